This design comes from an exercise in tuning for small area and a short achievable clock period on the open sky130 flow, not from production work. At most, simulation tests tie the RTL to the original design; equivalence was not proved. Order is by start time. A run may have started before the one above it ended, and the first run may already hold edits. Some runs may be left out. An edit can pass the tests and still lose a function that they never use. For runs 2 to 7 and 23, only the layout was checked, not whether the RTL still works.

`flow/design.v`:
```
module fp_multi
#(parameter number_length = 27,
				exponent_length = 8,
				fraction_length = 18)
(
	input [number_length-1:0] in_A,
	input [number_length-1:0] in_B,
	output [number_length-1:0] out_Prod
);
	wire								A_s;
	wire [exponent_length-1:0]	A_e;
	wire [fraction_length-1:0]	A_f;
	wire								B_s;
	wire [exponent_length-1:0]	B_e;
	wire [fraction_length-1:0]	B_f;
	assign A_s = in_A[number_length-1];
	assign A_e = in_A[number_length-2:fraction_length];
	assign A_f = {1'b1, in_A[fraction_length-1:1]};			 
	assign B_s = in_B[number_length-1];
	assign B_e = in_B[number_length-2:fraction_length];
	assign B_f = {1'b1, in_B[fraction_length-1:1]};
	wire        out_Prod_s;
	assign out_Prod_s = A_s ^ B_s;
	wire [fraction_length+fraction_length-1:0] pre_prod_frac;
	assign pre_prod_frac = A_f * B_f;
	wire [exponent_length:0]  pre_prod_exp;		 
	assign pre_prod_exp = A_e + B_e;
	wire [exponent_length-1:0] out_Prod_e;
	wire [fraction_length-1:0] out_Prod_f;
	assign out_Prod_e = pre_prod_frac[fraction_length+fraction_length-1] ? (pre_prod_exp-9'd126) : (pre_prod_exp - 9'd127);  
	assign out_Prod_f = pre_prod_frac[fraction_length+fraction_length-1] ? pre_prod_frac[fraction_length+fraction_length-2:fraction_length-1] : 
																							  pre_prod_frac[fraction_length+fraction_length-3:fraction_length-2];
	wire        underflow;
	assign underflow = pre_prod_exp < 9'h80;
	assign out_Prod = underflow     	  ? 27'b0 :
							(B_e == 8'd0)    ? 27'b0 :
							(A_e == 8'd0)    ? 27'b0 :
							{out_Prod_s, out_Prod_e, out_Prod_f};
endmodule
module fp_adder 
#(parameter number_length = 27,
				exponent_length = 8,
				fraction_length = 18)
(
	input clock,
	input [number_length-1:0] in_A,
	input [number_length-1:0] in_B,
	output [number_length-1:0] out_Sum
);
	wire								A_s;
	wire [exponent_length-1:0]	A_e;
	wire [fraction_length-1:0]	A_f;
	wire								B_s;
	wire [exponent_length-1:0]	B_e;
	wire [fraction_length-1:0]	B_f;
	assign A_s = in_A[number_length-1];
	assign A_e = in_A[number_length-2:fraction_length];
	assign A_f = {1'b1, in_A[fraction_length-1:1]};			 
	assign B_s = in_B[number_length-1];
	assign B_e = in_B[number_length-2:fraction_length];
	assign B_f = {1'b1, in_B[fraction_length-1:1]};
	wire [exponent_length-1:0] exp_diff_A;
	wire [exponent_length-1:0] exp_diff_B;
	wire [exponent_length-1:0] exp_larger;
	wire [fraction_length+fraction_length:0] A_f_shifted;
	wire [fraction_length+fraction_length:0] B_f_shifted;
	wire	A_larger;
	assign A_larger = (A_e > B_e) ? 1'b1:							 
							((A_e == B_e) && (A_f > B_f)) ? 1'b1 : 1'b0;
	assign exp_diff_A = B_e - A_e;  
	assign exp_diff_B = A_e - B_e;  
	assign exp_larger = (B_e > A_e) ? B_e : A_e;
	assign A_f_shifted = A_larger ? {1'b0, A_f, {fraction_length{1'b0}}} : 		 
								(exp_diff_A > 8'd21) ? 37'b0 :
								({1'b0, A_f, {fraction_length{1'b0}}} >> exp_diff_A);	
	assign B_f_shifted = ~A_larger ? {1'b0, B_f, {fraction_length{1'b0}}} : 
								(exp_diff_B > 8'd21) ? 37'b0 :
								({1'b0, B_f, {fraction_length{1'b0}}} >> exp_diff_B);
	wire [fraction_length+fraction_length:0] pre_sum;
	assign pre_sum = ((A_s^B_s) &  A_larger) ? A_f_shifted - B_f_shifted :
                    ((A_s^B_s) & ~A_larger) ? B_f_shifted - A_f_shifted :
                    A_f_shifted + B_f_shifted;
	reg  [fraction_length+fraction_length:0] 		buf_pre_sum;
	reg  [exponent_length-1:0]  						buf_larger_exp;
	reg         											buf_A_e_zero;
	reg         											buf_B_e_zero;
	reg  [number_length-1:0] 							buf_A;
	reg  [number_length-1:0] 							buf_B;
	reg         											buf_out_Sum_s;
	always @(posedge clock) begin
        buf_pre_sum    <= pre_sum;
        buf_larger_exp <= exp_larger;
        buf_A_e_zero   <= (A_e == 8'b0);
        buf_B_e_zero   <= (B_e == 8'b0);
        buf_A          <= in_A;
        buf_B          <= in_B;
        buf_out_Sum_s  <= A_larger ? A_s : B_s;
    end
	wire [fraction_length+fraction_length:0] pre_frac;
	assign pre_frac = buf_pre_sum;
	wire [fraction_length-1:0] out_Sum_f;
	wire [7:0]  shft_amount;
	assign shft_amount =  pre_frac[36] ? 8'd0  : pre_frac[35] ? 8'd1  :
								 pre_frac[34] ? 8'd2  : pre_frac[33] ? 8'd3  :
								 pre_frac[32] ? 8'd4  : pre_frac[31] ? 8'd5  :
								 pre_frac[30] ? 8'd6  : pre_frac[29] ? 8'd7  :
								 pre_frac[28] ? 8'd8  : pre_frac[27] ? 8'd9  :
								 pre_frac[26] ? 8'd10 : pre_frac[25] ? 8'd11 :
								 pre_frac[24] ? 8'd12 : pre_frac[23] ? 8'd13 :
								 pre_frac[22] ? 8'd14 : pre_frac[21] ? 8'd15 :
								 pre_frac[20] ? 8'd16 : pre_frac[19] ? 8'd17 :
								 pre_frac[18] ? 8'd18 : pre_frac[17] ? 8'd19 :
								 pre_frac[16] ? 8'd20 : pre_frac[15] ? 8'd21 :
								 pre_frac[14] ? 8'd22 : pre_frac[13] ? 8'd23 :
								 pre_frac[12] ? 8'd24 : pre_frac[11] ? 8'd25 :
								 pre_frac[10] ? 8'd26 : pre_frac[9]  ? 8'd27 :
								 pre_frac[8]  ? 8'd28 : pre_frac[7]  ? 8'd29 :
								 pre_frac[6]  ? 8'd30 : pre_frac[5]  ? 8'd31 :
								 pre_frac[4]  ? 8'd32 : pre_frac[3]  ? 8'd33 :
								 pre_frac[2]  ? 8'd34 : pre_frac[1]  ? 8'd35 :
								 pre_frac[0]  ? 8'd36 : 8'd37;
	wire [53:0] pre_frac_shft, uflow_shft;
	assign pre_frac_shft = {pre_frac, 17'b0} << (shft_amount+1);
	assign uflow_shft = {pre_frac, 17'b0} << (shft_amount);
	assign out_Sum_f = pre_frac_shft[53:36];
	wire [7:0] out_Sum_e;
	assign out_Sum_e = buf_larger_exp - shft_amount + 8'b1;
	wire underflow;
	assign underflow = ~uflow_shft[53];	 
	assign out_Sum = (buf_A_e_zero && buf_B_e_zero)   ? 27'b0 :		 
							buf_A_e_zero                     ? buf_B :
							buf_B_e_zero                     ? buf_A :
							underflow                        ? 27'b0 :
							(pre_frac == 0)                  ? 27'b0 :
							{buf_out_Sum_s, out_Sum_e, out_Sum_f};
endmodule 
module jh_efield(
	input rst,
	input clock,
	input [26:0] r,				 
	input [26:0] V_right,				 
	input [26:0] V_left,					 
	input [26:0] V_top,		 
	input [26:0] V_bottom,	 
	output [26:0] fdtd_result
);
	wire [26:0] const1, const2, const3, const1xr;
	assign const1 = 27'b001110101110011010101100000;		 
	assign const2 = 27'b001111001010110100000001000;		 
	assign const3 = 27'b001111101111010100101111111;		 
	wire [26:0] out1, out2, out3, out4, out5;
	wire [26:0] out6, out7, out8;
	reg [26:0] dalayed_out4;
	reg [26:0] dalayed_out5;
	reg [26:0] dalayed_out6, dalayed_out6_2, dalayed_out6_3;
	reg [26:0] dalayed_out7;
	always @(posedge clock) begin
		dalayed_out4 <= out4;
		dalayed_out5 <= out5;
		dalayed_out6 <= out6;
		dalayed_out7 <= out7;
		dalayed_out6_2 <= dalayed_out6;
		dalayed_out6_3 <= dalayed_out6_2;
	end
	fp_multi mul0(const1, r, const1xr);
	fp_adder add1(clock, V_top, {~V_bottom[26], V_bottom[25:0]}, out1);	
	fp_adder add2(clock, V_top, V_bottom, out2);
	fp_adder add3(clock, V_right, V_left, out3);
	fp_multi mul1(out1, const1xr, out4);	
	fp_multi mul2(out2, const2, out5);
	fp_multi mul3(out3, const3, out6);
	fp_adder add5(clock, dalayed_out5, dalayed_out4, out7);
	fp_adder add6(clock, dalayed_out6_3, dalayed_out7, out8); 
	assign fdtd_result = out8; 
endmodule 
```
`flow/run.sh`:
```
#!/bin/bash
# synth_recipe.tcl (not shown) runs the flow's synth.tcl, then flattens the netlist and writes it again
# the make line also repeats each setting of config.mk as NAME=value (left out here)
make -C /OpenROAD-flow-scripts/flow DESIGN_CONFIG=/design/flow/config.mk WORK_HOME=/design/flow/orfs CLKGATE_MAP_FILE= SYNTH_SCRIPT=/design/flow/synth_recipe.tcl finish
```
`flow/config.mk`:
```
export PLATFORM = sky130hd
export DESIGN_NAME = jh_efield
export DESIGN_NICKNAME = jh_efield
export VERILOG_FILES = /design/flow/design.v
export SDC_FILE = /design/flow/constraint.sdc
export NUM_CORES = 4
export LEC_CHECK = 0
export CAP_MARGIN = 20
export CORE_MARGIN = 2
export CORE_UTILIZATION = 40
export SLEW_MARGIN = 20
```
`flow/constraint.sdc`:
```
create_clock -name core_clock -period 17.0 [get_ports {clock}]
set_input_delay 3.4000 -clock core_clock [delete_from_list [all_inputs] [get_ports {clock}]]
set_output_delay 3.4000 -clock core_clock [all_outputs]
set_load 0.01 [all_outputs]
```
==> results.yml, run 1 <==
synth:
  synth_area_sq_um: 90200
  synth_fp_nets: 13300
  syn_inst: 11600
  synth-async-reset-ratio: 0
  synth_edf_count: 0
  yosysSeqAreaShare: 0.134
  ys_types: 104
  syn_avg_cell_area_sq_um: 7.79
  yosys_warnings: 2
  yosys_register_bits: 604
  synth_flop_cell: "dfxtp_1"
cts:
  cts_buffers: 69
  tritoncts: "done"
  clock_sinks: 604
  hold_buffers: 0
  path_clk_slew_ns: 0.06
  insertion_delay_ns: 0.73
  clock_path_buffers: 3
  cts-root-buf: "clkbuf_16"
  h-tree-depth: 3
routing:
  vias: 85800
  postRouteAntennaNets: 0
  drt_iter0_markers: 7926
  drt-wirelength-per-cell_um: 22.0
  vias_per_cell: 5.83
  dr.pass1.iters: 8
  drc: 0
  routed_wirelength_mm: 323
critical_path:
  cp_max_fo: 11
  slowest_delay_ns: 0.58
  worstSetupPathType: "in -> reg"
  r2r-start: "add3.buf_pre_sum[2]"
  ff2ff_setup_slack_ns: 4.00
  cp-end-kind: "flip-flop"
  cpMostUsedCell: "fa_1"
  path_buf_inv: 14
  worst_setup_path_start_kind: "input pin"
  worstRegToRegCells: 39
  critical_path_arrival_ns: 16.97
  cp_slowest_cell: "fa_1"
  critPathTopFamily: "adder cells"
  regToRegEndpoint: "dalayed_out6[5]"
  worstPathRequired_ns: 17.56
worst_hold_path:
  whs_path_depth: 0
  holdPathEnd: "dalayed_out6_2[15]"
  hp-start: "dalayed_out6[15]"
  hp-class: "reg -> reg"
final_layout:
  final_cell_mix: "inv_1, nand2_1, nor2_1"
  seqCellArea_sq_um: 12100
  final_util: 0.441
  drive_gt1_frac: 0.0709
  syn_to_final_growth_pct: 9.71
  fin_nets: 13300
  multiInputGateArea_sq_um: 71600
  layout_commonest_cell: "inv_1"
  fill_cells: 22600
sta:
  worstMarginPinSlew_ns: 1.27
  finalSetupViolations: 0
  finClkSkew_ns: 0.0398
  slew_viol_final: 0
  hold_violations: 0
  fmax_mhz: 60.9
  min_period_ns: 16.41
  relSlewSlack: 0.151
  finalCritPeriodShare: 0.965
global_routing:
  grt-ovfl-total: 0
  grt_pass1_vias: 83500
  antenna_found_initial: 31
  grt_usage: 0.273
  grt_max_degree: 71
  grt_pass1_wl_mm: 495
place:
  place_congestion: 1.01
  hpwlAfterDp_mm: 267
  portBuffers: 157
die:
  die_width_um: 479
  start_util: 0.402
  io_pins: 164
  die_area_sq_um: 229000
  core-area_sq_um: 224000
  num_rows: 174
  fp.dieH_um: 479
job:
  drv_cap: 0
outcome:
  status: "timing/DRC/antenna clean"
sequential cells by signal, summed over array words and instances, names as in the netlist, 27 cells and up:
signal            cells
add2.buf_pre_sum     37
add5.buf_A           27
add3.buf_pre_sum     37
add6.buf_pre_sum     37
add6.buf_A           27
dalayed_out6_3       27
dalayed_out5         27
add6.buf_B           27
dalayed_out6_2       27
dalayed_out6         27
add5.buf_B           27
dalayed_out4         27
add1.buf_pre_sum     36
dalayed_out7         27
add5.buf_pre_sum     37
worst register-to-register path: cells and delay by family, from the launching register on:
| kind | cells | cell delay, ns |
|---|---|---|
| AOI/OAI and AO/OA | 18 | 4.89 |
| DFF | 1 | 0.46 |
| muxes | 3 | 0.79 |
| and+or+nand+nor | 4 | 1.29 |
| adders and majority gates | 8 | 3.81 |
| buffers and inverters | 6 | 1.63 |
routing by layer:
metal / vias up / wire length, um / track usage
met3: 567 / 23000 / 0.0380
li1: 40500 / - / -
met1: 41400 / 141000 / 0.368
met4: 12 / 12100 / 0.0955
met2: 3268 / 147000 / 0.447
met5: - / 87 / 0
what timing repair did:
| action | 4_1_cts | 5_1_grt |
|---|---|---|
| endpoints found under the hold margin | 0 | 0 |
| buffers inserted | 1 | 2 |
| pin swaps | 1 | 6 |
| gates resized for setup | 1 | 16 |
| cloned | 0 | 0 |
| endpoints found under the setup margin | 11 | 26 |
worst max path at each step:
| stage | startpoint | end | slack, ns | cells past startpoint |
|---|---|---|---|---|
| finish | r[2] | dalayed_out4[22] | 0.59 | 58 |
| global route | r[2] | dalayed_out4[12] | -0.05 | 57 |
| CTS | r[4] | dalayed_out4[22] | 0.05 | 58 |
| detailed placement | r[4] | dalayed_out4[22] | -0.79 | 57 |
| global placement | r[4] | dalayed_out4[7] | -0.70 | 59 |
| floorplan | r[4] | dalayed_out4[19] | 0.31 | 50 |
synth_stat cells, types with 185 or more instances:
library cell  count  share of area
a21o_1          198          0.016
a21oi_1         819          0.045
clkbuf_1        394          0.016
dfxtp_1         604           0.13
fa_1            545           0.12
ha_1            997           0.14
inv_1          1323          0.055
mux2i_1         454          0.050
nand2_1        1126          0.047
nand3_1         201          0.011
nor2_1         1030          0.043
nor3_1          278          0.015
o21ai_0         745          0.041
xnor2_1         344          0.033
xor2_1          185          0.018
cell families (layout without fill, tap and decap cells):
logic type               count (synthesis)  after routing  synth area share
other                                    0              3                 0
buffers and inverters                 1824           1956            0.0767
flip-flops                             604            604             0.134
XOR/XNOR                               532            532            0.0519
AO/OA/AOI/OAI                         2952           2952             0.208
multiplexers                           688            688            0.0967
adder cells (fa/ha/maj)               1542           1542             0.259
AND/OR/NAND/NOR                       3439           3439             0.174
area by class of cell:
| class | instances | share of cell area |
|---|---|---|
| diodes | 3 | 0.0000758 |
| flip-flops and latches | 604 | 0.122 |
| well taps | 2992 | 0.0378 |
| clock buffers | 91 | 0.0193 |
| clock inverters | 34 | 0.00458 |
| repair buffers | 492 | 0.0420 |
| inverters | 1339 | 0.0508 |
| multi-input cells | 9153 | 0.723 |
stage by stage:
stage / worst slack [ns] / cells / setup TNS, ns / hold slack [ns] / area, sq um
6_report: 0.592 / 14700 / 0 / 0.316 / 99000
5_1_grt: -0.0467 / 14700 / -0.207 / 0.330 / 99000
4_1_cts: 0.0514 / 14700 / 0 / 0.320 / 98900
3_5_place_dp: -0.794 / 14600 / -16.65 / 0.312 / 96500
3_3_place_gp: -0.696 / 14600 / -13.98 / 0.310 / 96500
2_1_floorplan: 0.312 / 11600 / 0 / 0.310 / 90200
Power of run 1 is left out: the tool's default activity adds up to more than one toggle a clock period on the data nets, which glitch-free logic cannot reach.
==> run 2: changes to the inputs <==
==> flow/design.v (replaced) <==
module fpa_prep (
	input  [26:0] in_A,
	input  [26:0] in_B,
	output        a_gt,
	output [26:0] L,
	output        S_s,
	output [16:0] S_f,
	output [4:0]  d5,
	output        S_z
);
	assign a_gt = in_A[25:1] > in_B[25:1];
	assign L   = a_gt ? in_A : in_B;
	wire [26:0] S = a_gt ? in_B : in_A;
	wire [7:0] d = a_gt ? (in_A[25:18] - in_B[25:18]) : (in_B[25:18] - in_A[25:18]);
	assign S_s = S[26];
	assign S_f = S[17:1];
	assign d5  = (d > 8'd21) ? 5'd31 : d[4:0];
	assign S_z = (S[25:18] == 8'd0);
endmodule
module fpa_align (
	input  [26:0] L,
	input  [16:0] S_f,
	input  [4:0]  d5,
	input         S_z,
	output [20:0] Lt,
	output [19:0] Xw,
	output        st
);
	wire L_z = (L[25:18] == 8'd0);
	wire [17:0] Sf = {1'b1, S_f};
	wire big = (d5 > 5'd21) | S_z;
	assign Lt = L_z ? 21'd0 : {2'b01, L[17:1], L[0] & S_z, 1'b0};
	assign Xw = big ? 20'd0 : ({Sf, 2'b00} >> d5);
	reg s;
	integer i;
	always @* begin
		s = 1'b0;
		for (i = 0; i < 18; i = i + 1)
			if ((i + 18 >= d5) && (i + 3 <= d5)) s = s | Sf[i];
	end
	assign st = s & ~big;
endmodule
module fpa_norm (
	input         sgn,
	input  [7:0]  Le,
	input  [20:0] F,
	output [26:0] out_Sum
);
	reg [4:0] lz;
	integer i;
	always @* begin
		lz = 5'd0;
		for (i = 0; i < 21; i = i + 1) if (F[i]) lz = 5'd20 - i;
	end
	wire [20:0] Fn = F << lz;
	wire [7:0] e = Le + 8'd1 - {3'b0, lz};
	assign out_Sum = (F == 21'd0) ? 27'd0 : {sgn, e, Fn[19:2]};
endmodule
module fpa_norm_add (
	input         sgn,
	input  [7:0]  Le,
	input  [20:0] F,
	output [26:0] out_Sum
);
	assign out_Sum = F[20] ? {sgn, Le + 8'd1, F[19:2]} :
	                 F[19] ? {sgn, Le, F[18:1]} : 27'd0;
endmodule
module fpa_front (
	input  [26:0] in_A,
	input  [26:0] in_B,
	output [29:0] pre
);
	wire a_gt, S_s, S_z;
	wire [26:0] L;
	wire [16:0] S_f;
	wire [4:0] d5;
	fpa_prep p (.in_A(in_A), .in_B(in_B), .a_gt(a_gt), .L(L), .S_s(S_s), .S_f(S_f), .d5(d5), .S_z(S_z));
	wire [20:0] Lt;
	wire [19:0] Xw;
	wire st;
	fpa_align a (.L(L), .S_f(S_f), .d5(d5), .S_z(S_z), .Lt(Lt), .Xw(Xw), .st(st));
	wire sub = L[26] ^ S_s;
	wire [20:0] F = sub ? (Lt - {1'b0, Xw} - {20'd0, st}) : (Lt + {1'b0, Xw});
	assign pre = {L[26], L[25:18], F};
endmodule
module fp_multi (
	input  [26:0] in_A,
	input  [26:0] in_B,
	output [26:0] out_Prod
);
	wire [35:0] p = {1'b1, in_A[17:1]} * {1'b1, in_B[17:1]};
	wire [8:0] es = in_A[25:18] + in_B[25:18];
	wire [7:0] e = es[7:0] + (p[35] ? 8'd130 : 8'd129);
	wire z = (es < 9'h80) | (in_A[25:18] == 8'd0) | (in_B[25:18] == 8'd0);
	assign out_Prod = z ? 27'd0 : {in_A[26] ^ in_B[26], e, p[35] ? p[34:17] : p[33:16]};
endmodule
module fpm_out #(parameter [7:0] ce = 8'd0) (
	input  [26:0] in_A,
	input  [35:0] p,
	output [26:0] out_Prod
);
	wire [8:0] es = in_A[25:18] + ce;
	wire [7:0] e = es[7:0] + (p[35] ? 8'd130 : 8'd129);
	wire z = (es < 9'h80) | (in_A[25:18] == 8'd0);
	assign out_Prod = z ? 27'd0 : {in_A[26], e, p[35] ? p[34:17] : p[33:16]};
endmodule
module fp_mul_c1 (input [26:0] in_A, output [26:0] out_Prod);
	wire [17:0] x = {1'b1, in_A[17:1]};
	wire [35:0] p = {x, 18'd0} - {x, 15'd0} + {x, 13'd0} - {x, 10'd0} - {x, 8'd0} - {x, 6'd0} - {x, 4'd0};
	fpm_out #(8'd117) o (.in_A(in_A), .p(p), .out_Prod(out_Prod));
endmodule
module fp_mul_c2 (input [26:0] in_A, output [26:0] out_Prod);
	wire [17:0] x = {1'b1, in_A[17:1]};
	wire [35:0] p = {x, 18'd0} - {x, 16'd0} - {x, 14'd0} - {x, 12'd0} + {x, 10'd0} + {x, 2'd0};
	fpm_out #(8'd121) o (.in_A(in_A), .p(p), .out_Prod(out_Prod));
endmodule
module fp_mul_c3 (input [26:0] in_A, output [26:0] out_Prod);
	wire [17:0] x = {1'b1, in_A[17:1]};
	wire [35:0] p = {x, 18'd0} - {x, 14'd0} + {x, 12'd0} + {x, 10'd0} + {x, 8'd0} - {x, 6'd0} - {18'd0, x};
	fpm_out #(8'd125) o (.in_A(in_A), .p(p), .out_Prod(out_Prod));
endmodule
module jh_efield(
	input rst,
	input clock,
	input [26:0] r,				 
	input [26:0] V_right,				 
	input [26:0] V_left,					 
	input [26:0] V_top,		 
	input [26:0] V_bottom,	 
	output [26:0] fdtd_result
);
	wire        tb_gt, tb_Ss, tb_Sz;
	wire [26:0] tb_L;
	wire [16:0] tb_Sf;
	wire [4:0]  tb_d5;
	fpa_prep prep12 (.in_A(V_top), .in_B(V_bottom), .a_gt(tb_gt), .L(tb_L), .S_s(tb_Ss),
	                 .S_f(tb_Sf), .d5(tb_d5), .S_z(tb_Sz));
	wire        rl_gt, rl_Ss, rl_Sz;
	wire [26:0] rl_L;
	wire [16:0] rl_Sf;
	wire [4:0]  rl_d5;
	fpa_prep prep3 (.in_A(V_right), .in_B(V_left), .a_gt(rl_gt), .L(rl_L), .S_s(rl_Ss),
	                .S_f(rl_Sf), .d5(rl_d5), .S_z(rl_Sz));
	reg        s0_tb_gt, s0_tb_Ss, s0_tb_Sz, s0_rl_Ss, s0_rl_Sz;
	reg [26:0] s0_tb_L, s0_rl_L, s0_r;
	reg [16:0] s0_tb_Sf, s0_rl_Sf;
	reg [4:0]  s0_tb_d5, s0_rl_d5;
	always @(posedge clock) begin
		s0_tb_gt <= tb_gt; s0_tb_L <= tb_L; s0_tb_Ss <= tb_Ss; s0_tb_Sf <= tb_Sf;
		s0_tb_d5 <= tb_d5; s0_tb_Sz <= tb_Sz;
		s0_rl_L <= rl_L; s0_rl_Ss <= rl_Ss; s0_rl_Sf <= rl_Sf;
		s0_rl_d5 <= rl_d5; s0_rl_Sz <= rl_Sz;
		s0_r <= r;
	end
	wire [20:0] tb_Lt;
	wire [19:0] tb_Xw;
	wire        tb_st;
	fpa_align al12 (.L(s0_tb_L), .S_f(s0_tb_Sf), .d5(s0_tb_d5), .S_z(s0_tb_Sz),
	                .Lt(tb_Lt), .Xw(tb_Xw), .st(tb_st));
	wire [20:0] tb_Fa = tb_Lt + {1'b0, tb_Xw};
	wire [20:0] tb_Fs = tb_Lt - {1'b0, tb_Xw} - {20'd0, tb_st};
	wire sg2 = s0_tb_L[26];
	wire sg1 = s0_tb_L[26] ^ ~s0_tb_gt;
	wire [26:0] tb_sum, tb_dif;
	fpa_norm_add n_a (.sgn(1'b0), .Le(s0_tb_L[25:18]), .F(tb_Fa), .out_Sum(tb_sum));
	fpa_norm     n_s (.sgn(1'b0), .Le(s0_tb_L[25:18]), .F(tb_Fs), .out_Sum(tb_dif));
	wire sub2 = s0_tb_L[26] ^ s0_tb_Ss;
	wire [26:0] out1 = {sg1, sub2 ? tb_sum[25:0] : tb_dif[25:0]};
	wire [26:0] out2 = {sg2, sub2 ? tb_dif[25:0] : tb_sum[25:0]};
	wire [20:0] rl_Lt;
	wire [19:0] rl_Xw;
	wire        rl_st;
	fpa_align al3 (.L(s0_rl_L), .S_f(s0_rl_Sf), .d5(s0_rl_d5), .S_z(s0_rl_Sz),
	               .Lt(rl_Lt), .Xw(rl_Xw), .st(rl_st));
	wire sub3 = s0_rl_L[26] ^ s0_rl_Ss;
	wire [20:0] rl_F = sub3 ? (rl_Lt - {1'b0, rl_Xw} - {20'd0, rl_st}) : (rl_Lt + {1'b0, rl_Xw});
	wire [26:0] out3;
	fpa_norm n3 (.sgn(s0_rl_L[26]), .Le(s0_rl_L[25:18]), .F(rl_F), .out_Sum(out3));
	wire [26:0] c1r;
	fp_mul_c1 mul0 (.in_A(s0_r), .out_Prod(c1r));
	reg [26:1] s1_t1, s1_t2, s1_t3, s1_c1r;
	always @(posedge clock) begin
		s1_t1 <= out1[26:1];
		s1_t2 <= out2[26:1];
		s1_t3 <= out3[26:1];
		s1_c1r <= c1r[26:1];
	end
	wire [26:0] out4, out5, out6;
	fp_multi  mul1 (.in_A({s1_t1, 1'b0}), .in_B({s1_c1r, 1'b0}), .out_Prod(out4));
	fp_mul_c2 mul2 (.in_A({s1_t2, 1'b0}), .out_Prod(out5));
	fp_mul_c3 mul3 (.in_A({s1_t3, 1'b0}), .out_Prod(out6));
	reg [26:0] s2_p4, s2_p5, s2_p6;
	always @(posedge clock) begin
		s2_p4 <= out4;
		s2_p5 <= out5;
		s2_p6 <= out6;
	end
	wire [29:0] pre5;
	fpa_front add5 (.in_A(s2_p5), .in_B(s2_p4), .pre(pre5));
	reg [29:0] s3_pre5;
	reg [26:0] s3_p6;
	always @(posedge clock) begin
		s3_pre5 <= pre5;
		s3_p6 <= s2_p6;
	end
	wire [26:0] out7;
	fpa_norm n5 (.sgn(s3_pre5[29]), .Le(s3_pre5[28:21]), .F(s3_pre5[20:0]), .out_Sum(out7));
	wire [29:0] pre6;
	fpa_front add6 (.in_A(s3_p6), .in_B(out7), .pre(pre6));
	reg [29:0] s4_pre6;
	always @(posedge clock) s4_pre6 <= pre6;
	fpa_norm n6 (.sgn(s4_pre6[29]), .Le(s4_pre6[28:21]), .F(s4_pre6[20:0]), .out_Sum(fdtd_result));
endmodule
--- a/flow/config.mk
+++ b/flow/config.mk
@@ -5,6 +5,7 @@
 export SDC_FILE = /design/flow/constraint.sdc
 export NUM_CORES = 4
 export LEC_CHECK = 0
+export ABC_AREA = 1
 export CAP_MARGIN = 20
 export CORE_MARGIN = 2
 export CORE_UTILIZATION = 40
==> run 2 against run 1 <==
Compared with the run above: register-to-register slack improved by 0.65 ns; worst setup slack gained 4.1 ns; first-iteration DRC count is 54% lower; non-clock buffer count is 283 lower; hold slack about the same; global-route usage shrank 5.3 points; sequential cell count is 203 lower; die area shrank 36%; largest cell class unchanged.
==> results.yml, run 2 <==
global_routing:
  grt_pass1_vias: 51400
  antenna_found_initial: 2
  grt-ovfl-total: 0
  grt_usage: 0.221
  grt_max_degree: 92
  grt_pass1_wl_mm: 267
final_layout:
  fin_cells: 10300
  reg_top3: "s3_pre5: 30 flops, s4_pre6: 30 flops"
  fill_cells: 14700
  layout_commonest_cell: "nand2_1"
  syn_to_final_growth_pct: 8.72
  num_antenna_cells: 0
  postLayoutCellArea_sq_um: 62100
  drive_gt1_frac: 0.0266
  final_cell_mix: "nand2_1, inv_1, ha_1"
  fin_nets: 9734
place:
  dpl-instance-area_sq_um: 60500
  portBuffers: 161
  place_congestion: 0.943
  hpwlAfterDp_mm: 134
  place_inst: 10200
  place_ws_ns: 4.91
sta:
  slew_viol_final: 0
  relSlewSlack: 0.298
  worstMarginPinSlew_ns: 1.05
  hold_violations: 0
  rsz0062_at_grt: "no"
  fin_ws_ns: 4.65
  min_period_ns: 12.35
  finClkSkew_ns: 0.0358
  fmax_mhz: 81.0
  setup_tns_ns: 0
  finalSetupViolations: 0
  finalCritPeriodShare: 0.727
routing:
  drc: 0
  drt-wirelength-per-cell_um: 15.7
  drt_iter0_markers: 3611
  routed_wirelength_mm: 162
  vias: 52800
  dr.pass1.iters: 6
  vias_per_cell: 5.12
  postRouteAntennaNets: 0
critical_path:
  cp_max_fo: 35
  worst_setup_path_start_kind: "flip-flop"
  worstPathRequired_ns: 17.57
  critical_path_arrival_ns: 12.92
  r2r-start: "s3_pre5[2]"
  regToRegEndpoint: "s4_pre6[20]"
  cp_slowest_cell: "inv_1"
  worstSetupPathType: "reg -> reg"
  cp-end-kind: "flip-flop"
  ff2ff_setup_slack_ns: 4.65
  critPathLaunch: "s3_pre5[2]"
  slowest_delay_ns: 0.78
  cpMostUsedCell: "nand2_1"
  worstRegToRegCells: 68
worst_hold_path:
  hp-class: "reg -> reg"
  hp-start: "s2_p6[24]"
  holdPathEnd: "s3_p6[24]"
  whs_path_depth: 0
synth:
  ys_top_cells_by_count: "nand2_1, inv_1, ha_1, o21ai_0, nand3_1"
  yosysTopAreaCell: "ha_1"
  yosys_warnings: 3
  ys_types: 72
  synth_area_sq_um: 57100
  yosysSeqAreaShare: 0.140
  synth-async-reset-ratio: 0
  synth_flop_cell: "dfxtp_1"
  yosys-top-cells-area: "ha_1, fa_1, dfxtp_1"
  yosys_register_bits: 401
  yosysMostFrequentCell: "nand2_1"
  yosysTopAreaCellShare: 0.166
  synth_fp_nets: 9731
  syn_avg_cell_area_sq_um: 6.82
  synth_edf_count: 0
  syn_inst: 8381
cts:
  tritoncts: "done"
  h-tree-depth: 2
  insertion_delay_ns: 0.64
  cts-root-buf: "clkbuf_16"
  clock_path_buffers: 3
  cts_resized: 0
  clock_sinks: 401
  postCtsSetupRepairBufs: 0
  path_clk_slew_ns: 0.06
  hold_buffers: 0
  cts_buffers: 48
die:
  die_area_sq_um: 146000
  num_rows: 138
  io_pins: 164
  core-area_sq_um: 142000
  die_width_um: 382
  fp.dieH_um: 382
  start_util: 0.403
job:
  drv_cap: 0
outcome:
  status: "timing/DRC/antenna clean"
## run 2: cell types whose count changed in the layout (fill, tap and decap cells not counted), moves of 266 or more
cell / delta
a21oi_1: -334
buf_4: -283
mux2i_1: -441
nand2_1: +846
nand3_1: +383
nor2_1: -478
xnor2_1: -266
## run 2: how the worst max path moves through the flow
stage	end	slack, ns	cells after the start
after global routing	s4_pre6[20]	3.22	68
after CTS	s4_pre6[20]	4.84	68
after detailed placement	s4_pre6[20]	4.91	68
after global placement	s4_pre6[20]	5.03	67
after floorplan	s4_pre6[19]	8.20	77
final	s4_pre6[20]	4.65	68
## run 2: final cells by class
| class | count | area, sq um | share of cell area |
|---|---|---|---|
| Timing Repair Buffer | 209 | 1970 | 0.0317 |
| Multi-Input combinational cell | 6230 | 42500 | 0.684 |
| Tap cell | 1890 | 2360 | 0.0381 |
| Clock buffer | 57 | 1310 | 0.0210 |
| Inverter | 1494 | 5610 | 0.0903 |
| Sequential cell | 401 | 8030 | 0.129 |
| Clock inverter | 30 | 365 | 0.00588 |
## run 2: per-stage QoR
stage	util	hold WS (ns)
after floorplan	-	0.310
after global placement	0.426	0.312
after detailed placement	0.426	0.312
after CTS	0.438	0.304
after global routing	0.438	0.308
final	0.438	0.315
## run 2: logic make-up (layout without fill, tap and decap cells)
kind of cell | count (synthesis) | in the layout | share of synthesized area
and+or+nand+nor | 3350 | 3350 | 0.243
AOI/OAI and AO/OA | 1445 | 1445 | 0.141
DFF | 401 | 401 | 0.140
muxes | 14 | 14 | 0.00247
other | 1 | 1 | 0.0000656
adders and majority gates | 1213 | 1213 | 0.325
buffers and inverters | 1750 | 1790 | 0.116
xor gates and xnor gates | 207 | 207 | 0.0319
## run 2: routing by layer
| metal | routed length (um) | vias to the layer above | GRT usage |
|---|---|---|---|
| met2 | 72700 | 1341 | 0.364 |
| met5 | 0 | - | 0 |
| met1 | 77300 | 24400 | 0.310 |
| met3 | 7700 | 211 | 0.0216 |
| met4 | 3880 | 0 | 0.0527 |
| li1 | - | 26800 | - |
## run 2: critical path: cells and delay by family, from the launching register on
family                     cells  cell delay, ns
AOI/OAI and AO/OA             14            2.32
adders and majority gates      5            1.54
buffers and inverters         10            2.45
DFF                            1            0.38
and+or+nand+nor               39            5.56
Power of run 2 is left out for the same reason.
==> run 3: changes to the inputs <==
--- a/flow/config.mk
+++ b/flow/config.mk
@@ -5,7 +5,7 @@
 export SDC_FILE = /design/flow/constraint.sdc
 export NUM_CORES = 4
 export LEC_CHECK = 0
-export ABC_AREA = 1
+export ABC_AREA = 0
 export CAP_MARGIN = 20
 export CORE_MARGIN = 2
 export CORE_UTILIZATION = 40
==> run 3 against run 2 <==
Compared with the run above: still clean on timing, DRC and antenna; critical path depth shrank 23; utilization grew 0.17 points; sequential share of layout area shrank 0.40 points; die area grew 2.8%; synthesized cell count shrank 13%; routed wire length grew 2.5%; non-clock buffer count grew 21; synthesized area grew 2.8%; final cell count shrank 10%.
==> results.yml, run 3 <==
global_routing:
  grt_usage: 0.217
  grt_pass1_wl_mm: 270
  grt_max_degree: 71
  grt-ovfl-total: 0
  antenna_found_initial: 1
  grt_pass1_vias: 50500
die:
  core-area_sq_um: 146000
  die_area_sq_um: 150000
  num_rows: 140
  fp.dieH_um: 387
  die_width_um: 387
  io_pins: 164
  start_util: 0.403
outcome:
  status: "timing/DRC/antenna clean"
cts:
  path_clk_slew_ns: 0.06
  clock_sinks: 401
  cts-root-buf: "clkbuf_16"
  h-tree-depth: 2
  insertion_delay_ns: 0.64
  postCtsSetupRepairBufs: 0
  hold_buffers: 0
  cts_resized: 0
  clock_path_buffers: 3
  cts_buffers: 50
  tritoncts: "done"
final_layout:
  layout_commonest_cell: "inv_1"
  reg_top3: "s3_pre5: 30 flops, s4_pre6: 30 flops"
  drive_gt1_frac: 0.0542
  final_cell_mix: "inv_1, ha_1, nand2_1"
  num_antenna_cells: 0
  postLayoutCellArea_sq_um: 64100
  fin_nets: 8674
  syn_to_final_growth_pct: 9.14
synth:
  yosysMostFrequentCell: "inv_1"
  synth_edf_count: 0
  ys_top_cells_by_count: "inv_1, ha_1, nand2_1, nor2_1, a21oi_1"
  ys_types: 110
  yosysSeqAreaShare: 0.137
  synth_fp_nets: 8668
  syn_inst: 7318
  yosys_warnings: 3
  synth-async-reset-ratio: 0
  yosys_register_bits: 401
  synth_area_sq_um: 58800
  synth_flop_cell: "dfxtp_1"
  syn_avg_cell_area_sq_um: 8.03
  yosys-top-cells-area: "ha_1, fa_1, dfxtp_1"
  yosysTopAreaCell: "ha_1"
  yosysTopAreaCellShare: 0.162
place:
  portBuffers: 161
  hpwlAfterDp_mm: 135
  dpl-instance-area_sq_um: 62300
  place_congestion: 0.930
worst_hold_path:
  hp-class: "reg -> reg"
  hp-start: "s2_p6[11]"
  holdPathEnd: "s3_p6[11]"
  whs_path_depth: 0
critical_path:
  cp_slowest_cell: "or4_1"
  cp-end-kind: "flip-flop"
  critical_path_arrival_ns: 12.43
  worstPathRequired_ns: 17.51
  cp_max_fo: 50
  cpMostUsedCell: "a21oi_1"
  worstRegToRegCells: 45
  r2r-start: "s3_pre5[1]"
  regToRegEndpoint: "s4_pre6[19]"
  ff2ff_setup_slack_ns: 5.09
  critPathTopFamily: "compound AO/OA/AOI/OAI gates"
  worst_setup_path_start_kind: "flip-flop"
  worstSetupPathType: "reg -> reg"
  path_buf_inv: 4
  cp_num_cells: 45
  slowest_delay_ns: 0.56
sta:
  rsz0062_at_grt: "no"
  finClkSkew_ns: 0.0289
  fmax_mhz: 83.9
  worstMarginPinSlew_ns: 1.05
  finalSetupViolations: 0
  hold_violations: 0
  setup_tns_ns: 0
  finalCritPeriodShare: 0.701
  min_period_ns: 11.91
  slew_viol_final: 0
  relSlewSlack: 0.299
job:
  drv_cap: 0
routing:
  drt-wirelength-per-cell_um: 17.8
  drt_iter0_markers: 3531
  vias_per_cell: 5.50
  dr.pass1.iters: 7
  drc: 0
  vias: 51000
  postRouteAntennaNets: 0
  routed_wirelength_mm: 166
## run 3: cell type report
cell class / instances / area [sq um]
well taps: 1917 / 2400
repair buffers: 230 / 2140
inverters: 922 / 3460
flip-flops and latches: 401 / 8030
fillers: 14600 / 81600
clock buffers: 57 / 1350
clock inverters: 33 / 419
multi-input cells: 5719 / 46300
## run 3: worst max-delay path by stage
| stage | from | endpoint | slack (ns) |
|---|---|---|---|
| 2_1_floorplan | s3_pre5[12] | s4_pre6[19] | 7.19 |
| 3_3_place_gp | s3_pre5[1] | s4_pre6[19] | 5.18 |
| 3_5_place_dp | s3_pre5[1] | s4_pre6[19] | 5.26 |
| 4_1_cts | s3_pre5[1] | s4_pre6[19] | 5.18 |
| 5_1_grt | s3_pre5[1] | s4_pre6[19] | 4.13 |
| 6_report | s3_pre5[1] | s4_pre6[19] | 5.09 |
## run 3: logic make-up after synthesis
kind of cell | Yosys count | share of synthesized area
flops | 401 | 0.137
mux | 333 | 0.0625
compound gates | 1695 | 0.189
other cells | 1 | 0.0000638
xor+xnor | 271 | 0.0410
buf+inv | 1198 | 0.0774
fa+ha+maj | 1213 | 0.316
simple gates | 2206 | 0.177
## run 3: per-stage QoR
step	std cells	util	setup WS, ns	hold slack, ns
floorplan	7318	-	7.19	0.310
global placement	9187	0.428	5.18	0.312
detailed placement	9187	0.428	5.26	0.312
CTS	9277	0.440	5.18	0.326
global route	9279	0.440	4.13	0.338
finish	9279	0.440	5.09	0.327
## run 3: metal layers
layer | GRT usage | part of all wire | vias up | wire length, um
met1 | 0.294 | 0.47 | 24300 | 77200
met2 | 0.371 | 0.47 | 1228 | 77600
met4 | 0.0559 | 0.025 | 0 | 4220
met5 | 0 | 0 | - | 0
met3 | 0.0188 | 0.040 | 227 | 6600
li1 | - | - | 25200 | -
Power of run 3 is left out for the same reason.
==> run 4: changes to the inputs <==
--- a/flow/config.mk
+++ b/flow/config.mk
@@ -5,8 +5,9 @@
 export SDC_FILE = /design/flow/constraint.sdc
 export NUM_CORES = 4
 export LEC_CHECK = 0
-export ABC_AREA = 0
+export ABC_AREA = 1
 export CAP_MARGIN = 20
 export CORE_MARGIN = 2
-export CORE_UTILIZATION = 40
+export CORE_UTILIZATION = 65
+export SETUP_SLACK_MARGIN = 5
 export SLEW_MARGIN = 20
==> run 4 against run 3 <==
Compared with the run above: routed wire length is 7.9% lower; critical path type unchanged; critical path depth rose by 13; global-route usage up 12 points; sequential share of layout area up 0.60 points; sequential cell count unchanged; fmax rose by 9.7%; utilization up 26 points.
==> results.yml, run 4 <==
outcome:
  status: "timing/DRC/antenna clean"
final_layout:
  num_antenna_cells: 0
  fin_nets: 9731
  reg_top3: "s3_pre5: 30 flops, s4_pre6: 30 flops"
  seqCellArea_sq_um: 8030
  layout_commonest_cell: "nand2_1"
  drive_gt1_frac: 0.0271
  postLayoutCellArea_sq_um: 61200
  syn_to_final_growth_pct: 7.07
  fill_cells: 7527
  fin_cells: 9572
  multiInputGateArea_sq_um: 42500
  final_cell_mix: "nand2_1, inv_1, ha_1"
sta:
  fmax_mhz: 92.1
  finalCritPeriodShare: 0.639
  worstMarginPinSlew_ns: 1.09
  slew_viol_final: 0
  hold_violations: 0
  finalSetupViolations: 0
  setup_tns_ns: 0
  finClkSkew_ns: 0.0350
  rsz0062_at_grt: "no"
  min_period_ns: 10.86
  relSlewSlack: 0.274
worst_hold_path:
  hp-start: "s2_p6[24]"
  holdPathEnd: "s3_p6[24]"
  whs_path_depth: 0
  hp-class: "reg -> reg"
global_routing:
  grt_pass1_vias: 52300
  antenna_found_initial: 0
  grt_usage: 0.337
  grt-ovfl-total: 0
  grt_max_degree: 92
  grt_pass1_wl_mm: 253
critical_path:
  cp_slowest_cell: "buf_4"
  critical_path_arrival_ns: 11.34
  worst_setup_path_start_kind: "flip-flop"
  worstSetupPathType: "reg -> reg"
  ff2ff_setup_slack_ns: 6.14
  worstRegToRegCells: 58
  cp-end-kind: "flip-flop"
  worstPathRequired_ns: 17.49
  slowest_delay_ns: 0.53
  regToRegEndpoint: "s4_pre6[20]"
  r2r-start: "s3_pre5[17]"
  cpMostUsedCell: "nor2_1"
  cp_max_fo: 68
synth:
  synth-async-reset-ratio: 0
  yosysSeqAreaShare: 0.140
  ys_top_cells_by_count: "nand2_1, inv_1, ha_1, o21ai_0, nand3_1"
  ys_types: 72
  yosysTopAreaCell: "ha_1"
  yosys-top-cells-area: "ha_1, fa_1, dfxtp_1"
  yosysMostFrequentCell: "nand2_1"
  syn_inst: 8381
  synth_area_sq_um: 57100
  syn_avg_cell_area_sq_um: 6.82
  synth_fp_nets: 9731
  yosysTopAreaCellShare: 0.166
  yosys_register_bits: 401
  yosys_warnings: 3
  synth_edf_count: 0
  synth_flop_cell: "dfxtp_1"
cts:
  hold_buffers: 0
  path_clk_slew_ns: 0.06
  h-tree-depth: 2
  cts-root-buf: "clkbuf_16"
  clock_sinks: 401
  insertion_delay_ns: 0.60
  cts_buffers: 45
  tritoncts: "done"
  clock_path_buffers: 3
die:
  die_width_um: 301
  start_util: 0.658
  fp.dieH_um: 301
  io_pins: 164
  core-area_sq_um: 86900
  num_rows: 108
  die_area_sq_um: 90300
place:
  place_inst: 9475
  dpl-instance-area_sq_um: 59400
  portBuffers: 161
  place_congestion: 1.01
  hpwlAfterDp_mm: 126
routing:
  drc: 0
  drt_iter0_markers: 4237
  drt-wirelength-per-cell_um: 15.9
  routed_wirelength_mm: 153
  vias_per_cell: 5.65
  dr.pass1.iters: 9
  vias: 54100
  postRouteAntennaNets: 0
job:
  drv_cap: 0
run 4: cell types whose count changed after synthesis, moves of 164 or more:
cell     delta
nand2_1  +1272
inv_1     +547
and2_1    -164
o21ai_0   +276
mux2i_1   -204
nand3_1   +410
run 4: area by class of cell:
class	count	share of cell area
Sequential cell	401	0.131
Tap cell	1155	0.0236
Clock buffer	55	0.0203
Multi-Input combinational cell	6231	0.695
Inverter	1494	0.0918
Clock inverter	28	0.00558
Timing Repair Buffer	207	0.0322
Timing Repair inverter	1	0.0000818
run 4: cells by family (layout without fill, tap and decap cells):
logic type,Yosys count,in the layout,share of synthesized area
xor gates and xnor gates,207,207,0.0319
adders and majority gates,1213,1213,0.325
AOI/OAI and AO/OA,1445,1445,0.141
DFF,401,401,0.140
muxes,14,14,0.00247
buffers and inverters,1750,1785,0.116
other,1,1,0.0000656
and+or+nand+nor,3350,3351,0.243
run 4: worst max path at each step:
stage | cells past startpoint | slack [ns] | endpoint | from
2_1_floorplan | 77 | 8.20 | s4_pre6[19] | s3_pre5[1]
3_3_place_gp | 66 | 5.33 | s4_pre6[20] | s3_pre5[1]
3_5_place_dp | 58 | 5.27 | s4_pre6[20] | s3_pre5[17]
4_1_cts | 74 | 5.19 | s4_pre6[20] | s3_pre5[3]
5_1_grt | 87 | 4.97 | s4_pre6[19] | s3_pre5[3]
6_report | 58 | 6.14 | s4_pre6[20] | s3_pre5[17]
run 4: worst max-delay path: cells and delay by family, from the launching register on:
family | cells | cell delay [ns]
AND/OR/NAND/NOR | 32 | 4.49
XOR/XNOR | 2 | 0.28
AO/OA/AOI/OAI | 12 | 2.41
flip-flops | 1 | 0.33
adder cells (fa/ha/maj) | 5 | 1.75
buffers and inverters | 7 | 1.47
run 4: through the flow:
stage	hold WS [ns]	setup WS [ns]	utilization
2_1_floorplan	0.310	8.20	-
3_3_place_gp	0.310	5.33	0.684
3_5_place_dp	0.312	5.27	0.684
4_1_cts	0.284	5.19	0.702
5_1_grt	0.290	4.97	0.704
6_report	0.292	6.14	0.704
run 4: per-layer routing:
metal,global-route usage,vias to the layer above,share of wire
li1,-,26800,-
met1,0.440,25000,0.43
met5,0,-,0
met4,0.117,0,0.037
met2,0.576,1830,0.47
met3,0.0397,382,0.067
run 4: repair_timing:
| action | CTS | global route |
|---|---|---|
| gates resized for setup | 0 | 13 |
| buffers inserted | 0 | 11 |
| endpoints found under the setup margin | 0 | 12 |
Power of run 4 is left out for the same reason.
==> run 5: changes to the inputs <==
==> flow/design.v (replaced) <==
module fpa_prep (
	input  [26:0] in_A,
	input  [26:0] in_B,
	output [26:0] L,
	output        S_s,
	output [16:0] S_f,
	output [4:0]  d5,
	output        S_z,
	output        a_gt
);
	wire [8:0] dAB = {1'b0, in_A[25:18]} - {1'b0, in_B[25:18]};
	wire [8:0] dBA = {1'b0, in_B[25:18]} - {1'b0, in_A[25:18]};
	assign a_gt = dBA[8];
	assign L = a_gt ? in_A : in_B;
	wire [26:0] S = a_gt ? in_B : in_A;
	wire [7:0] d = a_gt ? dAB[7:0] : dBA[7:0];
	assign S_s = S[26];
	assign S_f = S[17:1];
	assign d5  = (d > 8'd21) ? 5'd31 : d[4:0];
	assign S_z = (S[25:18] == 8'd0);
endmodule
module fpa_core (
	input  [26:0] L,
	input         L_s,
	input         S_s,
	input         sub,
	input  [16:0] S_f,
	input  [4:0]  d5,
	input         S_z,
	output        sgn,
	output [20:0] F,
	output [4:0]  lz,
	output        z
);
	wire [17:0] Lf = {1'b1, L[17:1]};
	wire [17:0] Sf = {1'b1, S_f};
	wire L_z = (L[25:18] == 8'd0);
	wire big = (d5 > 5'd21) | S_z;
	wire [20:0] Lt = L_z ? 21'd0 : {2'b01, L[17:1], L[0] & S_z, 1'b0};
	wire [19:0] Xw = big ? 20'd0 : ({Sf, 2'b00} >> d5);
	reg s;
	integer i;
	always @* begin
		s = 1'b0;
		for (i = 0; i < 18; i = i + 1)
			if ((i + 18 >= d5) && (i + 3 <= d5)) s = s | Sf[i];
	end
	wire st = s & ~big;
	wire [20:0] Ff = sub ? (Lt - {1'b0, Xw} - {20'd0, st}) : (Lt + {1'b0, Xw});
	wire [4:0] lzf = Ff[20] ? 5'd0 : Ff[19] ? 5'd1 : 5'd2;
	wire close = sub & ~S_z & (d5[4:1] == 4'd0);
	wire [19:0] X1 = {1'b0, Lf, 1'b0} - (d5[0] ? {2'b0, Sf} : {1'b0, Sf, 1'b0});
	wire [18:0] X2 = {Sf, 1'b0} - {Lf, 1'b0};
	wire use1 = d5[0] | ~X1[19];
	wire [18:0] R = use1 ? X1[18:0] : X2;
	reg [4:0] lzc;
	always @* begin
		lzc = 5'd19;
		for (i = 0; i < 19; i = i + 1) if (R[i]) lzc = 5'd18 - i;
	end
	assign sgn = (close & ~use1) ? S_s : L_s;
	assign F  = close ? {1'b0, R, 1'b0} : Ff;
	assign lz = close ? lzc + 5'd1 : lzf;
	assign z  = close ? (R == 19'd0) : L_z;
endmodule
module fpa_back (
	input         sgn,
	input  [7:0]  Le,
	input  [20:0] F,
	input  [4:0]  lz,
	input         z,
	output [26:0] out_Sum
);
	wire [20:0] Fn = F << lz;
	wire [7:0] e = Le + 8'd1 - {3'b0, lz};
	assign out_Sum = z ? 27'd0 : {sgn, e, Fn[19:2]};
endmodule
module fpa_front (
	input  [26:0] in_A,
	input  [26:0] in_B,
	output [35:0] pre
);
	wire [26:0] L;
	wire S_s, S_z;
	wire [16:0] S_f;
	wire [4:0] d5;
	fpa_prep p (.in_A(in_A), .in_B(in_B), .L(L), .S_s(S_s), .S_f(S_f), .d5(d5), .S_z(S_z), .a_gt());
	wire sgn, z;
	wire [20:0] F;
	wire [4:0] lz;
	fpa_core c (.L(L), .L_s(L[26]), .S_s(S_s), .sub(L[26] ^ S_s), .S_f(S_f), .d5(d5), .S_z(S_z), .sgn(sgn), .F(F), .lz(lz), .z(z));
	assign pre = {sgn, L[25:18], F, lz, z};
endmodule
module fpa_norm (
	input  [35:0] pre,
	output [26:0] out_Sum
);
	fpa_back b (.sgn(pre[35]), .Le(pre[34:27]), .F(pre[26:6]), .lz(pre[5:1]), .z(pre[0]), .out_Sum(out_Sum));
endmodule
module fp_multi (
	input  [26:0] in_A,
	input  [26:0] in_B,
	output [26:0] out_Prod
);
	wire [35:0] p = {1'b1, in_A[17:1]} * {1'b1, in_B[17:1]};
	wire [8:0] es = in_A[25:18] + in_B[25:18];
	wire [7:0] e = es[7:0] + (p[35] ? 8'd130 : 8'd129);
	wire z = (es < 9'h80) | (in_A[25:18] == 8'd0) | (in_B[25:18] == 8'd0);
	assign out_Prod = z ? 27'd0 : {in_A[26] ^ in_B[26], e, p[35] ? p[34:17] : p[33:16]};
endmodule
module fpm_out #(parameter [7:0] ce = 8'd0) (
	input  [26:0] in_A,
	input  [35:0] p,
	output [26:0] out_Prod
);
	wire [8:0] es = in_A[25:18] + ce;
	wire [7:0] e = es[7:0] + (p[35] ? 8'd130 : 8'd129);
	wire z = (es < 9'h80) | (in_A[25:18] == 8'd0);
	assign out_Prod = z ? 27'd0 : {in_A[26], e, p[35] ? p[34:17] : p[33:16]};
endmodule
module fp_mul_c1 (input [26:0] in_A, output [26:0] out_Prod);
	wire [17:0] x = {1'b1, in_A[17:1]};
	wire [35:0] p = {x, 18'd0} - {x, 15'd0} + {x, 13'd0} - {x, 10'd0} - {x, 8'd0} - {x, 6'd0} - {x, 4'd0};
	fpm_out #(8'd117) o (.in_A(in_A), .p(p), .out_Prod(out_Prod));
endmodule
module fp_mul_c2 (input [26:0] in_A, output [26:0] out_Prod);
	wire [17:0] x = {1'b1, in_A[17:1]};
	wire [35:0] p = {x, 18'd0} - {x, 16'd0} - {x, 14'd0} - {x, 12'd0} + {x, 10'd0} + {x, 2'd0};
	fpm_out #(8'd121) o (.in_A(in_A), .p(p), .out_Prod(out_Prod));
endmodule
module fp_mul_c3 (input [26:0] in_A, output [26:0] out_Prod);
	wire [17:0] x = {1'b1, in_A[17:1]};
	wire [35:0] p = {x, 18'd0} - {x, 14'd0} + {x, 12'd0} + {x, 10'd0} + {x, 8'd0} - {x, 6'd0} - {18'd0, x};
	fpm_out #(8'd125) o (.in_A(in_A), .p(p), .out_Prod(out_Prod));
endmodule
module jh_efield(
	input rst,
	input clock,
	input [26:0] r,				 
	input [26:0] V_right,				 
	input [26:0] V_left,					 
	input [26:0] V_top,		 
	input [26:0] V_bottom,	 
	output [26:0] fdtd_result
);
	wire        tb_gt, tb_Ss, tb_Sz;
	wire [26:0] tb_L;
	wire [16:0] tb_Sf;
	wire [4:0]  tb_d5;
	fpa_prep prep12 (.in_A(V_top), .in_B(V_bottom), .L(tb_L), .S_s(tb_Ss),
	                 .S_f(tb_Sf), .d5(tb_d5), .S_z(tb_Sz), .a_gt(tb_gt));
	wire        rl_Ss, rl_Sz;
	wire [26:0] rl_L;
	wire [16:0] rl_Sf;
	wire [4:0]  rl_d5;
	fpa_prep prep3 (.in_A(V_right), .in_B(V_left), .L(rl_L), .S_s(rl_Ss),
	                .S_f(rl_Sf), .d5(rl_d5), .S_z(rl_Sz), .a_gt());
	reg        s0_tb_gt, s0_tb_Ss, s0_tb_Sz, s0_rl_Ss, s0_rl_Sz;
	reg [26:0] s0_tb_L, s0_rl_L, s0_r;
	reg [16:0] s0_tb_Sf, s0_rl_Sf;
	reg [4:0]  s0_tb_d5, s0_rl_d5;
	always @(posedge clock) begin
		s0_tb_gt <= tb_gt; s0_tb_L <= tb_L; s0_tb_Ss <= tb_Ss; s0_tb_Sf <= tb_Sf;
		s0_tb_d5 <= tb_d5; s0_tb_Sz <= tb_Sz;
		s0_rl_L <= rl_L; s0_rl_Ss <= rl_Ss; s0_rl_Sf <= rl_Sf;
		s0_rl_d5 <= rl_d5; s0_rl_Sz <= rl_Sz;
		s0_r <= r;
	end
	wire sub2 = s0_tb_L[26] ^ s0_tb_Ss;
	wire dL_s = s0_tb_L[26] ^ ~(sub2 | s0_tb_gt);
	wire dS_s = s0_tb_Ss ^ ~(sub2 | ~s0_tb_gt);
	wire top_s = s0_tb_gt ? s0_tb_L[26] : s0_tb_Ss;
	wire        a_sgn, a_z, d_sgn, d_z;
	wire [20:0] a_F, d_F;
	wire [4:0]  a_lz, d_lz;
	fpa_core c_add (.L(s0_tb_L), .L_s(top_s), .S_s(s0_tb_Ss), .sub(1'b0), .S_f(s0_tb_Sf),
	                .d5(s0_tb_d5), .S_z(s0_tb_Sz), .sgn(a_sgn), .F(a_F), .lz(a_lz), .z(a_z));
	fpa_core c_dif (.L(s0_tb_L), .L_s(sub2 ? s0_tb_L[26] : dL_s), .S_s(sub2 ? s0_tb_Ss : dS_s),
	                .sub(1'b1), .S_f(s0_tb_Sf),
	                .d5(s0_tb_d5), .S_z(s0_tb_Sz), .sgn(d_sgn), .F(d_F), .lz(d_lz), .z(d_z));
	wire [26:0] tb_sum = a_z ? 27'd0 : a_F[20] ? {a_sgn, s0_tb_L[25:18] + 8'd1, a_F[19:2]}
	                                           : {a_sgn, s0_tb_L[25:18], a_F[18:1]};
	wire [26:0] tb_dif;
	fpa_back b_dif (.sgn(d_sgn), .Le(s0_tb_L[25:18]), .F(d_F), .lz(d_lz), .z(d_z), .out_Sum(tb_dif));
	wire [26:0] out1 = sub2 ? tb_sum : tb_dif;
	wire [26:0] out2 = sub2 ? tb_dif : tb_sum;
	wire        rl_sgn, rl_z;
	wire [20:0] rl_F;
	wire [4:0]  rl_lz;
	fpa_core c3 (.L(s0_rl_L), .L_s(s0_rl_L[26]), .S_s(s0_rl_Ss), .sub(s0_rl_L[26] ^ s0_rl_Ss),
	             .S_f(s0_rl_Sf), .d5(s0_rl_d5), .S_z(s0_rl_Sz),
	             .sgn(rl_sgn), .F(rl_F), .lz(rl_lz), .z(rl_z));
	wire [26:0] out3;
	fpa_back b3 (.sgn(rl_sgn), .Le(s0_rl_L[25:18]), .F(rl_F), .lz(rl_lz), .z(rl_z), .out_Sum(out3));
	wire [26:0] c1r;
	fp_mul_c1 mul0 (.in_A(s0_r), .out_Prod(c1r));
	reg [26:1] s1_t1, s1_t2, s1_t3, s1_c1r;
	always @(posedge clock) begin
		s1_t1 <= out1[26:1];
		s1_t2 <= out2[26:1];
		s1_t3 <= out3[26:1];
		s1_c1r <= c1r[26:1];
	end
	wire [26:0] out4, out5, out6;
	fp_multi  mul1 (.in_A({s1_t1, 1'b0}), .in_B({s1_c1r, 1'b0}), .out_Prod(out4));
	fp_mul_c2 mul2 (.in_A({s1_t2, 1'b0}), .out_Prod(out5));
	fp_mul_c3 mul3 (.in_A({s1_t3, 1'b0}), .out_Prod(out6));
	reg [26:0] s2_p4, s2_p5, s2_p6;
	always @(posedge clock) begin
		s2_p4 <= out4;
		s2_p5 <= out5;
		s2_p6 <= out6;
	end
	wire [35:0] pre5;
	fpa_front add5 (.in_A(s2_p5), .in_B(s2_p4), .pre(pre5));
	reg [35:0] s3_pre5;
	reg [26:0] s3_p6;
	always @(posedge clock) begin
		s3_pre5 <= pre5;
		s3_p6 <= s2_p6;
	end
	wire [26:0] out7;
	fpa_norm n5 (.pre(s3_pre5), .out_Sum(out7));
	wire [35:0] pre6;
	fpa_front add6 (.in_A(s3_p6), .in_B(out7), .pre(pre6));
	reg [35:0] s4_pre6;
	always @(posedge clock) s4_pre6 <= pre6;
	fpa_norm n6 (.pre(s4_pre6), .out_Sum(fdtd_result));
endmodule
--- a/flow/config.mk
+++ b/flow/config.mk
@@ -8,6 +8,5 @@
 export ABC_AREA = 1
 export CAP_MARGIN = 20
 export CORE_MARGIN = 2
-export CORE_UTILIZATION = 65
-export SETUP_SLACK_MARGIN = 5
+export CORE_UTILIZATION = 40
 export SLEW_MARGIN = 20
==> run 5 against run 4 <==
Compared with the run above: register-to-register slack lost 0.35 ns; global-route usage is 10 points lower; non-clock buffer count up 14; final cell count up 21%; hold slack better by 0.025 ns; routed wire length rose by 25%; critical path depth shrank 2; cell area is 13% higher; die area increased by 80%; fmax down 3.1%.
==> results.yml, run 5 <==
sta:
  fmax_mhz: 89.3
  rsz0062_at_grt: "no"
  min_period_ns: 11.20
  relSlewSlack: 0.320
  finClkSkew_ns: 0.0377
  hold_violations: 0
  worstMarginPinSlew_ns: 1.02
  slew_viol_final: 0
  setup_tns_ns: 0
  finalCritPeriodShare: 0.659
  finalSetupViolations: 0
synth:
  yosysMostFrequentCell: "nand2_1"
  synth-async-reset-ratio: 0
  yosys_warnings: 2
  synth_fp_nets: 10900
  ys_top_cells_by_count: "nand2_1, inv_1, ha_1, o21ai_0, nor2_1"
  syn_avg_cell_area_sq_um: 6.72
  yosysTopAreaCellShare: 0.159
  synth_edf_count: 0
  yosys_register_bits: 411
  yosysTopAreaCell: "ha_1"
  yosys-top-cells-area: "ha_1, fa_1, dfxtp_1"
  ys_types: 87
  yosysSeqAreaShare: 0.129
  synth_flop_cell: "dfxtp_1"
  synth_area_sq_um: 63700
  syn_inst: 9477
cts:
  path_clk_slew_ns: 0.07
  insertion_delay_ns: 0.66
  postCtsSetupRepairBufs: 0
  h-tree-depth: 2
  hold_buffers: 0
  cts_resized: 0
  clock_sinks: 411
  clock_path_buffers: 3
  tritoncts: "done"
  cts-root-buf: "clkbuf_16"
  cts_buffers: 49
critical_path:
  critical_path_arrival_ns: 11.76
  slowest_delay_ns: 0.59
  cpMostUsedCell: "nand2_1"
  critPathLaunch: "s3_pre5[3]"
  cp_max_fo: 34
  r2r-start: "s3_pre5[3]"
  cp-end-kind: "flip-flop"
  cp_slowest_cell: "clkinv_1"
  worstRegToRegCells: 56
  worstSetupPathType: "reg -> reg"
  worstPathRequired_ns: 17.55
  worst_setup_path_start_kind: "flip-flop"
global_routing:
  grt_max_degree: 81
  grt-ovfl-total: 0
  grt_pass1_wl_mm: 306
  antenna_found_initial: 1
  grt_pass1_vias: 57600
  grt_usage: 0.232
worst_hold_path:
  hp-start: "s2_p6[5]"
  whs_path_depth: 0
  hp-class: "reg -> reg"
place:
  place_congestion: 0.953
  hpwlAfterDp_mm: 159
  portBuffers: 161
die:
  num_rows: 146
  die_area_sq_um: 162000
  fp.dieH_um: 403
  die_width_um: 403
  io_pins: 164
  start_util: 0.402
  core-area_sq_um: 158000
routing:
  drc: 0
  drt-wirelength-per-cell_um: 16.5
  postRouteAntennaNets: 0
  dr.pass1.iters: 8
  vias_per_cell: 5.16
  drt_iter0_markers: 4183
  vias: 59700
  routed_wirelength_mm: 191
final_layout:
  syn_to_final_growth_pct: 8.15
  fin_nets: 10900
  multiInputGateArea_sq_um: 47800
  layout_commonest_cell: "nand2_1"
  fill_cells: 16600
  seqCellArea_sq_um: 8230
  final_cell_mix: "nand2_1, inv_1, ha_1"
  reg_top3: "s3_pre5: 35 flops, s4_pre6: 35 flops"
  drive_gt1_frac: 0.0345
outcome:
  status: "timing/DRC/antenna clean"
job:
  drv_cap: 0
==> run 5: path summary, 6_finish.rpt <==
kind                                    to  slack (ns)
worst max-delay path            s4_pre6[2]        5.80
worst min register to register    s3_p6[5]        0.32
worst min-delay path              s3_p6[5]        0.32
worst max register to register  s4_pre6[2]        5.80
==> run 5: kinds of logic (layout without fill, tap and decap cells) <==
| group | Yosys count | count (layout) | synth area share |
|---|---|---|---|
| simple gates | 3598 | 3598 | 0.234 |
| buf+inv | 1976 | 2010 | 0.120 |
| compound gates | 1879 | 1879 | 0.166 |
| fa+ha+maj | 1269 | 1269 | 0.304 |
| flops | 411 | 411 | 0.129 |
| xor+xnor | 312 | 312 | 0.0429 |
| mux | 31 | 31 | 0.00487 |
| other cells | 1 | 2 | 0.0000589 |
==> run 5: routing by layer <==
metal | global-route usage | routed length (um) | vias up
li1 | - | - | 30400
met1 | 0.318 | 90200 | 27600
met2 | 0.385 | 85900 | 1505
met3 | 0.0203 | 9030 | 278
met4 | 0.0730 | 6300 | 0
met5 | 0 | 0 | -
==> run 5: through the flow <==
| step | hold slack [ns] | std cells | area [sq um] | utilization | worst slack [ns] |
|---|---|---|---|---|---|
| 6_report | 0.317 | 11600 | 68800 | 0.435 | 5.80 |
| 5_1_grt | 0.330 | 11600 | 68800 | 0.435 | 4.65 |
| 4_1_cts | 0.323 | 11600 | 68800 | 0.435 | 5.95 |
| 3_5_place_dp | 0.312 | 11500 | 67100 | 0.424 | 5.98 |
| 3_3_place_gp | 0.310 | 11500 | 67100 | 0.424 | 5.86 |
| 2_1_floorplan | 0.310 | 9477 | 63700 | - | 8.64 |
==> run 5: worst max-delay path, delay by kind of cell, from the launching register on <==
family,cells,cell delay (ns)
flip-flops,1,0.50
AO/OA/AOI/OAI,12,2.39
XOR/XNOR,1,0.13
AND/OR/NAND/NOR,28,3.92
adder cells (fa/ha/maj),5,1.99
buffers and inverters,10,2.18
==> run 5: area by class of cell <==
cell class              instances  area share
clock inverters                29     0.00620
inverters                    1697      0.0925
multi-input cells            7090       0.694
well taps                    2072      0.0377
repair buffers                221      0.0299
flip-flops and latches        411       0.120
diodes                          1   0.0000363
clock buffers                  63      0.0197
Power of run 5 is left out for the same reason.
==> run 6: changes to the inputs <==
--- a/flow/design.v
+++ b/flow/design.v
@@ -28,10 +28,12 @@
 	input  [4:0]  d5,
 	input         S_z,
 	output        sgn,
+	output [7:0]  e,
 	output [20:0] F,
 	output [4:0]  lz,
 	output        z
 );
+	wire [7:0] Le = L[25:18];
 	wire [17:0] Lf = {1'b1, L[17:1]};
 	wire [17:0] Sf = {1'b1, S_f};
 	wire L_z = (L[25:18] == 8'd0);
@@ -62,17 +64,18 @@
 	assign F  = close ? {1'b0, R, 1'b0} : Ff;
 	assign lz = close ? lzc + 5'd1 : lzf;
 	assign z  = close ? (R == 19'd0) : L_z;
+	wire [7:0] ef = Ff[20] ? Le + 8'd1 : Ff[19] ? Le : Le - 8'd1;
+	assign e  = close ? Le - {3'b0, lzc} : ef;
 endmodule
 module fpa_back (
 	input         sgn,
-	input  [7:0]  Le,
+	input  [7:0]  e,
 	input  [20:0] F,
 	input  [4:0]  lz,
 	input         z,
 	output [26:0] out_Sum
 );
 	wire [20:0] Fn = F << lz;
-	wire [7:0] e = Le + 8'd1 - {3'b0, lz};
 	assign out_Sum = z ? 27'd0 : {sgn, e, Fn[19:2]};
 endmodule
 module fpa_front (
@@ -86,16 +89,18 @@
 	wire [4:0] d5;
 	fpa_prep p (.in_A(in_A), .in_B(in_B), .L(L), .S_s(S_s), .S_f(S_f), .d5(d5), .S_z(S_z), .a_gt());
 	wire sgn, z;
+	wire [7:0] e;
 	wire [20:0] F;
 	wire [4:0] lz;
-	fpa_core c (.L(L), .L_s(L[26]), .S_s(S_s), .sub(L[26] ^ S_s), .S_f(S_f), .d5(d5), .S_z(S_z), .sgn(sgn), .F(F), .lz(lz), .z(z));
-	assign pre = {sgn, L[25:18], F, lz, z};
+	fpa_core c (.L(L), .L_s(L[26]), .S_s(S_s), .sub(L[26] ^ S_s), .S_f(S_f), .d5(d5), .S_z(S_z),
+	            .sgn(sgn), .e(e), .F(F), .lz(lz), .z(z));
+	assign pre = {sgn, e, F, lz, z};
 endmodule
 module fpa_norm (
 	input  [35:0] pre,
 	output [26:0] out_Sum
 );
-	fpa_back b (.sgn(pre[35]), .Le(pre[34:27]), .F(pre[26:6]), .lz(pre[5:1]), .z(pre[0]), .out_Sum(out_Sum));
+	fpa_back b (.sgn(pre[35]), .e(pre[34:27]), .F(pre[26:6]), .lz(pre[5:1]), .z(pre[0]), .out_Sum(out_Sum));
 endmodule
 module fp_multi (
 	input  [26:0] in_A,
@@ -103,6 +108,42 @@
 	output [26:0] out_Prod
 );
 	wire [35:0] p = {1'b1, in_A[17:1]} * {1'b1, in_B[17:1]};
+	wire [8:0] es = in_A[25:18] + in_B[25:18];
+	wire [7:0] e = es[7:0] + (p[35] ? 8'd130 : 8'd129);
+	wire z = (es < 9'h80) | (in_A[25:18] == 8'd0) | (in_B[25:18] == 8'd0);
+	assign out_Prod = z ? 27'd0 : {in_A[26] ^ in_B[26], e, p[35] ? p[34:17] : p[33:16]};
+endmodule
+module fp_mul_b8 (
+	input  [26:0] in_A,
+	input  [26:0] in_B,
+	input  [19:0] c3,
+	output [26:0] out_Prod
+);
+	wire [17:0] y  = {1'b1, in_A[17:1]};
+	wire [17:0] cf = {1'b1, in_B[17:1]};
+	wire [18:0] yx = {y, 1'b0};
+	reg  [35:0] row [0:5];
+	reg  [5:0]  s;
+	reg  [19:0] m;
+	reg  [3:0]  g;
+	integer i;
+	always @* begin
+		for (i = 0; i < 6; i = i + 1) begin
+			g = yx[3*i +: 4];
+			s[i] = g[3];
+			case (g)
+				4'b0001, 4'b0010, 4'b1101, 4'b1110: m = {2'b00, cf};
+				4'b0011, 4'b0100, 4'b1011, 4'b1100: m = {1'b0, cf, 1'b0};
+				4'b0101, 4'b0110, 4'b1001, 4'b1010: m = c3;
+				4'b0111, 4'b1000:                   m = {cf, 2'b00};
+				default:                            m = 20'd0;
+			endcase
+			row[i] = {15'd0, ~s[i], m ^ {20{s[i]}}} << (3 * i);
+		end
+	end
+	wire [35:0] negs = {15'd0, s[5], 2'b00, s[4], 2'b00, s[3], 2'b00, s[2], 2'b00, s[1], 2'b00, s[0]};
+	localparam [35:0] K = 36'h0 - 36'h924900000;    
+	wire [35:0] p = row[0] + row[1] + row[2] + row[3] + row[4] + row[5] + {cf, 18'd0} + negs + K;
 	wire [8:0] es = in_A[25:18] + in_B[25:18];
 	wire [7:0] e = es[7:0] + (p[35] ? 8'd130 : 8'd129);
 	wire z = (es < 9'h80) | (in_A[25:18] == 8'd0) | (in_B[25:18] == 8'd0);
@@ -156,7 +197,7 @@
 	fpa_prep prep3 (.in_A(V_right), .in_B(V_left), .L(rl_L), .S_s(rl_Ss),
 	                .S_f(rl_Sf), .d5(rl_d5), .S_z(rl_Sz), .a_gt());
 	reg        s0_tb_gt, s0_tb_Ss, s0_tb_Sz, s0_rl_Ss, s0_rl_Sz;
-	reg [26:0] s0_tb_L, s0_rl_L, s0_r;
+	reg [26:0] s0_tb_L, s0_rl_L;
 	reg [16:0] s0_tb_Sf, s0_rl_Sf;
 	reg [4:0]  s0_tb_d5, s0_rl_d5;
 	always @(posedge clock) begin
@@ -164,45 +205,52 @@
 		s0_tb_d5 <= tb_d5; s0_tb_Sz <= tb_Sz;
 		s0_rl_L <= rl_L; s0_rl_Ss <= rl_Ss; s0_rl_Sf <= rl_Sf;
 		s0_rl_d5 <= rl_d5; s0_rl_Sz <= rl_Sz;
-		s0_r <= r;
+	end
+	reg  [26:1] r_q1, c1r_q2;
+	reg  [19:0] c3_q3;
+	wire [26:0] c1r;
+	fp_mul_c1 mul0 (.in_A({r_q1, 1'b0}), .out_Prod(c1r));
+	wire [17:0] c1f = {1'b1, c1r_q2[17:1]};
+	always @(posedge clock) begin
+		r_q1 <= r[26:1];
+		c1r_q2 <= c1r[26:1];
+		c3_q3 <= {2'b00, c1f} + {1'b0, c1f, 1'b0};
 	end
 	wire sub2 = s0_tb_L[26] ^ s0_tb_Ss;
 	wire dL_s = s0_tb_L[26] ^ ~(sub2 | s0_tb_gt);
 	wire dS_s = s0_tb_Ss ^ ~(sub2 | ~s0_tb_gt);
 	wire top_s = s0_tb_gt ? s0_tb_L[26] : s0_tb_Ss;
 	wire        a_sgn, a_z, d_sgn, d_z;
+	wire [7:0]  a_e, d_e;
 	wire [20:0] a_F, d_F;
 	wire [4:0]  a_lz, d_lz;
 	fpa_core c_add (.L(s0_tb_L), .L_s(top_s), .S_s(s0_tb_Ss), .sub(1'b0), .S_f(s0_tb_Sf),
-	                .d5(s0_tb_d5), .S_z(s0_tb_Sz), .sgn(a_sgn), .F(a_F), .lz(a_lz), .z(a_z));
+	                .d5(s0_tb_d5), .S_z(s0_tb_Sz), .sgn(a_sgn), .e(a_e), .F(a_F), .lz(a_lz), .z(a_z));
 	fpa_core c_dif (.L(s0_tb_L), .L_s(sub2 ? s0_tb_L[26] : dL_s), .S_s(sub2 ? s0_tb_Ss : dS_s),
 	                .sub(1'b1), .S_f(s0_tb_Sf),
-	                .d5(s0_tb_d5), .S_z(s0_tb_Sz), .sgn(d_sgn), .F(d_F), .lz(d_lz), .z(d_z));
-	wire [26:0] tb_sum = a_z ? 27'd0 : a_F[20] ? {a_sgn, s0_tb_L[25:18] + 8'd1, a_F[19:2]}
-	                                           : {a_sgn, s0_tb_L[25:18], a_F[18:1]};
+	                .d5(s0_tb_d5), .S_z(s0_tb_Sz), .sgn(d_sgn), .e(d_e), .F(d_F), .lz(d_lz), .z(d_z));
+	wire [26:0] tb_sum = a_z ? 27'd0 : {a_sgn, a_e, a_F[20] ? a_F[19:2] : a_F[18:1]};
 	wire [26:0] tb_dif;
-	fpa_back b_dif (.sgn(d_sgn), .Le(s0_tb_L[25:18]), .F(d_F), .lz(d_lz), .z(d_z), .out_Sum(tb_dif));
+	fpa_back b_dif (.sgn(d_sgn), .e(d_e), .F(d_F), .lz(d_lz), .z(d_z), .out_Sum(tb_dif));
 	wire [26:0] out1 = sub2 ? tb_sum : tb_dif;
 	wire [26:0] out2 = sub2 ? tb_dif : tb_sum;
 	wire        rl_sgn, rl_z;
+	wire [7:0]  rl_e;
 	wire [20:0] rl_F;
 	wire [4:0]  rl_lz;
 	fpa_core c3 (.L(s0_rl_L), .L_s(s0_rl_L[26]), .S_s(s0_rl_Ss), .sub(s0_rl_L[26] ^ s0_rl_Ss),
 	             .S_f(s0_rl_Sf), .d5(s0_rl_d5), .S_z(s0_rl_Sz),
-	             .sgn(rl_sgn), .F(rl_F), .lz(rl_lz), .z(rl_z));
+	             .sgn(rl_sgn), .e(rl_e), .F(rl_F), .lz(rl_lz), .z(rl_z));
 	wire [26:0] out3;
-	fpa_back b3 (.sgn(rl_sgn), .Le(s0_rl_L[25:18]), .F(rl_F), .lz(rl_lz), .z(rl_z), .out_Sum(out3));
-	wire [26:0] c1r;
-	fp_mul_c1 mul0 (.in_A(s0_r), .out_Prod(c1r));
-	reg [26:1] s1_t1, s1_t2, s1_t3, s1_c1r;
+	fpa_back b3 (.sgn(rl_sgn), .e(rl_e), .F(rl_F), .lz(rl_lz), .z(rl_z), .out_Sum(out3));
+	reg [26:1] s1_t1, s1_t2, s1_t3;
 	always @(posedge clock) begin
 		s1_t1 <= out1[26:1];
 		s1_t2 <= out2[26:1];
 		s1_t3 <= out3[26:1];
-		s1_c1r <= c1r[26:1];
 	end
 	wire [26:0] out4, out5, out6;
-	fp_multi  mul1 (.in_A({s1_t1, 1'b0}), .in_B({s1_c1r, 1'b0}), .out_Prod(out4));
+	fp_mul_b8 mul1 (.in_A({s1_t1, 1'b0}), .in_B({c1r_q2, 1'b0}), .c3(c3_q3), .out_Prod(out4));
 	fp_mul_c2 mul2 (.in_A({s1_t2, 1'b0}), .out_Prod(out5));
 	fp_mul_c3 mul3 (.in_A({s1_t3, 1'b0}), .out_Prod(out6));
 	reg [26:0] s2_p4, s2_p5, s2_p6;
==> flow/flow/run.sh (new file) <==
#!/bin/bash
# Layout flow: the standard flow (standard.sh), with one change to synthesis:
# Yosys does not map adders onto the library's full/half-adder cells
# (ADDER_MAP_FILE left empty), so ABC maps that logic together with the rest
# and can time it. Everything else is the standard flow and settings.
set -euo pipefail
cd "$(dirname "$0")/.."
export ADDER_MAP_FILE=
bash standard.sh > standard.log 2>&1
==> flow/standard.sh (new file) <==
#!/bin/bash
# synth_recipe.tcl (not shown) runs the flow's synth.tcl, then flattens the netlist and writes it again
# the make line also repeats each setting of config.mk as NAME=value (left out here)
make -C /OpenROAD-flow-scripts/flow DESIGN_CONFIG=/design/flow/config.mk WORK_HOME=/design/flow/orfs CLKGATE_MAP_FILE= SYNTH_SCRIPT=/design/flow/synth_recipe.tcl "${@:-finish}"
--- a/flow/config.mk
+++ b/flow/config.mk
@@ -8,5 +8,6 @@
 export ABC_AREA = 1
 export CAP_MARGIN = 20
 export CORE_MARGIN = 2
-export CORE_UTILIZATION = 40
+export CORE_UTILIZATION = 65
+export SETUP_SLACK_MARGIN = 5
 export SLEW_MARGIN = 20
removed: flow/run.sh
==> run 6 against run 5 <==
Compared with the run above: synthesized area up 1.9%; clock skew fell by 0.0059 ns; worst setup slack better by 2.8 ns; die area is 37% lower; sequential share of layout area up 0.63 points; hold slack got worse by 0.0047 ns; register-to-register slack better by 2.8 ns; highest routed layer is now met5.
==> results.yml, run 6 <==
cts:
  clock_path_buffers: 3
  h-tree-depth: 2
  tritoncts: "done"
  hold_buffers: 0
  cts_buffers: 51
  postCtsSetupRepairBufs: 0
  cts_resized: 0
  path_clk_slew_ns: 0.06
  cts-root-buf: "clkbuf_16"
  clock_sinks: 431
  insertion_delay_ns: 0.69
place:
  portBuffers: 161
  dpl-instance-area_sq_um: 66700
  hpwlAfterDp_mm: 180
  place_inst: 13600
  place_congestion: 1.06
  place_ws_ns: 9.17
synth:
  synth_edf_count: 0
  yosysSeqAreaShare: 0.133
  synthAdderAreaFrac: 0.00280
  synth_compound_area_frac: 0.193
  synth_top_family_by_area: "simple AND/OR/NAND/NOR gates"
  yosysMostFrequentCell: "nand2_1"
  ys_types: 80
  syn_avg_cell_area_sq_um: 5.21
  yosysTopAreaCellShare: 0.231
  syn_inst: 12400
  synth_fp_nets: 12600
  synth_xor_area_frac: 0.0841
  yosys-top-cells-area: "nand2_1, dfxtp_1, inv_1"
  synth_area_sq_um: 64900
  synth_flop_cell: "dfxtp_1"
  yosysTopAreaCell: "nand2_1"
  synthMuxAreaShare: 0.00343
  ys_top_cells_by_count: "nand2_1, inv_1, nor2_1, nand3_1, o21ai_0"
  yosys_warnings: 4
  synth-async-reset-ratio: 0
  yosys.area_share.simple: 0.455
  yosys_register_bits: 431
critical_path:
  cp-end-kind: "flip-flop"
  worstSetupPathType: "reg -> reg"
  cp_slowest_cell: "nand3_2"
  path_buf_inv: 5
  worstPathRequired_ns: 17.57
  ff2ff_setup_slack_ns: 8.63
  cpMostUsedCell: "nand2_1"
  worstRegToRegCells: 40
  regToRegEndpoint: "s3_pre5[34]"
  slowest_delay_ns: 0.65
  critical_path_arrival_ns: 8.94
  worst_setup_path_start_kind: "flip-flop"
  critPathTopFamily: "simple AND/OR/NAND/NOR gates"
  cp_max_fo: 87
  r2r-start: "s2_p4[21]"
routing:
  drc: 0
  drt-wirelength-per-cell_um: 16.5
  postRouteAntennaNets: 0
  drt_iter0_markers: 10100
  vias: 81000
  vias_per_cell: 5.92
  dr.pass1.iters: 13
  routed_wirelength_mm: 226
global_routing:
  grt_pass1_vias: 72300
  antenna_found_initial: 2
  grt_max_degree: 88
  grt-ovfl-total: 0
  grt_usage: 0.420
  grt_pass1_wl_mm: 357
die:
  die_area_sq_um: 102000
  num_rows: 115
  die_width_um: 320
  fp.dieH_um: 320
  core-area_sq_um: 98700
  io_pins: 164
  start_util: 0.657
sta:
  rsz0062_at_grt: "no"
  finalCritPeriodShare: 0.492
  finClkSkew_ns: 0.0317
  fmax_mhz: 119
  worstMarginPinSlew_ns: 1.19
  slew_viol_final: 0
  setup_tns_ns: 0
  relSlewSlack: 0.198
  fin_ws_ns: 8.63
  hold_violations: 0
  finalSetupViolations: 0
  min_period_ns: 8.37
final_layout:
  fin_nets: 12500
  syn_to_final_growth_pct: 5.70
  drive_gt1_frac: 0.0481
  num_antenna_cells: 0
  final_cell_mix: "nand2_1, inv_1, nor2_1"
  reg_top3: "s3_pre5: 35 flops, s4_pre6: 35 flops"
  fin_cells: 13700
  layout_commonest_cell: "nand2_1"
  postLayoutCellArea_sq_um: 68600
worst_hold_path:
  holdPathEnd: "s3_p6[6]"
  hp-class: "reg -> reg"
  whs_path_depth: 0
  hp-start: "s2_p6[6]"
job:
  drv_cap: 0
outcome:
  status: "timing/DRC/antenna clean"
[run 6: cell types whose count changed in the layout (fill, tap and decap cells not counted), moves of 54 or more]
| cell | change |
|---|---|
| a221oi_1 | +54 |
| or2_2 | +78 |
| nand3_1 | +473 |
| nand2_2 | +65 |
| a21oi_1 | -98 |
| o21ai_1 | +105 |
| nand2_1 | +1799 |
| xor2_1 | +262 |
| fa_1 | -460 |
| ha_1 | -809 |
| nand4_1 | +71 |
| o22ai_1 | +80 |
| nor2_1 | +810 |
| o21ai_0 | +82 |
[run 6: layout make-up]
cell class	count	area (sq um)
Clock inverter	27	405
Sequential cell	431	8630
Multi-Input combinational cell	9891	47900
Clock buffer	64	1400
Tap cell	1287	1610
Fill cell	9179	30200
Timing Repair Buffer	201	1930
Inverter	1785	6710
[run 6: how the worst max path moves through the flow]
stage / startpoint / endpoint / slack (ns) / cells after the start
after floorplan: V_left[20] / s0_rl_d5[0] / 11.42 / 16
after global placement: s2_p4[21] / s3_pre5[34] / 9.44 / 40
after detailed placement: s2_p4[21] / s3_pre5[34] / 9.17 / 40
after CTS: s2_p4[21] / s3_pre5[34] / 9.04 / 40
after global routing: s2_p4[21] / s3_pre5[34] / 8.12 / 40
final: s2_p4[21] / s3_pre5[34] / 8.63 / 40
[run 6: per-layer routing]
layer | routed length [um] | part of all wire | global-route usage
met5 | 9 | 0.000040 | 0.00142
met4 | 11200 | 0.050 | 0.192
met3 | 26600 | 0.12 | 0.0906
met2 | 97300 | 0.43 | 0.674
met1 | 91100 | 0.40 | 0.537
[run 6: cell families after synthesis]
| kind of cell | Yosys count |
|---|---|
| flops | 431 |
| fa+ha+maj | 18 |
| compound gates | 2177 |
| simple gates | 7056 |
| mux | 22 |
| buf+inv | 2126 |
| xor+xnor | 618 |
[run 6: stage by stage]
step,utilization,hold WS (ns)
finish,0.695,0.312
global route,0.695,0.326
CTS,0.694,0.309
detailed placement,0.676,0.312
global placement,0.676,0.312
floorplan,-,0.310
Power of run 6 is left out for the same reason.
==> run 7: changes to the inputs <==
--- a/flow/design.v
+++ b/flow/design.v
@@ -8,15 +8,34 @@
 	output        S_z,
 	output        a_gt
 );
+	fpa_diff  df (.in_A(in_A), .in_B(in_B), .a_gt(a_gt), .d5(d5));
+	fpa_swap  sw (.in_A(in_A), .in_B(in_B), .a_gt(a_gt), .L(L), .S_s(S_s), .S_f(S_f), .S_z(S_z));
+endmodule
+module fpa_diff (
+	input  [26:0] in_A,
+	input  [26:0] in_B,
+	output        a_gt,
+	output [4:0]  d5
+);
 	wire [8:0] dAB = {1'b0, in_A[25:18]} - {1'b0, in_B[25:18]};
 	wire [8:0] dBA = {1'b0, in_B[25:18]} - {1'b0, in_A[25:18]};
 	assign a_gt = dBA[8];
+	wire [7:0] d = a_gt ? dAB[7:0] : dBA[7:0];
+	assign d5  = (d > 8'd21) ? 5'd31 : d[4:0];
+endmodule
+module fpa_swap (
+	input  [26:0] in_A,
+	input  [26:0] in_B,
+	input         a_gt,
+	output [26:0] L,
+	output        S_s,
+	output [16:0] S_f,
+	output        S_z
+);
 	assign L = a_gt ? in_A : in_B;
 	wire [26:0] S = a_gt ? in_B : in_A;
-	wire [7:0] d = a_gt ? dAB[7:0] : dBA[7:0];
 	assign S_s = S[26];
 	assign S_f = S[17:1];
-	assign d5  = (d > 8'd21) ? 5'd31 : d[4:0];
 	assign S_z = (S[25:18] == 8'd0);
 endmodule
 module fpa_core (
@@ -184,28 +203,22 @@
 	input [26:0] V_bottom,	 
 	output [26:0] fdtd_result
 );
-	wire        tb_gt, tb_Ss, tb_Sz;
-	wire [26:0] tb_L;
-	wire [16:0] tb_Sf;
-	wire [4:0]  tb_d5;
-	fpa_prep prep12 (.in_A(V_top), .in_B(V_bottom), .L(tb_L), .S_s(tb_Ss),
-	                 .S_f(tb_Sf), .d5(tb_d5), .S_z(tb_Sz), .a_gt(tb_gt));
-	wire        rl_Ss, rl_Sz;
-	wire [26:0] rl_L;
-	wire [16:0] rl_Sf;
-	wire [4:0]  rl_d5;
-	fpa_prep prep3 (.in_A(V_right), .in_B(V_left), .L(rl_L), .S_s(rl_Ss),
-	                .S_f(rl_Sf), .d5(rl_d5), .S_z(rl_Sz), .a_gt());
-	reg        s0_tb_gt, s0_tb_Ss, s0_tb_Sz, s0_rl_Ss, s0_rl_Sz;
-	reg [26:0] s0_tb_L, s0_rl_L;
-	reg [16:0] s0_tb_Sf, s0_rl_Sf;
-	reg [4:0]  s0_tb_d5, s0_rl_d5;
-	always @(posedge clock) begin
-		s0_tb_gt <= tb_gt; s0_tb_L <= tb_L; s0_tb_Ss <= tb_Ss; s0_tb_Sf <= tb_Sf;
-		s0_tb_d5 <= tb_d5; s0_tb_Sz <= tb_Sz;
-		s0_rl_L <= rl_L; s0_rl_Ss <= rl_Ss; s0_rl_Sf <= rl_Sf;
-		s0_rl_d5 <= rl_d5; s0_rl_Sz <= rl_Sz;
-	end
+	reg [26:0] s0_top, s0_bot, s0_rgt, s0_lft;
+	always @(posedge clock) begin
+		s0_top <= V_top; s0_bot <= V_bottom;
+		s0_rgt <= V_right; s0_lft <= V_left;
+	end
+	wire       s0_tb_gt, s0_rl_gt;
+	wire [4:0] s0_tb_d5, s0_rl_d5;
+	fpa_diff diff12 (.in_A(s0_top), .in_B(s0_bot), .a_gt(s0_tb_gt), .d5(s0_tb_d5));
+	fpa_diff diff3 (.in_A(s0_rgt), .in_B(s0_lft), .a_gt(s0_rl_gt), .d5(s0_rl_d5));
+	wire        s0_tb_Ss, s0_tb_Sz, s0_rl_Ss, s0_rl_Sz;
+	wire [26:0] s0_tb_L, s0_rl_L;
+	wire [16:0] s0_tb_Sf, s0_rl_Sf;
+	fpa_swap swap12 (.in_A(s0_top), .in_B(s0_bot), .a_gt(s0_tb_gt), .L(s0_tb_L), .S_s(s0_tb_Ss),
+	                 .S_f(s0_tb_Sf), .S_z(s0_tb_Sz));
+	fpa_swap swap3 (.in_A(s0_rgt), .in_B(s0_lft), .a_gt(s0_rl_gt), .L(s0_rl_L), .S_s(s0_rl_Ss),
+	                .S_f(s0_rl_Sf), .S_z(s0_rl_Sz));
 	reg  [26:1] r_q1, c1r_q2;
 	reg  [19:0] c3_q3;
 	wire [26:0] c1r;
--- a/flow/config.mk
+++ b/flow/config.mk
@@ -8,6 +8,6 @@
 export ABC_AREA = 1
 export CAP_MARGIN = 20
 export CORE_MARGIN = 2
-export CORE_UTILIZATION = 65
+export CORE_UTILIZATION = 55
 export SETUP_SLACK_MARGIN = 5
 export SLEW_MARGIN = 20
==> run 7 against run 6 <==
Compared with the run above: global-route usage shrank 5.4 points; synthesized cell count grew 4.6%; non-clock buffer count shrank 6; first-iteration DRC count shrank 8.7%; die area grew 23%; fmax grew 1.5%; synthesized area grew 4.4%; routed wire length grew 7.0%; critical endpoint is now s1_t3[12]; highest routed layer unchanged.
==> results.yml, run 7 <==
outcome:
  status: "timing/DRC/antenna clean"
global_routing:
  grt_max_degree: 89
  grt-ovfl-total: 0
  grt_pass1_vias: 74300
  busiest_layer: "met2"
  grt_pass1_wl_mm: 381
  use_met2: 0.570
  use_met1: 0.496
  grt_usage: 0.366
  antenna_found_initial: 6
  use_met3: 0.0741
place:
  place_congestion: 1.09
  portBuffers: 161
  hpwlAfterDp_mm: 199
synth:
  yosysTopAreaCell: "nand2_1"
  ys_top_cells_by_count: "nand2_1, inv_1, nor2_1, nand3_1, o21ai_0"
  yosys_register_bits: 436
  ys_types: 96
  yosysSeqAreaShare: 0.129
  synth_edf_count: 0
  syn_avg_cell_area_sq_um: 5.20
  yosys-top-cells-area: "nand2_1, dfxtp_1, inv_1"
  synth_area_sq_um: 67700
  yosysTopAreaCellShare: 0.241
  yosysMostFrequentCell: "nand2_1"
  synth-async-reset-ratio: 0
  yosys_warnings: 4
  synth_flop_cell: "dfxtp_1"
  syn_inst: 13000
  synth_fp_nets: 13200
routing:
  routed_wirelength_mm: 242
  postRouteAntennaNets: 0
  drt_iter0_markers: 9262
  dr.pass1.iters: 10
  drt-wirelength-per-cell_um: 16.6
  drc: 0
  vias: 83500
  vias_per_cell: 5.72
critical_path:
  critPathLaunch: "s0_rgt[22]"
  worstPathRequired_ns: 17.52
  cp_max_fo: 81
  cp-end-kind: "flip-flop"
  worstRegToRegCells: 41
  critical_path_arrival_ns: 8.77
  slowest_delay_ns: 0.88
  worst_setup_path_start_kind: "flip-flop"
  cp_slowest_cell: "o21ai_0"
  worstSetupPathType: "reg -> reg"
  r2r-start: "s0_rgt[22]"
  cpMostUsedCell: "nand2_1"
final_layout:
  reg_top3: "s3_pre5: 35 flops, s4_pre6: 35 flops"
  layout_commonest_cell: "nand2_1"
  multiInputGateArea_sq_um: 50300
  fin_nets: 13100
  final_cell_mix: "nand2_1, inv_1, nor2_1"
  drive_gt1_frac: 0.0480
  seqCellArea_sq_um: 8730
  fill_cells: 12700
  syn_to_final_growth_pct: 5.87
worst_hold_path:
  whs_path_depth: 0
  hp-class: "reg -> reg"
  hp-start: "s2_p6[2]"
die:
  die_area_sq_um: 126000
  fp.dieH_um: 355
  die_width_um: 355
  start_util: 0.555
  core-area_sq_um: 122000
  io_pins: 164
  num_rows: 128
cts:
  postCtsSetupRepairBufs: 0
  hold_buffers: 0
  clock_path_buffers: 3
  cts_resized: 0
  cts-root-buf: "clkbuf_16"
  cts_buffers: 49
  h-tree-depth: 2
  path_clk_slew_ns: 0.06
  tritoncts: "done"
  insertion_delay_ns: 0.66
  clock_sinks: 436
sta:
  rsz0062_at_grt: "no"
  fmax_mhz: 121
  worstMarginPinSlew_ns: 1.20
  finalSetupViolations: 0
  min_period_ns: 8.25
  finalCritPeriodShare: 0.485
  setup_tns_ns: 0
  hold_violations: 0
  finClkSkew_ns: 0.0360
  slew_viol_final: 0
  relSlewSlack: 0.199
job:
  drv_cap: 0
[run 7: metrics by stage]
step	cell area, sq um	cells	worst slack (ns)	hold slack, ns	utilization
finish	71700	14600	8.75	0.325	0.588
global route	71700	14600	7.88	0.331	0.588
CTS	71700	14600	8.99	0.325	0.588
detailed placement	69900	14500	9.04	0.312	0.573
global placement	69900	14500	9.12	0.311	0.573
floorplan	67700	13000	11.87	0.310	-
[run 7: worst paths after layout]
path                            slack [ns]        end
worst max-delay path                  8.75  s1_t3[12]
worst min-delay path                  0.33   s3_p6[2]
worst max register to register        8.75  s1_t3[12]
worst min register to register        0.33   s3_p6[2]
[run 7: critical path, delay by kind of cell, from the launching register on]
family | cells | cell delay, ns
and+or+nand+nor | 34 | 5.62
AOI/OAI and AO/OA | 1 | 0.88
buffers and inverters | 6 | 1.25
DFF | 1 | 0.34
[run 7: routing by layer]
layer	up-vias	routed length [um]
li1	41700	-
met1	37200	105000
met2	4049	101000
met3	648	26000
met4	8	10000
met5	-	69
[run 7: cells by family (layout without fill, tap and decap cells)]
family	after synthesis	in the layout	synth area share
mux	15	15	0.00224
xor+xnor	616	616	0.0801
buf+inv	2197	2156	0.129
simple gates	7610	7610	0.475
compound gates	2130	2130	0.182
flops	436	436	0.129
fa+ha+maj	15	15	0.00222
other cells	0	1	0
[run 7: layout make-up]
cell class	count	area share
repair buffers	195	0.0260
multi-input cells	10400	0.701
clock inverters	32	0.00579
flip-flops and latches	436	0.122
diodes	1	0.0000349
well taps	1625	0.0284
inverters	1869	0.0981
clock buffers	60	0.0188
Power of run 7 is left out for the same reason.
==> run 8: changes to the inputs <==
--- a/flow/design.v
+++ b/flow/design.v
@@ -67,7 +67,7 @@
 			if ((i + 18 >= d5) && (i + 3 <= d5)) s = s | Sf[i];
 	end
 	wire st = s & ~big;
-	wire [20:0] Ff = sub ? (Lt - {1'b0, Xw} - {20'd0, st}) : (Lt + {1'b0, Xw});
+	wire [20:0] Ff = Lt + {sub, Xw ^ {20{sub}}} + {20'd0, sub & ~st};
 	wire [4:0] lzf = Ff[20] ? 5'd0 : Ff[19] ? 5'd1 : 5'd2;
 	wire close = sub & ~S_z & (d5[4:1] == 4'd0);
 	wire [19:0] X1 = {1'b0, Lf, 1'b0} - (d5[0] ? {2'b0, Sf} : {1'b0, Sf, 1'b0});
@@ -273,18 +273,19 @@
 		s2_p6 <= out6;
 	end
 	wire [35:0] pre5;
+	wire [26:0] out7;
 	fpa_front add5 (.in_A(s2_p5), .in_B(s2_p4), .pre(pre5));
-	reg [35:0] s3_pre5;
-	reg [26:0] s3_p6;
-	always @(posedge clock) begin
-		s3_pre5 <= pre5;
+	fpa_norm n5 (.pre(pre5), .out_Sum(out7));
+	reg [26:0] s3_p7, s3_p6;
+	always @(posedge clock) begin
+		s3_p7 <= out7;
 		s3_p6 <= s2_p6;
 	end
-	wire [26:0] out7;
-	fpa_norm n5 (.pre(s3_pre5), .out_Sum(out7));
 	wire [35:0] pre6;
-	fpa_front add6 (.in_A(s3_p6), .in_B(out7), .pre(pre6));
-	reg [35:0] s4_pre6;
-	always @(posedge clock) s4_pre6 <= pre6;
-	fpa_norm n6 (.pre(s4_pre6), .out_Sum(fdtd_result));
-endmodule
+	wire [26:0] out8;
+	fpa_front add6 (.in_A(s3_p6), .in_B(s3_p7), .pre(pre6));
+	fpa_norm n6 (.pre(pre6), .out_Sum(out8));
+	reg [26:0] s4_out;
+	always @(posedge clock) s4_out <= out8;
+	assign fdtd_result = s4_out;
+endmodule
==> flow/flow/run.sh (replaced) <==
#!/bin/bash
# Layout flow: the standard flow (standard.sh) with two changes:
# - synthesis does not map adders onto the library's full/half-adder cells
#   (ADDER_MAP_FILE left empty), so ABC maps and times that logic with the rest;
# - timing repair (floorplan, CTS and global-route steps) aims for 10 ns of
#   setup slack instead of 0 (SETUP_SLACK_MARGIN), so that it works on the
#   paths that set the period the design achieves. The clock period and the
#   constraints are the design's, unchanged.
set -euo pipefail
cd "$(dirname "$0")/.."
export ADDER_MAP_FILE=
export SETUP_SLACK_MARGIN=10
bash standard.sh > standard.log 2>&1
--- a/flow/config.mk
+++ b/flow/config.mk
@@ -8,6 +8,5 @@
 export ABC_AREA = 1
 export CAP_MARGIN = 20
 export CORE_MARGIN = 2
-export CORE_UTILIZATION = 55
-export SETUP_SLACK_MARGIN = 5
+export CORE_UTILIZATION = 50
 export SLEW_MARGIN = 20
==> run 8 against run 7 <==
Compared with the run above: sequential cell count fell by 16; die area rose by 2.4%; critical path depth rose by 5; largest cell class unchanged; hold slack got worse by 0.0015 ns; first-iteration DRC count fell by 13%; utilization fell by 3.3 points; highest routed layer unchanged; still clean; synthesized area fell by 6.9%; non-clock buffer count rose by 132.
==> results.yml, run 8 <==
global_routing:
  grt-ovfl-total: 0
  grt_pass1_wl_mm: 363
  grt_usage: 0.341
  grt_pass1_vias: 68500
  grt_max_degree: 76
  antenna_found_initial: 2
synth:
  syn_inst: 11900
  synth_edf_count: 0
  synth_flop_cell: "dfxtp_1"
  yosysTopAreaCellShare: 0.235
  synth-async-reset-ratio: 0
  synth_compound_area_frac: 0.177
  synthAdderAreaFrac: 0.00304
  ys_top_cells_by_count: "nand2_1, inv_1, nor2_1, nand3_1, o21ai_0"
  yosysSeqAreaShare: 0.133
  syn_avg_cell_area_sq_um: 5.30
  synth_fp_nets: 12000
  yosys_register_bits: 420
  yosys_warnings: 4
  yosysMostFrequentCell: "nand2_1"
  yosys.area_share.simple: 0.460
  synthMuxAreaShare: 0.00111
  yosys-top-cells-area: "nand2_1, dfxtp_1, inv_1"
  synth_top_family_by_area: "simple AND/OR/NAND/NOR gates"
  synth_area_sq_um: 63100
  synth_xor_area_frac: 0.102
  ys_types: 94
  yosysTopAreaCell: "nand2_1"
critical_path:
  slowest_delay_ns: 0.50
  critical_path_arrival_ns: 7.18
  ff2ff_setup_slack_ns: 10.36
  worst_setup_path_start_kind: "flip-flop"
  path_buf_inv: 9
  cp_max_fo: 18
  cpMostUsedCell: "nand2_1"
  cp-end-kind: "flip-flop"
  worstSetupPathType: "reg -> reg"
  critPathTopFamily: "simple AND/OR/NAND/NOR gates"
  worstPathRequired_ns: 17.54
  cp_slowest_cell: "dfxtp_2"
place:
  hpwlAfterDp_mm: 186
  place_congestion: 1.01
  place_ws_ns: 8.62
  portBuffers: 161
final_layout:
  drive_gt1_frac: 0.0675
  final_util: 0.554
  syn_to_final_growth_pct: 10.2
  layout_commonest_cell: "nand2_1"
  fill_cells: 13300
  num_antenna_cells: 0
  final_cell_mix: "nand2_1, inv_1, nor2_1"
  multiInputGateArea_sq_um: 48100
  seqCellArea_sq_um: 8420
  fin_nets: 12100
sta:
  min_period_ns: 6.64
  finClkSkew_ns: 0.0558
  relSlewSlack: 0.122
  hold_violations: 0
  fin_ws_ns: 10.36
  slew_viol_final: 0
  setup_tns_ns: 0
  rsz0062_at_grt: "yes"
  finalSetupViolations: 0
  fmax_mhz: 151
  worstMarginPinSlew_ns: 1.31
  finalCritPeriodShare: 0.390
die:
  num_rows: 130
  start_util: 0.503
  fp.dieH_um: 359
  core-area_sq_um: 125000
  io_pins: 164
  die_area_sq_um: 129000
  die_width_um: 359
cts:
  cts-root-buf: "clkbuf_16"
  h-tree-depth: 2
  insertion_delay_ns: 0.67
  clock_sinks: 420
  tritoncts: "done"
  clock_path_buffers: 3
  cts_buffers: 48
  hold_buffers: 0
  path_clk_slew_ns: 0.07
routing:
  wl_met3_mm: 19.2
  postRouteAntennaNets: 0
  drc: 0
  top_layer: "met5"
  drt_iter0_markers: 8098
  routed_wirelength_mm: 235
  met1_length_mm: 102
  vias_per_cell: 5.64
  dr.pass1.iters: 8
  vias: 77100
  drt-wirelength-per-cell_um: 17.2
  dr_wl_met2_mm: 103
worst_hold_path:
  hp-class: "reg -> reg"
outcome:
  status: "timing/DRC/antenna clean"
job:
  drv_cap: 0
==> run 8: cell families (layout without fill, tap and decap cells) <==
| family | after synthesis | count (layout) |
|---|---|---|
| compound gates | 1937 | 1937 |
| xor+xnor | 734 | 734 |
| fa+ha+maj | 19 | 19 |
| buf+inv | 1940 | 2044 |
| flops | 420 | 420 |
| mux | 7 | 7 |
| simple gates | 6841 | 6871 |
==> run 8: routing by layer <==
metal / track usage / vias to the layer above
li1: - / 38500
met1: 0.456 / 34700
met2: 0.558 / 3266
met3: 0.0421 / 553
met4: 0.130 / 2
met5: 0 / -
==> run 8: stage by stage <==
step / hold slack, ns / instances / cell area (sq um)
after CTS: 0.325 / 13600 / 67600
final: 0.324 / 13700 / 69500
after global placement: 0.311 / 13400 / 65400
after detailed placement: 0.312 / 13400 / 65400
after floorplan: 0.310 / 11900 / 63100
after global routing: 0.333 / 13700 / 69500
==> run 8: worst paths after layout <==
check / to / start / cells after the start
setup reg to reg: s3_p7[13] / s2_p5[25] / 46
hold reg to reg: s3_p6[5] / s2_p6[5] / 0
hold / removal: s3_p6[5] / s2_p6[5] / 0
setup / recovery: s3_p7[13] / s2_p5[25] / 46
==> run 8: layout make-up <==
class	count	area share
clock buffer	62	0.0190
tap	1650	0.0297
timing repair buffer	327	0.0453
inverter	1630	0.0897
sequential	420	0.121
clock inverter	23	0.00346
timing repair inverter	2	0.000180
multi-input combinational	9568	0.691
==> run 8: timing repair <==
item,4_1_cts,5_1_grt
resized for setup,57,198
setup buffers,22,102
pin swaps,17,38
cloned,13,22
setup endpoints to repair,156,155
Power of run 8 is left out for the same reason.
==> run 9: changes to the inputs <==
==> flow/flow/run.sh (replaced) <==
#!/bin/bash
# Layout flow: the standard flow (standard.sh) with two changes:
# - synthesis does not map adders onto the library's full/half-adder cells
#   (ADDER_MAP_FILE left empty), so ABC maps and times that logic with the rest;
# - timing repair (floorplan, CTS and global-route steps) aims for 11.5 ns of
#   setup slack instead of 0 (SETUP_SLACK_MARGIN), so that it works on the
#   paths that set the period the design achieves. The clock period and the
#   constraints are the design's, unchanged.
set -euo pipefail
cd "$(dirname "$0")/.."
export ADDER_MAP_FILE=
export SETUP_SLACK_MARGIN=11.5
bash standard.sh > standard.log 2>&1
==> run 9 against run 8 <==
Compared with the run above: synthesized area unchanged; global-route usage increased by 2.7 points; sequential cell count unchanged; fmax increased by 12%; critical endpoint is now s1_t2[16]; highest routed layer unchanged.
==> results.yml, run 9 <==
final_layout:
  num_antenna_cells: 0
  drive_gt1_frac: 0.321
  seqCellArea_sq_um: 8620
  multiInputGateArea_sq_um: 60900
  fin_nets: 13000
  layout_commonest_cell: "nand2_1"
  postLayoutCellArea_sq_um: 90500
  fill_cells: 10300
  final_cell_mix: "nand2_1, inv_1, nor2_1"
  syn_to_final_growth_pct: 43.5
  final_util: 0.722
global_routing:
  grt_usage: 0.368
  grt_max_degree: 53
  grt-ovfl-total: 0
  grt_pass1_vias: 74100
  antenna_found_initial: 1
  grt_pass1_wl_mm: 391
synth:
  syn_inst: 11900
  synth_area_sq_um: 63100
  yosysTopAreaCell: "nand2_1"
  syn_avg_cell_area_sq_um: 5.30
  synth_edf_count: 0
  yosysMostFrequentCell: "nand2_1"
  synth_flop_cell: "dfxtp_1"
  yosysSeqAreaShare: 0.133
  synth-async-reset-ratio: 0
  yosys-top-cells-area: "nand2_1, dfxtp_1, inv_1"
  yosysTopAreaCellShare: 0.235
  synth_fp_nets: 12000
  yosys_register_bits: 420
  ys_top_cells_by_count: "nand2_1, inv_1, nor2_1, nand3_1, o21ai_0"
  ys_types: 94
  yosys_warnings: 4
cts:
  path_clk_slew_ns: 0.06
  cts_buffers: 48
  clock_sinks: 420
  h-tree-depth: 2
  insertion_delay_ns: 0.68
  clock_path_buffers: 3
  hold_buffers: 0
  tritoncts: "done"
  cts-root-buf: "clkbuf_16"
routing:
  vias_per_cell: 5.93
  routed_wirelength_mm: 279
  postRouteAntennaNets: 0
  dr.pass1.iters: 10
  drt-wirelength-per-cell_um: 19.2
  drt_iter0_markers: 10400
  vias: 86300
  drc: 0
job:
  drv_cap: 0
critical_path:
  slowest_delay_ns: 0.37
  critical_path_arrival_ns: 6.57
  worst_setup_path_start_kind: "flip-flop"
  cp_max_fo: 7
  critPathTopFamily: "simple AND/OR/NAND/NOR gates"
  worstPathRequired_ns: 17.62
  cp-end-kind: "flip-flop"
  cpMostUsedCell: "nand2_1"
  cp_slowest_cell: "dfxtp_4"
  worstSetupPathType: "reg -> reg"
  path_buf_inv: 8
sta:
  min_period_ns: 5.95
  fmax_mhz: 168
  whs_ns: 0.318
  worstMarginPinSlew_ns: 1.09
  setup_tns_ns: 0
  hold_violations: 0
  finalSetupViolations: 0
  relSlewSlack: 0.268
  rsz0062_at_grt: "yes"
  slew_viol_final: 0
  finalCritPeriodShare: 0.350
  finClkSkew_ns: 0.0541
die:
  fp.dieH_um: 359
  core-area_sq_um: 125000
  start_util: 0.503
  num_rows: 130
  die_width_um: 359
  io_pins: 164
  die_area_sq_um: 129000
place:
  portBuffers: 161
  hpwlAfterDp_mm: 186
  dpl-instance-area_sq_um: 65400
  place_congestion: 1.01
worst_hold_path:
  hp-class: "reg -> reg"
outcome:
  status: "timing/DRC/antenna clean"
==> run 9: cell count changes in the layout (fill, tap and decap cells not counted), moves of 267 or more <==
cell / change
nand3_1: -373
nand2_2: +687
nand2_1: -1041
nand2_4: +335
buf_4: +641
o21ai_0: -267
nor2_1: -271
nand3_2: +281
==> run 9: stage by stage <==
step	setup slack (ns)	std cells
detailed placement	8.62	13400
global placement	8.63	13400
finish	11.05	14600
global route	10.84	14600
CTS	11.48	14000
floorplan	12.24	11900
==> run 9: layout make-up <==
class	count	share of cell area
clock buffers	62	0.0146
clock inverters	23	0.00265
inverters	1630	0.0728
multi-input cells	9602	0.673
flip-flops and latches	420	0.0952
well taps	1650	0.0228
repair buffers	1150	0.118
repair inverters	15	0.00148
==> run 9: path summary, 6_finish.rpt <==
path | depth (start not counted) | to | slack (ns) | start
max | 49 | s1_t2[16] | 11.05 | s0_bot[24]
min | 0 | s3_p6[15] | 0.32 | s2_p6[15]
max reg2reg | 49 | s1_t2[16] | 11.05 | s0_bot[24]
min reg2reg | 0 | s3_p6[15] | 0.32 | s2_p6[15]
==> run 9: worst reg2reg max path, delay by kind of cell, from the launching register on <==
| family | cells | cell delay (ns) |
|---|---|---|
| DFF | 1 | 0.37 |
| xor gates and xnor gates | 1 | 0.20 |
| buffers and inverters | 8 | 1.01 |
| AOI/OAI and AO/OA | 2 | 0.47 |
| and+or+nand+nor | 38 | 3.87 |
==> run 9: cells by family after synthesis <==
| kind of cell | synth area share |
|---|---|
| AND/OR/NAND/NOR | 0.460 |
| buffers and inverters | 0.123 |
| AO/OA/AOI/OAI | 0.177 |
| XOR/XNOR | 0.102 |
| flip-flops | 0.133 |
| adder cells (fa/ha/maj) | 0.00304 |
| multiplexers | 0.00111 |
==> run 9: timing repair <==
item	in CTS	in global routing
buffers inserted	421	510
endpoints found under the hold margin	0	0
endpoints found under the setup margin	189	205
gates resized for setup	1424	2691
pin swaps	351	978
gates cloned	73	25
==> run 9: layer usage <==
layer	share of wire	global-route usage	wire length, um
met3	0.099	0.0544	27500
met2	0.44	0.603	124000
met5	0.000072	0	20
met4	0.070	0.182	19400
met1	0.39	0.471	108000
Power of run 9 is left out for the same reason.
==> run 10: changes to the inputs <==
--- a/flow/design.v
+++ b/flow/design.v
@@ -17,10 +17,28 @@
 	output        a_gt,
 	output [4:0]  d5
 );
-	wire [8:0] dAB = {1'b0, in_A[25:18]} - {1'b0, in_B[25:18]};
-	wire [8:0] dBA = {1'b0, in_B[25:18]} - {1'b0, in_A[25:18]};
+	wire [7:0] dAB;
+	wire [8:0] dBA;
+	fpa_esub es (.eA(in_A[25:18]), .eB(in_B[25:18]), .dAB(dAB), .dBA(dBA));
+	fpa_dsel ds (.dAB(dAB), .dBA(dBA), .a_gt(a_gt), .d5(d5));
+endmodule
+module fpa_esub (
+	input  [7:0] eA,
+	input  [7:0] eB,
+	output [7:0] dAB,
+	output [8:0] dBA
+);
+	assign dAB = eA - eB;
+	assign dBA = {1'b0, eB} - {1'b0, eA};
+endmodule
+module fpa_dsel (
+	input  [7:0] dAB,
+	input  [8:0] dBA,
+	output       a_gt,
+	output [4:0] d5
+);
 	assign a_gt = dBA[8];
-	wire [7:0] d = a_gt ? dAB[7:0] : dBA[7:0];
+	wire [7:0] d = a_gt ? dAB : dBA[7:0];
 	assign d5  = (d > 8'd21) ? 5'd31 : d[4:0];
 endmodule
 module fpa_swap (
@@ -203,15 +221,23 @@
 	input [26:0] V_bottom,	 
 	output [26:0] fdtd_result
 );
+	wire [7:0] tb_dAB, rl_dAB;
+	wire [8:0] tb_dBA, rl_dBA;
+	fpa_esub es12 (.eA(V_top[25:18]), .eB(V_bottom[25:18]), .dAB(tb_dAB), .dBA(tb_dBA));
+	fpa_esub es3 (.eA(V_right[25:18]), .eB(V_left[25:18]), .dAB(rl_dAB), .dBA(rl_dBA));
 	reg [26:0] s0_top, s0_bot, s0_rgt, s0_lft;
+	reg [7:0]  s0_tb_dAB, s0_rl_dAB;
+	reg [8:0]  s0_tb_dBA, s0_rl_dBA;
 	always @(posedge clock) begin
 		s0_top <= V_top; s0_bot <= V_bottom;
 		s0_rgt <= V_right; s0_lft <= V_left;
+		s0_tb_dAB <= tb_dAB; s0_tb_dBA <= tb_dBA;
+		s0_rl_dAB <= rl_dAB; s0_rl_dBA <= rl_dBA;
 	end
 	wire       s0_tb_gt, s0_rl_gt;
 	wire [4:0] s0_tb_d5, s0_rl_d5;
-	fpa_diff diff12 (.in_A(s0_top), .in_B(s0_bot), .a_gt(s0_tb_gt), .d5(s0_tb_d5));
-	fpa_diff diff3 (.in_A(s0_rgt), .in_B(s0_lft), .a_gt(s0_rl_gt), .d5(s0_rl_d5));
+	fpa_dsel ds12 (.dAB(s0_tb_dAB), .dBA(s0_tb_dBA), .a_gt(s0_tb_gt), .d5(s0_tb_d5));
+	fpa_dsel ds3 (.dAB(s0_rl_dAB), .dBA(s0_rl_dBA), .a_gt(s0_rl_gt), .d5(s0_rl_d5));
 	wire        s0_tb_Ss, s0_tb_Sz, s0_rl_Ss, s0_rl_Sz;
 	wire [26:0] s0_tb_L, s0_rl_L;
 	wire [16:0] s0_tb_Sf, s0_rl_Sf;
@@ -273,19 +299,34 @@
 		s2_p6 <= out6;
 	end
 	wire [35:0] pre5;
-	wire [26:0] out7;
 	fpa_front add5 (.in_A(s2_p5), .in_B(s2_p4), .pre(pre5));
-	fpa_norm n5 (.pre(pre5), .out_Sum(out7));
-	reg [26:0] s3_p7, s3_p6;
+	reg [35:0] s3_pre5;
+	reg [26:0] s3_p6;
 	always @(posedge clock) begin
-		s3_p7 <= out7;
+		s3_pre5 <= pre5;
 		s3_p6 <= s2_p6;
 	end
-	wire [35:0] pre6;
-	wire [26:0] out8;
-	fpa_front add6 (.in_A(s3_p6), .in_B(s3_p7), .pre(pre6));
-	fpa_norm n6 (.pre(pre6), .out_Sum(out8));
-	reg [26:0] s4_out;
-	always @(posedge clock) s4_out <= out8;
-	assign fdtd_result = s4_out;
+	wire [26:0] out7;
+	fpa_norm n5 (.pre(s3_pre5), .out_Sum(out7));
+	wire [7:0] e7 = s3_pre5[0] ? 8'd0 : s3_pre5[34:27];
+	wire [7:0] a6_dAB;
+	wire [8:0] a6_dBA;
+	fpa_esub es6 (.eA(s3_p6[25:18]), .eB(e7), .dAB(a6_dAB), .dBA(a6_dBA));
+	wire       a6_gt;
+	wire [4:0] a6_d5;
+	fpa_dsel ds6 (.dAB(a6_dAB), .dBA(a6_dBA), .a_gt(a6_gt), .d5(a6_d5));
+	wire        a6_Ss, a6_Sz;
+	wire [26:0] a6_L;
+	wire [16:0] a6_Sf;
+	fpa_swap swap6 (.in_A(s3_p6), .in_B(out7), .a_gt(a6_gt), .L(a6_L), .S_s(a6_Ss),
+	                .S_f(a6_Sf), .S_z(a6_Sz));
+	wire        a6_sgn, a6_z;
+	wire [7:0]  a6_e;
+	wire [20:0] a6_F;
+	wire [4:0]  a6_lz;
+	fpa_core c6 (.L(a6_L), .L_s(a6_L[26]), .S_s(a6_Ss), .sub(a6_L[26] ^ a6_Ss), .S_f(a6_Sf),
+	             .d5(a6_d5), .S_z(a6_Sz), .sgn(a6_sgn), .e(a6_e), .F(a6_F), .lz(a6_lz), .z(a6_z));
+	reg [35:0] s4_pre6;
+	always @(posedge clock) s4_pre6 <= {a6_sgn, a6_e, a6_F, a6_lz, a6_z};
+	fpa_norm n6 (.pre(s4_pre6), .out_Sum(fdtd_result));
 endmodule
==> flow/flow/run.sh (replaced) <==
#!/bin/bash
# Layout flow: the standard flow (standard.sh) with two changes:
# - synthesis does not map adders onto the library's full/half-adder cells
#   (ADDER_MAP_FILE left empty), so ABC maps and times that logic with the rest;
# - timing repair (floorplan, CTS and global-route steps) aims for 10.5 ns of
#   setup slack instead of 0 (SETUP_SLACK_MARGIN), so that it works on the
#   paths that set the period the design achieves. The clock period and the
#   constraints are the design's, unchanged.
set -euo pipefail
cd "$(dirname "$0")/.."
export ADDER_MAP_FILE=
export SETUP_SLACK_MARGIN=10.5
bash standard.sh > standard.log 2>&1
==> run 10 against run 9 <==
Compared with the run above: die area grew 3.9%; fmax decreased by 4.3%; critical path depth decreased by 38; synthesized area grew 3.9%; cell area down 21%; clock skew rose by 0.023 ns; utilization shrank 17 points; largest cell class unchanged.
==> results.yml, run 10 <==
synth:
  synth-async-reset-ratio: 0
  synthAdderAreaFrac: 0.00275
  yosysSeqAreaShare: 0.143
  yosys_register_bits: 468
  yosysMostFrequentCell: "nand2_1"
  synth_compound_area_frac: 0.180
  syn_avg_cell_area_sq_um: 5.41
  yosys_warnings: 4
  synth_edf_count: 0
  ys_types: 98
  yosysTopAreaCell: "nand2_1"
  yosys-top-cells-area: "nand2_1, dfxtp_1, inv_1"
  yosysTopAreaCellShare: 0.219
  synth_top_family_by_area: "simple AND/OR/NAND/NOR gates"
  synth_area_sq_um: 65600
  ys_top_cells_by_count: "nand2_1, inv_1, nor2_1, nand3_1, o21ai_0"
  synth_xor_area_frac: 0.0920
  synth_fp_nets: 12300
  synth_flop_cell: "dfxtp_1"
  synthMuxAreaShare: 0.00155
  yosys.area_share.simple: 0.451
  syn_inst: 12100
sta:
  setup_tns_ns: 0
  fmax_mhz: 161
  finalSetupViolations: 0
  finClkSkew_ns: 0.0776
  relSlewSlack: 0.208
  rsz0062_at_grt: "no"
  worstMarginPinSlew_ns: 1.18
  finalCritPeriodShare: 0.366
  min_period_ns: 6.22
  hold_violations: 0
  slew_viol_final: 0
critical_path:
  cp_max_fo: 20
  cp-end-kind: "primary output"
  worstPathRequired_ns: 13.60
  regToRegEndpoint: "s3_pre5[28]"
  critical_path_arrival_ns: 2.82
  worstRegToRegCells: 37
  r2r-start: "s2_p5[24]"
  ff2ff_setup_slack_ns: 10.84
  worst_setup_path_start_kind: "flip-flop"
  worstSetupPathType: "reg -> out"
global_routing:
  grt-ovfl-total: 0
  antenna_found_initial: 5
  grt_pass1_wl_mm: 362
  grt_usage: 0.326
  grt_max_degree: 92
  grt_pass1_vias: 68700
worst_hold_path:
  holdPathEnd: "s3_p6[0]"
  hp-class: "reg -> reg"
  hp-start: "s2_p6[0]"
  whs_path_depth: 0
cts:
  cts-root-buf: "clkbuf_16"
  insertion_delay_ns: 0.70
  hold_buffers: 0
  clock_sinks: 468
  clock_path_buffers: 3
  h-tree-depth: 2
  cts_buffers: 56
  tritoncts: "done"
  path_clk_slew_ns: 0.06
die:
  fp.dieH_um: 366
  io_pins: 164
  die_width_um: 366
  start_util: 0.505
  num_rows: 132
  core-area_sq_um: 130000
  die_area_sq_um: 134000
final_layout:
  syn_to_final_growth_pct: 9.36
  layout_commonest_cell: "nand2_1"
  num_antenna_cells: 0
  fin_nets: 12300
  final_cell_mix: "nand2_1, inv_1, nor2_1"
  drive_gt1_frac: 0.0863
  reg_top3: "s3_pre5: 35 flops, s4_pre6: 35 flops"
  fill_cells: 13900
routing:
  dr.pass1.iters: 9
  routed_wirelength_mm: 234
  vias: 77500
  vias_per_cell: 5.56
  postRouteAntennaNets: 0
  drc: 0
  drt-wirelength-per-cell_um: 16.8
  drt_iter0_markers: 7856
place:
  place_congestion: 1.01
  portBuffers: 161
  hpwlAfterDp_mm: 185
outcome:
  status: "timing/DRC/antenna clean"
job:
  drv_cap: 0
==> run 10: logic make-up (layout without fill, tap and decap cells) <==
| kind of cell | Yosys count | count (layout) |
|---|---|---|
| XOR/XNOR | 679 | 679 |
| multiplexers | 10 | 10 |
| AO/OA/AOI/OAI | 2017 | 2018 |
| buffers and inverters | 2047 | 2106 |
| AND/OR/NAND/NOR | 6884 | 6911 |
| adder cells (fa/ha/maj) | 18 | 18 |
| flip-flops | 468 | 468 |
==> run 10: per-stage QoR <==
step | util | hold slack [ns] | instances | instance area (sq um) | setup slack (ns)
3_5_place_dp | 0.521 | 0.312 | 13700 | 67600 | 8.95
6_report | 0.552 | 0.324 | 14000 | 71700 | 10.78
2_1_floorplan | - | 0.310 | 12100 | 65600 | 11.90
5_1_grt | 0.552 | 0.333 | 14000 | 71700 | 10.47
3_3_place_gp | 0.521 | 0.310 | 13700 | 67600 | 9.01
4_1_cts | 0.540 | 0.326 | 13900 | 70100 | 10.49
==> run 10: metal layers <==
metal	wire length, um	share of wire	track usage
met1	106000	0.45	0.458
met2	99500	0.43	0.514
met3	21200	0.091	0.0448
met4	7290	0.031	0.0991
met5	26	0.00011	0
==> run 10: worst max path at each step <==
stage / from / end / slack, ns / cells past startpoint
6_report: s4_pre6[1] / fdtd_result[15] / 10.78 / 11
5_1_grt: s0_rl_dBA[8] / s1_t3[9] / 10.47 / 46
4_1_cts: s2_p5[25] / s3_pre5[28] / 10.49 / 32
3_5_place_dp: s0_tb_dBA[8] / s1_t2[4] / 8.95 / 42
3_3_place_gp: s0_tb_dBA[8] / s1_t2[4] / 9.01 / 42
2_1_floorplan: s4_pre6[1] / fdtd_result[17] / 11.90 / 10
==> run 10: cell type report <==
cell class              instances  area (sq um)  area share
inverters                    1711          6560      0.0915
flip-flops and latches        468          9390       0.131
clock buffers                  64          1480      0.0207
clock inverters                42           616     0.00859
repair inverters                3          16.3    0.000227
multi-input cells            9636         48700       0.679
well taps                    1742          2180      0.0304
repair buffers                286          2780      0.0387
==> run 10: worst max-delay path: stages, from the launching register on <==
cell             delay, ns
dfxtp_1               0.30
buf_4                 0.24
inv_4                 0.13
nand2_1               0.08
nand2_1               0.06
o21ai_0               0.24
nor2_1                0.08
a31oi_1               0.28
nand2_1               0.10
nand3_1               0.08
a21oi_1               0.06
clkdlybuf4s50_1       0.49
==> run 10: repair_timing <==
action | in CTS | in global routing
hold endpoints to repair | 0 | 0
setup buffers | 10 | 82
pin swaps | 14 | 32
setup endpoints to repair | 171 | 157
resized for setup | 54 | 191
cloned | 17 | 18
Power of run 10 is left out for the same reason.
==> run 11: changes to the inputs <==
==> flow/flow/run.sh (replaced) <==
#!/bin/bash
# Layout flow: the standard flow (standard.sh) with two changes:
# - synthesis does not map adders onto the library's full/half-adder cells
#   (ADDER_MAP_FILE left empty), so ABC maps and times that logic with the rest;
# - timing repair (floorplan, CTS and global-route steps) aims for 11 ns of
#   setup slack instead of 0 (SETUP_SLACK_MARGIN), so that it works on the
#   paths that set the period the design achieves. The clock period and the
#   constraints are the design's, unchanged.
set -euo pipefail
cd "$(dirname "$0")/.."
export ADDER_MAP_FILE=
export SETUP_SLACK_MARGIN=11
bash standard.sh > standard.log 2>&1
--- a/flow/config.mk
+++ b/flow/config.mk
@@ -9,4 +9,5 @@
 export CAP_MARGIN = 20
 export CORE_MARGIN = 2
 export CORE_UTILIZATION = 50
+export PLACE_DENSITY = 0.75
 export SLEW_MARGIN = 20
==> run 11 against run 10 <==
Compared with the run above: first-iteration DRC count rose by 12%; fmax rose by 6.2%; sequential cell count unchanged; register-to-register slack gained 0.32 ns; synthesized area unchanged; largest cell class unchanged.
==> results.yml, run 11 <==
outcome:
  status: "timing/DRC/antenna clean"
sta:
  hold_violations: 0
  min_period_ns: 5.86
  slew_viol_final: 0
  finClkSkew_ns: 0.0750
  fin_ws_ns: 11.14
  setup_tns_ns: 0
  rsz0062_at_grt: "yes"
  worstMarginPinSlew_ns: 0.983
  fmax_mhz: 171
  finalCritPeriodShare: 0.345
  finalSetupViolations: 0
  relSlewSlack: 0.338
die:
  num_rows: 132
  start_util: 0.505
  fp.dieH_um: 366
  core-area_sq_um: 130000
  die_width_um: 366
  die_area_sq_um: 134000
  io_pins: 164
synth:
  yosys_warnings: 4
  yosys_register_bits: 468
  synth-async-reset-ratio: 0
  synthAdderAreaFrac: 0.00275
  yosysSeqAreaShare: 0.143
  synth_xor_area_frac: 0.0920
  yosys.area_share.simple: 0.451
  ys_top_cells_by_count: "nand2_1, inv_1, nor2_1, nand3_1, o21ai_0"
  synth_compound_area_frac: 0.180
  yosysTopAreaCell: "nand2_1"
  synth_top_family_by_area: "simple AND/OR/NAND/NOR gates"
  ys_types: 98
  yosysTopAreaCellShare: 0.219
  yosys-top-cells-area: "nand2_1, dfxtp_1, inv_1"
  synth_area_sq_um: 65600
  syn_inst: 12100
  synth_fp_nets: 12300
  yosysMostFrequentCell: "nand2_1"
  synthMuxAreaShare: 0.00155
  synth_flop_cell: "dfxtp_1"
  syn_avg_cell_area_sq_um: 5.41
  synth_edf_count: 0
cts:
  cts_buffers: 54
  clock_path_buffers: 3
  cts-root-buf: "clkbuf_16"
  path_clk_slew_ns: 0.06
  tritoncts: "done"
  insertion_delay_ns: 0.68
  hold_buffers: 0
  clock_sinks: 468
  h-tree-depth: 2
final_layout:
  seqCellArea_sq_um: 9420
  final_cell_mix: "nand2_1, inv_1, nor2_1"
  syn_to_final_growth_pct: 13.3
  fill_cells: 13300
  fin_nets: 12400
  postLayoutCellArea_sq_um: 74300
  drive_gt1_frac: 0.117
  fin_cells: 14100
  layout_commonest_cell: "nand2_1"
  multiInputGateArea_sq_um: 50400
  reg_top3: "s3_pre5: 35 flops, s4_pre6: 35 flops"
routing:
  routed_wirelength_mm: 236
  vias_per_cell: 5.62
  vias: 79000
  drt-wirelength-per-cell_um: 16.8
  postRouteAntennaNets: 0
  drt_iter0_markers: 8761
  dr.pass1.iters: 9
  drc: 0
critical_path:
  critical_path_arrival_ns: 2.46
  cp-end-kind: "primary output"
  critPathTopFamily: "buffers and inverters"
  cp_slowest_cell: "clkdlybuf4s50_1"
  worstSetupPathType: "reg -> out"
  slowest_delay_ns: 0.56
  cpMostUsedCell: "nand2_1"
  path_buf_inv: 3
  worstPathRequired_ns: 13.60
  cp_max_fo: 10
  cp_cell_sequence: "buf_6, nand2_1, nand3_1, nand2_1, nor2_1, inv_1, o22ai_1, clkdlybuf4s50_1"
  worst_setup_path_start_kind: "flip-flop"
global_routing:
  grt_pass1_vias: 68800
  grt_usage: 0.324
  antenna_found_initial: 1
  grt-ovfl-total: 0
  grt_max_degree: 86
  grt_pass1_wl_mm: 361
job:
  drv_cap: 0
place:
  place_congestion: 1.03
  place_inst: 13700
  dpl-instance-area_sq_um: 67600
  hpwlAfterDp_mm: 181
  place_ws_ns: 8.91
  portBuffers: 161
worst_hold_path:
  hp-class: "reg -> reg"
run 11: cell counts after synthesis:
Identical to the previous run, type by type.
run 11: logic make-up (layout without fill, tap and decap cells):
kind of cell	after synthesis	after routing
compound gates	2017	2018
xor+xnor	679	679
fa+ha+maj	18	18
buf+inv	2047	2199
flops	468	468
mux	10	10
other cells	0	1
simple gates	6884	6921
run 11: worst reg2reg max path: cells and delay by family, from the launching register on:
kind / cells / cell delay, ns
AND/OR/NAND/NOR: 26 / 3.18
buffers and inverters: 6 / 0.89
AO/OA/AOI/OAI: 5 / 1.12
flip-flops: 1 / 0.37
XOR/XNOR: 1 / 0.17
run 11: what timing repair did:
action                                  CTS  global route
endpoints found under the setup margin  185           177
resized for setup                       150           576
buffers inserted                         43           139
cloned                                   23            32
pin swaps                                20           101
run 11: layer usage:
metal / share of wire / vias up / global-route usage / wire length (um)
li1: - / 39400 / - / -
met2: 0.42 / 3477 / 0.508 / 100000
met3: 0.090 / 650 / 0.0449 / 21300
met4: 0.041 / 2 / 0.109 / 9640
met5: 0.000030 / - / 0 / 7
met1: 0.44 / 35600 / 0.452 / 105000
run 11: area by class of cell:
| cell class | count | area share |
|---|---|---|
| diodes | 1 | 0.0000337 |
| clock buffers | 67 | 0.0198 |
| clock inverters | 32 | 0.00596 |
| inverters | 1711 | 0.0893 |
| multi-input cells | 9646 | 0.678 |
| flip-flops and latches | 468 | 0.127 |
| well taps | 1742 | 0.0293 |
| repair buffers | 380 | 0.0499 |
| repair inverters | 9 | 0.000892 |
run 11: per-stage QoR:
stage | util | hold WS (ns)
3_5_place_dp | 0.521 | 0.313
2_1_floorplan | - | 0.310
6_report | 0.572 | 0.322
5_1_grt | 0.572 | 0.325
4_1_cts | 0.544 | 0.326
3_3_place_gp | 0.521 | 0.311
run 11: path summary, 6_finish.rpt:
check / from / endpoint / cells past startpoint / slack (ns)
setup reg to reg: s3_pre5[0] / s4_pre6[29] / 38 / 11.16
setup / recovery: s4_pre6[1] / fdtd_result[8] / 8 / 11.14
hold / removal: s2_p6[22] / s3_p6[22] / 0 / 0.32
hold reg to reg: s2_p6[22] / s3_p6[22] / 0 / 0.32
Power of run 11 is left out for the same reason.
==> run 12: changes to the inputs <==
--- a/flow/config.mk
+++ b/flow/config.mk
@@ -9,5 +9,4 @@
 export CAP_MARGIN = 20
 export CORE_MARGIN = 2
 export CORE_UTILIZATION = 50
-export PLACE_DENSITY = 0.75
 export SLEW_MARGIN = 20
==> run 12 against run 11 <==
Compared with the run above: routed wire length rose by 2.3%; sequential share of layout area down 0.14 points; utilization grew 0.62 points; count of clock-buffer cells in the layout down 3; die area unchanged; fmax down 0.88%; highest routed layer unchanged.
==> results.yml, run 12 <==
outcome:
  status: "timing/DRC/antenna clean"
synth:
  yosys_warnings: 4
  ys_types: 98
  synth_edf_count: 0
  syn_avg_cell_area_sq_um: 5.41
  synth-async-reset-ratio: 0
  yosysMostFrequentCell: "nand2_1"
  synth_fp_nets: 12300
  yosys_register_bits: 468
  synth_flop_cell: "dfxtp_1"
  ys_top_cells_by_count: "nand2_1, inv_1, nor2_1, nand3_1, o21ai_0"
  yosysTopAreaCellShare: 0.219
  yosysSeqAreaShare: 0.143
  synth_area_sq_um: 65600
  yosys-top-cells-area: "nand2_1, dfxtp_1, inv_1"
  syn_inst: 12100
  yosysTopAreaCell: "nand2_1"
sta:
  rsz0062_at_grt: "yes"
  slew_viol_final: 0
  worstMarginPinSlew_ns: 1.12
  finalSetupViolations: 0
  relSlewSlack: 0.245
  min_period_ns: 5.91
  hold_violations: 0
  finClkSkew_ns: 0.0744
  finalCritPeriodShare: 0.348
  fmax_mhz: 169
  setup_tns_ns: 0
critical_path:
  cp_slowest_cell: "clkdlybuf4s50_1"
  worstSetupPathType: "reg -> out"
  critical_path_arrival_ns: 2.51
  worst_setup_path_start_kind: "flip-flop"
  cpMostUsedCell: "nand2_1"
  worstPathRequired_ns: 13.60
  slowest_delay_ns: 0.49
  cp_cell_sequence: "buf_12, inv_8, nand2_1, nand2_1, o21ai_1, nor2_1, a31oi_1, o22ai_1, clkdlybuf4s50_1"
  ff2ff_setup_slack_ns: 11.13
  cp-end-kind: "primary output"
  critPathTopFamily: "buffers and inverters"
  cp_max_fo: 20
  path_buf_inv: 3
final_layout:
  seqCellArea_sq_um: 9420
  layout_commonest_cell: "nand2_1"
  reg_top3: "s3_pre5: 35 flops, s4_pre6: 35 flops"
  syn_to_final_growth_pct: 14.6
  fin_nets: 12400
  multiInputGateArea_sq_um: 50800
  fill_cells: 13600
  num_antenna_cells: 0
  drive_gt1_frac: 0.125
  final_cell_mix: "nand2_1, inv_1, nor2_1"
cts:
  tritoncts: "done"
  cts-root-buf: "clkbuf_16"
  h-tree-depth: 2
  insertion_delay_ns: 0.70
  hold_buffers: 0
  path_clk_slew_ns: 0.06
  clock_sinks: 468
  cts_buffers: 56
  clock_path_buffers: 3
routing:
  vias_per_cell: 5.61
  routed_wirelength_mm: 242
  drc: 0
  dr.pass1.iters: 8
  drt_iter0_markers: 8078
  postRouteAntennaNets: 0
  drt-wirelength-per-cell_um: 17.2
  vias: 78900
place:
  hpwlAfterDp_mm: 185
  place_congestion: 1.01
  portBuffers: 161
die:
  core-area_sq_um: 130000
  die_width_um: 366
  start_util: 0.505
  num_rows: 132
  die_area_sq_um: 134000
  io_pins: 164
  fp.dieH_um: 366
global_routing:
  grt_usage: 0.330
  grt_pass1_vias: 69400
  grt_pass1_wl_mm: 366
  antenna_found_initial: 5
  grt-ovfl-total: 0
  grt_max_degree: 53
worst_hold_path:
  hp-class: "reg -> reg"
job:
  drv_cap: 0
## run 12: layout make-up
type / instances / share of cell area
sequential: 468 / 0.125
clock buffer: 64 / 0.0197
inverter: 1711 / 0.0890
clock inverter: 42 / 0.00820
timing repair buffer: 394 / 0.0520
timing repair inverter: 8 / 0.000800
tap: 1742 / 0.0290
multi-input combinational: 9648 / 0.676
## run 12: worst register-to-register path, delay by kind of cell, from the launching register on
kind | cells | cell delay (ns)
compound gates | 3 | 1.03
xor+xnor | 1 | 0.23
buf+inv | 6 | 0.83
flops | 1 | 0.38
simple gates | 23 | 3.24
## run 12: logic make-up (layout without fill, tap and decap cells)
kind of cell / after synthesis / in the layout / share of synthesized area
AOI/OAI and AO/OA: 2017 / 2018 / 0.180
xor gates and xnor gates: 679 / 679 / 0.0920
adders and majority gates: 18 / 18 / 0.00275
buffers and inverters: 2047 / 2219 / 0.129
DFF: 468 / 468 / 0.143
muxes: 10 / 10 / 0.00155
and+or+nand+nor: 6884 / 6923 / 0.451
## run 12: timing repair
action	4_1_cts	5_1_grt
gates resized for setup	178	664
setup endpoints to repair	190	173
pin swaps	25	133
gates cloned	28	30
buffers inserted	41	153
## run 12: worst paths after layout
path	startpoint	endpoint	cells past startpoint
worst max-delay path	s4_pre6[1]	fdtd_result[13]	9
worst min-delay path	s2_p6[0]	s3_p6[0]	0
worst max register to register	s3_pre5[0]	s4_pre6[28]	33
worst min register to register	s2_p6[0]	s3_p6[0]	0
## run 12: routing by layer
layer | wire, um | track usage | vias up
li1 | - | - | 39400
met1 | 108000 | 0.461 | 35600
met2 | 104000 | 0.521 | 3296
met3 | 21600 | 0.0476 | 575
met4 | 8660 | 0.104 | 4
met5 | 47 | 0 | -
## run 12: stage by stage
stage	instance area [sq um]	cells	setup WS [ns]	hold slack, ns	utilization
floorplan	65600	12100	11.90	0.310	-
global placement	67600	13700	9.01	0.310	0.521
detailed placement	67600	13700	8.95	0.312	0.521
CTS	71000	13900	11.00	0.326	0.547
global route	75100	14100	10.80	0.332	0.579
finish	75100	14100	11.09	0.324	0.579
Power of run 12 is left out for the same reason.
==> run 13: changes to the inputs <==
--- a/flow/design.v
+++ b/flow/design.v
@@ -246,14 +246,14 @@
 	fpa_swap swap3 (.in_A(s0_rgt), .in_B(s0_lft), .a_gt(s0_rl_gt), .L(s0_rl_L), .S_s(s0_rl_Ss),
 	                .S_f(s0_rl_Sf), .S_z(s0_rl_Sz));
 	reg  [26:1] r_q1, c1r_q2;
-	reg  [19:0] c3_q3;
+	reg  [19:0] c3_q2;
 	wire [26:0] c1r;
 	fp_mul_c1 mul0 (.in_A({r_q1, 1'b0}), .out_Prod(c1r));
-	wire [17:0] c1f = {1'b1, c1r_q2[17:1]};
+	wire [17:0] c1f = {1'b1, c1r[17:1]};
 	always @(posedge clock) begin
 		r_q1 <= r[26:1];
 		c1r_q2 <= c1r[26:1];
-		c3_q3 <= {2'b00, c1f} + {1'b0, c1f, 1'b0};
+		c3_q2 <= {2'b00, c1f} + {1'b0, c1f, 1'b0};
 	end
 	wire sub2 = s0_tb_L[26] ^ s0_tb_Ss;
 	wire dL_s = s0_tb_L[26] ^ ~(sub2 | s0_tb_gt);
@@ -289,7 +289,7 @@
 		s1_t3 <= out3[26:1];
 	end
 	wire [26:0] out4, out5, out6;
-	fp_mul_b8 mul1 (.in_A({s1_t1, 1'b0}), .in_B({c1r_q2, 1'b0}), .c3(c3_q3), .out_Prod(out4));
+	fp_mul_b8 mul1 (.in_A({s1_t1, 1'b0}), .in_B({c1r_q2, 1'b0}), .c3(c3_q2), .out_Prod(out4));
 	fp_mul_c2 mul2 (.in_A({s1_t2, 1'b0}), .out_Prod(out5));
 	fp_mul_c3 mul3 (.in_A({s1_t3, 1'b0}), .out_Prod(out6));
 	reg [26:0] s2_p4, s2_p5, s2_p6;
--- a/flow/config.mk
+++ b/flow/config.mk
@@ -9,4 +9,5 @@
 export CAP_MARGIN = 20
 export CORE_MARGIN = 2
 export CORE_UTILIZATION = 50
+export PLACE_DENSITY = 0.75
 export SLEW_MARGIN = 20
==> run 13 against run 12 <==
Compared with the run above: first-iteration DRC count up 7.5%; largest cell class unchanged; non-clock buffer count up 28; sequential share of layout area about the same; register-to-register slack better by 0.03 ns; still clean; critical endpoint unchanged; die area down 0.42%; via count up 1.0%; synthesized cell count up 1.1%; cell area up 0.52%; sequential cell count down 1; global-route usage up 0.79 points.
==> results.yml, run 13 <==
sta:
  worstMarginPinSlew_ns: 1.20
  relSlewSlack: 0.190
  slew_viol_final: 0
  whs_ns: 0.321
  rsz0062_at_grt: "yes"
  finalCritPeriodShare: 0.349
  finalSetupViolations: 0
  hold_violations: 0
  fmax_mhz: 169
  finClkSkew_ns: 0.0608
  setup_tns_ns: 0
  min_period_ns: 5.93
final_layout:
  final_cell_mix: "nand2_1, inv_1, nor2_1"
  syn_to_final_growth_pct: 15.7
  layout_commonest_cell: "nand2_1"
  fill_cells: 13400
  num_antenna_cells: 0
  reg_top3: "s3_pre5: 35 flops, s4_pre6: 35 flops"
  drive_gt1_frac: 0.124
  fin_nets: 12600
die:
  start_util: 0.504
  die_width_um: 365
  num_rows: 132
  io_pins: 164
  fp.dieH_um: 365
  core-area_sq_um: 129000
  die_area_sq_um: 133000
global_routing:
  antenna_found_initial: 3
  grt_usage: 0.338
  grt_pass1_wl_mm: 368
  grt_pass1_vias: 70200
  grt-ovfl-total: 0
  grt_max_degree: 53
synth:
  synthAdderAreaFrac: 0.00245
  yosysTopAreaCell: "nand2_1"
  syn_avg_cell_area_sq_um: 5.32
  yosysSeqAreaShare: 0.143
  syn_inst: 12300
  ys_types: 91
  yosys_register_bits: 467
  synth_xor_area_frac: 0.0923
  yosysTopAreaCellShare: 0.235
  yosys_warnings: 4
  yosys.area_share.simple: 0.456
  ys_top_cells_by_count: "nand2_1, inv_1, nor2_1, nand3_1, o21ai_0"
  synth-async-reset-ratio: 0
  synth_edf_count: 0
  yosysMostFrequentCell: "nand2_1"
  synthMuxAreaShare: 0.00172
  synth_top_family_by_area: "simple AND/OR/NAND/NOR gates"
  synth_area_sq_um: 65300
  synth_compound_area_frac: 0.176
  yosys-top-cells-area: "nand2_1, dfxtp_1, inv_1"
  synth_flop_cell: "dfxtp_1"
  synth_fp_nets: 12400
outcome:
  status: "timing/DRC/antenna clean"
routing:
  dr.pass1.iters: 9
  vias: 79700
  routed_wirelength_mm: 242
  drc: 0
  drt-wirelength-per-cell_um: 17.0
  postRouteAntennaNets: 0
  drt_iter0_markers: 8680
  vias_per_cell: 5.59
worst_hold_path:
  hp-class: "reg -> reg"
  whs_path_depth: 0
cts:
  clock_path_buffers: 3
  path_clk_slew_ns: 0.07
  cts_buffers: 54
  insertion_delay_ns: 0.69
  tritoncts: "done"
  h-tree-depth: 2
  cts-root-buf: "clkbuf_16"
  hold_buffers: 0
  clock_sinks: 467
critical_path:
  worst_setup_path_start_kind: "flip-flop"
  worstRegToRegCells: 36
  critical_path_arrival_ns: 2.53
  worstPathRequired_ns: 13.60
  cp-end-kind: "primary output"
  cp_max_fo: 10
  worstSetupPathType: "reg -> out"
place:
  place_congestion: 1.01
  hpwlAfterDp_mm: 187
  portBuffers: 161
job:
  drv_cap: 0
[run 13: changes by cell type after synthesis, sizes merged, moves of 30 or more]
cell / delta
nand4: -35
nor2: +42
buf: -36
nand2: +205
a21oi: +30
inv: +40
nand3: -43
[run 13: what timing repair did]
item	CTS	global route
endpoints found under the setup margin	206	205
gates resized for setup	251	811
setup buffers	65	147
pin swaps	32	138
cloned	26	27
[run 13: area by class of cell]
| cell class | count | area (sq um) | share of cell area |
|---|---|---|---|
| multi-input cells | 9780 | 50900 | 0.675 |
| flip-flops and latches | 467 | 9470 | 0.125 |
| inverters | 1745 | 6820 | 0.0903 |
| repair buffers | 422 | 4070 | 0.0540 |
| well taps | 1742 | 2180 | 0.0289 |
| clock buffers | 61 | 1430 | 0.0189 |
| clock inverters | 38 | 529 | 0.00701 |
| repair inverters | 7 | 61.3 | 0.000812 |
[run 13: stage by stage]
step	setup WS (ns)	std cells	area, sq um	util
6_report	11.07	14300	75500	0.583
5_1_grt	10.75	14300	75500	0.583
4_1_cts	11.00	14100	71300	0.550
3_5_place_dp	8.86	13900	67600	0.522
3_3_place_gp	8.96	13900	67600	0.522
2_1_floorplan	11.91	12300	65300	-
[run 13: worst max-delay path: stages, from the launching register on]
cell and delay, ns:
dfxtp_4 0.39, buf_4 0.18, nand2_1 0.06, nand2_1 0.16, o21ai_0 0.15, nand2_1 0.09
nand2_1 0.08, o21ai_0 0.17, clkdlybuf4s50_1 0.56
[run 13: metal layers]
metal  up-vias  wire length (um)  GRT usage
li1      39700                 -          -
met1     35800            106000      0.464
met2      3536            106000      0.546
met3       648             21100     0.0449
met4         6              9420      0.107
met5         -                46          0
[run 13: path summary, 6_finish.rpt]
path                            slack [ns]        from               to
worst max-delay path                 11.07  s4_pre6[1]  fdtd_result[13]
worst min-delay path                  0.32    s2_p6[4]         s3_p6[4]
worst max register to register       11.16    s1_t1[6]         s2_p4[6]
worst min register to register        0.32    s2_p6[4]         s3_p6[4]
[run 13: kinds of logic after synthesis]
family | after synthesis
AND/OR/NAND/NOR | 7039
buffers and inverters | 2050
AO/OA/AOI/OAI | 1999
XOR/XNOR | 679
flip-flops | 467
adder cells (fa/ha/maj) | 16
multiplexers | 11
Power of run 13 is left out for the same reason.
==> run 14: changes to the inputs <==
--- a/flow/config.mk
+++ b/flow/config.mk
@@ -9,5 +9,5 @@
 export CAP_MARGIN = 20
 export CORE_MARGIN = 2
 export CORE_UTILIZATION = 50
-export PLACE_DENSITY = 0.75
+export PLACE_DENSITY = 0.85
 export SLEW_MARGIN = 20
==> run 14 against run 13 <==
Compared with the run above: fmax down 0.99%; synthesized area unchanged; count of clock-buffer cells in the layout unchanged; synthesized cell count did not move; register-to-register slack is essentially flat.
==> results.yml, run 14 <==
outcome:
  status: "timing/DRC/antenna clean"
cts:
  cts-root-buf: "clkbuf_16"
  tritoncts: "done"
  clock_sinks: 467
  path_clk_slew_ns: 0.06
  h-tree-depth: 2
  cts_buffers: 52
  insertion_delay_ns: 0.68
  hold_buffers: 0
  clock_path_buffers: 3
sta:
  finClkSkew_ns: 0.0332
  slew_viol_final: 0
  relSlewSlack: 0.228
  hold_violations: 0
  fmax_mhz: 167
  finalCritPeriodShare: 0.352
  rsz0062_at_grt: "yes"
  finalSetupViolations: 0
  setup_tns_ns: 0
  whs_ns: 0.319
  min_period_ns: 5.99
  worstMarginPinSlew_ns: 1.15
critical_path:
  worstPathRequired_ns: 13.60
  cp_cell_sequence: "clkbuf_4, nand2_1, nand3_1, o21ai_0, o21ai_1, o211ai_1, a21oi_1, clkdlybuf4s50_1"
  critical_path_arrival_ns: 2.59
  worstSetupPathType: "reg -> out"
  worst_setup_path_start_kind: "flip-flop"
  cp-end-kind: "primary output"
  path_buf_inv: 2
  cp_slowest_cell: "clkdlybuf4s50_1"
  worstRegToRegCells: 43
  cp_max_fo: 6
  critPathTopFamily: "buffers and inverters"
  ff2ff_setup_slack_ns: 11.15
  slowest_delay_ns: 0.55
  r2r-start: "s3_pre5[0]"
  regToRegEndpoint: "s4_pre6[34]"
place:
  place_inst: 13900
  portBuffers: 161
  hpwlAfterDp_mm: 166
  place_congestion: 1.04
  dpl-instance-area_sq_um: 67600
die:
  die_area_sq_um: 133000
  start_util: 0.504
  io_pins: 164
  fp.dieH_um: 365
  num_rows: 132
  core-area_sq_um: 129000
  die_width_um: 365
routing:
  vias_per_cell: 5.56
  drt_iter0_markers: 10500
  routed_wirelength_mm: 218
  drt-wirelength-per-cell_um: 15.3
  postRouteAntennaNets: 0
  vias: 78900
  dr.pass1.iters: 9
  drc: 0
final_layout:
  final_cell_mix: "nand2_1, inv_1, nor2_1"
  layout_commonest_cell: "nand2_1"
  fin_cells: 14200
  postLayoutCellArea_sq_um: 73500
  fin_nets: 12500
  drive_gt1_frac: 0.103
  syn_to_final_growth_pct: 12.7
  reg_top3: "s3_pre5: 35 flops, s4_pre6: 35 flops"
global_routing:
  grt_pass1_wl_mm: 336
  use_met2: 0.471
  antenna_found_initial: 0
  use_met3: 0.0464
  grt_max_degree: 87
  busiest_layer: "met2"
  use_met1: 0.415
  grt-ovfl-total: 0
  grt_pass1_vias: 67000
  grt_usage: 0.302
worst_hold_path:
  holdPathEnd: "s3_p6[21]"
  whs_path_depth: 0
  hp-start: "s2_p6[21]"
  hp-class: "reg -> reg"
synth:
  yosysTopAreaCellShare: 0.235
  yosysTopAreaCell: "nand2_1"
  yosys_warnings: 4
  ys_types: 91
  syn_avg_cell_area_sq_um: 5.32
  synth-async-reset-ratio: 0
  yosysSeqAreaShare: 0.143
  syn_inst: 12300
  synth_flop_cell: "dfxtp_1"
  synth_fp_nets: 12400
  synth_area_sq_um: 65300
  yosys_register_bits: 467
  yosys-top-cells-area: "nand2_1, dfxtp_1, inv_1"
  yosysMostFrequentCell: "nand2_1"
  ys_top_cells_by_count: "nand2_1, inv_1, nor2_1, nand3_1, o21ai_0"
  synth_edf_count: 0
job:
  drv_cap: 0
[run 14: cell count changes in the layout (fill, tap and decap cells not counted), sizes merged, moves of 2 or more]
cell | previous run | this run
inv | 1712 | 1717
bufbuf | 4 | 1
nand2 | 4216 | 4207
clkbuf | 68 | 71
clkinv | 44 | 36
buf | 250 | 190
nand3 | 907 | 909
[run 14: layout make-up]
class / instances / area [sq um]
Inverter: 1745 / 6780
Timing Repair inverter: 8 / 55.1
Multi-Input combinational cell: 9774 / 49800
Clock inverter: 32 / 405
Antenna cell: 1 / 2.50
Fill cell: 12900 / 55900
Tap cell: 1742 / 2180
Clock buffer: 61 / 1410
Timing Repair Buffer: 362 / 3460
Sequential cell: 467 / 9450
[run 14: worst max path at each step]
stage                 startpoint         endpoint  slack (ns)  cells after the start
global placement    s0_tb_dBA[8]         s1_t2[4]        9.25                     39
CTS                 s0_rl_dBA[8]        s1_t3[17]       10.95                     37
floorplan             s4_pre6[1]  fdtd_result[14]       11.91                     10
finish                s4_pre6[1]  fdtd_result[17]       11.01                      8
detailed placement  s0_tb_dBA[8]         s1_t2[4]        9.24                     39
global route          s3_pre5[0]      s4_pre6[32]       10.84                     44
[run 14: per-stage QoR]
step / utilization / setup WS [ns]
after floorplan: - / 11.91
after global placement: 0.522 / 9.25
after detailed placement: 0.522 / 9.24
after CTS: 0.542 / 10.95
after global routing: 0.568 / 10.84
final: 0.568 / 11.01
[run 14: what timing repair did]
item	4_1_cts	5_1_grt
pin swaps	19	75
setup endpoints to repair	175	209
resized for setup	127	594
gates cloned	16	30
buffers inserted	32	126
[run 14: cell families (layout without fill, tap and decap cells)]
| logic type | after synthesis | count (layout) | synth area share |
|---|---|---|---|
| XOR/XNOR | 679 | 679 | 0.0923 |
| flip-flops | 467 | 467 | 0.143 |
| buffers and inverters | 2050 | 2208 | 0.128 |
| other | 0 | 1 | 0 |
| multiplexers | 11 | 11 | 0.00172 |
| AO/OA/AOI/OAI | 1999 | 2000 | 0.176 |
| AND/OR/NAND/NOR | 7039 | 7068 | 0.456 |
| adder cells (fa/ha/maj) | 16 | 16 | 0.00245 |
[run 14: layer usage]
layer  up-vias  part of all wire
li1      39500                 -
met1     34300              0.42
met2      4311              0.42
met3       770              0.11
met4         0             0.047
met5         -                 0
Power of run 14 is left out for the same reason.
==> run 15: changes to the inputs <==
--- a/flow/config.mk
+++ b/flow/config.mk
@@ -9,5 +9,6 @@
 export CAP_MARGIN = 20
 export CORE_MARGIN = 2
 export CORE_UTILIZATION = 50
-export PLACE_DENSITY = 0.85
+export CTS_BUF_LIST = sky130_fd_sc_hd__clkbuf_8
+export PLACE_DENSITY = 0.75
 export SLEW_MARGIN = 20
==> run 15 against run 14 <==
Compared with the run above: synthesized cell count unchanged; sequential share of layout area is 0.26 points lower; final cell count grew 0.81%; via count is 1.2% higher.
==> results.yml, run 15 <==
final_layout:
  final_cell_mix: "nand2_1, inv_1, nor2_1"
  seqCellArea_sq_um: 9470
  drive_gt1_frac: 0.124
  reg_top3: "s3_pre5: 35 flops, s4_pre6: 35 flops"
  fill_cells: 13400
  syn_to_final_growth_pct: 15.2
  fin_nets: 12600
  final_util: 0.581
  multiInputGateArea_sq_um: 50800
  layout_commonest_cell: "nand2_1"
synth:
  yosysSeqAreaShare: 0.143
  synth_fp_nets: 12400
  synth_area_sq_um: 65300
  yosys-top-cells-area: "nand2_1, dfxtp_1, inv_1"
  yosysTopAreaCell: "nand2_1"
  yosysMostFrequentCell: "nand2_1"
  synth_edf_count: 0
  ys_types: 91
  yosys_register_bits: 467
  yosys_warnings: 4
  syn_inst: 12300
  syn_avg_cell_area_sq_um: 5.32
  yosysTopAreaCellShare: 0.235
  synth_flop_cell: "dfxtp_1"
  synth-async-reset-ratio: 0
  ys_top_cells_by_count: "nand2_1, inv_1, nor2_1, nand3_1, o21ai_0"
worst_hold_path:
  hp-start: "s2_p6[15]"
  hp-class: "reg -> reg"
  holdPathEnd: "s3_p6[15]"
  whs_path_depth: 0
critical_path:
  cp-end-kind: "primary output"
  cp_max_fo: 6
  worstPathRequired_ns: 13.60
  path_buf_inv: 3
  cpMostUsedCell: "nand2_1"
  worstSetupPathType: "reg -> out"
  worst_setup_path_start_kind: "flip-flop"
  regToRegEndpoint: "s1_t1[17]"
  slowest_delay_ns: 0.38
  critPathTopFamily: "buffers and inverters"
  cp_cell_sequence: "buf_4, buf_12, nand2_1, nand2_1, o21ai_1, nor2_1, o311ai_2, a21oi_1, dlygate4sd2_1"
  ff2ff_setup_slack_ns: 11.16
  worstRegToRegCells: 36
  r2r-start: "s0_tb_dBA[8]"
  critical_path_arrival_ns: 2.49
  cp_slowest_cell: "dfxtp_4"
die:
  die_width_um: 365
  core-area_sq_um: 129000
  fp.dieH_um: 365
  start_util: 0.504
  io_pins: 164
  num_rows: 132
  die_area_sq_um: 133000
sta:
  setup_tns_ns: 0
  finalSetupViolations: 0
  relSlewSlack: 0.140
  finClkSkew_ns: 0.0411
  fmax_mhz: 170
  whs_ns: 0.320
  hold_violations: 0
  fin_ws_ns: 11.11
  rsz0062_at_grt: "yes"
  finalCritPeriodShare: 0.347
  slew_viol_final: 0
  worstMarginPinSlew_ns: 1.28
  min_period_ns: 5.89
global_routing:
  grt_max_degree: 53
  antenna_found_initial: 4
  grt_pass1_vias: 70600
  grt-ovfl-total: 0
  grt_pass1_wl_mm: 368
  grt_usage: 0.339
outcome:
  status: "timing/DRC/antenna clean"
cts:
  clock_sinks: 467
  h-tree-depth: 3
  insertion_delay_ns: 0.81
  hold_buffers: 0
  clock_path_buffers: 3
  cts-root-buf: "clkbuf_8"
  path_clk_slew_ns: 0.06
  tritoncts: "done"
  cts_buffers: 85
place:
  place_congestion: 1.01
  hpwlAfterDp_mm: 187
  place_ws_ns: 8.86
  portBuffers: 161
routing:
  drc: 0
  vias: 79800
  drt_iter0_markers: 8553
  routed_wirelength_mm: 242
  vias_per_cell: 5.58
  drt-wirelength-per-cell_um: 16.9
  postRouteAntennaNets: 0
  dr.pass1.iters: 10
job:
  drv_cap: 0
run 15: cell counts after synthesis:
Identical to the previous run, type by type.
run 15: per-stage QoR:
stage / cells / area, sq um
2_1_floorplan: 12300 / 65300
3_3_place_gp: 13900 / 67600
3_5_place_dp: 13900 / 67600
4_1_cts: 14200 / 71200
5_1_grt: 14300 / 75200
6_report: 14300 / 75200
run 15: repair_timing:
| item | 4_1_cts | 5_1_grt |
|---|---|---|
| gates resized for setup | 261 | 782 |
| gates cloned | 24 | 26 |
| setup buffers | 70 | 128 |
| endpoints found under the setup margin | 206 | 207 |
| pin swaps | 31 | 115 |
run 15: kinds of logic after synthesis:
kind of cell,Yosys count,synth area share
AO/OA/AOI/OAI,1999,0.176
XOR/XNOR,679,0.0923
adder cells (fa/ha/maj),16,0.00245
buffers and inverters,2050,0.128
flip-flops,467,0.143
multiplexers,11,0.00172
AND/OR/NAND/NOR,7039,0.456
run 15: how the worst max path moves through the flow:
stage | end | start | slack, ns | cells after the start
after floorplan | fdtd_result[14] | s4_pre6[1] | 11.91 | 10
after global placement | s1_t2[4] | s0_tb_dBA[8] | 8.96 | 39
after detailed placement | s1_t2[4] | s0_tb_dBA[8] | 8.86 | 39
after CTS | fdtd_result[16] | s4_pre6[1] | 10.90 | 12
after global routing | s2_p4[2] | s1_t1[6] | 10.87 | 42
final | fdtd_result[14] | s4_pre6[1] | 11.11 | 9
run 15: worst register-to-register path: cells and delay by family, from the launching register on:
kind	cells	cell delay, ns
flops	1	0.37
simple gates	22	3.26
buf+inv	8	1.02
compound gates	6	1.07
run 15: final cells by class:
cell class,count,area share
multi-input combinational,9779,0.676
clock buffer,100,0.0183
clock inverter,58,0.00760
inverter,1745,0.0907
timing repair inverter,6,0.000682
sequential,467,0.126
timing repair buffer,407,0.0519
tap,1742,0.0290
antenna,3,0.0000998
run 15: layer usage:
layer | share of wire | track usage | vias up
met2 | 0.44 | 0.546 | 3515
met3 | 0.087 | 0.0520 | 630
met4 | 0.038 | 0.108 | 6
met1 | 0.44 | 0.461 | 35900
li1 | - | - | 39700
met5 | 0.00016 | 0 | -
Power of run 15 is left out for the same reason.
==> run 16: changes to the inputs <==
--- a/flow/config.mk
+++ b/flow/config.mk
@@ -9,6 +9,5 @@
 export CAP_MARGIN = 20
 export CORE_MARGIN = 2
 export CORE_UTILIZATION = 50
-export CTS_BUF_LIST = sky130_fd_sc_hd__clkbuf_8
-export PLACE_DENSITY = 0.75
+export PLACE_DENSITY = 0.95
 export SLEW_MARGIN = 20
==> run 16 against run 15 <==
Compared with the run above: count of clock-buffer cells in the layout down 41; fmax down 2.8%; final cell count down 0.72%; still clean; first-iteration DRC count up 45%; via count up 2.8%; register-to-register slack worse by 0.22 ns; non-clock buffer count down 36.
==> results.yml, run 16 <==
job:
  drv_cap: 0
global_routing:
  use_met3: 0.0596
  grt_max_degree: 85
  antenna_found_initial: 2
  use_met1: 0.382
  busiest_layer: "met2"
  grt_pass1_vias: 69600
  use_met2: 0.475
  grt-ovfl-total: 0
  grt_usage: 0.297
  grt_pass1_wl_mm: 334
critical_path:
  regToRegEndpoint: "s1_t2[4]"
  cp-end-kind: "flip-flop"
  cp_max_fo: 18
  cpMostUsedCell: "nand2_1"
  endpoint: "s1_t2[4]"
  critical_path_arrival_ns: 6.59
  slowest_delay_ns: 0.43
  worstPathRequired_ns: 17.53
  path_buf_inv: 8
  cp_num_cells: 41
  worst_setup_path_start_kind: "flip-flop"
  r2r-start: "s0_tb_dBA[8]"
  critPathLaunch: "s0_tb_dBA[8]"
  ff2ff_setup_slack_ns: 10.94
  worstSetupPathType: "reg -> reg"
  critPathTopFamily: "simple AND/OR/NAND/NOR gates"
  worstRegToRegCells: 41
  cp_slowest_cell: "dfxtp_4"
synth:
  synthAdderAreaFrac: 0.00245
  synth_top_family_by_area: "simple AND/OR/NAND/NOR gates"
  ys_top_cells_by_count: "nand2_1, inv_1, nor2_1, nand3_1, o21ai_0"
  yosysMostFrequentCell: "nand2_1"
  syn_avg_cell_area_sq_um: 5.32
  yosysTopAreaCell: "nand2_1"
  synthMuxAreaShare: 0.00172
  synth_flop_cell: "dfxtp_1"
  synth_area_sq_um: 65300
  yosys_warnings: 4
  yosys-top-cells-area: "nand2_1, dfxtp_1, inv_1"
  ys_types: 91
  yosysTopAreaCellShare: 0.235
  yosys.area_share.simple: 0.456
  synth_edf_count: 0
  synth_fp_nets: 12400
  synth_compound_area_frac: 0.176
  yosys_register_bits: 467
  syn_inst: 12300
  yosysSeqAreaShare: 0.143
  synth-async-reset-ratio: 0
  synth_xor_area_frac: 0.0923
final_layout:
  final_util: 0.567
  seqCellArea_sq_um: 9450
  fill_cells: 11900
  final_cell_mix: "nand2_1, inv_1, nor2_1"
  syn_to_final_growth_pct: 12.5
  reg_top3: "s3_pre5: 35 flops, s4_pre6: 35 flops"
  fin_nets: 12600
  layout_commonest_cell: "nand2_1"
  multiInputGateArea_sq_um: 49600
  drive_gt1_frac: 0.101
place:
  place_congestion: 1.11
  portBuffers: 161
  hpwlAfterDp_mm: 162
cts:
  hold_buffers: 0
  path_clk_slew_ns: 0.06
  insertion_delay_ns: 0.68
  clock_path_buffers: 3
  clock_sinks: 467
  h-tree-depth: 2
  cts-root-buf: "clkbuf_16"
  cts_buffers: 51
  tritoncts: "done"
outcome:
  status: "timing/DRC/antenna clean"
routing:
  routed_wirelength_mm: 221
  dr.pass1.iters: 22
  drt-wirelength-per-cell_um: 15.5
  vias: 82000
  drc: 0
  postRouteAntennaNets: 0
  drt_iter0_markers: 12400
  vias_per_cell: 5.78
sta:
  relSlewSlack: 0.250
  rsz0062_at_grt: "yes"
  finalSetupViolations: 0
  worstMarginPinSlew_ns: 1.12
  slew_viol_final: 0
  min_period_ns: 6.06
  fmax_mhz: 165
  whs_ns: 0.317
  setup_tns_ns: 0
  finClkSkew_ns: 0.0350
  hold_violations: 0
  finalCritPeriodShare: 0.357
die:
  die_area_sq_um: 133000
  num_rows: 132
  fp.dieH_um: 365
  core-area_sq_um: 129000
  die_width_um: 365
  io_pins: 164
  start_util: 0.504
worst_hold_path:
  hp-class: "reg -> reg"
[run 16: area by class of cell]
type,instances,share of cell area
diodes,1,0.0000341
clock buffers,59,0.0179
clock inverters,35,0.00647
inverters,1745,0.0921
multi-input cells,9777,0.675
flip-flops and latches,467,0.129
well taps,1742,0.0297
repair buffers,371,0.0492
repair inverters,7,0.000613
[run 16: cell families after synthesis]
kind of cell | after synthesis
AOI/OAI and AO/OA | 1999
xor gates and xnor gates | 679
adders and majority gates | 16
buffers and inverters | 2050
DFF | 467
muxes | 11
and+or+nand+nor | 7039
[run 16: through the flow]
stage / setup WS [ns] / cell area [sq um] / std cells
floorplan: 11.91 / 65300 / 12300
global placement: 9.34 / 67500 / 13900
detailed placement: 9.19 / 67500 / 13900
CTS: 10.99 / 70100 / 14000
global route: 10.67 / 73400 / 14200
finish: 10.94 / 73400 / 14200
[run 16: repair_timing]
item,in CTS,in global routing
gates resized for setup,118,546
cloned,15,35
setup buffers,24,146
endpoints found under the setup margin,195,215
pin swaps,15,74
[run 16: routing by layer]
metal,vias up,routed length (um)
li1,39500,-
met3,1267,28800
met4,2,13800
met2,5678,93900
met5,-,8
met1,35600,84000
[run 16: worst min path at each step]
stage	depth (start not counted)	end	startpoint	slack, ns
2_1_floorplan	0	s3_p6[0]	s2_p6[0]	0.31
3_3_place_gp	0	s3_p6[14]	s2_p6[14]	0.31
3_5_place_dp	0	s3_p6[11]	s2_p6[11]	0.31
4_1_cts	0	s3_p6[11]	s2_p6[11]	0.32
5_1_grt	0	s3_p6[12]	s2_p6[12]	0.32
6_report	0	s3_p6[11]	s2_p6[11]	0.32
Power of run 16 is left out for the same reason.
==> run 17: changes to the inputs <==
--- a/flow/config.mk
+++ b/flow/config.mk
@@ -8,6 +8,8 @@
 export ABC_AREA = 1
 export CAP_MARGIN = 20
 export CORE_MARGIN = 2
-export CORE_UTILIZATION = 50
-export PLACE_DENSITY = 0.95
+export CORE_UTILIZATION = 65
+export CTS_CLUSTER_DIAMETER = 100
+export CTS_CLUSTER_SIZE = 30
+export PLACE_DENSITY = 0.85
 export SLEW_MARGIN = 20
==> run 17 against run 16 <==
Compared with the run above: largest cell class unchanged; cell area fell by 0.60%; sequential cell count is the same; die area is 23% lower; clock skew grew 0.022 ns; critical path type is now reg -> out; routed wire length up 5.4%; non-clock buffer count rose by 38; final cell count shrank 3.2%; worst setup slack improved by 0.12 ns; first-iteration DRC count down 17%; register-to-register slack improved by 0.24 ns; critical endpoint is now fdtd_result[9].
==> results.yml, run 17 <==
outcome:
  status: "timing/DRC/antenna clean"
global_routing:
  grt_max_degree: 87
  grt_usage: 0.410
  grt_pass1_vias: 70800
  grt-ovfl-total: 0
  grt_pass1_wl_mm: 353
  antenna_found_initial: 1
synth:
  synth_compound_area_frac: 0.176
  yosysTopAreaCellShare: 0.235
  synthAdderAreaFrac: 0.00245
  ys_top_cells_by_count: "nand2_1, inv_1, nor2_1, nand3_1, o21ai_0"
  yosys.area_share.simple: 0.456
  yosysTopAreaCell: "nand2_1"
  synth_flop_cell: "dfxtp_1"
  synth_edf_count: 0
  yosys-top-cells-area: "nand2_1, dfxtp_1, inv_1"
  synth_top_family_by_area: "simple AND/OR/NAND/NOR gates"
  synth_area_sq_um: 65300
  yosys_warnings: 4
  synthMuxAreaShare: 0.00172
  ys_types: 91
  synth_fp_nets: 12400
  yosysMostFrequentCell: "nand2_1"
  yosys_register_bits: 467
  yosysSeqAreaShare: 0.143
  syn_inst: 12300
  syn_avg_cell_area_sq_um: 5.32
  synth_xor_area_frac: 0.0923
  synth-async-reset-ratio: 0
routing:
  vias: 81500
  drt-wirelength-per-cell_um: 16.9
  dr_wl_met2_mm: 101
  postRouteAntennaNets: 0
  vias_per_cell: 5.93
  dr.pass1.iters: 14
  routed_wirelength_mm: 232
  drt_iter0_markers: 10300
  wl_met3_mm: 26.6
  top_layer: "met5"
  met1_length_mm: 91.4
  drc: 0
die:
  num_rows: 116
  die_area_sq_um: 103000
  fp.dieH_um: 321
  die_width_um: 321
  start_util: 0.654
  io_pins: 164
  core-area_sq_um: 99900
cts:
  insertion_delay_ns: 0.67
  clock_sinks: 467
  clock_path_buffers: 3
  cts_buffers: 26
  tritoncts: "done"
  path_clk_slew_ns: 0.12
  cts-root-buf: "clkbuf_16"
  h-tree-depth: 1
final_layout:
  reg_top3: "s3_pre5: 35 flops, s4_pre6: 35 flops"
  drive_gt1_frac: 0.110
  num_antenna_cells: 0
  syn_to_final_growth_pct: 11.8
  fin_nets: 12600
  seqCellArea_sq_um: 9460
  fill_cells: 8869
  layout_commonest_cell: "nand2_1"
  multiInputGateArea_sq_um: 50200
  final_cell_mix: "nand2_1, inv_1, nor2_1"
job:
  drv_cap: 0
critical_path:
  cp_max_fo: 7
  worstSetupPathType: "reg -> out"
  cp_slowest_cell: "clkdlybuf4s50_1"
  worst_setup_path_start_kind: "flip-flop"
  cp-end-kind: "primary output"
  slowest_delay_ns: 0.56
  cp_cell_sequence: "buf_4, nand2_1, nand2_1, o21ai_0, nor2_1, inv_1, o21ai_0, clkdlybuf4s50_1"
  critical_path_arrival_ns: 2.54
  worstPathRequired_ns: 13.60
sta:
  finClkSkew_ns: 0.0572
  hold_violations: 0
  rsz0062_at_grt: "yes"
  relSlewSlack: 0.150
  min_period_ns: 5.94
  finalSetupViolations: 0
  finalCritPeriodShare: 0.350
  worstMarginPinSlew_ns: 1.26
  setup_tns_ns: 0
  fmax_mhz: 168
  slew_viol_final: 0
worst_hold_path:
  hp-class: "reg -> reg"
place:
  hpwlAfterDp_mm: 177
  portBuffers: 161
  place_congestion: 1.11
==> run 17: cell counts after synthesis <==
No cell type changed its count.
==> run 17: critical path, delay by kind of cell (launching register included) <==
kind	cells	cell delay, ns
compound gates	2	0.30
buf+inv	3	0.77
flops	1	0.42
simple gates	3	0.39
==> run 17: path summary, 6_finish.rpt <==
| kind | from | end | slack [ns] | cells after the start |
|---|---|---|---|---|
| worst max-delay path | s4_pre6[1] | fdtd_result[9] | 11.06 | 8 |
| worst min-delay path | s2_p6[24] | s3_p6[24] | 0.32 | 0 |
| worst max register to register | s0_tb_dBA[8] | s1_t1[20] | 11.18 | 38 |
| worst min register to register | s2_p6[24] | s3_p6[24] | 0.32 | 0 |
==> run 17: routing by layer <==
metal  up-vias  track usage
met3      1024       0.0723
met4         2        0.182
met2      4829        0.662
met1     36100        0.534
li1      39500            -
met5         -            0
==> run 17: layout make-up <==
cell class / count / share of cell area
multi-input cells: 9777 / 0.688
flip-flops and latches: 467 / 0.130
inverters: 1745 / 0.0927
repair buffers: 409 / 0.0534
well taps: 1298 / 0.0223
clock buffers: 29 / 0.00950
clock inverters: 14 / 0.00365
repair inverters: 6 / 0.000651
==> run 17: kinds of logic after synthesis <==
| logic type | count (synthesis) |
|---|---|
| AOI/OAI and AO/OA | 1999 |
| xor gates and xnor gates | 679 |
| adders and majority gates | 16 |
| buffers and inverters | 2050 |
| DFF | 467 |
| muxes | 11 |
| and+or+nand+nor | 7039 |
==> run 17: metrics by stage <==
stage	area, sq um	setup WS [ns]	std cells	hold WS [ns]	utilization
final	73000	11.06	13700	0.316	0.731
after global routing	73000	10.76	13700	0.330	0.731
after CTS	68900	11.00	13500	0.325	0.690
after detailed placement	67000	9.13	13400	0.313	0.671
after global placement	67000	9.26	13400	0.311	0.671
after floorplan	65300	11.91	12300	0.310	-
==> run 17: what timing repair did <==
| action | in CTS | in global routing |
|---|---|---|
| endpoints found under the setup margin | 192 | 209 |
| gates cloned | 20 | 30 |
| buffers inserted | 34 | 172 |
| hold buffers | 0 | 0 |
| gates resized for setup | 150 | 686 |
| pin swaps | 24 | 105 |
Power of run 17 is left out for the same reason.
==> run 18: changes to the inputs <==
==> flow/flow/run.sh (replaced) <==
#!/bin/bash
# Layout flow: the standard flow (standard.sh) with two changes:
# - synthesis does not map adders onto the library's full/half-adder cells
#   (ADDER_MAP_FILE left empty), so ABC maps and times that logic with the rest;
# - timing repair (floorplan, CTS and global-route steps) aims for 11.25 ns of
#   setup slack instead of 0 (SETUP_SLACK_MARGIN), so that it works on the
#   paths that set the period the design achieves. The clock period and the
#   constraints are the design's, unchanged.
set -euo pipefail
cd "$(dirname "$0")/.."
export ADDER_MAP_FILE=
export SETUP_SLACK_MARGIN=11.25
bash standard.sh > standard.log 2>&1
--- a/flow/config.mk
+++ b/flow/config.mk
@@ -8,7 +8,7 @@
 export ABC_AREA = 1
 export CAP_MARGIN = 20
 export CORE_MARGIN = 2
-export CORE_UTILIZATION = 65
+export CORE_UTILIZATION = 50
 export CTS_CLUSTER_DIAMETER = 100
 export CTS_CLUSTER_SIZE = 30
 export PLACE_DENSITY = 0.85
==> run 18 against run 17 <==
Compared with the run above: critical path type is now reg -> reg; non-clock buffer count rose by 98; sequential share of layout area fell by 0.44 points; count of clock-buffer cells in the layout is 1 lower; critical path depth increased by 27.
==> results.yml, run 18 <==
routing:
  drt-wirelength-per-cell_um: 15.6
  vias_per_cell: 5.62
  drc: 0
  routed_wirelength_mm: 223
  vias: 80200
  dr.pass1.iters: 13
  postRouteAntennaNets: 0
  drt_iter0_markers: 10400
synth:
  ys_types: 91
  yosysTopAreaCell: "nand2_1"
  yosysTopAreaCellShare: 0.235
  syn_avg_cell_area_sq_um: 5.32
  synth_area_sq_um: 65300
  yosys-top-cells-area: "nand2_1, dfxtp_1, inv_1"
  yosysMostFrequentCell: "nand2_1"
  yosys.area_share.simple: 0.456
  synth-async-reset-ratio: 0
  yosys_warnings: 4
  synthAdderAreaFrac: 0.00245
  synthMuxAreaShare: 0.00172
  synth_top_family_by_area: "simple AND/OR/NAND/NOR gates"
  synth_compound_area_frac: 0.176
  yosysSeqAreaShare: 0.143
  yosys_register_bits: 467
  synth_fp_nets: 12400
  synth_flop_cell: "dfxtp_1"
  syn_inst: 12300
  ys_top_cells_by_count: "nand2_1, inv_1, nor2_1, nand3_1, o21ai_0"
  synth_edf_count: 0
  synth_xor_area_frac: 0.0923
critical_path:
  cp_max_fo: 21
  worstSetupPathType: "reg -> reg"
  slowest_delay_ns: 0.54
  worst_setup_path_start_kind: "flip-flop"
  cpMostUsedCell: "nand2_1"
  critical_path_arrival_ns: 6.32
  cp-end-kind: "flip-flop"
  worstPathRequired_ns: 17.57
  cp_slowest_cell: "o21ai_0"
cts:
  hold_buffers: 0
  cts-root-buf: "clkbuf_16"
  h-tree-depth: 1
  path_clk_slew_ns: 0.11
  clock_path_buffers: 3
  clock_sinks: 467
  tritoncts: "done"
  cts_buffers: 27
  insertion_delay_ns: 0.68
final_layout:
  fin_nets: 12700
  syn_to_final_growth_pct: 16.0
  reg_top3: "s3_pre5: 35 flops, s4_pre6: 35 flops"
  final_cell_mix: "nand2_1, inv_1, nor2_1"
  fill_cells: 12500
  drive_gt1_frac: 0.136
  layout_commonest_cell: "nand2_1"
  num_antenna_cells: 0
place:
  portBuffers: 161
  hpwlAfterDp_mm: 166
  place_congestion: 1.04
die:
  core-area_sq_um: 129000
  num_rows: 132
  start_util: 0.504
  die_width_um: 365
  fp.dieH_um: 365
  die_area_sq_um: 133000
  io_pins: 164
global_routing:
  grt_pass1_vias: 67000
  grt_usage: 0.302
  antenna_found_initial: 2
  grt_pass1_wl_mm: 337
  grt-ovfl-total: 0
  grt_max_degree: 53
sta:
  relSlewSlack: 0.261
  slew_viol_final: 0
  finalCritPeriodShare: 0.338
  setup_tns_ns: 0
  fmax_mhz: 174
  hold_violations: 0
  finClkSkew_ns: 0.0340
  finalSetupViolations: 0
  whs_ns: 0.323
  rsz0062_at_grt: "yes"
  worstMarginPinSlew_ns: 1.10
  min_period_ns: 5.75
worst_hold_path:
  hp-class: "reg -> reg"
outcome:
  status: "timing/DRC/antenna clean"
job:
  drv_cap: 0
## run 18: cell counts after synthesis
No cell type changed its count.
## run 18: per-layer routing
metal,GRT usage,vias up,part of all wire
met5,0,-,0.00010
met4,0.114,4,0.051
met3,0.0490,903,0.11
met2,0.474,4614,0.42
met1,0.414,34900,0.41
li1,-,39800,-
## run 18: timing repair
item,CTS,global route
pin swaps,30,184
resized for setup,241,1024
endpoints found under the setup margin,196,223
gates cloned,28,25
buffers inserted,62,236
## run 18: kinds of logic (layout without fill, tap and decap cells)
logic type	count (synthesis)	after routing
xor gates and xnor gates	679	679
DFF	467	467
muxes	11	11
adders and majority gates	16	16
and+or+nand+nor	7039	7069
buffers and inverters	2050	2305
AOI/OAI and AO/OA	1999	2000
## run 18: area by class of cell
cell class | instances | area, sq um | area share
Clock buffer | 28 | 689 | 0.00910
Clock inverter | 16 | 298 | 0.00393
Inverter | 1745 | 6850 | 0.0904
Multi-Input combinational cell | 9775 | 51300 | 0.678
Sequential cell | 467 | 9480 | 0.125
Tap cell | 1742 | 2180 | 0.0288
Timing Repair Buffer | 507 | 4830 | 0.0638
Timing Repair inverter | 9 | 77.6 | 0.00102
## run 18: worst max-delay path: cells and delay by family (launching register included)
family | cells | cell delay [ns]
buffers and inverters | 5 | 0.80
flip-flops | 1 | 0.37
AO/OA/AOI/OAI | 7 | 1.54
AND/OR/NAND/NOR | 23 | 2.92
## run 18: stage by stage
| stage | util | worst slack, ns | cell area (sq um) | cells |
|---|---|---|---|---|
| floorplan | - | 11.91 | 65300 | 12300 |
| global placement | 0.522 | 9.25 | 67600 | 13900 |
| detailed placement | 0.522 | 9.24 | 67600 | 13900 |
| CTS | 0.542 | 11.15 | 70200 | 14000 |
| global route | 0.585 | 10.97 | 75700 | 14300 |
| finish | 0.585 | 11.25 | 75700 | 14300 |
## run 18: worst paths after layout
check,startpoint,endpoint,slack (ns),depth (start not counted)
hold reg to reg,s2_p6[24],s3_p6[24],0.32,0
setup / recovery,s2_p4[25],s3_pre5[33],11.25,35
setup reg to reg,s2_p4[25],s3_pre5[33],11.25,35
hold / removal,s2_p6[24],s3_p6[24],0.32,0
Power of run 18 is left out for the same reason.
==> run 19: changes to the inputs <==
==> flow/flow/run.sh (replaced) <==
#!/bin/bash
# Layout flow: the standard flow (standard.sh) with two changes:
# - synthesis does not map adders onto the library's full/half-adder cells
#   (ADDER_MAP_FILE left empty), so ABC maps and times that logic with the rest;
# - timing repair (floorplan, CTS and global-route steps) aims for 11 ns of
#   setup slack instead of 0 (SETUP_SLACK_MARGIN), so that it works on the
#   paths that set the period the design achieves. The clock period and the
#   constraints are the design's, unchanged.
set -euo pipefail
cd "$(dirname "$0")/.."
export ADDER_MAP_FILE=
export SETUP_SLACK_MARGIN=11
bash standard.sh > standard.log 2>&1
==> run 19 against run 18 <==
Compared with the run above: routed wire length fell by 3.5%; non-clock buffer count fell by 134; die area is the same; fmax is 2.1% lower; utilization shrank 2.3 points; synthesized area unchanged; cell area shrank 3.9%; critical path depth down 27; register-to-register slack lost 0.05 ns; synthesized cell count stayed put; largest cell class unchanged.
==> results.yml, run 19 <==
synth:
  yosys-top-cells-area: "nand2_1, dfxtp_1, inv_1"
  yosysSeqAreaShare: 0.143
  synth_edf_count: 0
  syn_inst: 12300
  yosysTopAreaCellShare: 0.235
  yosysTopAreaCell: "nand2_1"
  synth-async-reset-ratio: 0
  yosys_register_bits: 467
  yosysMostFrequentCell: "nand2_1"
  ys_types: 91
  synth_fp_nets: 12400
  ys_top_cells_by_count: "nand2_1, inv_1, nor2_1, nand3_1, o21ai_0"
  syn_avg_cell_area_sq_um: 5.32
  yosys_warnings: 4
  synth_flop_cell: "dfxtp_1"
  synth_area_sq_um: 65300
final_layout:
  final_cell_mix: "nand2_1, inv_1, nor2_1"
  fin_nets: 12500
  num_antenna_cells: 0
  layout_commonest_cell: "nand2_1"
  reg_top3: "s3_pre5: 35 flops, s4_pre6: 35 flops"
  syn_to_final_growth_pct: 11.5
  drive_gt1_frac: 0.101
place:
  hpwlAfterDp_mm: 166
  place_congestion: 1.04
  portBuffers: 161
sta:
  rsz0062_at_grt: "yes"
  whs_ns: 0.324
  fmax_mhz: 170
  setup_tns_ns: 0
  relSlewSlack: 0.254
  hold_violations: 0
  finClkSkew_ns: 0.0307
  worstMarginPinSlew_ns: 1.11
  slew_viol_final: 0
  finalSetupViolations: 0
  min_period_ns: 5.87
  finalCritPeriodShare: 0.345
die:
  start_util: 0.504
  die_area_sq_um: 133000
  num_rows: 132
  fp.dieH_um: 365
  io_pins: 164
  core-area_sq_um: 129000
  die_width_um: 365
global_routing:
  use_met3: 0.0448
  grt_max_degree: 87
  busiest_layer: "met2"
  use_met1: 0.411
  antenna_found_initial: 0
  grt_usage: 0.298
  grt_pass1_wl_mm: 332
  grt-ovfl-total: 0
  use_met2: 0.468
  grt_pass1_vias: 66500
routing:
  drt_iter0_markers: 9839
  dr.pass1.iters: 9
  routed_wirelength_mm: 215
  vias: 78600
  postRouteAntennaNets: 0
  vias_per_cell: 5.56
  drc: 0
  drt-wirelength-per-cell_um: 15.2
cts:
  h-tree-depth: 1
  clock_sinks: 467
  clock_path_buffers: 3
  tritoncts: "done"
  insertion_delay_ns: 0.67
  cts-root-buf: "clkbuf_16"
  path_clk_slew_ns: 0.11
  cts_buffers: 27
worst_hold_path:
  hp-class: "reg -> reg"
critical_path:
  cp-end-kind: "primary output"
  path_buf_inv: 2
  cp_cell_sequence: "buf_4, nand2_1, nand3_1, o21ai_0, nand2_1, nand3_1, o22ai_1, clkdlybuf4s50_1"
  slowest_delay_ns: 0.57
  worstPathRequired_ns: 13.60
  worst_setup_path_start_kind: "flip-flop"
  cp_slowest_cell: "clkdlybuf4s50_1"
  worstSetupPathType: "reg -> out"
  cp_max_fo: 7
  critPathTopFamily: "buffers and inverters"
  ff2ff_setup_slack_ns: 11.20
  critical_path_arrival_ns: 2.47
job:
  drv_cap: 0
outcome:
  status: "timing/DRC/antenna clean"
-- run 19: cell types whose count changed in the layout (fill, tap and decap cells not counted), moves of 52 or more --
cell,previous run,this run
buf_4,292,179
nand2_1,3867,3979
nand2_2,257,171
nand3_1,786,845
nand3_2,99,47
nor2_1,1183,1237
o21ai_0,660,718
-- run 19: final cells by class --
class / instances / area (sq um)
multi-input cells: 9774 / 49800
clock buffers: 28 / 689
inverters: 1745 / 6750
flip-flops and latches: 467 / 9450
fillers: 13100 / 56700
repair inverters: 6 / 40.0
repair buffers: 373 / 3560
well taps: 1742 / 2180
clock inverters: 16 / 298
-- run 19: path summary, 6_finish.rpt --
| path | cells past startpoint | start | to |
|---|---|---|---|
| worst max register to register | 40 | s0_tb_dBA[8] | s1_t2[9] |
| worst min register to register | 0 | s2_p6[25] | s3_p6[25] |
| worst max-delay path | 8 | s4_pre6[1] | fdtd_result[11] |
| worst min-delay path | 0 | s2_p6[25] | s3_p6[25] |
-- run 19: worst reg2reg max path, delay by kind of cell, from the launching register on --
kind | cells | cell delay, ns
AOI/OAI and AO/OA | 7 | 0.98
and+or+nand+nor | 24 | 3.17
buffers and inverters | 9 | 1.17
DFF | 1 | 0.39
-- run 19: timing repair --
item | 4_1_cts | 5_1_grt
cloned | 15 | 30
setup endpoints to repair | 177 | 207
gates resized for setup | 131 | 600
pin swaps | 19 | 75
hold buffers | 0 | 0
setup buffers | 33 | 135
-- run 19: kinds of logic after synthesis --
group           synth area share
simple gates               0.456
flops                      0.143
mux                      0.00172
buf+inv                    0.128
xor+xnor                  0.0923
compound gates             0.176
fa+ha+maj                0.00245
-- run 19: per-layer routing --
layer / wire [um] / vias up
met1: 90400 / 34100
met3: 24000 / 753
li1: - / 39500
met2: 90800 / 4259
met4: 10100 / 0
met5: 0 / -
-- run 19: stage by stage --
stage | instance area (sq um) | std cells | util | setup slack [ns]
3_5_place_dp | 67600 | 13900 | 0.522 | 9.24
6_report | 72800 | 14200 | 0.562 | 11.13
2_1_floorplan | 65300 | 12300 | - | 11.91
3_3_place_gp | 67600 | 13900 | 0.522 | 9.25
4_1_cts | 69400 | 14000 | 0.536 | 10.95
5_1_grt | 72800 | 14200 | 0.562 | 10.89
Power of run 19 is left out for the same reason.
==> run 20: changes to the inputs <==
--- a/flow/config.mk
+++ b/flow/config.mk
@@ -11,5 +11,6 @@
 export CORE_UTILIZATION = 50
 export CTS_CLUSTER_DIAMETER = 100
 export CTS_CLUSTER_SIZE = 30
+export GPL_ROUTABILITY_DRIVEN = 0
 export PLACE_DENSITY = 0.85
 export SLEW_MARGIN = 20
==> run 20 against run 19 <==
Compared with the run above: synthesized area is the same; utilization shrank 0.49 points; sequential share of layout area grew 0.13 points; critical path depth grew 2; final cell count is essentially flat; critical endpoint is now fdtd_result[14]; hold slack lost 0.014 ns; die area is the same; fmax shrank 0.64%; highest routed layer is now met5; cell area shrank 0.86%; routed wire length shrank 3.9%.
==> results.yml, run 20 <==
worst_hold_path:
  holdPathEnd: "s3_p6[17]"
  hp-start: "s2_p6[17]"
  hp-class: "reg -> reg"
  whs_path_depth: 0
cts:
  clock_sinks: 467
  h-tree-depth: 1
  cts_buffers: 25
  path_clk_slew_ns: 0.11
  cts-root-buf: "clkbuf_16"
  hold_buffers: 0
  insertion_delay_ns: 0.65
  clock_path_buffers: 3
  tritoncts: "done"
critical_path:
  slowest_delay_ns: 0.49
  regToRegEndpoint: "s1_t2[4]"
  worstPathRequired_ns: 13.60
  ff2ff_setup_slack_ns: 11.10
  cpMostUsedCell: "nand2_1"
  critical_path_arrival_ns: 2.51
  cp-end-kind: "primary output"
  r2r-start: "s0_tb_dBA[8]"
  worstRegToRegCells: 40
  cp_slowest_cell: "clkdlybuf4s50_1"
  worst_setup_path_start_kind: "flip-flop"
  worstSetupPathType: "reg -> out"
  cp_max_fo: 18
  cp_cell_sequence: "clkinv_4, nand2_1, nand2_1, o21ai_1, nand2_1, nand2_1, nand2_1, o311ai_1, a21oi_1, clkdlybuf4s50_1"
synth:
  synth_edf_count: 0
  yosys_register_bits: 467
  synth_top_family_by_area: "simple AND/OR/NAND/NOR gates"
  yosys.area_share.simple: 0.456
  synth-async-reset-ratio: 0
  ys_top_cells_by_count: "nand2_1, inv_1, nor2_1, nand3_1, o21ai_0"
  synthAdderAreaFrac: 0.00245
  synth_fp_nets: 12400
  yosysSeqAreaShare: 0.143
  synth_xor_area_frac: 0.0923
  yosysMostFrequentCell: "nand2_1"
  synth_compound_area_frac: 0.176
  syn_avg_cell_area_sq_um: 5.32
  synth_flop_cell: "dfxtp_1"
  syn_inst: 12300
  yosysTopAreaCell: "nand2_1"
  synth_area_sq_um: 65300
  yosys_warnings: 4
  yosys-top-cells-area: "nand2_1, dfxtp_1, inv_1"
  synthMuxAreaShare: 0.00172
  ys_types: 91
  yosysTopAreaCellShare: 0.235
sta:
  finalSetupViolations: 0
  finalCritPeriodShare: 0.347
  fmax_mhz: 169
  hold_violations: 0
  min_period_ns: 5.91
  worstMarginPinSlew_ns: 1.19
  finClkSkew_ns: 0.0302
  rsz0062_at_grt: "yes"
  slew_viol_final: 0
  setup_tns_ns: 0
  relSlewSlack: 0.202
global_routing:
  grt_max_degree: 87
  grt_usage: 0.282
  grt_pass1_wl_mm: 319
  grt-ovfl-total: 0
  antenna_found_initial: 2
  grt_pass1_vias: 67000
routing:
  vias: 79100
  drt_iter0_markers: 9912
  dr.pass1.iters: 15
  vias_per_cell: 5.59
  drt-wirelength-per-cell_um: 14.6
  routed_wirelength_mm: 207
  postRouteAntennaNets: 0
  drc: 0
die:
  io_pins: 164
  core-area_sq_um: 129000
  num_rows: 132
  fp.dieH_um: 365
  die_width_um: 365
  start_util: 0.504
  die_area_sq_um: 133000
final_layout:
  num_antenna_cells: 0
  drive_gt1_frac: 0.0931
  final_cell_mix: "nand2_1, inv_1, nor2_1"
  reg_top3: "s3_pre5: 35 flops, s4_pre6: 35 flops"
  syn_to_final_growth_pct: 10.5
  layout_commonest_cell: "nand2_1"
  fill_cells: 12600
  fin_nets: 12500
outcome:
  status: "timing/DRC/antenna clean"
place:
  hpwlAfterDp_mm: 156
  portBuffers: 161
job:
  drv_cap: 0
-- run 20: cell count changes in the layout (fill, tap and decap cells not counted), sizes merged, moves of 2 or more --
cell	delta
nor2	+2
dlygate4sd2	-4
clkdlybuf4s50	+5
buf	-4
clkbuf	-3
inv	-3
-- run 20: worst max-delay path by stage --
stage	start	to	slack [ns]	cells after the start
floorplan	s4_pre6[1]	fdtd_result[14]	11.91	10
global placement	s3_pre5[0]	s4_pre6[34]	9.53	41
detailed placement	s3_pre5[0]	s4_pre6[34]	9.52	41
CTS	r_q1[16]	c3_q2[17]	11.00	39
global route	s1_t1[3]	s2_p4[2]	10.51	43
finish	s4_pre6[1]	fdtd_result[14]	11.09	10
-- run 20: worst max-delay path, delay by kind of cell (launching register included) --
kind	cells	cell delay (ns)
AOI/OAI and AO/OA	3	0.40
and+or+nand+nor	5	0.38
DFF	1	0.43
buffers and inverters	2	0.62
-- run 20: cell type report --
class,instances,area [sq um],area share
clock buffers,26,639,0.00886
clock inverters,15,229,0.00317
inverters,1745,6740,0.0935
multi-input cells,9776,49400,0.684
flip-flops and latches,467,9460,0.131
well taps,1742,2180,0.0302
repair buffers,368,3490,0.0484
repair inverters,2,12.5,0.000173
-- run 20: what timing repair did --
action                                  in CTS  in global routing
resized for setup                           95                512
setup buffers                               23                146
pin swaps                                   20                 66
gates cloned                                15                 26
endpoints found under the setup margin     184                211
-- run 20: kinds of logic (layout without fill, tap and decap cells) --
family / Yosys count / in the layout
compound gates: 1999 / 2000
xor+xnor: 679 / 679
fa+ha+maj: 16 / 16
buf+inv: 2050 / 2156
flops: 467 / 467
mux: 11 / 11
simple gates: 7039 / 7070
-- run 20: routing by layer --
layer  up-vias  wire length (um)  track usage
met3      1028             24900       0.0485
li1      39400                 -            -
met2      4656             86500        0.446
met1     33900             83600        0.375
met5         -               100            0
met4         6             11900        0.127
-- run 20: through the flow --
| step | setup WS (ns) | std cells | hold slack, ns | area (sq um) | util |
|---|---|---|---|---|---|
| after floorplan | 11.91 | 12300 | 0.310 | 65300 | - |
| after CTS | 11.00 | 14000 | 0.317 | 69100 | 0.533 |
| final | 11.09 | 14100 | 0.310 | 72100 | 0.557 |
| after detailed placement | 9.52 | 13900 | 0.312 | 67500 | 0.522 |
| after global routing | 10.51 | 14100 | 0.313 | 72100 | 0.557 |
| after global placement | 9.53 | 13900 | 0.310 | 67500 | 0.522 |
Power of run 20 is left out for the same reason.
==> run 21: changes to the inputs <==
--- a/flow/design.v
+++ b/flow/design.v
@@ -31,6 +31,16 @@
 	assign dAB = eA - eB;
 	assign dBA = {1'b0, eB} - {1'b0, eA};
 endmodule
+module fpa_dsel1 (
+	input  [8:0] dBA,
+	output       a_gt,
+	output [4:0] d5
+);
+	assign a_gt = dBA[8];
+	wire [4:0] nd = ~dBA[4:0] + 5'd1;
+	wire big = a_gt ? (dBA < 9'h1eb) : (dBA[7:0] > 8'd21);
+	assign d5 = big ? 5'd31 : a_gt ? nd : dBA[4:0];
+endmodule
 module fpa_dsel (
 	input  [7:0] dAB,
 	input  [8:0] dBA,
@@ -221,23 +231,20 @@
 	input [26:0] V_bottom,	 
 	output [26:0] fdtd_result
 );
-	wire [7:0] tb_dAB, rl_dAB;
-	wire [8:0] tb_dBA, rl_dBA;
-	fpa_esub es12 (.eA(V_top[25:18]), .eB(V_bottom[25:18]), .dAB(tb_dAB), .dBA(tb_dBA));
-	fpa_esub es3 (.eA(V_right[25:18]), .eB(V_left[25:18]), .dAB(rl_dAB), .dBA(rl_dBA));
+	wire [8:0] tb_dBA = {1'b0, V_bottom[25:18]} - {1'b0, V_top[25:18]};
+	wire [8:0] rl_dBA = {1'b0, V_left[25:18]} - {1'b0, V_right[25:18]};
 	reg [26:0] s0_top, s0_bot, s0_rgt, s0_lft;
-	reg [7:0]  s0_tb_dAB, s0_rl_dAB;
 	reg [8:0]  s0_tb_dBA, s0_rl_dBA;
 	always @(posedge clock) begin
 		s0_top <= V_top; s0_bot <= V_bottom;
 		s0_rgt <= V_right; s0_lft <= V_left;
-		s0_tb_dAB <= tb_dAB; s0_tb_dBA <= tb_dBA;
-		s0_rl_dAB <= rl_dAB; s0_rl_dBA <= rl_dBA;
+		s0_tb_dBA <= tb_dBA;
+		s0_rl_dBA <= rl_dBA;
 	end
 	wire       s0_tb_gt, s0_rl_gt;
 	wire [4:0] s0_tb_d5, s0_rl_d5;
-	fpa_dsel ds12 (.dAB(s0_tb_dAB), .dBA(s0_tb_dBA), .a_gt(s0_tb_gt), .d5(s0_tb_d5));
-	fpa_dsel ds3 (.dAB(s0_rl_dAB), .dBA(s0_rl_dBA), .a_gt(s0_rl_gt), .d5(s0_rl_d5));
+	fpa_dsel1 ds12 (.dBA(s0_tb_dBA), .a_gt(s0_tb_gt), .d5(s0_tb_d5));
+	fpa_dsel1 ds3 (.dBA(s0_rl_dBA), .a_gt(s0_rl_gt), .d5(s0_rl_d5));
 	wire        s0_tb_Ss, s0_tb_Sz, s0_rl_Ss, s0_rl_Sz;
 	wire [26:0] s0_tb_L, s0_rl_L;
 	wire [16:0] s0_tb_Sf, s0_rl_Sf;
==> flow/flow/run.sh (replaced) <==
#!/bin/bash
# Layout flow: the standard flow (standard.sh) with two changes:
# - synthesis does not map adders onto the library's full/half-adder cells
#   (ADDER_MAP_FILE left empty), so ABC maps and times that logic with the rest;
# - timing repair (floorplan, CTS and global-route steps) aims for 10.75 ns of
#   setup slack instead of 0 (SETUP_SLACK_MARGIN), so that it works on the
#   paths that set the period the design achieves. The clock period and the
#   constraints are the design's, unchanged.
set -euo pipefail
cd "$(dirname "$0")/.."
export ADDER_MAP_FILE=
export SETUP_SLACK_MARGIN=10.75
bash standard.sh > standard.log 2>&1
--- a/flow/config.mk
+++ b/flow/config.mk
@@ -11,6 +11,5 @@
 export CORE_UTILIZATION = 50
 export CTS_CLUSTER_DIAMETER = 100
 export CTS_CLUSTER_SIZE = 30
-export GPL_ROUTABILITY_DRIVEN = 0
 export PLACE_DENSITY = 0.85
 export SLEW_MARGIN = 20
==> run 21 against run 20 <==
Compared with the run above: sequential share of layout area down 0.11 points; register-to-register slack worse by 0.07 ns; hold slack better by 0.024 ns; worst setup slack worse by 0.35 ns; critical endpoint is now fdtd_result[3]; utilization down 0.87 points; global-route usage up 1.9 points; sequential cell count down 14; via count down 2.1%; synthesized area down 1.4%.
==> results.yml, run 21 <==
outcome:
  status: "timing/DRC/antenna clean"
sta:
  slew_viol_final: 0
  finalSetupViolations: 0
  min_period_ns: 6.26
  setup_tns_ns: 0
  worstMarginPinSlew_ns: 1.33
  fin_ws_ns: 10.74
  fmax_mhz: 160
  rsz0062_at_grt: "yes"
  finalCritPeriodShare: 0.368
  relSlewSlack: 0.112
  finClkSkew_ns: 0.0313
  hold_violations: 0
cts:
  cts_buffers: 27
  tritoncts: "done"
  h-tree-depth: 1
  path_clk_slew_ns: 0.10
  clock_sinks: 453
  clock_path_buffers: 3
  insertion_delay_ns: 0.66
  cts-root-buf: "clkbuf_16"
final_layout:
  final_util: 0.548
  drive_gt1_frac: 0.0687
  fin_nets: 12400
  final_cell_mix: "nand2_1, inv_1, nor2_1"
  syn_to_final_growth_pct: 8.81
  reg_top3: "s3_pre5: 35 flops, s4_pre6: 35 flops"
  layout_commonest_cell: "nand2_1"
  fin_cells: 14000
job:
  drv_cap: 0
routing:
  dr.pass1.iters: 8
  drc: 0
  drt_iter0_markers: 9019
  routed_wirelength_mm: 213
  drt-wirelength-per-cell_um: 15.3
  vias_per_cell: 5.55
  vias: 77400
  postRouteAntennaNets: 0
die:
  die_area_sq_um: 132000
  die_width_um: 363
  fp.dieH_um: 363
  core-area_sq_um: 128000
  io_pins: 164
  num_rows: 131
  start_util: 0.504
global_routing:
  grt_usage: 0.302
  grt_pass1_vias: 66700
  grt_max_degree: 81
  grt-ovfl-total: 0
  antenna_found_initial: 2
  grt_pass1_wl_mm: 333
synth:
  yosys_register_bits: 453
  yosys-top-cells-area: "nand2_1, dfxtp_1, inv_1"
  yosysMostFrequentCell: "nand2_1"
  synth_fp_nets: 12400
  synth_area_sq_um: 64300
  ys_types: 88
  synth_edf_count: 0
  yosysTopAreaCellShare: 0.241
  syn_inst: 12200
  yosysTopAreaCell: "nand2_1"
  yosysSeqAreaShare: 0.141
  synth_flop_cell: "dfxtp_1"
  synth-async-reset-ratio: 0
  yosys_warnings: 4
  ys_top_cells_by_count: "nand2_1, inv_1, nor2_1, nand3_1, o21ai_0"
  syn_avg_cell_area_sq_um: 5.26
critical_path:
  worst_setup_path_start_kind: "flip-flop"
  worstSetupPathType: "reg -> out"
  critical_path_arrival_ns: 2.86
  cp_max_fo: 20
  worstPathRequired_ns: 13.60
  cp-end-kind: "primary output"
place:
  place_congestion: 1.06
  hpwlAfterDp_mm: 168
  portBuffers: 161
  place_ws_ns: 9.76
  place_inst: 13800
worst_hold_path:
  hp-class: "reg -> reg"
## run 21: stage by stage
stage	area [sq um]	hold WS (ns)
floorplan	64300	0.310
global placement	66700	0.310
detailed placement	66700	0.312
CTS	68100	0.332
global route	70000	0.337
finish	70000	0.334
## run 21: path summary, 6_finish.rpt
kind / start / to / slack [ns] / cells past startpoint
setup / recovery: s4_pre6[1] / fdtd_result[3] / 10.74 / 11
hold / removal: s2_p6[2] / s3_p6[2] / 0.33 / 0
setup reg to reg: s2_p4[25] / s3_pre5[34] / 11.03 / 37
hold reg to reg: s2_p6[2] / s3_p6[2] / 0.33 / 0
## run 21: area by class of cell
cell class                 instances  area (sq um)
timing repair buffer             314          2940
clock inverter                    18           343
timing repair inverter             7          41.3
tap                             1662          2080
antenna                            1          2.50
sequential                       453          9110
fill                           13100         57700
clock buffer                      27           676
inverter                        1745          6670
multi-input combinational       9726         48200
## run 21: metal layers
metal  global-route usage  vias to the layer above  wire length, um
met5                    0                        -                0
met4                0.116                        0            10100
met3               0.0418                      698            22100
met2                0.482                     3912            90700
met1                0.409                    33600            90200
li1                     -                    39200                -
## run 21: timing repair
item	4_1_cts	5_1_grt
gates cloned	8	23
endpoints found under the hold margin	0	0
endpoints found under the setup margin	145	176
hold buffers	0	0
buffers inserted	12	93
resized for setup	53	313
pin swaps	6	41
## run 21: critical path, cell delays in order, from the launching register on
cell	delay (ns)
dfxtp_1	0.36
buf_8	0.18
clkinvlp_4	0.18
buf_4	0.18
nand2_1	0.08
nand3_1	0.06
o21ai_0	0.12
nor2_1	0.07
a31oi_1	0.29
buf_4	0.17
nor2_1	0.03
clkdlybuf4s50_1	0.47
## run 21: cell families (layout without fill, tap and decap cells)
group,Yosys count,in the layout,synth area share
buf+inv,2064,2111,0.128
fa+ha+maj,16,16,0.00251
other cells,0,1,0
mux,14,14,0.00222
compound gates,1982,1982,0.175
xor+xnor,658,658,0.0906
flops,453,453,0.141
simple gates,7036,7056,0.461
Power of run 21 is left out for the same reason.
==> run 22: changes to the inputs <==
==> flow/flow/run.sh (replaced) <==
#!/bin/bash
# Layout flow: the standard flow (standard.sh) with two changes:
# - synthesis does not map adders onto the library's full/half-adder cells
#   (ADDER_MAP_FILE left empty), so ABC maps and times that logic with the rest;
# - timing repair (floorplan, CTS and global-route steps) aims for 11 ns of
#   setup slack instead of 0 (SETUP_SLACK_MARGIN), so that it works on the
#   paths that set the period the design achieves. The clock period and the
#   constraints are the design's, unchanged.
set -euo pipefail
cd "$(dirname "$0")/.."
export ADDER_MAP_FILE=
export SETUP_SLACK_MARGIN=11
bash standard.sh > standard.log 2>&1
==> run 22 against run 21 <==
Compared with the run above: global-route usage up 0.21 points; highest routed layer unchanged; still clean; synthesized cell count unchanged; synthesized area did not move; hold slack about the same; sequential share of layout area down 0.21 points.
==> results.yml, run 22 <==
routing:
  vias_per_cell: 5.59
  routed_wirelength_mm: 217
  drt-wirelength-per-cell_um: 15.5
  postRouteAntennaNets: 0
  vias: 78500
  drc: 0
  drt_iter0_markers: 9387
  dr.pass1.iters: 12
synth:
  yosysSeqAreaShare: 0.141
  synth_area_sq_um: 64300
  synth_edf_count: 0
  synth_flop_cell: "dfxtp_1"
  syn_inst: 12200
  yosys-top-cells-area: "nand2_1, dfxtp_1, inv_1"
  synth_fp_nets: 12400
  yosysTopAreaCellShare: 0.241
  yosys_warnings: 4
  yosysTopAreaCell: "nand2_1"
  syn_avg_cell_area_sq_um: 5.26
  synth-async-reset-ratio: 0
  yosysMostFrequentCell: "nand2_1"
  ys_top_cells_by_count: "nand2_1, inv_1, nor2_1, nand3_1, o21ai_0"
  ys_types: 88
  yosys_register_bits: 453
final_layout:
  fin_nets: 12500
  syn_to_final_growth_pct: 11.2
  layout_commonest_cell: "nand2_1"
  drive_gt1_frac: 0.0877
  fill_cells: 12900
  reg_top3: "s3_pre5: 35 flops, s4_pre6: 35 flops"
  final_cell_mix: "nand2_1, inv_1, nor2_1"
  fin_cells: 14000
global_routing:
  antenna_found_initial: 2
  grt_pass1_vias: 67100
  grt_pass1_wl_mm: 336
  grt_usage: 0.304
  grt_max_degree: 82
  grt-ovfl-total: 0
die:
  num_rows: 131
  io_pins: 164
  die_width_um: 363
  fp.dieH_um: 363
  die_area_sq_um: 132000
  core-area_sq_um: 128000
  start_util: 0.504
cts:
  cts-root-buf: "clkbuf_16"
  path_clk_slew_ns: 0.10
  cts_buffers: 27
  clock_sinks: 453
  h-tree-depth: 1
  clock_path_buffers: 3
  tritoncts: "done"
  insertion_delay_ns: 0.68
critical_path:
  cp_max_fo: 10
  path_buf_inv: 5
  worst_setup_path_start_kind: "flip-flop"
  critPathTopFamily: "buffers and inverters"
  cp-end-kind: "primary output"
  critical_path_arrival_ns: 2.56
  worstSetupPathType: "reg -> out"
  slowest_delay_ns: 0.38
  cp_cell_sequence: "buf_8, clkinvlp_4, buf_6, nand2_1, nand3_1, o21ai_2, nor2_1, a31oi_1, buf_4, nor2_1, dlygate4sd2_1"
  worstPathRequired_ns: 13.60
  cp_slowest_cell: "dfxtp_4"
  cpMostUsedCell: "nor2_1"
sta:
  slew_viol_final: 0
  finClkSkew_ns: 0.0305
  rsz0062_at_grt: "yes"
  relSlewSlack: 0.194
  finalSetupViolations: 0
  worstMarginPinSlew_ns: 1.20
  hold_violations: 0
  finalCritPeriodShare: 0.350
  setup_tns_ns: 0
  fmax_mhz: 168
  min_period_ns: 5.96
place:
  place_congestion: 1.06
  place_inst: 13800
  portBuffers: 161
  hpwlAfterDp_mm: 168
worst_hold_path:
  hp-class: "reg -> reg"
job:
  drv_cap: 0
outcome:
  status: "timing/DRC/antenna clean"
[run 22: cell types whose count changed in the layout (fill, tap and decap cells not counted), moves of 18 or more]
cell     delta
nor2_2     +18
o21ai_1    +20
buf_4      +43
o21ai_2    +19
nand2_2    +42
nor2_1     -33
nand2_1    -51
nand3_1    -19
o21ai_0    -42
[run 22: timing repair]
item	CTS	global route
hold buffers	0	0
endpoints found under the setup margin	166	192
pin swaps	11	79
resized for setup	106	563
buffers inserted	24	139
cloned	16	28
[run 22: worst paths after layout]
path                                 start              to  slack [ns]  cells past startpoint
worst max-delay path            s4_pre6[1]  fdtd_result[3]       11.04                     11
worst min-delay path              s2_p6[2]        s3_p6[2]        0.33                      0
worst max register to register   s2_p4[23]     s3_pre5[34]       11.25                     41
worst min register to register    s2_p6[2]        s3_p6[2]        0.33                      0
[run 22: area by class of cell]
type	count	area, sq um	area share
diodes	1	2.50	0.0000350
clock buffers	27	676	0.00944
clock inverters	18	343	0.00479
inverters	1745	6730	0.0941
multi-input cells	9734	49000	0.684
flip-flops and latches	453	9160	0.128
well taps	1662	2080	0.0291
repair buffers	374	3550	0.0496
repair inverters	10	61.3	0.000857
[run 22: cell families after synthesis]
kind of cell,Yosys count,share of synthesized area
adders and majority gates,16,0.00251
buffers and inverters,2064,0.128
DFF,453,0.141
and+or+nand+nor,7036,0.461
xor gates and xnor gates,658,0.0906
muxes,14,0.00222
AOI/OAI and AO/OA,1982,0.175
[run 22: metrics by stage]
stage | util | hold WS [ns] | cell area [sq um] | worst slack [ns]
floorplan | - | 0.310 | 64300 | 11.93
global placement | 0.523 | 0.310 | 66700 | 9.79
detailed placement | 0.523 | 0.312 | 66700 | 9.76
CTS | 0.536 | 0.332 | 68400 | 10.96
global route | 0.560 | 0.337 | 71600 | 10.85
finish | 0.560 | 0.334 | 71600 | 11.04
[run 22: routing by layer]
layer / routed length, um / track usage
met2: 92600 / 0.487
met5: 0 / 0
met1: 90900 / 0.410
met4: 11300 / 0.118
met3: 22400 / 0.0416
Power of run 22 is left out for the same reason.
==> run 23: changes to the inputs <==
--- a/flow/design.v
+++ b/flow/design.v
@@ -141,13 +141,14 @@
 	wire [4:0] lz;
 	fpa_core c (.L(L), .L_s(L[26]), .S_s(S_s), .sub(L[26] ^ S_s), .S_f(S_f), .d5(d5), .S_z(S_z),
 	            .sgn(sgn), .e(e), .F(F), .lz(lz), .z(z));
-	assign pre = {sgn, e, F, lz, z};
+	assign pre = {sgn & ~z, z ? 8'd0 : e, F, lz, z};
 endmodule
 module fpa_norm (
 	input  [35:0] pre,
 	output [26:0] out_Sum
 );
-	fpa_back b (.sgn(pre[35]), .e(pre[34:27]), .F(pre[26:6]), .lz(pre[5:1]), .z(pre[0]), .out_Sum(out_Sum));
+	wire [20:0] Fn = pre[26:6] << pre[5:1];
+	assign out_Sum = {pre[35:27], Fn[19:2]};
 endmodule
 module fp_multi (
 	input  [26:0] in_A,
@@ -315,7 +316,7 @@
 	end
 	wire [26:0] out7;
 	fpa_norm n5 (.pre(s3_pre5), .out_Sum(out7));
-	wire [7:0] e7 = s3_pre5[0] ? 8'd0 : s3_pre5[34:27];
+	wire [7:0] e7 = s3_pre5[34:27];
 	wire [7:0] a6_dAB;
 	wire [8:0] a6_dBA;
 	fpa_esub es6 (.eA(s3_p6[25:18]), .eB(e7), .dAB(a6_dAB), .dBA(a6_dBA));
@@ -334,6 +335,6 @@
 	fpa_core c6 (.L(a6_L), .L_s(a6_L[26]), .S_s(a6_Ss), .sub(a6_L[26] ^ a6_Ss), .S_f(a6_Sf),
 	             .d5(a6_d5), .S_z(a6_Sz), .sgn(a6_sgn), .e(a6_e), .F(a6_F), .lz(a6_lz), .z(a6_z));
 	reg [35:0] s4_pre6;
-	always @(posedge clock) s4_pre6 <= {a6_sgn, a6_e, a6_F, a6_lz, a6_z};
+	always @(posedge clock) s4_pre6 <= {a6_sgn & ~a6_z, a6_z ? 8'd0 : a6_e, a6_F, a6_lz, a6_z};
 	fpa_norm n6 (.pre(s4_pre6), .out_Sum(fdtd_result));
 endmodule
==> run 23 against run 22 <==
Compared with the run above: worst setup slack got worse by 0.0031 ns; count of clock-buffer cells in the layout rose by 3; sequential share of layout area barely moved; first-iteration DRC count fell by 12%; critical path depth fell by 1; via count fell by 2.1%; still clean on timing, DRC and antenna; synthesized cell count fell by 1.6%; critical endpoint is now fdtd_result[17]; synthesized area fell by 0.66%.
==> results.yml, run 23 <==
outcome:
  status: "timing/DRC/antenna clean"
routing:
  drt_iter0_markers: 8305
  routed_wirelength_mm: 214
  drc: 0
  vias_per_cell: 5.55
  dr.pass1.iters: 10
  drt-wirelength-per-cell_um: 15.5
  postRouteAntennaNets: 0
  vias: 76800
synth:
  yosys_warnings: 4
  yosys_register_bits: 451
  synth_area_sq_um: 63900
  yosysSeqAreaShare: 0.141
  synth_flop_cell: "dfxtp_1"
  ys_types: 93
  ys_top_cells_by_count: "nand2_1, inv_1, nor2_1, nand3_1, o21ai_0"
  yosysTopAreaCell: "nand2_1"
  synth_fp_nets: 12200
  yosysMostFrequentCell: "nand2_1"
  syn_inst: 12000
  synth-async-reset-ratio: 0
  synth_edf_count: 0
  syn_avg_cell_area_sq_um: 5.31
  yosys-top-cells-area: "nand2_1, dfxtp_1, inv_1"
  yosysTopAreaCellShare: 0.235
final_layout:
  fin_nets: 12300
  num_antenna_cells: 0
  final_cell_mix: "nand2_1, inv_1, nor2_1"
  reg_top3: "s3_pre5: 34 flops, s4_pre6: 34 flops"
  fin_cells: 13800
  multiInputGateArea_sq_um: 48400
  seqCellArea_sq_um: 9130
  fill_cells: 12900
  layout_commonest_cell: "nand2_1"
  syn_to_final_growth_pct: 11.3
  drive_gt1_frac: 0.0926
critical_path:
  cp-end-kind: "primary output"
  cp_max_fo: 8
  worstSetupPathType: "reg -> out"
  slowest_delay_ns: 0.56
  worstPathRequired_ns: 13.60
  ff2ff_setup_slack_ns: 11.15
  worst_setup_path_start_kind: "flip-flop"
  critical_path_arrival_ns: 2.56
  cpMostUsedCell: "nand2_1"
  cp_slowest_cell: "clkdlybuf4s50_1"
  cp_cell_sequence: "buf_4, nand2_1, nand2_1, inv_1, nand2_1, o21ai_0, nand2_1, nand2_1, o211ai_1, clkdlybuf4s50_1"
job:
  drv_cap: 0
cts:
  clock_sinks: 451
  h-tree-depth: 1
  cts-root-buf: "clkbuf_16"
  clock_path_buffers: 3
  cts_buffers: 30
  tritoncts: "done"
  path_clk_slew_ns: 0.11
  insertion_delay_ns: 0.69
global_routing:
  grt_usage: 0.303
  grt-ovfl-total: 0
  grt_pass1_wl_mm: 333
  grt_pass1_vias: 66400
  grt_max_degree: 80
  antenna_found_initial: 0
place:
  portBuffers: 161
  place_inst: 13600
  place_congestion: 1.04
  place_ws_ns: 9.40
  hpwlAfterDp_mm: 164
die:
  die_area_sq_um: 131000
  core-area_sq_um: 127000
  io_pins: 164
  fp.dieH_um: 362
  die_width_um: 362
  num_rows: 131
  start_util: 0.503
worst_hold_path:
  hp-class: "reg -> reg"
sta:
  worstMarginPinSlew_ns: 1.06
  relSlewSlack: 0.283
  finalSetupViolations: 0
  hold_violations: 0
  finClkSkew_ns: 0.0320
  fmax_mhz: 168
  finalCritPeriodShare: 0.351
  rsz0062_at_grt: "yes"
  slew_viol_final: 0
  setup_tns_ns: 0
  fin_ws_ns: 11.04
  min_period_ns: 5.96
==> run 23: changes by cell type after synthesis, moves of 8 or more <==
cell	previous run	this run
o21ai_1	153	145
o211ai_1	32	74
nor3_1	91	75
inv_2	87	77
nand2_2	73	92
xor2_1	518	506
nand3_1	932	879
o21ai_0	857	834
inv_1	1631	1623
clkbuf_1	155	123
a21boi_0	28	20
xnor2_1	135	145
nand2_1	4125	4003
clkbuf_8	0	15
==> run 23: what timing repair did <==
| action | 4_1_cts | 5_1_grt |
|---|---|---|
| pin swaps | 14 | 97 |
| cloned | 20 | 29 |
| gates resized for setup | 125 | 507 |
| hold buffers | 0 | 0 |
| setup endpoints to repair | 149 | 198 |
| setup buffers | 28 | 129 |
==> run 23: final timing paths <==
kind	start	end	cells after the start
setup / recovery	s4_pre6[1]	fdtd_result[17]	10
hold / removal	s2_p6[5]	s3_p6[5]	0
setup reg to reg	s3_pre5[27]	s4_pre6[34]	35
hold reg to reg	s2_p6[5]	s3_p6[5]	0
==> run 23: per-layer routing <==
layer,track usage,part of all wire,vias to the layer above
li1,-,-,38800
met5,0,0,-
met4,0.119,0.046,0
met3,0.0447,0.10,631
met1,0.406,0.42,33600
met2,0.488,0.43,3853
==> run 23: area by class of cell <==
cell class	count	share of cell area
multi-input combinational	9559	0.680
clock inverter	23	0.00642
timing repair buffer	366	0.0509
tap	1662	0.0292
timing repair inverter	10	0.000950
sequential	451	0.128
inverter	1733	0.0939
clock buffer	30	0.0106
==> run 23: cell families (layout without fill, tap and decap cells) <==
kind of cell | Yosys count | count (layout) | share of synthesized area
flip-flops | 451 | 451 | 0.141
multiplexers | 15 | 15 | 0.00235
XOR/XNOR | 655 | 655 | 0.0904
AO/OA/AOI/OAI | 1970 | 1971 | 0.177
buffers and inverters | 2046 | 2162 | 0.131
AND/OR/NAND/NOR | 6871 | 6898 | 0.455
adder cells (fa/ha/maj) | 20 | 20 | 0.00315
==> run 23: per-stage QoR <==
stage          hold slack (ns)  utilization  instance area (sq um)
6_report                 0.325        0.559                  71100
5_1_grt                  0.338        0.559                  71100
4_1_cts                  0.328        0.536                  68200
3_5_place_dp             0.312        0.519                  66100
3_3_place_gp             0.310        0.519                  66100
2_1_floorplan            0.310            -                  63900
==> run 23: critical path, delay by kind of cell (launching register included) <==
kind	cells	cell delay, ns
AND/OR/NAND/NOR	5	0.35
flip-flops	1	0.46
AO/OA/AOI/OAI	2	0.30
buffers and inverters	3	0.76
Power of run 23 is left out for the same reason.
==> run 24: changes to the inputs <==
--- a/flow/design.v
+++ b/flow/design.v
@@ -141,14 +141,13 @@
 	wire [4:0] lz;
 	fpa_core c (.L(L), .L_s(L[26]), .S_s(S_s), .sub(L[26] ^ S_s), .S_f(S_f), .d5(d5), .S_z(S_z),
 	            .sgn(sgn), .e(e), .F(F), .lz(lz), .z(z));
-	assign pre = {sgn & ~z, z ? 8'd0 : e, F, lz, z};
+	assign pre = {sgn, e, F, lz, z};
 endmodule
 module fpa_norm (
 	input  [35:0] pre,
 	output [26:0] out_Sum
 );
-	wire [20:0] Fn = pre[26:6] << pre[5:1];
-	assign out_Sum = {pre[35:27], Fn[19:2]};
+	fpa_back b (.sgn(pre[35]), .e(pre[34:27]), .F(pre[26:6]), .lz(pre[5:1]), .z(pre[0]), .out_Sum(out_Sum));
 endmodule
 module fp_multi (
 	input  [26:0] in_A,
@@ -316,7 +315,7 @@
 	end
 	wire [26:0] out7;
 	fpa_norm n5 (.pre(s3_pre5), .out_Sum(out7));
-	wire [7:0] e7 = s3_pre5[34:27];
+	wire [7:0] e7 = s3_pre5[0] ? 8'd0 : s3_pre5[34:27];
 	wire [7:0] a6_dAB;
 	wire [8:0] a6_dBA;
 	fpa_esub es6 (.eA(s3_p6[25:18]), .eB(e7), .dAB(a6_dAB), .dBA(a6_dBA));
@@ -335,6 +334,6 @@
 	fpa_core c6 (.L(a6_L), .L_s(a6_L[26]), .S_s(a6_Ss), .sub(a6_L[26] ^ a6_Ss), .S_f(a6_Sf),
 	             .d5(a6_d5), .S_z(a6_Sz), .sgn(a6_sgn), .e(a6_e), .F(a6_F), .lz(a6_lz), .z(a6_z));
 	reg [35:0] s4_pre6;
-	always @(posedge clock) s4_pre6 <= {a6_sgn & ~a6_z, a6_z ? 8'd0 : a6_e, a6_F, a6_lz, a6_z};
+	always @(posedge clock) s4_pre6 <= {a6_sgn, a6_e, a6_F, a6_lz, a6_z};
 	fpa_norm n6 (.pre(s4_pre6), .out_Sum(fdtd_result));
 endmodule
--- a/flow/config.mk
+++ b/flow/config.mk
@@ -11,5 +11,5 @@
 export CORE_UTILIZATION = 50
 export CTS_CLUSTER_DIAMETER = 100
 export CTS_CLUSTER_SIZE = 30
-export PLACE_DENSITY = 0.85
+export PLACE_DENSITY = 0.8
 export SLEW_MARGIN = 20
==> run 24 against run 23 <==
Compared with the run above: sequential cell count grew 2; register-to-register slack gained 0.10 ns; synthesized cell count is 1.6% higher; synthesized area increased by 0.67%; clock skew rose by 0.037 ns; die area grew 0.66%; via count grew 0.61%; worst setup slack better by 0.079 ns; critical path type unchanged; utilization is 0.19 points higher; critical endpoint is now fdtd_result[11].
==> results.yml, run 24 <==
synth:
  yosys_warnings: 4
  ys_top_cells_by_count: "nand2_1, inv_1, nor2_1, nand3_1, o21ai_0"
  yosysSeqAreaShare: 0.141
  synth_area_sq_um: 64300
  synthAdderAreaFrac: 0.00251
  yosys-top-cells-area: "nand2_1, dfxtp_1, inv_1"
  yosys.area_share.simple: 0.461
  synthMuxAreaShare: 0.00222
  synth_flop_cell: "dfxtp_1"
  synth_edf_count: 0
  synth_fp_nets: 12400
  yosysMostFrequentCell: "nand2_1"
  ys_types: 88
  yosysTopAreaCellShare: 0.241
  syn_avg_cell_area_sq_um: 5.26
  yosysTopAreaCell: "nand2_1"
  synth_top_family_by_area: "simple AND/OR/NAND/NOR gates"
  syn_inst: 12200
  yosys_register_bits: 453
  synth_xor_area_frac: 0.0906
  synth_compound_area_frac: 0.175
  synth-async-reset-ratio: 0
outcome:
  status: "timing/DRC/antenna clean"
cts:
  cts_buffers: 28
  clock_sinks: 453
  insertion_delay_ns: 0.69
  cts-root-buf: "clkbuf_16"
  h-tree-depth: 1
  clock_path_buffers: 3
  hold_buffers: 0
  path_clk_slew_ns: 0.10
  tritoncts: "done"
sta:
  setup_tns_ns: 0
  rsz0062_at_grt: "yes"
  worstMarginPinSlew_ns: 1.18
  fin_ws_ns: 11.12
  hold_violations: 0
  relSlewSlack: 0.204
  slew_viol_final: 0
  finalSetupViolations: 0
  finalCritPeriodShare: 0.346
  fmax_mhz: 170
  min_period_ns: 5.88
  finClkSkew_ns: 0.0693
worst_hold_path:
  hp-class: "reg -> reg"
final_layout:
  reg_top3: "s3_pre5: 35 flops, s4_pre6: 35 flops"
  fin_nets: 12500
  num_antenna_cells: 0
  final_cell_mix: "nand2_1, inv_1, nor2_1"
  syn_to_final_growth_pct: 11.4
  drive_gt1_frac: 0.0888
  layout_commonest_cell: "nand2_1"
critical_path:
  critical_path_arrival_ns: 2.48
  worstPathRequired_ns: 13.60
  cp-end-kind: "primary output"
  critPathTopFamily: "buffers and inverters"
  cp_cell_sequence: "clkinvlp_4, buf_4, nand2_1, nand2_1, o21ai_0, nand2_1, nand2_1, o21ai_0, clkdlybuf4s50_1"
  worstSetupPathType: "reg -> out"
  cp_slowest_cell: "clkdlybuf4s50_1"
  cpMostUsedCell: "nand2_1"
  cp_max_fo: 8
  path_buf_inv: 3
  slowest_delay_ns: 0.48
  worst_setup_path_start_kind: "flip-flop"
place:
  hpwlAfterDp_mm: 167
  place_ws_ns: 8.99
  place_congestion: 1.05
  portBuffers: 161
die:
  die_area_sq_um: 132000
  num_rows: 131
  start_util: 0.504
  die_width_um: 363
  io_pins: 164
  fp.dieH_um: 363
  core-area_sq_um: 128000
global_routing:
  grt_max_degree: 64
  grt_pass1_vias: 65900
  grt_usage: 0.302
  grt_pass1_wl_mm: 333
  antenna_found_initial: 2
  grt-ovfl-total: 0
routing:
  dr.pass1.iters: 9
  routed_wirelength_mm: 215
  drt_iter0_markers: 8745
  vias_per_cell: 5.52
  drc: 0
  vias: 77300
  drt-wirelength-per-cell_um: 15.4
  postRouteAntennaNets: 0
job:
  drv_cap: 0
run 24: area by class of cell:
cell class	count	area, sq um
Clock buffer	30	718
Clock inverter	17	319
Fill cell	13200	56000
Inverter	1745	6720
Multi-Input combinational cell	9738	49200
Sequential cell	453	9160
Tap cell	1662	2080
Timing Repair Buffer	357	3430
Timing Repair inverter	9	58.8
run 24: worst paths after layout:
check / cells past startpoint / to / slack, ns / startpoint
setup / recovery: 9 / fdtd_result[11] / 11.12 / s4_pre6[1]
hold / removal: 0 / s3_p6[1] / 0.33 / s2_p6[1]
setup reg to reg: 36 / s1_t1[2] / 11.25 / s0_tb_dBA[8]
hold reg to reg: 0 / s3_p6[1] / 0.33 / s2_p6[1]
run 24: logic make-up (layout without fill, tap and decap cells):
group / Yosys count / after routing
xor+xnor: 658 / 658
flops: 453 / 453
compound gates: 1982 / 1982
simple gates: 7036 / 7068
mux: 14 / 14
buf+inv: 2064 / 2158
fa+ha+maj: 16 / 16
run 24: worst register-to-register path, delay by kind of cell (launching register included):
kind            cells  cell delay [ns]
compound gates      5             1.07
buf+inv             8             1.12
flops               1             0.42
simple gates       23             3.00
run 24: metrics by stage:
| stage | util | hold slack (ns) | instance area (sq um) | cells |
|---|---|---|---|---|
| after floorplan | - | 0.310 | 64300 | 12200 |
| final | 0.561 | 0.329 | 71700 | 14000 |
| after detailed placement | 0.522 | 0.312 | 66700 | 13800 |
| after global placement | 0.522 | 0.311 | 66700 | 13800 |
| after global routing | 0.561 | 0.331 | 71700 | 14000 |
| after CTS | 0.537 | 0.330 | 68600 | 13900 |
run 24: timing repair:
| item | CTS | global route |
|---|---|---|
| cloned | 18 | 30 |
| buffers inserted | 29 | 125 |
| pin swaps | 15 | 88 |
| gates resized for setup | 154 | 543 |
| endpoints found under the setup margin | 174 | 194 |
run 24: layer usage:
layer  vias to the layer above  global-route usage  routed length [um]
met4                         2               0.101                8420
met2                      3582               0.481               92700
met5                         -                   0                  11
met1                     33800               0.417               94000
li1                      39300                   -                   -
met3                       625              0.0423               20200
Power of run 24 is left out for the same reason.
==> run 25: changes to the inputs <==
--- a/flow/config.mk
+++ b/flow/config.mk
@@ -11,5 +11,5 @@
 export CORE_UTILIZATION = 50
 export CTS_CLUSTER_DIAMETER = 100
 export CTS_CLUSTER_SIZE = 30
-export PLACE_DENSITY = 0.8
+export PLACE_DENSITY = 0.9
 export SLEW_MARGIN = 20
==> run 25 against run 24 <==
Compared with the run above: clock skew down 0.045 ns; critical path depth down 1; via count up 1.7%; hold slack worse by 0.0034 ns; largest cell class unchanged; count of clock-buffer cells in the layout down 5; synthesized cell count unchanged; global-route usage down 0.14 points; worst setup slack worse by 0.060 ns; first-iteration DRC count up 10%.
==> results.yml, run 25 <==
sta:
  finalSetupViolations: 0
  fin_ws_ns: 11.06
  slew_viol_final: 0
  fmax_mhz: 168
  setup_tns_ns: 0
  worstMarginPinSlew_ns: 1.18
  min_period_ns: 5.94
  finClkSkew_ns: 0.0246
  finalCritPeriodShare: 0.349
  whs_ns: 0.326
  rsz0062_at_grt: "yes"
  relSlewSlack: 0.208
  hold_violations: 0
critical_path:
  worstRegToRegCells: 39
  critical_path_arrival_ns: 2.54
  worstSetupPathType: "reg -> out"
  ff2ff_setup_slack_ns: 11.15
  worst_setup_path_start_kind: "flip-flop"
  worstPathRequired_ns: 13.60
  r2r-start: "s0_tb_dBA[8]"
  critPathLaunch: "s4_pre6[1]"
  cp_max_fo: 10
  regToRegEndpoint: "s1_t1[4]"
  cp-end-kind: "primary output"
final_layout:
  num_antenna_cells: 0
  layout_commonest_cell: "nand2_1"
  postLayoutCellArea_sq_um: 71000
  drive_gt1_frac: 0.0809
  final_cell_mix: "nand2_1, inv_1, nor2_1"
  fin_nets: 12400
  fill_cells: 12500
  syn_to_final_growth_pct: 10.4
  seqCellArea_sq_um: 9140
  reg_top3: "s3_pre5: 35 flops, s4_pre6: 35 flops"
  multiInputGateArea_sq_um: 48900
die:
  num_rows: 131
  start_util: 0.504
  fp.dieH_um: 363
  die_area_sq_um: 132000
  core-area_sq_um: 128000
  die_width_um: 363
  io_pins: 164
synth:
  synth_flop_cell: "dfxtp_1"
  yosys_warnings: 4
  synth_area_sq_um: 64300
  syn_avg_cell_area_sq_um: 5.26
  yosysSeqAreaShare: 0.141
  yosysMostFrequentCell: "nand2_1"
  yosys_register_bits: 453
  synth_fp_nets: 12400
  synth_edf_count: 0
  yosysTopAreaCell: "nand2_1"
  syn_inst: 12200
  synth-async-reset-ratio: 0
  yosys-top-cells-area: "nand2_1, dfxtp_1, inv_1"
  ys_types: 88
  ys_top_cells_by_count: "nand2_1, inv_1, nor2_1, nand3_1, o21ai_0"
  yosysTopAreaCellShare: 0.241
global_routing:
  antenna_found_initial: 0
  grt_usage: 0.301
  grt-ovfl-total: 0
  grt_max_degree: 81
  grt_pass1_vias: 67200
  grt_pass1_wl_mm: 333
routing:
  drc: 0
  postRouteAntennaNets: 0
  routed_wirelength_mm: 215
  vias_per_cell: 5.62
  dr.pass1.iters: 12
  drt-wirelength-per-cell_um: 15.3
  vias: 78600
  drt_iter0_markers: 9646
place:
  place_ws_ns: 9.08
  dpl-instance-area_sq_um: 66600
  portBuffers: 161
  place_congestion: 1.08
  hpwlAfterDp_mm: 166
cts:
  cts-root-buf: "clkbuf_16"
  clock_path_buffers: 3
  clock_sinks: 453
  tritoncts: "done"
  cts_buffers: 25
  insertion_delay_ns: 0.65
  path_clk_slew_ns: 0.11
  h-tree-depth: 1
worst_hold_path:
  hp-class: "reg -> reg"
  holdPathEnd: "s3_p6[13]"
  hp-start: "s2_p6[13]"
  whs_path_depth: 0
job:
  drv_cap: 0
outcome:
  status: "timing/DRC/antenna clean"
run 25: kinds of logic (layout without fill, tap and decap cells):
group / after synthesis / count (layout) / synth area share
compound gates: 1982 / 1982 / 0.175
xor+xnor: 658 / 658 / 0.0906
fa+ha+maj: 16 / 16 / 0.00251
buf+inv: 2064 / 2134 / 0.128
flops: 453 / 453 / 0.141
mux: 14 / 14 / 0.00222
simple gates: 7036 / 7061 / 0.461
run 25: final cells by class:
class	count	share of cell area
Sequential cell	453	0.129
Timing Repair Buffer	343	0.0459
Tap cell	1662	0.0293
Timing Repair inverter	7	0.000634
Clock buffer	25	0.00881
Inverter	1745	0.0946
Multi-Input combinational cell	9731	0.688
Clock inverter	14	0.00389
run 25: worst max path at each step:
| stage | endpoint |
|---|---|
| 2_1_floorplan | fdtd_result[16] |
| 3_3_place_gp | s1_t1[6] |
| 3_5_place_dp | s1_t1[3] |
| 4_1_cts | s3_pre5[34] |
| 5_1_grt | s1_t3[16] |
| 6_report | fdtd_result[13] |
run 25: metal layers:
layer	global-route usage	share of wire
met1	0.405	0.41
met2	0.487	0.43
met3	0.0426	0.11
met4	0.109	0.045
met5	0	0
run 25: stage by stage:
step | instances | utilization
6_report | 14000 | 0.556
5_1_grt | 14000 | 0.556
4_1_cts | 13800 | 0.535
3_5_place_dp | 13800 | 0.522
3_3_place_gp | 13800 | 0.522
2_1_floorplan | 12200 | -
run 25: critical path, stage by stage, from the launching register on:
cell and delay [ns]:
dfxtp_4 0.42, buf_4 0.20, nand2_1 0.07, nand2_1 0.09
o21ai_0 0.09, inv_1 0.09, o21ai_0 0.11, o21ai_0 0.23
clkdlybuf4s50_1 0.58
run 25: what timing repair did:
action                     in CTS  in global routing
gates resized for setup       117                495
hold buffers                    0                  0
setup buffers                  30                115
setup endpoints to repair     168                197
cloned                         19                 19
pin swaps                      15                 77
Power of run 25 is left out for the same reason.

## separate check: timing with driven ports
The results above use ideal ports. As a check the final layouts listed here were re-extracted and re-timed, cells and wires unchanged. Step 1 assumes that a clkbuf_16 drives the clock port and a buf_2 every other input. Step 2, shift: input delay + t, output delay - t, t = (earliest + latest rising clock arrival at the registers) / 2. This alone moves slack from input paths to output paths. Slacks: ideal / step 1 / step 2; pairs: ideal / step 1.
run	t (ns)	slack for setup (ns)	hold slack, ns	worst register clock-pin slew, ns
run 1	0.784	0.592 / 0.629 / -0.156	0.316 / 0.316 / 0.316	0.08 / 0.08
run 2	0.699	4.648 / 4.648 / 4.648	0.315 / 0.315 / 0.315	0.07 / 0.07
run 3	0.700	5.086 / 5.086 / 5.086	0.327 / 0.327 / 0.327	0.07 / 0.07
run 4	0.655	6.143 / 6.143 / 6.143	0.292 / 0.292 / 0.292	0.07 / 0.07
run 5	0.716	5.797 / 5.797 / 5.797	0.317 / 0.317 / 0.317	0.07 / 0.07
run 6	0.756	8.628 / 8.628 / 8.628	0.312 / 0.312 / 0.312	0.07 / 0.07
run 7	0.727	8.753 / 8.753 / 8.753	0.325 / 0.325 / 0.325	0.07 / 0.07
run 8	0.726	10.362 / 10.362 / 10.362	0.324 / 0.324 / 0.324	0.07 / 0.07
run 9	0.740	11.050 / 11.050 / 11.050	0.318 / 0.318 / 0.318	0.08 / 0.08
run 10	0.740	10.780 / 10.701 / 10.841	0.324 / 0.324 / 0.324	0.09 / 0.09
run 11	0.726	11.141 / 11.062 / 11.062	0.322 / 0.322 / 0.322	0.08 / 0.08
run 12	0.744	11.089 / 11.010 / 11.105	0.324 / 0.324 / 0.324	0.09 / 0.09
run 13	0.748	11.071 / 10.988 / 11.112	0.321 / 0.321 / 0.321	0.07 / 0.07
run 14	0.734	11.012 / 10.937 / 11.147	0.319 / 0.319 / 0.319	0.08 / 0.08
run 15	0.868	11.109 / 11.030 / 11.137	0.320 / 0.320 / 0.320	0.08 / 0.08
run 16	0.734	10.939 / 10.939 / 10.939	0.317 / 0.317 / 0.317	0.08 / 0.08
run 17	0.722	11.057 / 10.980 / 11.082	0.316 / 0.316 / 0.316	0.12 / 0.12
run 18	0.738	11.254 / 11.213 / 11.254	0.323 / 0.323 / 0.323	0.11 / 0.11
run 19	0.736	11.131 / 11.056 / 11.199	0.324 / 0.324 / 0.324	0.11 / 0.11
run 20	0.711	11.094 / 11.020 / 11.101	0.310 / 0.310 / 0.310	0.11 / 0.11
run 21	0.722	10.740 / 10.670 / 11.027	0.334 / 0.334 / 0.334	0.12 / 0.12
run 22	0.730	11.044 / 10.973 / 11.254	0.334 / 0.334 / 0.334	0.12 / 0.12
run 23	0.755	11.041 / 10.968 / 11.153	0.325 / 0.325 / 0.325	0.11 / 0.11
run 24	0.740	11.120 / 11.035 / 11.248	0.329 / 0.329 / 0.329	0.11 / 0.11
run 25	0.708	11.060 / 10.988 / 11.151	0.326 / 0.326 / 0.326	0.12 / 0.12
Met with ideal ports but missed after step 2: setup timing in run 1. For run 1, which loses most, drivers alone change the setup slack by +0.037 ns; drivers and shift together by -0.748 ns.
